This design comes from an exercise in tuning for a short achievable clock period and few clock cycles on the open sky130 flow, not from production work.
RTL that was checked went through simulation tests only; none was proved equivalent to the original.
Order is by start time. A run may have started before the one above it ended, and the first run may already hold edits.
Some runs may be left out. An edit can pass the tests and still lose a function that they never use.
No functional check of the RTL was part of runs 2 to 6.
Power figures rest on the tool's default switching activity, not on a simulated workload.

File: flow/config.mk
export PLATFORM = sky130hd
export DESIGN_NAME = y86cpu
export DESIGN_NICKNAME = y86cpu
export VERILOG_FILES = /design/flow/design.v
export SDC_FILE = /design/flow/constraint.sdc
export NUM_CORES = 4
export LEC_CHECK = 0
export CAP_MARGIN = 20
export CORE_MARGIN = 2
export CORE_UTILIZATION = 40
export SETUP_SLACK_MARGIN = 3.5
export SLEW_MARGIN = 20
export TNS_END_PERCENT = 100
File: flow/constraint.sdc
create_clock -name core_clock -period 7.0 [get_ports {clk}]
set_input_delay 1.4000 -clock core_clock [delete_from_list [all_inputs] [get_ports {clk}]]
set_output_delay 1.4000 -clock core_clock [all_outputs]
set_load 0.01 [all_outputs]
File: flow/design.v
module y86cpu(
    input   wire                clk,
    input   wire                rst,
    input   wire[47:0]      rom_data_i,
    input   wire[31:0]         mem_data_i,
    output  wire                mem_read_o,
    output  wire                mem_write_o,
    output  wire[31:0]         mem_addr_o,
    output  wire[31:0]         mem_data_o,
    output  wire[31:0]         rom_addr_o,
    output  wire                halted_o
);
    reg [31:0]  N_valC, N_p1, N_p2, N_p5, N_p6, N_ret;
    reg [5:0]   N_sel;               
    reg         BR;                  
    reg [2:0]   ras_ptr;
    reg [31:0]  ras [0:7];
    reg [7:0]   ras_v;
    reg         zf, sf, of;
    reg         halted;
    reg         redir;
    reg [31:0]  redir_pc;
    reg [2:0]   redir_ptr;
    reg         D_valid;
    reg [3:0]   D_icode, D_ifun;
    reg [3:0]   D_srcA, D_srcB, D_dstE, D_dstM;
    reg [31:0]  D_valC, D_pred;
    reg         D_unres, D_ptaken;
    reg [2:0]   D_ptr;
    reg         E_valid;
    reg [3:0]   E_icode, E_ifun, E_dstE, E_dstM;
    reg [31:0]  E_aluA, E_aluB, E_valA, E_pred;
    reg         E_lateA;             
    reg         E_setcc, E_rr, E_load, E_halt;
    reg         E_fsum, E_fdiff, E_fand, E_fxor;
    reg         E_addrA;
    reg [2:0]   E_ptr;
    reg         M_valid;
    reg [3:0]   M_icode, M_dstE, M_dstM;
    reg [31:0]  M_valA, M_valE, M_addr, M_pred;
    reg [2:0]   M_ptr;
    reg [31:0]  regs [0:7];
    wire kill = redir | halted;
    wire Dv = D_valid & ~kill;
    wire Ev = E_valid & ~kill;
    wire Mv = M_valid & ~kill;
    function [31:0] ks_add(input [31:0] a, input [31:0] b, input cin);
        reg [31:0] g, p, gg, pp, gn, pn;
        integer i, d;
        begin
            g  = a & b;
            p  = a ^ b;
            gg = g;
            gg[0] = g[0] | (p[0] & cin);
            pp = p;
            for (d = 1; d < 32; d = d * 2) begin
                for (i = 0; i < 32; i = i + 1) begin
                    if (i >= d) begin
                        gn[i] = gg[i] | (pp[i] & gg[i-d]);
                        pn[i] = pp[i] & pp[i-d];
                    end else begin
                        gn[i] = gg[i];
                        pn[i] = pp[i];
                    end
                end
                gg = gn;
                pp = pn;
            end
            ks_add = p ^ {gg[30:0], cin};
        end
    endfunction
    function cond_eval(input [3:0] fn, input z, input s, input o);
        case (fn)
            4'H0:   cond_eval = 1'b1;
            4'H1:   cond_eval = (s ^ o) | z;
            4'H2:    cond_eval = (s ^ o);
            4'H3:    cond_eval = z;
            4'H4:   cond_eval = ~z;
            4'H5:   cond_eval = ~(s ^ o);
            4'H6:    cond_eval = ~(s ^ o) & ~z;
            default: cond_eval = 1'b0;
        endcase
    endfunction
    wire e_cnd = cond_eval(E_ifun, zf, sf, of);
    wire brmis = BR;
    wire [31:0] e_add = ks_add(E_aluB, E_aluA, 1'b0);
    wire [31:0] e_sub = ks_add(E_aluB, ~E_aluA, 1'b1);
    wire [31:0] e_and = E_aluB & E_aluA;
    wire [31:0] e_xor = E_aluB ^ E_aluA;
    wire [31:0] e_valE = ({32{E_fsum}}  & e_add) | ({32{E_fdiff}} & e_sub) |
                         ({32{E_fand}}  & e_and) | ({32{E_fxor}}  & e_xor);
    wire [3:0]  e_dstE = (E_rr & ~e_cnd) ? 4'HF : E_dstE;
    wire [31:0] e_or  = E_aluB | E_aluA;
    wire        z_add = &(~(e_xor ^ {e_or[30:0], 1'b0}));
    wire        z_eq  = ~|e_xor;
    wire        z_and = ~|e_and;
    wire        n_zf  = (E_fsum & z_add) | ((E_fdiff | E_fxor) & z_eq) | (E_fand & z_and);
    wire        n_sf  = e_valE[31];
    wire        n_of  = E_fsum  ? ((E_aluA[31] == E_aluB[31]) & (e_add[31] != E_aluA[31])) :
                        E_fdiff ? ((E_aluA[31] != E_aluB[31]) & (e_sub[31] != E_aluB[31])) : 1'b0;
    wire M_isRet   = M_icode == 4'H9;
    wire M_isStore = (M_icode == 4'H4) | (M_icode == 4'HA) | (M_icode == 4'H8);
    wire M_isRead  = (M_icode == 4'H5) | (M_icode == 4'HB) | M_isRet;
    assign mem_read_o  = Mv & M_isRead;
    assign mem_write_o = Mv & M_isStore;
    assign mem_addr_o  = M_addr;
    assign mem_data_o  = M_valA;
    wire mismatch = Mv & M_isRet & (mem_data_i != M_pred);
    wire cc_sel = Ev & E_setcc;
    wire c_zf = cc_sel ? n_zf : zf;
    wire c_sf = cc_sel ? n_sf : sf;
    wire c_of = cc_sel ? n_of : of;
    wire [31:0] rvalA = regs[D_srcA[2:0]];
    wire [31:0] rvalB = regs[D_srcB[2:0]];
    wire hitEA  = Ev & ~D_srcA[3] & (D_srcA == e_dstE);
    wire hitMMA = Mv & ~D_srcA[3] & (D_srcA == M_dstM);
    wire hitMEA = Mv & ~D_srcA[3] & (D_srcA == M_dstE);
    wire hitEB  = Ev & ~D_srcB[3] & (D_srcB == e_dstE);
    wire hitMMB = Mv & ~D_srcB[3] & (D_srcB == M_dstM);
    wire hitMEB = Mv & ~D_srcB[3] & (D_srcB == M_dstE);
    wire [31:0] oldA = hitMMA ? mem_data_i : hitMEA ? M_valE : rvalA;
    wire [31:0] oldB = hitMMB ? mem_data_i : hitMEB ? M_valE : rvalB;
    wire D_useA  = (D_icode == 4'H2) | (D_icode == 4'H6);
    wire D_noB   = (D_icode == 4'H2) | (D_icode == 4'H3);
    wire D_pc    = (D_icode == 4'H8) | (D_icode == 4'H7);
    reg [31:0] constA;
    always @(*) begin
        case (D_icode)
            4'H8, 4'HA:    constA = 32'hfffffffc;
            4'H9, 4'HB:      constA = 32'd4;
            default:            constA = D_valC;
        endcase
    end
    wire [31:0] d_valA  = D_pc ? N_p5 : ((hitEA & ~D_srcA[3]) ? e_valE : oldA);
    wire [31:0] d_aluA  = (D_useA & hitEA) ? e_valE : (D_useA ? oldA : constA);
    wire [31:0] d_aluB  = (~D_noB & hitEB) ? e_valE : (D_noB ? 32'd0 : oldB);
    wire D_store  = (D_icode == 4'H4) | (D_icode == 4'HA);
    wire luA      = E_load & (E_dstM == D_srcA) & ~D_srcA[3];
    wire luB      = E_load & (E_dstM == D_srcB) & ~D_srcB[3];
    wire stall    = Dv & Ev & ((luA & ~D_store) | luB);
    wire lateA    = Ev & luA & D_store;
    wire [31:0] F_seq = ({32{N_sel[0]}} & N_valC) | ({32{N_sel[1]}} & N_p1) |
                        ({32{N_sel[2]}} & N_p2)   | ({32{N_sel[3]}} & N_p5) |
                        ({32{N_sel[4]}} & N_p6)   | ({32{N_sel[5]}} & N_ret);
    wire selR = redir;
    wire selE = brmis;                   
    wire selF = ~redir & ~brmis;
    wire [31:0] f_pc = ({32{selR}} & redir_pc) | ({32{selE}} & E_valA) | ({32{selF}} & F_seq);
    assign rom_addr_o = f_pc;
    wire [3:0]  f_icode = rom_data_i[47:44];
    wire [3:0]  f_ifun  = rom_data_i[43:40];
    wire [3:0]  f_rA    = rom_data_i[39:36];
    wire [3:0]  f_rB    = rom_data_i[35:32];
    wire [31:0] f_valC_j = {rom_data_i[15:8], rom_data_i[23:16], rom_data_i[31:24], rom_data_i[39:32]};
    wire [31:0] f_valC_r = {rom_data_i[7:0], rom_data_i[15:8], rom_data_i[23:16], rom_data_i[31:24]};
    wire        f_isJC   = (f_icode == 4'H7) | (f_icode == 4'H8);
    wire [31:0] f_valC   = f_isJC ? f_valC_j : f_valC_r;
    wire [31:0] f_pc1 = ks_add(f_pc, 32'd1, 1'b0);
    wire [31:0] f_pc2 = ks_add(f_pc, 32'd2, 1'b0);
    wire [31:0] f_pc5 = ks_add(f_pc, 32'd5, 1'b0);
    wire [31:0] f_pc6 = ks_add(f_pc, 32'd6, 1'b0);
    wire f_len2 = (f_icode == 4'H2) | (f_icode == 4'H6) | (f_icode == 4'HA) | (f_icode == 4'HB);
    wire f_len6 = (f_icode == 4'H3) | (f_icode == 4'H4) | (f_icode == 4'H5);
    wire f_len5 = (f_icode == 4'H7) | (f_icode == 4'H8);
    wire f_len1 = ~f_len2 & ~f_len6 & ~f_len5;
    wire D_isOP     = D_icode == 4'H6;
    wire cc_settled = ~(Dv & D_isOP) & ~(Ev & E_setcc);
    wire f_known    = (f_ifun == 4'H0) | cc_settled;
    wire f_ptaken   = (f_ifun != 4'H3);
    wire f_jtaken   = f_known ? cond_eval(f_ifun, zf, sf, of) : f_ptaken;
    reg [3:0] f_srcA, f_srcB, f_dstE, f_dstM;
    always @(*) begin
        f_srcA = 4'HF; f_srcB = 4'HF; f_dstE = 4'HF; f_dstM = 4'HF;
        case (f_icode)
            4'H2: begin f_srcA = f_rA; f_dstE = f_rB; end
            4'H3: begin f_dstE = f_rB; end
            4'H4: begin f_srcA = f_rA; f_srcB = f_rB; end
            4'H5: begin f_srcB = f_rB; f_dstM = f_rA; end
            4'H6:    begin f_srcA = f_rA; f_srcB = f_rB; f_dstE = f_rB; end
            4'H8:   begin f_srcB = 4'H4; f_dstE = 4'H4; end
            4'H9:    begin f_srcA = 4'H4; f_srcB = 4'H4; f_dstE = 4'H4; end
            4'HA:  begin f_srcA = f_rA; f_srcB = 4'H4; f_dstE = 4'H4; end
            4'HB:   begin f_srcA = 4'H4; f_srcB = 4'H4; f_dstE = 4'H4; f_dstM = f_rA; end
            default: ;
        endcase
    end
    wire        E_mov    = E_rr | (E_icode == 4'H3);
    wire [31:0] pushval  = (hitEA & ~D_srcA[3]) ? E_aluA : oldA;
    wire        pushknow = Dv & (D_icode == 4'HA) & ~D_srcA[3] & ~(hitEA & ~E_mov) &
                           ~(Ev & luA);
    wire [2:0]  ras_base = redir ? redir_ptr : (brmis ? E_ptr : ras_ptr);
    wire [2:0]  ras_up   = ras_base + 3'd1;
    wire [2:0]  ras_dn   = ras_base - 3'd1;
    wire [31:0] ras_top  = ras_v[ras_base] ? ras[ras_base] : 32'd0;
    wire [31:0] ret_pred = pushknow ? pushval : ras_top;
    reg  [2:0]  f_ptr;
    always @(*) begin
        case (f_icode)
            4'H8:  f_ptr = ras_up;
            4'H9:   f_ptr = pushknow ? ras_base : ras_dn;
            default: f_ptr = ras_base;
        endcase
    end
    wire f_isJ   = f_icode == 4'H7;
    wire f_isRet = f_icode == 4'H9;
    wire [5:0] f_sel = {f_isRet, f_len6, f_isJ & ~f_jtaken, f_len2, f_len1 & ~f_isRet,
                        (f_isJ & f_jtaken) | (f_icode == 4'H8)};
    always @(posedge clk) begin
        if (rst) begin
            N_sel   <= 6'b000001;
            N_valC  <= 32'd0;
            ras_ptr <= 3'd0;
            ras_v   <= 8'd0;
        end else if (~stall) begin
            N_sel   <= f_sel;
            N_valC  <= f_valC_j;
            N_p1    <= f_pc1;
            N_p2    <= f_pc2;
            N_p5    <= f_pc5;
            N_p6    <= f_pc6;
            N_ret   <= ret_pred;
            ras_ptr <= f_ptr;
            if (f_icode == 4'H8) begin
                ras_v[ras_up] <= 1'b1;
                ras[ras_up]   <= f_pc5;
            end
        end
    end
    always @(posedge clk) begin
        if (rst) begin
            zf <= 1'b1; sf <= 1'b0; of <= 1'b0;
        end else if (cc_sel & ~mismatch) begin
            zf <= n_zf; sf <= n_sf; of <= n_of;
        end
    end
    wire halt_now = Ev & E_halt & ~mismatch;
    always @(posedge clk) begin
        if (rst) begin
            redir  <= 1'b0;
            halted <= 1'b0;
        end else begin
            redir  <= mismatch;
            halted <= halted | halt_now;
        end
        redir_pc  <= mem_data_i;
        redir_ptr <= M_ptr;
    end
    always @(posedge clk) begin
        if (rst | halted) begin
            D_valid <= 1'b0;
        end else if (~stall) begin
            D_valid <= 1'b1;
            D_icode <= f_icode;
            D_ifun  <= f_ifun;
            D_srcA  <= f_srcA;
            D_srcB  <= f_srcB;
            D_dstE  <= f_dstE;
            D_dstM  <= f_dstM;
            D_valC  <= f_valC;
            D_pred  <= ret_pred;
            D_unres <= (f_icode == 4'H7) & ~f_known;
            D_ptaken <= f_ptaken;
            D_ptr   <= f_ptr;
        end
    end
    wire d_cnd = cond_eval(D_ifun, c_zf, c_sf, c_of);
    always @(posedge clk)
        BR <= ~rst & Dv & ~stall & ~brmis & ~mismatch & ~halt_now &
              (D_icode == 4'H7) & D_unres & (d_cnd != D_ptaken);
    always @(posedge clk) begin
        E_valid <= ~rst & Dv & ~stall & ~brmis;
        E_icode <= D_icode;
        E_ifun  <= D_ifun;
        E_aluA  <= d_aluA;
        E_aluB  <= d_aluB;
        E_valA  <= ((D_icode == 4'H7) & ~D_ptaken) ? D_valC : d_valA;
        E_dstE  <= D_dstE;
        E_dstM  <= D_dstM;
        E_pred  <= D_pred;
        E_ptr   <= D_ptr;
        E_lateA <= lateA;
        E_setcc <= D_isOP;
        E_rr    <= D_icode == 4'H2;
        E_load  <= (D_icode == 4'H5) | (D_icode == 4'HB);
        E_halt  <= D_icode == 4'H0;
        E_fand  <= D_isOP & (D_ifun == 4'H2);
        E_fxor  <= D_isOP & (D_ifun == 4'H3);
        E_fdiff <= D_isOP & (D_ifun == 4'H1);
        E_fsum  <= ~(D_isOP & ((D_ifun == 4'H2) | (D_ifun == 4'H3) | (D_ifun == 4'H1)));
        E_addrA <= (D_icode == 4'HB) | (D_icode == 4'H9);
    end
    always @(posedge clk) begin
        M_valid <= ~rst & Ev;
        M_icode <= E_icode;
        M_valA  <= E_lateA ? mem_data_i : E_valA;
        M_valE  <= e_valE;
        M_addr  <= E_addrA ? E_valA : e_valE;
        M_dstE  <= e_dstE;
        M_dstM  <= E_dstM;
        M_pred  <= E_pred;
        M_ptr   <= E_ptr;
    end
    integer i;
    always @(posedge clk) begin
        for (i = 0; i < 8; i = i + 1) begin
            if (Mv && M_dstM == i)
                regs[i] <= mem_data_i;
            else if (Mv && M_dstE == i)
                regs[i] <= M_valE;
        end
    end
    assign halted_o = halted;
endmodule
File: flow/run.sh
#!/bin/bash
# synth_recipe.tcl (not shown) runs the flow's synth.tcl, then flattens the netlist and writes it again
# the make line also repeats each setting of config.mk as NAME=value (left out here)
make -C /OpenROAD-flow-scripts/flow DESIGN_CONFIG=/design/flow/config.mk WORK_HOME=/design/flow/orfs CLKGATE_MAP_FILE= SYNTH_SCRIPT=/design/flow/synth_recipe.tcl finish
==> reports/qor.yml, run 1 <==
power_and_ir_drop:
  vdd.ir_drop.worst_mv: 0.208
  power_per_cell_area_nw_per_um2: 278
  power.static_leakage_nw: 25.6
synthesis:
  netlist_instances: 4884
  synth_top_cells_by_count: "sky130_fd_sc_hd__edfxtp_1 (761), sky130_fd_sc_hd__nand2_1 (430), sky130_fd_sc_hd__dfxtp_1 (393), sky130_fd_sc_hd__mux2_2 (368), sky130_fd_sc_hd__nor2_1 (353)"
  synth.lib_cells_used.distinct: 103
  yosys_register_bits: 1154
  leading_cell_types_by_total_area_after_synthesis: "sky130_fd_sc_hd__edfxtp_1 (41%), sky130_fd_sc_hd__dfxtp_1 (14%), sky130_fd_sc_hd__mux2_2 (7.4%), sky130_fd_sc_hd__mux4_2 (3.6%), sky130_fd_sc_hd__nand2_1 (2.9%)"
  asyncSetResetFlopFracSynth_pct: 0
  ys.flop_type: "sky130_fd_sc_hd__edfxtp_1"
  avgSynthCellArea_um2: 11.5
  yosys_top_cell_by_area: "sky130_fd_sc_hd__edfxtp_1"
  synth-warning-count: 2
  post-synth-top-count-cell: "sky130_fd_sc_hd__edfxtp_1"
  synth.cell_area_um2: 56300
  synth.top_cell.area_share_pct: 40.6
  number_of_flops_mapped_to_enable_cells_by_yosys: 761
  ys_seq_area_share_pct: 54.5
timing:
  fmax_mhz: 265
  maxSlewHeadroom_pct: 26.6
  timing_worst_slew_pin_value_ps: 1100
  final.setup.worst_slack_ps: 3220
  timing.hold.ws_ps: 326
  final-hold-violation-count: 0
  post-route-period-util_pct: 54.0
  finalClockSkew_ps: 58.2
  finalMaxSlewViolations: 0
  rsz0062_at_grt: "true"
  post-route-min-period_ps: 3780
  final-setup-viol-count: 0
  tns_ps: 0
critical_path:
  worst_setup_path_end_kind: "output pin"
  startpoint_type: "register"
  startpoint: "N_sel[1]"
  timing_worst_setup_path_type: "reg2out"
  critical_path_arrival_ps: 2380
  worst_path_max_delay_cell: "sky130_fd_sc_hd__dfxtp_4"
  timing.critical_path.slowest_cell_delay_ps: 400
  critical_path_required_ps: 5600
  worst-path-max-fanout: 8
  reg2reg_from: "E_aluB[24]"
  timing.critical_path.cells: "buf_12 -> a22oi_2 -> a31oi_1 -> a221oi_2 -> buf_4 -> inv_8 -> buf_6"
  worst-r2r-cell-count: 15
floorplanning:
  initial_standard_cell_utilization_of_the_core_pct: 40.3
  floorplan.die.height_um: 379
  boundaryPins: 181
  placementRows: 137
  coreArea_um2: 140000
  floorplan.die_area_um2: 144000
  die_w_um: 379
detailed_routing:
  routed_via_density: 6.16
  drt.antenna.violating_nets: 0
  m1WireLength_um: 87000
  met2_wirelength_um: 98000
  routed_wire_length_per_instance_um: 30.6
  dr_wl_met3_um: 24000
  post-route-drc-count: 0
  highest_layer: "met5"
  routed_wirelength_um: 221000
  first_iter_violations: 6676
  drt_first_pass_iters: 7
  via_count: 44600
finish:
  largest_registers: "ras (256), regs (256)"
  share_of_final_layout_standard_cells_stronger_than_drive_strength_1_pct: 30.9
  area_delta_synth_final_pct: 24.9
  layout.nets: 5440
  final_core_area_utilization_pct: 50.4
  num-fill-cells: 12000
global_route:
  wire_length_of_the_first_global_routing_pass_um: 308000
  grt_antenna_before_repair: 9
  grt_max_degree: 80
  global_route.usage.total_pct: 29.7
  grt_overflow: 0
  grt_pass1_vias: 42000
placement:
  place.gp.congestion: 0.999
  place_worst_setup_slack_ps: 1880
  detailed_place_hpwl_um: 147000
  placement.io_buffers: 180
clock_tree:
  cts_tree: "built"
  cts.root.buffer_cell: "sky130_fd_sc_hd__clkbuf_16"
  clock_tree.htree_level_count: 3
  clk_buf_depth: 3
  cts_hold_buffers: 0
  clock_sink_count: 1154
  cts_buffers: 121
  worstSkewPairLatency_ps: 790
  clk_pin_slew_worst_setup_hold_paths_ps: 60
worst_hold_path:
  min-delay-start: "M_ptr[1]"
  hold_path_depth: 0
  timing.hold.worst.class: "reg2reg"
outcome:
  outcome: "no timing/DRC/antenna violations"
run:
  maxCapViolations: 0
## placed cells by master (no fill, tap or decap), types with 127 or more instances in the layout
cell,n
sky130_fd_sc_hd__buf_4,337
sky130_fd_sc_hd__mux2_2,362
sky130_fd_sc_hd__o21ai_0,216
sky130_fd_sc_hd__a21oi_1,238
sky130_fd_sc_hd__edfxtp_1,761
sky130_fd_sc_hd__clkbuf_16,127
sky130_fd_sc_hd__nand2_1,411
sky130_fd_sc_hd__inv_1,137
sky130_fd_sc_hd__clkdlybuf4s50_1,135
sky130_fd_sc_hd__dfxtp_1,356
sky130_fd_sc_hd__nor2_1,326
## stage by stage
stage	total power (W)	std cells	area [um^2]
final	0.0196	7238	70400
after global routing	0.0201	7237	70400
after CTS	0.0192	7167	68700
after detailed placement	0.0120	6701	60300
after global placement	0.0120	6697	60200
after floorplan	0.0106	4884	56500
## path summary, 6_finish.rpt
kind	endpoint	slack [ps]
setup / recovery	rom_addr_o[21]	3220
hold / removal	redir_ptr[1]	330
setup reg to reg	BR	3260
hold reg to reg	redir_ptr[1]	330
## power breakdown
part           switching (W)  internal, W
Clock                0.00290      0.00380
Sequential          0.000511      0.00794
Combinational        0.00239      0.00202
## critical path: cells and delay by family, from the launching register on
kind | cells | cell delay, ps
buffers and inverters | 4 | 530
AOI/OAI and AO/OA | 3 | 660
DFF | 1 | 400
## area by class of cell
| class | instances | area [um^2] | share of cell area [%] |
|---|---|---|---|
| multi-input cells | 3168 | 26400 | 37.6 |
| clock inverters | 69 | 752 | 1.07 |
| inverters | 191 | 786 | 1.12 |
| repair buffers | 617 | 5850 | 8.31 |
| clock buffers | 162 | 3400 | 4.83 |
| diodes | 1 | 2.50 | 0.00356 |
| well taps | 1876 | 2350 | 3.33 |
| flip-flops and latches | 1154 | 30800 | 43.8 |
## timing repair
item / in CTS / in global routing
setup endpoints to repair: 975 / 544
pin swaps: 103 / 111
resized for setup: 641 / 245
gates cloned: 8 / 6
buffers inserted: 227 / 64
## metal layers
layer  up-vias  global-route usage (%)
li1      18900                       -
met1     22200                    40.1
met2      2919                    45.5
met3       557                    6.83
met4        10                    13.5
met5         -                       0
## kinds of logic (layout without fill, tap and decap cells)
family          after synthesis  after routing  synth area share [%]
compound gates             1152           1153                  13.7
xor+xnor                    227            231                  3.54
fa+ha+maj                   105            105                  2.36
buf+inv                     568           1039                  4.14
flops                      1154           1154                  54.5
mux                         564            564                  12.8
other cells                   0              1                     0
simple gates               1114           1115                  8.90
Testbench counts, summed over its fixed seeds: cycles 56,719.
==> run 2, diff against run 1 <==
--- a/flow/design.v
+++ b/flow/design.v
@@ -12,4 +12,4 @@
 );
-    reg [31:0]  N_valC, N_p1, N_p2, N_p5, N_p6, N_ret;
-    reg [5:0]   N_sel;               
+    reg [31:0]  F_pc;                
+    reg [31:0]  N_p5;                
     reg         BR;                  
@@ -18,6 +18,6 @@
     reg [7:0]   ras_v;
-    reg         zf, sf, of;
+    reg         zf, lt;              
+    reg         zfp, ltp;            
     reg         halted;
     reg         redir;
-    reg [31:0]  redir_pc;
     reg [2:0]   redir_ptr;
@@ -37,3 +37,3 @@
     reg [2:0]   E_ptr;
-    reg         M_valid;
+    reg         M_valid, M_rd, M_wr;
     reg [3:0]   M_icode, M_dstE, M_dstM;
@@ -46,3 +46,3 @@
     wire Mv = M_valid & ~kill;
-    function [31:0] ks_add(input [31:0] a, input [31:0] b, input cin);
+    function [32:0] ks_add(input [31:0] a, input [31:0] b, input cin);
         reg [31:0] g, p, gg, pp, gn, pn;
@@ -68,14 +68,14 @@
             end
-            ks_add = p ^ {gg[30:0], cin};
+            ks_add = {gg[30], p ^ {gg[30:0], cin}};
         end
     endfunction
-    function cond_eval(input [3:0] fn, input z, input s, input o);
+    function cond_eval(input [3:0] fn, input z, input l);
         case (fn)
             4'H0:   cond_eval = 1'b1;
-            4'H1:   cond_eval = (s ^ o) | z;
-            4'H2:    cond_eval = (s ^ o);
+            4'H1:   cond_eval = l | z;
+            4'H2:    cond_eval = l;
             4'H3:    cond_eval = z;
             4'H4:   cond_eval = ~z;
-            4'H5:   cond_eval = ~(s ^ o);
-            4'H6:    cond_eval = ~(s ^ o) & ~z;
+            4'H5:   cond_eval = ~l;
+            4'H6:    cond_eval = ~l & ~z;
             default: cond_eval = 1'b0;
@@ -83,6 +83,8 @@
     endfunction
-    wire e_cnd = cond_eval(E_ifun, zf, sf, of);
+    wire e_cnd = cond_eval(E_ifun, zf, lt);
     wire brmis = BR;
-    wire [31:0] e_add = ks_add(E_aluB, E_aluA, 1'b0);
-    wire [31:0] e_sub = ks_add(E_aluB, ~E_aluA, 1'b1);
+    wire [32:0] e_add33 = ks_add(E_aluB, E_aluA, 1'b0);
+    wire [31:0] e_add = e_add33[31:0];
+    wire [32:0] e_sub33 = ks_add(E_aluB, ~E_aluA, 1'b1);
+    wire [31:0] e_sub = e_sub33[31:0];
     wire [31:0] e_and = E_aluB & E_aluA;
@@ -97,5 +99,5 @@
     wire        n_zf  = (E_fsum & z_add) | ((E_fdiff | E_fxor) & z_eq) | (E_fand & z_and);
-    wire        n_sf  = e_valE[31];
-    wire        n_of  = E_fsum  ? ((E_aluA[31] == E_aluB[31]) & (e_add[31] != E_aluA[31])) :
-                        E_fdiff ? ((E_aluA[31] != E_aluB[31]) & (e_sub[31] != E_aluB[31])) : 1'b0;
+    wire        lt_add = (E_aluA[31] == E_aluB[31]) ? E_aluB[31] : ~e_add33[32];
+    wire        lt_sub = (E_aluA[31] != E_aluB[31]) ? E_aluB[31] : ~e_sub33[32];
+    wire        n_lt  = (E_fsum & lt_add) | (E_fdiff & lt_sub) | ((E_fand | E_fxor) & e_valE[31]);
     wire M_isRet   = M_icode == 4'H9;
@@ -103,4 +105,4 @@
     wire M_isRead  = (M_icode == 4'H5) | (M_icode == 4'HB) | M_isRet;
-    assign mem_read_o  = Mv & M_isRead;
-    assign mem_write_o = Mv & M_isStore;
+    assign mem_read_o  = M_rd;
+    assign mem_write_o = M_wr;
     assign mem_addr_o  = M_addr;
@@ -110,4 +112,5 @@
     wire c_zf = cc_sel ? n_zf : zf;
-    wire c_sf = cc_sel ? n_sf : sf;
-    wire c_of = cc_sel ? n_of : of;
+    wire c_lt = cc_sel ? n_lt : lt;
+    wire r_zf = redir ? zfp : zf;
+    wire r_lt = redir ? ltp : lt;
     wire [31:0] rvalA = regs[D_srcA[2:0]];
@@ -141,9 +144,3 @@
     wire lateA    = Ev & luA & D_store;
-    wire [31:0] F_seq = ({32{N_sel[0]}} & N_valC) | ({32{N_sel[1]}} & N_p1) |
-                        ({32{N_sel[2]}} & N_p2)   | ({32{N_sel[3]}} & N_p5) |
-                        ({32{N_sel[4]}} & N_p6)   | ({32{N_sel[5]}} & N_ret);
-    wire selR = redir;
-    wire selE = brmis;                   
-    wire selF = ~redir & ~brmis;
-    wire [31:0] f_pc = ({32{selR}} & redir_pc) | ({32{selE}} & E_valA) | ({32{selF}} & F_seq);
+    wire [31:0] f_pc = ({32{brmis}} & E_valA) | ({32{~brmis}} & F_pc);
     assign rom_addr_o = f_pc;
@@ -157,6 +154,10 @@
     wire [31:0] f_valC   = f_isJC ? f_valC_j : f_valC_r;
-    wire [31:0] f_pc1 = ks_add(f_pc, 32'd1, 1'b0);
-    wire [31:0] f_pc2 = ks_add(f_pc, 32'd2, 1'b0);
-    wire [31:0] f_pc5 = ks_add(f_pc, 32'd5, 1'b0);
-    wire [31:0] f_pc6 = ks_add(f_pc, 32'd6, 1'b0);
+    wire [32:0] f_pc1x = ks_add(f_pc, 32'd1, 1'b0);
+    wire [31:0] f_pc1 = f_pc1x[31:0];
+    wire [32:0] f_pc2x = ks_add(f_pc, 32'd2, 1'b0);
+    wire [31:0] f_pc2 = f_pc2x[31:0];
+    wire [32:0] f_pc5x = ks_add(f_pc, 32'd5, 1'b0);
+    wire [31:0] f_pc5 = f_pc5x[31:0];
+    wire [32:0] f_pc6x = ks_add(f_pc, 32'd6, 1'b0);
+    wire [31:0] f_pc6 = f_pc6x[31:0];
     wire f_len2 = (f_icode == 4'H2) | (f_icode == 4'H6) | (f_icode == 4'HA) | (f_icode == 4'HB);
@@ -169,3 +170,3 @@
     wire f_ptaken   = (f_ifun != 4'H3);
-    wire f_jtaken   = f_known ? cond_eval(f_ifun, zf, sf, of) : f_ptaken;
+    wire f_jtaken   = f_known ? cond_eval(f_ifun, r_zf, r_lt) : f_ptaken;
     reg [3:0] f_srcA, f_srcB, f_dstE, f_dstM;
@@ -205,18 +206,21 @@
     wire f_isRet = f_icode == 4'H9;
-    wire [5:0] f_sel = {f_isRet, f_len6, f_isJ & ~f_jtaken, f_len2, f_len1 & ~f_isRet,
-                        (f_isJ & f_jtaken) | (f_icode == 4'H8)};
+    wire s_valC  = (f_isJ & f_jtaken) | (f_icode == 4'H8);
+    wire s_p5    = f_isJ & ~f_jtaken;
+    wire s_p1    = f_len1 & ~f_isRet;
+    wire [31:0] f_seq = ({32{s_valC}}  & f_valC_j) | ({32{s_p1}}   & f_pc1) |
+                        ({32{f_len2}}  & f_pc2)    | ({32{s_p5}}   & f_pc5) |
+                        ({32{f_len6}}  & f_pc6)    | ({32{f_isRet}} & ret_pred);
     always @(posedge clk) begin
         if (rst) begin
-            N_sel   <= 6'b000001;
-            N_valC  <= 32'd0;
+            F_pc    <= 32'd0;
             ras_ptr <= 3'd0;
             ras_v   <= 8'd0;
-        end else if (~stall) begin
-            N_sel   <= f_sel;
-            N_valC  <= f_valC_j;
-            N_p1    <= f_pc1;
-            N_p2    <= f_pc2;
+        end else begin
+            if (mismatch)
+                F_pc <= mem_data_i;
+            else if (~stall)
+                F_pc <= f_seq;
+        end
+        if (~rst & ~stall) begin
             N_p5    <= f_pc5;
-            N_p6    <= f_pc6;
-            N_ret   <= ret_pred;
             ras_ptr <= f_ptr;
@@ -230,6 +234,10 @@
         if (rst) begin
-            zf <= 1'b1; sf <= 1'b0; of <= 1'b0;
-        end else if (cc_sel & ~mismatch) begin
-            zf <= n_zf; sf <= n_sf; of <= n_of;
+            zf <= 1'b1; lt <= 1'b0;
+        end else if (redir) begin
+            zf <= zfp; lt <= ltp;
+        end else if (cc_sel) begin
+            zf <= n_zf; lt <= n_lt;
         end
+        zfp <= zf;
+        ltp <= lt;
     end
@@ -244,3 +252,2 @@
         end
-        redir_pc  <= mem_data_i;
         redir_ptr <= M_ptr;
@@ -265,5 +272,5 @@
     end
-    wire d_cnd = cond_eval(D_ifun, c_zf, c_sf, c_of);
+    wire d_cnd = cond_eval(D_ifun, c_zf, c_lt);
     always @(posedge clk)
-        BR <= ~rst & Dv & ~stall & ~brmis & ~mismatch & ~halt_now &
+        BR <= ~rst & Dv & ~stall & ~brmis & ~mismatch & ~(Ev & E_halt) &
               (D_icode == 4'H7) & D_unres & (d_cnd != D_ptaken);
@@ -293,2 +300,6 @@
         M_valid <= ~rst & Ev;
+        M_rd    <= ~rst & Ev & ~mismatch & ~halt_now &
+                   ((E_icode == 4'H5) | (E_icode == 4'HB) | (E_icode == 4'H9));
+        M_wr    <= ~rst & Ev & ~mismatch & ~halt_now &
+                   ((E_icode == 4'H4) | (E_icode == 4'HA) | (E_icode == 4'H8));
         M_icode <= E_icode;
==> run 2 against run 1 <==
Against the previous run:
- clock power shrank about 10%
- largest cell class unchanged
- count of clock-buffer cells in the layout down 18
- synthesized area is 7.3% lower
- critical endpoint is now F_pc[24]
==> reports/qor.yml, run 2 <==
outcome:
  outcome: "no timing/DRC/antenna violations"
global_route:
  grt_pass1_vias: 41300  # -1.6%
  grt_max_degree: 70  # -13%
  wire_length_of_the_first_global_routing_pass_um: 329000  # +6.9%
  grt_antenna_before_repair: 27  # +18
  grt_overflow: 0  # unchanged
  global_route.usage.total_pct: 35.1  # +5.4 points
timing:
  rsz0062_at_grt: "true"
  timing.hold.ws_ps: 311  # -15.3 ps
  maxSlewHeadroom_pct: 18.6  # -8.0 points
  tns_ps: 0  # unchanged
  fmax_mhz: 272  # +2.8%
  timing_worst_slew_pin_value_ps: 1220  # +119 ps
  post-route-period-util_pct: 52.5  # -1.5 points
  final-hold-violation-count: 0  # unchanged
  final-setup-viol-count: 0  # unchanged
  finalMaxSlewViolations: 0  # unchanged
  post-route-min-period_ps: 3680  # -102 ps
  finalClockSkew_ps: 70.3  # +12.1 ps
clock_tree:
  cts_hold_buffers: 0  # unchanged
  cts.root.buffer_cell: "sky130_fd_sc_hd__clkbuf_16"
  clock_tree.htree_level_count: 3  # unchanged
  clk_pin_slew_worst_setup_hold_paths_ps: 70  # about the same
  cts_buffers: 105  # -13%
  worstSkewPairLatency_ps: 780  # about the same
  clk_buf_depth: 3  # unchanged
  cts_tree: "built"
  clock_sink_count: 995  # -14%
synthesis:
  synth.lib_cells_used.distinct: 97  # -5.8%
  synth.top_cell.area_share_pct: 36.8  # -3.8 points
  netlist_instances: 4723  # -3.3%
  yosys_top_cell_by_area: "sky130_fd_sc_hd__edfxtp_1"
  synth.cell_area_um2: 52200  # -7.3%
  synth_top_cells_by_count: "sky130_fd_sc_hd__edfxtp_1 (640), sky130_fd_sc_hd__nand2_1 (457), sky130_fd_sc_hd__mux2_2 (385), sky130_fd_sc_hd__dfxtp_1 (355), sky130_fd_sc_hd__a21oi_1 (291)"
  ys.flop_type: "sky130_fd_sc_hd__edfxtp_1"
  yosys_register_bits: 995  # -14%
  post-synth-top-count-cell: "sky130_fd_sc_hd__edfxtp_1"
  avgSynthCellArea_um2: 11.1  # -4.1%
  ys_seq_area_share_pct: 50.4  # -4.1 points
  leading_cell_types_by_total_area_after_synthesis: "sky130_fd_sc_hd__edfxtp_1 (37%), sky130_fd_sc_hd__dfxtp_1 (14%), sky130_fd_sc_hd__mux2_2 (8.3%), sky130_fd_sc_hd__mux4_2 (4.3%), sky130_fd_sc_hd__nand2_1 (3.3%)"
  asyncSetResetFlopFracSynth_pct: 0  # unchanged
  number_of_flops_mapped_to_enable_cells_by_yosys: 640  # -16%
  synth-warning-count: 2  # unchanged
power_and_ir_drop:
  p_int_w: 0.0120  # -13%
  seq_power_share_pct: 41.7  # -1.5 points
  power_per_cell_area_nw_per_um2: 271  # -2.4%
  p_sw_w: 0.00554  # -4.4%
  power.static_leakage_nw: 23.2  # -9.1%
  clockPowerShare_pct: 34.3  # about the same
  vdd.ir_drop.worst_mv: 0.235  # +13%
  power.combinational.fraction_pct: 24.0  # +1.5 points
  power.switching_fraction_pct: 31.6  # +1.9 points
floorplanning:
  coreArea_um2: 129000  # -7.3%
  die_w_um: 365  # -3.7%
  boundaryPins: 181  # unchanged
  floorplan.die.height_um: 365  # -3.7%
  initial_standard_cell_utilization_of_the_core_pct: 40.3  # about the same
  placementRows: 132  # -3.6%
  floorplan.die_area_um2: 133000  # -7.2%
finish:
  stdcell_count: 6874  # -5.0%
  final_instance_area_um2: 64800  # -8.0%
  share_of_final_layout_standard_cells_stronger_than_drive_strength_1_pct: 30.2  # -0.79 points
  final_core_area_utilization_pct: 50.0  # -0.36 points
  most_common_cell_after_layout_fill_and_taps_aside: "sky130_fd_sc_hd__edfxtp_1"
  area_delta_synth_final_pct: 24.0
  layout.nets: 5220  # -4.0%
  layout_common_cells: "sky130_fd_sc_hd__edfxtp_1 (640), sky130_fd_sc_hd__nand2_1 (442), sky130_fd_sc_hd__mux2_2 (373)"
  largest_registers: "ras (256), regs (256)"
detailed_routing:
  post-route-drc-count: 0  # unchanged
  routed_wirelength_um: 241000  # +8.9%
  routed_wire_length_per_instance_um: 35.1  # +15%
  via_count: 45200  # +1.3%
  routed_via_density: 6.57  # +6.6%
  drt.antenna.violating_nets: 0  # unchanged
  first_iter_violations: 7272  # +8.9%
  drt_first_pass_iters: 7  # unchanged
critical_path:
  worst-r2r-cell-count: 12  # -3
  critical_path_arrival_ps: 4380  # +2000 ps
  ff2ff_setup_slack_ps: 3320  # +60 ps
  worst_setup_path_end_kind: "register"
  timing_worst_setup_path_type: "reg2reg"
  critical_path_required_ps: 7700  # +2100 ps
  reg2reg_from: "D_srcA[2]"
  startpoint_type: "register"
  worst_r2r_endpoint: "F_pc[24]"
  worst-path-max-fanout: 69  # +61
placement:
  detailed_place_hpwl_um: 164000  # +12%
  postPlaceCellArea_um2: 56400  # -6.5%
  place_inst: 6451  # -3.7%
  place.gp.congestion: 1.01  # +0.94%
  placement.io_buffers: 180  # unchanged
worst_hold_path:
  min-delay-start: "E_pred[31]"
  timing.hold.worst.class: "reg2reg"
  hold_path_depth: 0  # unchanged
  min_delay_worst_endpoint: "M_pred[31]"
run:
  maxCapViolations: 0  # unchanged
[run 2: cell types whose count changed after synthesis, moves of 33 or more]
cell	change
sky130_fd_sc_hd__dfxtp_1	-38
sky130_fd_sc_hd__a22oi_1	-93
sky130_fd_sc_hd__edfxtp_1	-121
sky130_fd_sc_hd__xnor2_1	-34
sky130_fd_sc_hd__xor2_1	-47
sky130_fd_sc_hd__o211ai_1	+33
sky130_fd_sc_hd__a31oi_1	-34
sky130_fd_sc_hd__nor2_1	-78
[run 2: worst max-delay path by stage]
stage / endpoint / depth (start not counted) / from
finish: F_pc[24] / 12 / D_srcA[2]
global route: rom_addr_o[0] / 8 / BR
CTS: rom_addr_o[24] / 6 / BR
detailed placement: F_pc[17] / 9 / mem_data_i[8]
global placement: F_pc[17] / 9 / mem_data_i[8]
floorplan: regs[7][0] / 4 / redir
[run 2: cell families after synthesis]
group                      Yosys count  share of synthesized area [%]
muxes                              584                           14.5
AOI/OAI and AO/OA                 1225                           15.9
buffers and inverters              547                           4.45
xor gates and xnor gates           145                           2.43
DFF                                995                           50.4
and+or+nand+nor                   1122                           9.78
adders and majority gates          105                           2.54
[run 2: power groups by stage]
| stage | Sequential [W] | Clock, W | Combinational, W |
|---|---|---|---|
| final | 0.00733 | 0.00602 | 0.00421 |
| after global placement | 0.00740 | 0 | 0.00348 |
| after floorplan | 0.00709 | 0 | 0.00220 |
| after detailed placement | 0.00740 | 0 | 0.00351 |
| after global routing | 0.00736 | 0.00626 | 0.00433 |
| after CTS | 0.00729 | 0.00604 | 0.00380 |
[run 2: per-layer routing]
| layer | routed length, um | share of wire (%) | track usage (%) | up-vias |
|---|---|---|---|---|
| met5 | 170 | 0.071 | 0 | - |
| met4 | 17000 | 7.1 | 19.2 | 26 |
| met3 | 34600 | 14 | 12.1 | 782 |
| met2 | 97900 | 41 | 49.5 | 3595 |
| met1 | 91200 | 38 | 47.1 | 22300 |
| li1 | - | - | - | 18500 |
[run 2: timing repair]
| item | 4_1_cts | 5_1_grt |
|---|---|---|
| setup buffers | 125 | 79 |
| pin swaps | 44 | 80 |
| resized for setup | 429 | 328 |
| gates cloned | 10 | 3 |
| setup endpoints to repair | 936 | 528 |
| endpoints found under the hold margin | 0 | 0 |
[run 2: layout make-up]
class | instances | area, um^2
antenna | 8 | 20.0
clock buffer | 144 | 3160
clock inverter | 54 | 597
fill | 11600 | 64700
inverter | 172 | 706
multi-input combinational | 3188 | 26300
sequential | 995 | 26400
tap | 1742 | 2180
timing repair buffer | 570 | 5410
timing repair inverter | 1 | 8.76
[run 2: critical path, stage by stage (launching register included)]
cell	delay (ps)
sky130_fd_sc_hd__edfxtp_1	410
sky130_fd_sc_hd__clkbuf_16	250
sky130_fd_sc_hd__inv_1	250
sky130_fd_sc_hd__buf_6	350
sky130_fd_sc_hd__a22o_1	200
sky130_fd_sc_hd__a222oi_1	80
sky130_fd_sc_hd__o21bai_1	170
sky130_fd_sc_hd__a221oi_1	350
sky130_fd_sc_hd__o22ai_2	230
sky130_fd_sc_hd__mux2i_1	590
sky130_fd_sc_hd__mux2_2	310
sky130_fd_sc_hd__nand2_1	90
sky130_fd_sc_hd__a21oi_1	150
[run 2: per-stage QoR]
step | total power [W] | setup slack [ps]
2_1_floorplan | 0.00929 | 3030
3_3_place_gp | 0.0109 | 1830
3_5_place_dp | 0.0109 | 1820
4_1_cts | 0.0171 | 3360
5_1_grt | 0.0179 | 3360
6_report | 0.0176 | 3320
==> run 3, diff against run 2 <==
--- a/flow/design.v
+++ b/flow/design.v
@@ -23,2 +23,3 @@
     reg [2:0]   redir_ptr;
+    reg [31:0]  redir_pc;
     reg         D_valid;
@@ -32,2 +33,3 @@
     reg [31:0]  E_aluA, E_aluB, E_valA, E_pred;
+    reg [31:0]  E_adrC;              
     reg         E_lateA;             
@@ -35,3 +37,2 @@
     reg         E_fsum, E_fdiff, E_fand, E_fxor;
-    reg         E_addrA;
     reg [2:0]   E_ptr;
@@ -89,2 +90,4 @@
     wire [31:0] e_sub = e_sub33[31:0];
+    wire [32:0] e_adr33 = ks_add(E_aluB, E_adrC, 1'b0);
+    wire [31:0] e_addr  = e_adr33[31:0];
     wire [31:0] e_and = E_aluB & E_aluA;
@@ -113,4 +116,2 @@
     wire c_lt = cc_sel ? n_lt : lt;
-    wire r_zf = redir ? zfp : zf;
-    wire r_lt = redir ? ltp : lt;
     wire [31:0] rvalA = regs[D_srcA[2:0]];
@@ -136,3 +137,5 @@
     end
-    wire [31:0] d_valA  = D_pc ? N_p5 : ((hitEA & ~D_srcA[3]) ? e_valE : oldA);
+    wire        D_alt   = (D_icode == 4'H7) & ~D_ptaken;
+    wire        eA_sel  = hitEA & ~D_pc;
+    wire [31:0] d_valA2 = eA_sel ? e_valE : (D_alt ? D_valC : (D_pc ? N_p5 : oldA));
     wire [31:0] d_aluA  = (D_useA & hitEA) ? e_valE : (D_useA ? oldA : constA);
@@ -154,10 +157,10 @@
     wire [31:0] f_valC   = f_isJC ? f_valC_j : f_valC_r;
-    wire [32:0] f_pc1x = ks_add(f_pc, 32'd1, 1'b0);
-    wire [31:0] f_pc1 = f_pc1x[31:0];
-    wire [32:0] f_pc2x = ks_add(f_pc, 32'd2, 1'b0);
-    wire [31:0] f_pc2 = f_pc2x[31:0];
-    wire [32:0] f_pc5x = ks_add(f_pc, 32'd5, 1'b0);
-    wire [31:0] f_pc5 = f_pc5x[31:0];
-    wire [32:0] f_pc6x = ks_add(f_pc, 32'd6, 1'b0);
-    wire [31:0] f_pc6 = f_pc6x[31:0];
+    wire [32:0] pF1 = ks_add(F_pc, 32'd1, 1'b0),   pE1 = ks_add(E_valA, 32'd1, 1'b0);
+    wire [32:0] pF2 = ks_add(F_pc, 32'd2, 1'b0),   pE2 = ks_add(E_valA, 32'd2, 1'b0);
+    wire [32:0] pF5 = ks_add(F_pc, 32'd5, 1'b0),   pE5 = ks_add(E_valA, 32'd5, 1'b0);
+    wire [32:0] pF6 = ks_add(F_pc, 32'd6, 1'b0),   pE6 = ks_add(E_valA, 32'd6, 1'b0);
+    wire [31:0] f_pc1 = ({32{brmis}} & pE1[31:0]) | ({32{~brmis}} & pF1[31:0]);
+    wire [31:0] f_pc2 = ({32{brmis}} & pE2[31:0]) | ({32{~brmis}} & pF2[31:0]);
+    wire [31:0] f_pc5 = ({32{brmis}} & pE5[31:0]) | ({32{~brmis}} & pF5[31:0]);
+    wire [31:0] f_pc6 = ({32{brmis}} & pE6[31:0]) | ({32{~brmis}} & pF6[31:0]);
     wire f_len2 = (f_icode == 4'H2) | (f_icode == 4'H6) | (f_icode == 4'HA) | (f_icode == 4'HB);
@@ -170,3 +173,3 @@
     wire f_ptaken   = (f_ifun != 4'H3);
-    wire f_jtaken   = f_known ? cond_eval(f_ifun, r_zf, r_lt) : f_ptaken;
+    wire f_jtaken   = f_known ? cond_eval(f_ifun, zf, lt) : f_ptaken;
     reg [3:0] f_srcA, f_srcB, f_dstE, f_dstM;
@@ -191,3 +194,3 @@
                            ~(Ev & luA);
-    wire [2:0]  ras_base = redir ? redir_ptr : (brmis ? E_ptr : ras_ptr);
+    wire [2:0]  ras_base = brmis ? E_ptr : ras_ptr;
     wire [2:0]  ras_up   = ras_base + 3'd1;
@@ -218,4 +221,4 @@
         end else begin
-            if (mismatch)
-                F_pc <= mem_data_i;
+            if (redir)
+                F_pc <= redir_pc;
             else if (~stall)
@@ -223,3 +226,5 @@
         end
-        if (~rst & ~stall) begin
+        if (~rst & redir) begin
+            ras_ptr <= redir_ptr;
+        end else if (~rst & ~stall) begin
             N_p5    <= f_pc5;
@@ -253,5 +258,6 @@
         redir_ptr <= M_ptr;
+        redir_pc  <= mem_data_i;
     end
     always @(posedge clk) begin
-        if (rst | halted) begin
+        if (rst | halted | redir) begin
             D_valid <= 1'b0;
@@ -272,6 +278,12 @@
     end
-    wire d_cnd = cond_eval(D_ifun, c_zf, c_lt);
+    wire d_brq = ~rst & Dv & ~stall & ~brmis & ~(Ev & E_halt) &
+                 (D_icode == 4'H7) & D_unres;
+    wire b00 = d_brq & (cond_eval(D_ifun, 1'b0, 1'b0) != D_ptaken);
+    wire b01 = d_brq & (cond_eval(D_ifun, 1'b0, 1'b1) != D_ptaken);
+    wire b10 = d_brq & (cond_eval(D_ifun, 1'b1, 1'b0) != D_ptaken);
+    wire b11 = d_brq & (cond_eval(D_ifun, 1'b1, 1'b1) != D_ptaken);
+    wire b_z0 = c_lt ? b01 : b00;
+    wire b_z1 = c_lt ? b11 : b10;
     always @(posedge clk)
-        BR <= ~rst & Dv & ~stall & ~brmis & ~mismatch & ~(Ev & E_halt) &
-              (D_icode == 4'H7) & D_unres & (d_cnd != D_ptaken);
+        BR <= c_zf ? b_z1 : b_z0;
     always @(posedge clk) begin
@@ -282,3 +294,3 @@
         E_aluB  <= d_aluB;
-        E_valA  <= ((D_icode == 4'H7) & ~D_ptaken) ? D_valC : d_valA;
+        E_valA  <= d_valA2;
         E_dstE  <= D_dstE;
@@ -296,3 +308,3 @@
         E_fsum  <= ~(D_isOP & ((D_ifun == 4'H2) | (D_ifun == 4'H3) | (D_ifun == 4'H1)));
-        E_addrA <= (D_icode == 4'HB) | (D_icode == 4'H9);
+        E_adrC  <= ((D_icode == 4'HB) | (D_icode == 4'H9)) ? 32'd0 : constA;
     end
@@ -307,3 +319,3 @@
         M_valE  <= e_valE;
-        M_addr  <= E_addrA ? E_valA : e_valE;
+        M_addr  <= e_addr;
         M_dstE  <= e_dstE;
==> run 3 against run 2 <==
Against the previous run:
- critical path type unchanged
- via count rose by 13%
- non-clock buffer count fell by 72
- sequential power rose by 5.3%
- clock skew rose by 34 ps
==> reports/qor.yml, run 3 <==
finish:
  most_common_cell_after_layout_fill_and_taps_aside: "sky130_fd_sc_hd__nand2_1"
  layout_common_cells: "sky130_fd_sc_hd__nand2_1 (752), sky130_fd_sc_hd__edfxtp_1 (640), sky130_fd_sc_hd__nor2_1 (373)"
  largest_registers: "ras (256), regs (256)"
  num-fill-cells: 13400  # +16%
  multi_input_area_um2: 30100  # +15%
  regArea_um2: 27700  # +4.8%
  share_of_final_layout_standard_cells_stronger_than_drive_strength_1_pct: 22.4  # -7.8 points
  area_delta_synth_final_pct: 18.9
  layout.nets: 6209  # +19%
global_route:
  global_route.usage.met3_pct: 8.21  # -3.8 points
  global_route_met1_utilization_pct: 43.9  # -3.2 points
  gr-usage-met2_pct: 51.9  # +2.4 points
  global_route.usage.total_pct: 34.4  # -0.67 points
  grt_max_degree: 75  # +7.1%
  grt_overflow: 0  # unchanged
  grt_antenna_before_repair: 18  # -33%
  most_used_layer_global_route: "met2"
  grt_pass1_vias: 47100  # +14%
  wire_length_of_the_first_global_routing_pass_um: 365000  # +11%
placement:
  placement.io_buffers: 180  # unchanged
  detailed_place_hpwl_um: 181000  # +10%
  place.gp.congestion: 1.03  # +2.0%
synthesis:
  yosys_top_cell_by_area: "sky130_fd_sc_hd__edfxtp_1"
  synth_top_cells_by_count: "sky130_fd_sc_hd__nand2_1 (759), sky130_fd_sc_hd__edfxtp_1 (640), sky130_fd_sc_hd__dfxtp_1 (418), sky130_fd_sc_hd__nor2_1 (402), sky130_fd_sc_hd__mux2_2 (379)"
  asyncSetResetFlopFracSynth_pct: 0  # unchanged
  post-synth-top-count-cell: "sky130_fd_sc_hd__nand2_1"
  number_of_flops_mapped_to_enable_cells_by_yosys: 640  # unchanged
  avgSynthCellArea_um2: 9.96  # -10%
  ys.flop_type: "sky130_fd_sc_hd__edfxtp_1"
  synth-warning-count: 2  # unchanged
  synth.lib_cells_used.distinct: 108  # +11%
  synth.top_cell.area_share_pct: 32.9  # -3.9 points
  leading_cell_types_by_total_area_after_synthesis: "sky130_fd_sc_hd__edfxtp_1 (33%), sky130_fd_sc_hd__dfxtp_1 (14%), sky130_fd_sc_hd__mux2_2 (7.3%), sky130_fd_sc_hd__nand2_1 (4.9%), sky130_fd_sc_hd__a21oi_1 (3.0%)"
  ys_seq_area_share_pct: 47.2  # -3.2 points
  yosys_register_bits: 1058  # +6.3%
  synth.cell_area_um2: 58400  # +12%
  netlist_instances: 5864  # +24%
critical_path:
  timing.critical_path.cells: "buf_4 -> inv_2 -> buf_4 -> mux2i_1 -> a21oi_1 -> a21oi_1 -> o21ai_0 -> nand2b_1 -> a21boi_0 -> a21oi_1 -> o211ai_1 -> a22oi_1 -> nor2_1"
  critPathMostFrequentCell: "sky130_fd_sc_hd__a21oi_1"
  timing_worst_setup_path_type: "reg2reg"
  worst_setup_path_end_kind: "register"
  critical_path_arrival_ps: 4430  # +50 ps
  timing.critical_path.slowest_cell_delay_ps: 570  # -20 ps
  path_buf_inv: 3  # unchanged
  critical_path_required_ps: 7690  # about the same
  critical-path-top-delay-family: "compound AO/OA/AOI/OAI gates"
  worst_path_max_delay_cell: "sky130_fd_sc_hd__a21oi_1"
  worst-path-max-fanout: 28  # -59%
  reg2reg_from: "D_srcA[0]"
  startpoint: "D_srcA[0]"
  startpoint_type: "register"
clock_tree:
  clock_tree.htree_level_count: 3  # unchanged
  clock_sink_count: 1058  # +6.3%
  worstSkewPairLatency_ps: 800  # +20 ps
  clk_buf_depth: 3  # unchanged
  clk_pin_slew_worst_setup_hold_paths_ps: 60  # about the same
  cts_buffers: 112  # +6.7%
  cts.root.buffer_cell: "sky130_fd_sc_hd__clkbuf_16"
  cts_tree: "built"
timing:
  finalMaxSlewViolations: 0  # unchanged
  timing_worst_slew_pin_value_ps: 1220  # +7.43 ps
  fmax_mhz: 268  # -1.6%
  post-route-period-util_pct: 53.4  # +0.87 points
  rsz0062_at_grt: "true"
  final-setup-viol-count: 0  # unchanged
  post-route-min-period_ps: 3740  # +60.9 ps
  tns_ps: 0  # unchanged
  maxSlewHeadroom_pct: 18.3  # -0.33 points
  final-hold-violation-count: 0  # unchanged
  finalClockSkew_ps: 104  # +33.7 ps
detailed_routing:
  routed_wirelength_um: 264000  # +9.6%
  first_iter_violations: 7627  # +4.9%
  via_count: 50800  # +13%
  drt_first_pass_iters: 6  # -1
  routed_via_density: 6.34  # -3.4%
  routed_wire_length_per_instance_um: 33.0  # -5.9%
  post-route-drc-count: 0  # unchanged
  drt.antenna.violating_nets: 0  # unchanged
floorplanning:
  floorplan.die.height_um: 386  # +5.7%
  boundaryPins: 181  # unchanged
  die_w_um: 386  # +5.7%
  floorplan.die_area_um2: 149000  # +12%
  placementRows: 140  # +6.1%
  initial_standard_cell_utilization_of_the_core_pct: 40.2  # -0.13 points
  coreArea_um2: 145000  # +12%
power_and_ir_drop:
  power.total_w: 0.0184  # +5.0%
  power.static_leakage_nw: 25.5  # +9.8%
  vdd.ir_drop.worst_mv: 0.231  # -1.6%
  power_per_cell_area_nw_per_um2: 265  # -2.1%
worst_hold_path:
  min-delay-start: "E_pred[29]"
  timing.hold.worst.class: "reg2reg"
outcome:
  outcome: "no timing/DRC/antenna violations"
run:
  maxCapViolations: 0  # unchanged
[run 3: cell types whose count changed after synthesis, moves of 36 or more]
cell                       before  now
sky130_fd_sc_hd__a21oi_1      291  352
sky130_fd_sc_hd__a31oi_1       28   71
sky130_fd_sc_hd__and3_1        24   62
sky130_fd_sc_hd__buf_1         17   62
sky130_fd_sc_hd__buf_2         69  119
sky130_fd_sc_hd__dfxtp_1      355  418
sky130_fd_sc_hd__mux4_2       100   36
sky130_fd_sc_hd__nand2_1      457  759
sky130_fd_sc_hd__nand3_1       70  165
sky130_fd_sc_hd__nor2_1       275  402
sky130_fd_sc_hd__nor3_1        79  115
sky130_fd_sc_hd__o221ai_1      68   20
sky130_fd_sc_hd__xnor2_1      120  163
sky130_fd_sc_hd__xor2_1        25  188
[run 3: cell families after synthesis]
| family | count (synthesis) | synth area share (%) |
|---|---|---|
| compound gates | 1352 | 15.3 |
| fa+ha+maj | 141 | 3.06 |
| xor+xnor | 351 | 5.26 |
| buf+inv | 661 | 4.78 |
| mux | 520 | 10.5 |
| simple gates | 1781 | 13.8 |
| flops | 1058 | 47.2 |
[run 3: power by group]
part           internal [W]  total, W  switching [W]  leakage [nW]
clock               0.00348   0.00625        0.00277          1.86
sequential          0.00718   0.00772       0.000537          9.44
combinational       0.00180   0.00447        0.00266          14.2
[run 3: worst paths after layout]
check	endpoint	slack (ps)	depth (start not counted)
max	F_pc[20]	3260	13
min	M_pred[29]	310	0
max reg2reg	F_pc[20]	3260	13
min reg2reg	M_pred[29]	310	0
[run 3: layer usage]
layer  vias up  share of wire, %
met2      3428                43
met4         8               8.2
li1      21600                 -
met3       856                11
met1     24900                37
met5         -             0.022
[run 3: area by class of cell]
| type | instances | share of cell area, % |
|---|---|---|
| antenna | 8 | 0.0288 |
| clock buffer | 158 | 4.61 |
| clock inverter | 55 | 0.944 |
| inverter | 165 | 0.950 |
| multi-input combinational | 4151 | 43.4 |
| sequential | 1058 | 39.9 |
| tap | 1917 | 3.45 |
| timing repair buffer | 498 | 6.75 |
[run 3: per-stage QoR]
| step | hold WS [ps] | instance area [um^2] | cells | utilization, % | setup WS, ps |
|---|---|---|---|---|---|
| finish | 306 | 69400 | 8010 | 47.8 | 3260 |
| global route | 315 | 69400 | 8002 | 47.8 | 3260 |
| global placement | 310 | 62300 | 7654 | 42.9 | 2060 |
| detailed placement | 312 | 62300 | 7656 | 42.9 | 2040 |
| floorplan | 310 | 58500 | 5864 | - | 2950 |
| CTS | 312 | 68100 | 7956 | 46.9 | 3250 |
[run 3: repair_timing]
action / in CTS / in global routing
pin swaps: 37 / 49
gates resized for setup: 333 / 304
gates cloned: 11 / 1
hold buffers: 0 / 0
buffers inserted: 76 / 45
setup endpoints to repair: 732 / 284
==> run 4, diff against run 3 <==
--- a/flow/config.mk
+++ b/flow/config.mk
@@ -10,3 +10,3 @@
 export CORE_UTILIZATION = 40
-export SETUP_SLACK_MARGIN = 3.5
+export SETUP_SLACK_MARGIN = 3.2
 export SLEW_MARGIN = 20
==> run 4 against run 3 <==
Against the previous run:
- wire length decreased by 1.3%
- power shrank 1.1%
- non-clock buffer count is 66 lower
- worst hold slack better by 4.4 ps
- synthesized cell count stayed put
- sequential share of layout area up 0.93 points
- critical path depth fell by 1
- critical endpoint is now F_pc[24]
- largest cell class unchanged
==> reports/qor.yml, run 4 <==
outcome:
  outcome: "no timing/DRC/antenna violations"
timing:
  fmax_mhz: 258  # -3.6%
  maxSlewHeadroom_pct: 16.8  # -1.4 points
  timing_worst_slew_pin_value_ps: 1250  # +23.7 ps
  final-setup-viol-count: 0  # unchanged
  post-route-min-period_ps: 3880  # +139 ps
  rsz0062_at_grt: "true"
  final.setup.worst_slack_ps: 3120  # -139 ps
  timing.hold.ws_ps: 311  # +4.35 ps
  final-hold-violation-count: 0  # unchanged
  post-route-period-util_pct: 55.4  # +2.0 points
  tns_ps: 0  # unchanged
  finalMaxSlewViolations: 0  # unchanged
  finalClockSkew_ps: 85.0  # -19.1 ps
placement:
  place.gp.congestion: 1.01  # -1.5%
  detailed_place_hpwl_um: 182000  # +0.40%
  placement.io_buffers: 180  # unchanged
  postPlaceCellArea_um2: 62300  # about the same
  place_worst_setup_slack_ps: 1950  # -85.6 ps
global_route:
  global_route.usage.total_pct: 33.9  # -0.58 points
  grt_max_degree: 90  # +20%
  wire_length_of_the_first_global_routing_pass_um: 359000  # -1.6%
  grt_overflow: 0  # unchanged
  grt_antenna_before_repair: 25  # +7
  grt_pass1_vias: 46700  # -0.82%
synthesis:
  ys.flop_type: "sky130_fd_sc_hd__edfxtp_1"
  ys_seq_area_share_pct: 47.2  # unchanged
  asyncSetResetFlopFracSynth_pct: 0  # unchanged
  number_of_flops_mapped_to_enable_cells_by_yosys: 640  # unchanged
  yosys_top_cell_by_area: "sky130_fd_sc_hd__edfxtp_1"
  yosys-mux-area-fraction_pct: 10.5  # unchanged
  synth.cell_area_um2: 58400  # unchanged
  synth-warning-count: 2  # unchanged
  synth_simple_gate_area_share_pct: 13.8  # unchanged
  yosys.area_share.adder_pct: 3.06  # unchanged
  combinational_family_with_the_most_area_after_synthesis: "compound AO/OA/AOI/OAI gates"
  synth_compound_area_share_pct: 15.3  # unchanged
  yosys_register_bits: 1058  # unchanged
  netlist_instances: 5864  # unchanged
  synth.lib_cells_used.distinct: 108  # unchanged
  leading_cell_types_by_total_area_after_synthesis: "sky130_fd_sc_hd__edfxtp_1 (33%), sky130_fd_sc_hd__dfxtp_1 (14%), sky130_fd_sc_hd__mux2_2 (7.3%), sky130_fd_sc_hd__nand2_1 (4.9%), sky130_fd_sc_hd__a21oi_1 (3.0%)"
  avgSynthCellArea_um2: 9.96  # unchanged
  synth.top_cell.area_share_pct: 32.9  # unchanged
  post-synth-top-count-cell: "sky130_fd_sc_hd__nand2_1"
  synth_top_cells_by_count: "sky130_fd_sc_hd__nand2_1 (759), sky130_fd_sc_hd__edfxtp_1 (640), sky130_fd_sc_hd__dfxtp_1 (418), sky130_fd_sc_hd__nor2_1 (402), sky130_fd_sc_hd__mux2_2 (379)"
  synth_xor_xnor_area_share_pct: 5.26  # unchanged
detailed_routing:
  routed_wire_length_per_instance_um: 32.8  # -0.43%
  drt.antenna.violating_nets: 0  # unchanged
  via_count: 50300  # -0.99%
  post-route-drc-count: 0  # unchanged
  routed_via_density: 6.34  # -0.15%
  drt_first_pass_iters: 10  # +4
  first_iter_violations: 7550  # -1.0%
  routed_wirelength_um: 261000  # -1.3%
critical_path:
  worst-path-max-fanout: 48  # +71%
  path_buf_inv: 1  # -2
  timing.critical_path.slowest_cell_delay_ps: 630  # +60 ps
  critical_path_arrival_ps: 4550  # +120 ps
  timing.critical_path.cells: "buf_12 -> nor2b_2 -> o2bb2ai_1 -> a21o_1 -> a21oi_1 -> o31ai_2 -> mux2i_1 -> nand2_1 -> o211ai_1 -> o31ai_4 -> a211oi_1 -> nor3_1"
  startpoint_type: "register"
  timing_worst_setup_path_type: "reg2reg"
  critical_path_required_ps: 7680  # about the same
  worst_setup_path_end_kind: "register"
  worst_path_max_delay_cell: "sky130_fd_sc_hd__o31ai_2"
  critical-path-top-delay-family: "compound AO/OA/AOI/OAI gates"
clock_tree:
  cts_tree: "built"
  clk_buf_depth: 3  # unchanged
  clock_sink_count: 1058  # unchanged
  clock_tree.htree_level_count: 3  # unchanged
  cts.root.buffer_cell: "sky130_fd_sc_hd__clkbuf_16"
  cts_buffers: 114  # +1.8%
  worstSkewPairLatency_ps: 790  # about the same
  cts_hold_buffers: 0  # unchanged
  clk_pin_slew_worst_setup_hold_paths_ps: 70  # about the same
power_and_ir_drop:
  power.static_leakage_nw: 24.9  # -2.4%
  power_per_cell_area_nw_per_um2: 269  # +1.5%
  vdd.ir_drop.worst_mv: 0.226  # -2.2%
finish:
  final_instance_area_um2: 67700  # -2.5%
  layout.nets: 6144  # -1.0%
  layout_common_cells: "sky130_fd_sc_hd__nand2_1 (755), sky130_fd_sc_hd__edfxtp_1 (640), sky130_fd_sc_hd__dfxtp_1 (393)"
  area_delta_synth_final_pct: 15.9
  most_common_cell_after_layout_fill_and_taps_aside: "sky130_fd_sc_hd__nand2_1"
  share_of_final_layout_standard_cells_stronger_than_drive_strength_1_pct: 18.5  # -3.9 points
  largest_registers: "ras (256), regs (256)"
floorplanning:
  coreArea_um2: 145000  # unchanged
  die_w_um: 386  # unchanged
  boundaryPins: 181  # unchanged
  floorplan.die.height_um: 386  # unchanged
  initial_standard_cell_utilization_of_the_core_pct: 40.2  # unchanged
  floorplan.die_area_um2: 149000  # unchanged
  placementRows: 140  # unchanged
run:
  maxCapViolations: 0  # unchanged
worst_hold_path:
  timing.hold.worst.class: "reg2reg"
-- run 4: cell counts after synthesis --
No cell type changed its count.
-- run 4: worst paths after layout --
| path | startpoint | endpoint | slack [ps] | depth (start not counted) |
|---|---|---|---|---|
| setup / recovery | D_srcA[0] | F_pc[24] | 3120 | 12 |
| hold / removal | D_ptr[1] | E_ptr[1] | 310 | 0 |
| setup reg to reg | D_srcA[0] | F_pc[24] | 3120 | 12 |
| hold reg to reg | D_ptr[1] | E_ptr[1] | 310 | 0 |
-- run 4: final cells by class --
type,count,area [um^2]
multi-input cells,4150,29100
flip-flops and latches,1058,27600
clock buffers,162,3220
inverters,165,643
well taps,1917,2400
fillers,13500,77500
clock inverters,53,656
diodes,6,15.0
repair buffers,432,4100
-- run 4: layer usage --
metal / track usage, % / up-vias / share of wire [%]
li1: - / 21400 / -
met1: 43.1 / 24600 / 37
met2: 51.3 / 3456 / 43
met3: 8.15 / 852 / 11
met4: 22.3 / 6 / 8.0
met5: 0 / - / 0.017
-- run 4: cell families (layout without fill, tap and decap cells) --
group / after synthesis / count (layout)
mux: 520 / 520
buf+inv: 661 / 812
compound gates: 1352 / 1352
xor+xnor: 351 / 351
fa+ha+maj: 141 / 141
flops: 1058 / 1058
simple gates: 1781 / 1786
other cells: 0 / 6
-- run 4: power by group --
part | internal [W] | switching [W] | leakage (nW)
clock network | 0.00356 | 0.00272 | 1.88
logic | 0.00168 | 0.00257 | 13.6
registers | 0.00717 | 0.000524 | 9.43
total | 0.0124 | 0.00581 | 24.9
-- run 4: repair_timing --
item                                    in CTS  in global routing
resized for setup                          109                 92
endpoints found under the setup margin     496                339
setup buffers                               27                 31
gates cloned                                 6                  5
pin swaps                                   11                 15
-- run 4: per-stage QoR --
| stage | total power (W) | utilization, % | std cells |
|---|---|---|---|
| floorplan | 0.0100 | - | 5864 |
| global placement | 0.0117 | 42.9 | 7648 |
| detailed placement | 0.0117 | 42.9 | 7652 |
| CTS | 0.0180 | 46.1 | 7900 |
| global route | 0.0187 | 46.6 | 7937 |
| finish | 0.0182 | 46.6 | 7943 |
==> run 5, diff against run 4 <==
--- a/flow/design.v
+++ b/flow/design.v
@@ -15,2 +15,3 @@
     reg         BR;                  
+    reg         BRn_o;
     reg [2:0]   ras_ptr;
@@ -18,2 +19,4 @@
     reg [7:0]   ras_v;
+    reg         P_call;
+    reg [2:0]   P_idx;
     reg         zf, lt;              
@@ -39,2 +42,3 @@
     reg         M_valid, M_rd, M_wr;
+    reg [7:0]   M_weE, M_weM;
     reg [3:0]   M_icode, M_dstE, M_dstM;
@@ -109,3 +113,3 @@
     assign mem_read_o  = M_rd;
-    assign mem_write_o = M_wr;
+    assign mem_write_o = M_wr & ~redir;
     assign mem_addr_o  = M_addr;
@@ -148,3 +152,3 @@
     wire [31:0] f_pc = ({32{brmis}} & E_valA) | ({32{~brmis}} & F_pc);
-    assign rom_addr_o = f_pc;
+    assign rom_addr_o = ({32{~BRn_o}} & E_valA) | ({32{BRn_o}} & F_pc);
     wire [3:0]  f_icode = rom_data_i[47:44];
@@ -191,5 +195,4 @@
     wire        E_mov    = E_rr | (E_icode == 4'H3);
-    wire [31:0] pushval  = (hitEA & ~D_srcA[3]) ? E_aluA : oldA;
-    wire        pushknow = Dv & (D_icode == 4'HA) & ~D_srcA[3] & ~(hitEA & ~E_mov) &
-                           ~(Ev & luA);
+    wire [31:0] pushval  = E_aluA;
+    wire        pushknow = Dv & (D_icode == 4'HA) & hitEA & E_mov;
     wire [2:0]  ras_base = brmis ? E_ptr : ras_ptr;
@@ -197,3 +200,4 @@
     wire [2:0]  ras_dn   = ras_base - 3'd1;
-    wire [31:0] ras_top  = ras_v[ras_base] ? ras[ras_base] : 32'd0;
+    wire [31:0] ras_top  = (P_call & (P_idx == ras_base)) ? N_p5 :
+                           (ras_v[ras_base] ? ras[ras_base] : 32'd0);
     wire [31:0] ret_pred = pushknow ? pushval : ras_top;
@@ -217,5 +221,13 @@
         if (rst) begin
+            ras_v   <= 8'd0;
+        end else if (P_call) begin
+            ras_v[P_idx] <= 1'b1;
+        end
+        if (P_call)
+            ras[P_idx] <= N_p5;
+        P_call <= ~rst & ~redir & ~stall & (f_icode == 4'H8);
+        P_idx  <= ras_up;
+        if (rst) begin
             F_pc    <= 32'd0;
             ras_ptr <= 3'd0;
-            ras_v   <= 8'd0;
         end else begin
@@ -231,6 +243,2 @@
             ras_ptr <= f_ptr;
-            if (f_icode == 4'H8) begin
-                ras_v[ras_up] <= 1'b1;
-                ras[ras_up]   <= f_pc5;
-            end
         end
@@ -286,4 +294,6 @@
     wire b_z1 = c_lt ? b11 : b10;
-    always @(posedge clk)
-        BR <= c_zf ? b_z1 : b_z0;
+    always @(posedge clk) begin
+        BR    <= c_zf ? b_z1 : b_z0;
+        BRn_o <= c_zf ? ~b_z1 : ~b_z0;
+    end
     always @(posedge clk) begin
@@ -310,8 +320,13 @@
     end
+    integer i;
     always @(posedge clk) begin
         M_valid <= ~rst & Ev;
-        M_rd    <= ~rst & Ev & ~mismatch & ~halt_now &
+        M_rd    <= ~rst & Ev &
                    ((E_icode == 4'H5) | (E_icode == 4'HB) | (E_icode == 4'H9));
-        M_wr    <= ~rst & Ev & ~mismatch & ~halt_now &
+        M_wr    <= ~rst & Ev &
                    ((E_icode == 4'H4) | (E_icode == 4'HA) | (E_icode == 4'H8));
+        for (i = 0; i < 8; i = i + 1) begin
+            M_weE[i] <= ~rst & Ev & (e_dstE == i);
+            M_weM[i] <= ~rst & Ev & (E_dstM == i);
+        end
         M_icode <= E_icode;
@@ -325,9 +340,6 @@
     end
-    integer i;
     always @(posedge clk) begin
         for (i = 0; i < 8; i = i + 1) begin
-            if (Mv && M_dstM == i)
-                regs[i] <= mem_data_i;
-            else if (Mv && M_dstE == i)
-                regs[i] <= M_valE;
+            if ((M_weM[i] | M_weE[i]) & ~redir)
+                regs[i] <= M_weM[i] ? mem_data_i : M_valE;
         end
--- a/flow/config.mk
+++ b/flow/config.mk
@@ -10,3 +10,3 @@
 export CORE_UTILIZATION = 40
-export SETUP_SLACK_MARGIN = 3.2
+export SETUP_SLACK_MARGIN = 3.5
 export SLEW_MARGIN = 20
==> run 5 against run 4 <==
Against the previous run:
- core utilization is 1.6 points higher
- power is 3.6% higher
- critical endpoint is now E_aluB[24]
- largest power group unchanged
- setup slack better by 250 ps
- synthesized area is 0.79% lower
- clock skew is 27 ps lower
==> reports/qor.yml, run 5 <==
detailed_routing:
  post-route-drc-count: 0  # unchanged
  first_iter_violations: 7610  # +0.79%
  routed_wirelength_um: 260000  # -0.50%
  drt.antenna.violating_nets: 0  # unchanged
  routed_wire_length_per_instance_um: 32.5  # -1.1%
  via_count: 51100  # +1.5%
  drt_first_pass_iters: 20  # +10
  routed_via_density: 6.39  # +0.88%
synthesis:
  synth_top_cells_by_count: "sky130_fd_sc_hd__nand2_1 (681), sky130_fd_sc_hd__edfxtp_1 (640), sky130_fd_sc_hd__nor2_1 (463), sky130_fd_sc_hd__dfxtp_1 (439), sky130_fd_sc_hd__a21oi_1 (408)"
  synth_xor_xnor_area_share_pct: 4.61  # -0.65 points
  synth.top_cell.area_share_pct: 33.2  # +0.26 points
  yosys.area_share.adder_pct: 3.11  # +0.046 points
  yosys-mux-area-fraction_pct: 9.90  # -0.60 points
  synth.lib_cells_used.distinct: 93  # -14%
  synth_simple_gate_area_share_pct: 13.2  # -0.64 points
  synth_compound_area_share_pct: 16.3  # +1.0 points
  ys.flop_type: "sky130_fd_sc_hd__edfxtp_1"
  yosys_top_cell_by_area: "sky130_fd_sc_hd__edfxtp_1"
  leading_cell_types_by_total_area_after_synthesis: "sky130_fd_sc_hd__edfxtp_1 (33%), sky130_fd_sc_hd__dfxtp_1 (15%), sky130_fd_sc_hd__mux2_2 (6.9%), sky130_fd_sc_hd__nand2_1 (4.4%), sky130_fd_sc_hd__a21oi_1 (3.5%)"
  avgSynthCellArea_um2: 9.89  # -0.67%
  number_of_flops_mapped_to_enable_cells_by_yosys: 640  # unchanged
  asyncSetResetFlopFracSynth_pct: 0  # unchanged
  post-synth-top-count-cell: "sky130_fd_sc_hd__nand2_1"
  synth-warning-count: 2  # unchanged
  ys_seq_area_share_pct: 48.3  # +1.1 points
  combinational_family_with_the_most_area_after_synthesis: "compound AO/OA/AOI/OAI gates"
  yosys_register_bits: 1079  # +2.0%
  netlist_instances: 5857  # -0.12%
  synth.cell_area_um2: 57900  # -0.79%
finish:
  largest_registers: "ras (256), regs (256)"
  stdcell_count: 7989  # +0.58%
  final_core_area_utilization_pct: 48.3  # +1.6 points
  area_delta_synth_final_pct: 19.7
  layout_common_cells: "sky130_fd_sc_hd__nand2_1 (674), sky130_fd_sc_hd__edfxtp_1 (640), sky130_fd_sc_hd__nor2_1 (412)"
  share_of_final_layout_standard_cells_stronger_than_drive_strength_1_pct: 22.0  # +3.5 points
  most_common_cell_after_layout_fill_and_taps_aside: "sky130_fd_sc_hd__nand2_1"
  layout.nets: 6191  # +0.76%
floorplanning:
  initial_standard_cell_utilization_of_the_core_pct: 40.3  # +0.12 points
  floorplan.die.height_um: 385  # -0.39%
  floorplan.die_area_um2: 148000  # -0.78%
  coreArea_um2: 144000  # -1.1%
  die_w_um: 385  # -0.39%
  boundaryPins: 181  # unchanged
  placementRows: 139  # -0.71%
timing:
  maxSlewHeadroom_pct: 13.1  # -3.7 points
  tns_ps: 0  # unchanged
  finalClockSkew_ps: 57.5  # -27.4 ps
  finalMaxSlewViolations: 0  # unchanged
  timing_worst_slew_pin_value_ps: 1300  # +56.2 ps
  fmax_mhz: 276  # +6.9%
  rsz0062_at_grt: "true"
  post-route-period-util_pct: 51.8  # -3.6 points
  final-setup-viol-count: 0  # unchanged
  post-route-min-period_ps: 3630  # -250 ps
  final-hold-violation-count: 0  # unchanged
  timing.hold.ws_ps: 327  # +16.6 ps
global_route:
  grt_overflow: 0  # unchanged
  grt_pass1_vias: 46900  # +0.44%
  global_route.usage.total_pct: 33.8  # about the same
  grt_max_degree: 79  # -12%
  grt_antenna_before_repair: 31  # +24%
  wire_length_of_the_first_global_routing_pass_um: 357000  # -0.46%
clock_tree:
  worstSkewPairLatency_ps: 780  # about the same
  clock_tree.htree_level_count: 3  # unchanged
  clk_pin_slew_worst_setup_hold_paths_ps: 70  # about the same
  clock_sink_count: 1079  # +2.0%
  cts_tree: "built"
  cts_buffers: 116  # +1.8%
  cts.root.buffer_cell: "sky130_fd_sc_hd__clkbuf_16"
  clk_buf_depth: 3  # unchanged
critical_path:
  startpoint_type: "register"
  worst-path-max-fanout: 5  # -90%
  timing_worst_setup_path_type: "reg2reg"
  worst_path_max_delay_cell: "sky130_fd_sc_hd__or4_4"
  critical_path_required_ps: 7640  # -40 ps
  timing.critical_path.cells: "inv_1 -> ha_4 -> or4_4 -> or3_4 -> a2111oi_4 -> nor4_4 -> o21bai_1 -> mux2_4 -> a211oi_4 -> buf_4 -> buf_6 -> o21ai_2"
  critical_path_arrival_ps: 4260  # -290 ps
  worst_setup_path_end_kind: "register"
  path_buf_inv: 3  # +2
  timing.critical_path.slowest_cell_delay_ps: 560  # -70 ps
  critical-path-top-delay-family: "simple AND/OR/NAND/NOR gates"
power_and_ir_drop:
  power_per_cell_area_nw_per_um2: 272  # +1.2%
  vdd.ir_drop.worst_mv: 0.189  # -16%
  power.switching_fraction_pct: 31.9  # +0.077 points
  p_int_w: 0.0129  # +3.5%
  seq_power_share_pct: 41.7  # -0.5 points
  p_sw_w: 0.00604  # +3.9%
  power.combinational.fraction_pct: 24.3  # +1.0 points
  power.static_leakage_nw: 25.5  # +2.4%
  clockPowerShare_pct: 34.0  # -0.4 points
placement:
  placement.io_buffers: 180  # unchanged
  detailed_place_hpwl_um: 175000  # -3.7%
  place_inst: 7603  # -0.64%
  place.gp.congestion: 1.01  # +0.19%
worst_hold_path:
  timing.hold.worst.class: "reg2reg"
run:
  maxCapViolations: 0  # unchanged
outcome:
  outcome: "no timing/DRC/antenna violations"
## run 5: changes by cell type after synthesis, moves of 56 or more
cell and change:
sky130_fd_sc_hd__a21oi_1 +56, sky130_fd_sc_hd__buf_2 -83, sky130_fd_sc_hd__clkbuf_1 +113, sky130_fd_sc_hd__nand2_1 -78
sky130_fd_sc_hd__nor2_1 +61, sky130_fd_sc_hd__o21ai_0 +87
## run 5: layout make-up
class                           count  area, um^2
Sequential cell                  1079       28100
Clock inverter                     55         564
Tap cell                         1903        2380
Fill cell                       13300       74300
Inverter                          182         721
Multi-Input combinational cell   4103       29500
Antenna cell                       15        37.5
Clock buffer                      167        3390
Timing Repair Buffer              485        4640
## run 5: what timing repair did
| item | 4_1_cts | 5_1_grt |
|---|---|---|
| cloned | 10 | 1 |
| buffers inserted | 49 | 89 |
| pin swaps | 50 | 82 |
| hold buffers | 0 | 0 |
| endpoints found under the setup margin | 322 | 176 |
| gates resized for setup | 364 | 246 |
## run 5: logic make-up (layout without fill, tap and decap cells)
logic type,after synthesis,count (layout)
AOI/OAI and AO/OA,1456,1459
xor gates and xnor gates,305,305
adders and majority gates,142,142
buffers and inverters,679,889
DFF,1079,1079
muxes,474,474
other,0,15
and+or+nand+nor,1722,1723
## run 5: worst paths after layout
| check | end | from | slack (ps) | cells past startpoint |
|---|---|---|---|---|
| setup reg to reg | E_aluB[24] | E_aluB[16] | 3370 | 12 |
| setup / recovery | E_aluB[24] | E_aluB[16] | 3370 | 12 |
| hold reg to reg | M_pred[26] | E_pred[26] | 330 | 0 |
| hold / removal | M_pred[26] | E_pred[26] | 330 | 0 |
## run 5: worst register-to-register path: stages (launching register included)
cell and delay, ps:
sky130_fd_sc_hd__dfxtp_4 350, sky130_fd_sc_hd__inv_1 90, sky130_fd_sc_hd__ha_4 220, sky130_fd_sc_hd__or4_4 570, sky130_fd_sc_hd__or3_4 450, sky130_fd_sc_hd__a2111oi_4 430, sky130_fd_sc_hd__nor4_4 120, sky130_fd_sc_hd__o21bai_1 200
sky130_fd_sc_hd__mux2_4 340, sky130_fd_sc_hd__a211oi_4 390, sky130_fd_sc_hd__buf_4 180, sky130_fd_sc_hd__buf_6 110, sky130_fd_sc_hd__o21ai_2 50
## run 5: metrics by stage
stage | power (W) | instance area [um^2] | setup slack (ps)
after floorplan | 0.0101 | 58000 | 2670
after global placement | 0.0118 | 61800 | 2300
after detailed placement | 0.0118 | 61800 | 2220
after CTS | 0.0184 | 67700 | 3260
after global routing | 0.0193 | 69300 | 3280
final | 0.0189 | 69300 | 3370
## run 5: layer usage
| layer | routed length [um] | vias to the layer above | global-route usage, % |
|---|---|---|---|
| met2 | 106000 | 3665 | 47.5 |
| li1 | - | 21600 | - |
| met1 | 102000 | 25000 | 45.8 |
| met5 | 105 | - | 0 |
| met4 | 17800 | 16 | 20.4 |
| met3 | 34000 | 741 | 9.84 |
## run 5: power groups by stage
stage / combinational [W] / clock, W / sequential, W
final: 0.00459 / 0.00643 / 0.00787
after global routing: 0.00477 / 0.00667 / 0.00790
after CTS: 0.00415 / 0.00644 / 0.00785
after detailed placement: 0.00382 / 0 / 0.00797
after global placement: 0.00380 / 0 / 0.00796
after floorplan: 0.00244 / 0 / 0.00762
==> run 6, diff against run 5 <==
--- a/flow/config.mk
+++ b/flow/config.mk
@@ -9,3 +9,4 @@
 export CORE_MARGIN = 2
-export CORE_UTILIZATION = 40
+export CORE_UTILIZATION = 55
+export PLACE_DENSITY = 0.72
 export SETUP_SLACK_MARGIN = 3.5
==> run 6 against run 5 <==
Against the previous run:
- still clean
- combinational power decreased by 2%
- count of clock-buffer cells in the layout decreased by 6
- wire length increased by 0.68%
- final cell count decreased by 7.1%
- sequential cell count unchanged
- power decreased by 2.0%
- synthesized cell count unchanged
- critical path depth unchanged
- clock skew increased by 32 ps
- critical endpoint unchanged
==> reports/qor.yml, run 6 <==
outcome:
  outcome: "no timing/DRC/antenna violations"
timing:
  final-hold-violation-count: 0  # unchanged
  fmax_mhz: 269  # -2.3%
  timing_worst_slew_pin_value_ps: 1200  # -100 ps
  final-setup-viol-count: 0  # unchanged
  post-route-min-period_ps: 3710  # +86.4 ps
  timing.hold.ws_ps: 323  # -4.15 ps
  finalMaxSlewViolations: 0  # unchanged
  maxSlewHeadroom_pct: 19.8  # +6.7 points
  tns_ps: 0  # unchanged
  finalClockSkew_ps: 89.2  # +31.7 ps
  rsz0062_at_grt: "true"
  post-route-period-util_pct: 53.0  # +1.2 points
detailed_routing:
  routed_wirelength_um: 261000  # +0.68%
  met2_wirelength_um: 102000  # -3.7%
  first_iter_violations: 9647  # +27%
  routed_wire_length_per_instance_um: 35.2  # +8.4%
  drt_first_pass_iters: 9  # -55%
  m1WireLength_um: 91400  # -10%
  highest_layer: "met5"
  dr_wl_met3_um: 45500  # +34%
  drt.antenna.violating_nets: 0  # unchanged
  routed_via_density: 7.10  # +11%
  post-route-drc-count: 0  # unchanged
  via_count: 52700  # +3.2%
floorplanning:
  placementRows: 119  # -14%
  die_w_um: 329  # -15%
  coreArea_um2: 105000  # -27%
  floorplan.die_area_um2: 108000  # -27%
  floorplan.die.height_um: 329  # -15%
  initial_standard_cell_utilization_of_the_core_pct: 55.3  # +15 points
  boundaryPins: 181  # unchanged
synthesis:
  leading_cell_types_by_total_area_after_synthesis: "sky130_fd_sc_hd__edfxtp_1 (33%), sky130_fd_sc_hd__dfxtp_1 (15%), sky130_fd_sc_hd__mux2_2 (6.9%), sky130_fd_sc_hd__nand2_1 (4.4%), sky130_fd_sc_hd__a21oi_1 (3.5%)"
  ys_seq_area_share_pct: 48.3  # unchanged
  synth-warning-count: 2  # unchanged
  asyncSetResetFlopFracSynth_pct: 0  # unchanged
  post-synth-top-count-cell: "sky130_fd_sc_hd__nand2_1"
  avgSynthCellArea_um2: 9.89  # unchanged
  synth.cell_area_um2: 57900  # unchanged
  synth.lib_cells_used.distinct: 93  # unchanged
  netlist_instances: 5857  # unchanged
  synth_top_cells_by_count: "sky130_fd_sc_hd__nand2_1 (681), sky130_fd_sc_hd__edfxtp_1 (640), sky130_fd_sc_hd__nor2_1 (463), sky130_fd_sc_hd__dfxtp_1 (439), sky130_fd_sc_hd__a21oi_1 (408)"
  yosys_register_bits: 1079  # unchanged
  ys.flop_type: "sky130_fd_sc_hd__edfxtp_1"
  yosys_top_cell_by_area: "sky130_fd_sc_hd__edfxtp_1"
  number_of_flops_mapped_to_enable_cells_by_yosys: 640  # unchanged
  synth.top_cell.area_share_pct: 33.2  # unchanged
power_and_ir_drop:
  power.static_leakage_nw: 25.0  # -1.9%
  vdd.ir_drop.worst_mv: 0.235  # +24%
  power_per_cell_area_nw_per_um2: 274  # +0.47%
critical_path:
  timing.critical_path.slowest_cell_delay_ps: 510  # -50 ps
  worst_path_max_delay_cell: "sky130_fd_sc_hd__or4_4"
  worst_r2r_endpoint: "E_aluB[24]"
  startpoint_type: "register"
  critical_path_arrival_ps: 4320  # +60 ps
  path_buf_inv: 3  # unchanged
  worst_setup_path_end_kind: "register"
  worst-path-max-fanout: 11  # +6
  startpoint: "E_aluA[17]"
  timing_worst_setup_path_type: "reg2reg"
  ff2ff_setup_slack_ps: 3290  # -90 ps
  reg2reg_from: "E_aluA[17]"
  critical_path_required_ps: 7600  # -40 ps
  timing.critical_path.cells: "inv_1 -> ha_4 -> or4_4 -> or3_4 -> a2111oi_4 -> nor4_4 -> o21bai_1 -> mux2_4 -> a211oi_4 -> buf_4 -> buf_4 -> o21ai_2"
  critPathMostFrequentCell: "sky130_fd_sc_hd__buf_4"
  worst-r2r-cell-count: 12  # unchanged
  critical-path-top-delay-family: "compound AO/OA/AOI/OAI gates"
clock_tree:
  cts_buffers: 109  # -6.0%
  cts.root.buffer_cell: "sky130_fd_sc_hd__clkbuf_16"
  clock_sink_count: 1079  # unchanged
  clk_buf_depth: 3  # unchanged
  cts_tree: "built"
  clk_pin_slew_worst_setup_hold_paths_ps: 60  # about the same
  clock_tree.htree_level_count: 3  # unchanged
  worstSkewPairLatency_ps: 760  # -20 ps
finish:
  area_delta_synth_final_pct: 16.8
  layout.nets: 6130  # -0.99%
  largest_registers: "ras (256), regs (256)"
  stdcell_count: 7420  # -7.1%
  layout_common_cells: "sky130_fd_sc_hd__nand2_1 (675), sky130_fd_sc_hd__edfxtp_1 (640), sky130_fd_sc_hd__nor2_1 (414)"
  share_of_final_layout_standard_cells_stronger_than_drive_strength_1_pct: 20.5  # -1.5 points
  num-fill-cells: 8236  # -38%
  most_common_cell_after_layout_fill_and_taps_aside: "sky130_fd_sc_hd__nand2_1"
global_route:
  grt_max_degree: 81  # +2.5%
  grt_pass1_vias: 47400  # +0.98%
  wire_length_of_the_first_global_routing_pass_um: 357000  # -0.14%
  grt_overflow: 0  # unchanged
  global_route.usage.total_pct: 46.6  # +13 points
  grt_antenna_before_repair: 52  # +68%
placement:
  place_inst: 7088  # -6.8%
  placement.io_buffers: 180  # unchanged
  place.gp.congestion: 1.10  # +8.1%
  detailed_place_hpwl_um: 174000  # -0.61%
worst_hold_path:
  hold_path_depth: 0  # unchanged
  timing.hold.worst.class: "reg2reg"
  min_delay_worst_endpoint: "M_pred[14]"
  min-delay-start: "E_pred[14]"
run:
  maxCapViolations: 0  # unchanged
==> run 6: final cells by class <==
type | instances | area [um^2] | area share (%)
sequential | 1079 | 28100 | 41.6
antenna | 28 | 70.1 | 0.104
multi-input combinational | 4100 | 29100 | 43.0
timing repair buffer | 434 | 4170 | 6.16
clock buffer | 161 | 3290 | 4.86
clock inverter | 45 | 454 | 0.671
tap | 1391 | 1740 | 2.57
inverter | 182 | 697 | 1.03
==> run 6: where the power goes <==
group	internal, W	leakage, nW	total [W]	switching [W]
registers	0.00730	9.58	0.00790	0.000597
clock network	0.00341	1.85	0.00611	0.00270
logic	0.00179	13.6	0.00451	0.00273
total	0.0125	25.0	0.0185	0.00602
==> run 6: cells by family (layout without fill, tap and decap cells) <==
| family | after synthesis | in the layout | share of synthesized area [%] |
|---|---|---|---|
| and+or+nand+nor | 1722 | 1722 | 13.2 |
| muxes | 474 | 474 | 9.90 |
| DFF | 1079 | 1079 | 48.3 |
| AOI/OAI and AO/OA | 1456 | 1457 | 16.3 |
| buffers and inverters | 679 | 822 | 4.52 |
| adders and majority gates | 142 | 142 | 3.11 |
| xor gates and xnor gates | 305 | 305 | 4.61 |
| other | 0 | 28 | 0 |
==> run 6: timing repair <==
action,CTS,global route
gates cloned,6,4
hold endpoints to repair,0,0
setup buffers,52,36
gates resized for setup,303,244
setup endpoints to repair,348,234
pin swaps,30,41
hold buffers,0,0
==> run 6: metal layers <==
layer	vias up	global-route usage, %
met1	25100	60.4
met3	1054	20.4
met4	30	31.7
met2	4953	62.4
li1	21500	-
met5	-	0.355
==> run 6: worst max-delay path by stage <==
stage / to / slack, ps / depth (start not counted)
detailed placement: F_pc[14] / 2120 / 11
CTS: rom_addr_o[2] / 3270 / 3
global route: E_aluB[24] / 3290 / 15
floorplan: D_dstE[0] / 2670 / 4
finish: E_aluB[24] / 3290 / 12
global placement: F_pc[30] / 2200 / 12
==> run 6: through the flow <==
| step | worst slack [ps] | power, W | util, % | area [um^2] |
|---|---|---|---|---|
| 4_1_cts | 3270 | 0.0180 | 63.3 | 66300 |
| 6_report | 3290 | 0.0185 | 64.5 | 67700 |
| 3_3_place_gp | 2200 | 0.0118 | 58.3 | 61100 |
| 2_1_floorplan | 2670 | 0.0101 | - | 58000 |
| 3_5_place_dp | 2120 | 0.0118 | 58.3 | 61100 |
| 5_1_grt | 3290 | 0.0188 | 64.5 | 67600 |
==> run 7, diff against run 6 <==
--- a/flow/design.v
+++ b/flow/design.v
@@ -37,2 +37,4 @@
     reg [31:0]  E_adrC;              
+    reg [31:0]  E_aluAn;             
+    reg [31:0]  E_adrB;              
     reg         E_lateA;             
@@ -90,7 +92,10 @@
     wire brmis = BR;
-    wire [32:0] e_add33 = ks_add(E_aluB, E_aluA, 1'b0);
+    wire [32:0] e_add33;
+    ks32 u_add(.a(E_aluB), .b(E_aluA), .cin(1'b0), .s(e_add33));
     wire [31:0] e_add = e_add33[31:0];
-    wire [32:0] e_sub33 = ks_add(E_aluB, ~E_aluA, 1'b1);
+    wire [32:0] e_sub33;
+    ks32 u_sub(.a(E_aluB), .b(E_aluAn), .cin(1'b1), .s(e_sub33));
     wire [31:0] e_sub = e_sub33[31:0];
-    wire [32:0] e_adr33 = ks_add(E_aluB, E_adrC, 1'b0);
+    wire [32:0] e_adr33;
+    ks32 u_adr(.a(E_adrB), .b(E_adrC), .cin(1'b0), .s(e_adr33));
     wire [31:0] e_addr  = e_adr33[31:0];
@@ -98,4 +103,9 @@
     wire [31:0] e_xor = E_aluB ^ E_aluA;
-    wire [31:0] e_valE = ({32{E_fsum}}  & e_add) | ({32{E_fdiff}} & e_sub) |
-                         ({32{E_fand}}  & e_and) | ({32{E_fxor}}  & e_xor);
+    wire [31:0] e_log  = ({32{E_fand}}  & e_and) | ({32{E_fxor}}  & e_xor);
+    wire [31:0] e_valE = ({32{E_fsum}}  & e_add) | ({32{E_fdiff}} & e_sub) | e_log;
+    function [31:0] efwd(input sel, input fsum, input fdiff, input [31:0] add,
+                         input [31:0] sub, input [31:0] log, input [31:0] other);
+        efwd = ({32{sel & fsum}} & add) | ({32{sel & fdiff}} & sub) |
+               ({32{sel}} & log) | ({32{~sel}} & other);
+    endfunction
     wire [3:0]  e_dstE = (E_rr & ~e_cnd) ? 4'HF : E_dstE;
@@ -143,5 +153,9 @@
     wire        eA_sel  = hitEA & ~D_pc;
-    wire [31:0] d_valA2 = eA_sel ? e_valE : (D_alt ? D_valC : (D_pc ? N_p5 : oldA));
-    wire [31:0] d_aluA  = (D_useA & hitEA) ? e_valE : (D_useA ? oldA : constA);
-    wire [31:0] d_aluB  = (~D_noB & hitEB) ? e_valE : (D_noB ? 32'd0 : oldB);
+    wire [31:0] d_valA2 = efwd(eA_sel, E_fsum, E_fdiff, e_add, e_sub, e_log,
+                               D_alt ? D_valC : (D_pc ? N_p5 : oldA));
+    wire [31:0] d_aluA  = efwd(D_useA & hitEA, E_fsum, E_fdiff, e_add, e_sub, e_log,
+                               D_useA ? oldA : constA);
+    wire [31:0] d_aluB  = efwd(~D_noB & hitEB, E_fsum, E_fdiff, e_add, e_sub, e_log,
+                               D_noB ? 32'd0 : oldB);
+    wire [31:0] d_adrB  = efwd(hitEB, E_fsum, E_fdiff, e_add, e_sub, e_log, oldB);
     wire D_store  = (D_icode == 4'H4) | (D_icode == 4'HA);
@@ -303,3 +317,5 @@
         E_aluA  <= d_aluA;
+        E_aluAn <= ~d_aluA;
         E_aluB  <= d_aluB;
+        E_adrB  <= d_adrB;
         E_valA  <= d_valA2;
@@ -348 +364,49 @@
 endmodule
+module ks32(
+    input   wire [31:0]     a,
+    input   wire [31:0]     b,
+    input   wire            cin,
+    output  wire [32:0]     s
+);
+    wire [31:0] g, p, c;
+    ks32_pg   u_pg(.a(a), .b(b), .g(g), .p(p));
+    ks32_tree u_tree(.g(g), .p(p), .cin(cin), .c(c));
+    assign s = {c[30], p ^ {c[30:0], cin}};
+endmodule
+module ks32_pg(
+    input   wire [31:0]     a,
+    input   wire [31:0]     b,
+    output  wire [31:0]     g,
+    output  wire [31:0]     p
+);
+    assign g = a & b;
+    assign p = a ^ b;
+endmodule
+module ks32_tree(
+    input   wire [31:0]     g,
+    input   wire [31:0]     p,
+    input   wire            cin,
+    output  reg  [31:0]     c
+);
+    reg [31:0] gg, pp, gn, pn;
+    integer i, d;
+    always @(*) begin
+        gg = g;
+        gg[0] = g[0] | (p[0] & cin);
+        pp = p;
+        for (d = 1; d < 32; d = d * 2) begin
+            for (i = 0; i < 32; i = i + 1) begin
+                if (i >= d) begin
+                    gn[i] = gg[i] | (pp[i] & gg[i-d]);
+                    pn[i] = pp[i] & pp[i-d];
+                end else begin
+                    gn[i] = gg[i];
+                    pn[i] = pp[i];
+                end
+            end
+            gg = gn;
+            pp = pn;
+        end
+        c = gg;
+    end
+endmodule
--- a/flow/config.mk
+++ b/flow/config.mk
@@ -9,6 +9,7 @@
 export CORE_MARGIN = 2
-export CORE_UTILIZATION = 55
-export PLACE_DENSITY = 0.72
+export CORE_UTILIZATION = 40
 export SETUP_SLACK_MARGIN = 3.5
 export SLEW_MARGIN = 20
+export SYNTH_HIERARCHICAL = 1
+export SYNTH_MINIMUM_KEEP_SIZE = 0
 export TNS_END_PERCENT = 100
==> run 7 against run 6 <==
Against the previous run:
- still clean
- count of clock-buffer cells in the layout decreased by 5
- core utilization decreased by 17 points
- setup slack improved by 72 ps
- wire length increased by 7.9%
- global-route usage decreased by 11 points
- critical path type is now reg2out
- critical endpoint is now rom_addr_o[18]
==> reports/qor.yml, run 7 <==
global_route:
  grt_antenna_before_repair: 35  # -33%
  grt_overflow: 0  # unchanged
  grt_pass1_vias: 47700  # +0.75%
  grt_max_degree: 70  # -14%
  wire_length_of_the_first_global_routing_pass_um: 384000  # +7.7%
  global_route.usage.total_pct: 35.7  # -11 points
placement:
  detailed_place_hpwl_um: 193000  # +11%
  place.gp.congestion: 1.04  # -5.6%
  place_worst_setup_slack_ps: 1680  # -443 ps
  placement.io_buffers: 180  # unchanged
  place_inst: 7765  # +9.6%
clock_tree:
  cts_buffers: 121  # +11%
  clock_sink_count: 1143  # +5.9%
  worstSkewPairLatency_ps: 800  # +40 ps
  cts.root.buffer_cell: "sky130_fd_sc_hd__clkbuf_16"
  cts_tree: "built"
  clk_pin_slew_worst_setup_hold_paths_ps: 60  # about the same
  clk_buf_depth: 3  # unchanged
  clock_tree.htree_level_count: 3  # unchanged
timing:
  final.setup.worst_slack_ps: 3360  # +72.4 ps
  finalMaxSlewViolations: 0  # unchanged
  final-setup-viol-count: 0  # unchanged
  tns_ps: 0  # unchanged
  finalClockSkew_ps: 67.1  # -22.0 ps
  fmax_mhz: 275  # +2.0%
  post-route-min-period_ps: 3640  # -72.4 ps
  final-hold-violation-count: 0  # unchanged
  timing_worst_slew_pin_value_ps: 1330  # +130 ps
  post-route-period-util_pct: 52.0  # -1.0 points
  maxSlewHeadroom_pct: 10.8  # -9.0 points
  rsz0062_at_grt: "true"
power_and_ir_drop:
  vdd.ir_drop.worst_mv: 0.234  # -0.29%
  power_per_cell_area_nw_per_um2: 282  # +2.9%
  power.static_leakage_nw: 26.9  # +7.5%
detailed_routing:
  drt_first_pass_iters: 8  # -1
  routed_via_density: 6.46  # -9.0%
  post-route-drc-count: 0  # unchanged
  via_count: 52500  # -0.41%
  routed_wirelength_um: 282000  # +7.9%
  first_iter_violations: 8489  # -12%
  routed_wire_length_per_instance_um: 34.8  # -1.3%
  drt.antenna.violating_nets: 0  # unchanged
critical_path:
  critical_path_required_ps: 5600  # -2000 ps
  timing.critical_path.slowest_cell_delay_ps: 480  # -30 ps
  timing.critical_path.cells: "buf_12 -> mux2_2 -> clkdlybuf4s50_1"
  timing_worst_setup_path_type: "reg2out"
  startpoint_type: "register"
  worst-path-max-fanout: 14  # +3
  worst_path_max_delay_cell: "sky130_fd_sc_hd__clkdlybuf4s50_1"
  worst_setup_path_end_kind: "output pin"
  critical_path_arrival_ps: 2240  # -2080 ps
floorplanning:
  floorplan.die.height_um: 392  # +19%
  coreArea_um2: 150000  # +43%
  die_w_um: 392  # +19%
  boundaryPins: 181  # unchanged
  initial_standard_cell_utilization_of_the_core_pct: 40.2  # -15 points
  placementRows: 142  # +19%
  floorplan.die_area_um2: 154000  # +42%
finish:
  layout.nets: 6218  # +1.4%
  area_delta_synth_final_pct: 18.8
  stdcell_count: 8117  # +9.4%
  largest_registers: "ras (256), regs (256)"
  layout_common_cells: "sky130_fd_sc_hd__edfxtp_1 (640), sky130_fd_sc_hd__nand2_1 (628), sky130_fd_sc_hd__dfxtp_1 (435)"
  most_common_cell_after_layout_fill_and_taps_aside: "sky130_fd_sc_hd__edfxtp_1"
  share_of_final_layout_standard_cells_stronger_than_drive_strength_1_pct: 21.5  # +1.0 points
outcome:
  outcome: "no timing/DRC/antenna violations"
synthesis:
  avgSynthCellArea_um2: 10.3  # +4.0%
  synth-warning-count: 9  # +7
  netlist_instances: 5850  # -0.12%
  synth.cell_area_um2: 60200  # +3.9%
worst_hold_path:
  timing.hold.worst.class: "reg2reg"
run:
  maxCapViolations: 0  # unchanged
==> run 7: worst paths after layout <==
check,start,to,slack (ps),depth (start not counted)
worst max register to register,E_aluB[26],BR,3380,15
worst min register to register,E_pred[12],M_pred[12],280,0
worst max-delay path,BRn_o,rom_addr_o[18],3360,3
worst min-delay path,E_pred[12],M_pred[12],280,0
==> run 7: area by class of cell <==
cell class	count	area (um^2)
Antenna cell	29	72.6
Clock buffer	156	3430
Clock inverter	76	928
Fill cell	13800	78100
Inverter	157	604
Multi-Input combinational cell	4091	30400
Sequential cell	1143	29400
Tap cell	2016	2520
Timing Repair Buffer	449	4160
==> run 7: critical path: cells and delay by family (launching register included) <==
family	cells	cell delay, ps
flops	1	380
buf+inv	2	660
mux	1	370
==> run 7: metrics by stage <==
| stage | instance area, um^2 | total power, W | hold slack (ps) | utilization (%) |
|---|---|---|---|---|
| after floorplan | 60300 | 0.0107 | 310 | - |
| after global routing | 71400 | 0.0206 | 294 | 47.8 |
| final | 71500 | 0.0202 | 283 | 47.8 |
| after detailed placement | 64400 | 0.0126 | 312 | 43.0 |
| after global placement | 64400 | 0.0126 | 311 | 43.0 |
| after CTS | 70800 | 0.0198 | 275 | 47.3 |
==> run 7: timing repair <==
item	4_1_cts	5_1_grt
pin swaps	74	21
hold buffers	0	0
gates resized for setup	340	114
buffers inserted	56	23
cloned	9	2
endpoints found under the setup margin	298	124
==> run 7: power breakdown <==
part	internal, W	total, W	switching, W
registers	0.00777	0.00843	0.000667
logic	0.00191	0.00467	0.00276
clock network	0.00405	0.00705	0.00300
==> run 7: per-layer routing <==
| metal | GRT usage (%) | up-vias | part of all wire, % |
|---|---|---|---|
| met1 | 48.4 | 25800 | 39 |
| met4 | 22.7 | 32 | 7.2 |
| met2 | 48.9 | 4113 | 40 |
| li1 | - | 21800 | - |
| met5 | 0.351 | - | 0.089 |
| met3 | 11.0 | 795 | 14 |
Testbench counts for the RTL of run 7, summed over its fixed seeds: cycles 56,719.
==> run 8, diff against run 7 <==
--- a/flow/design.v
+++ b/flow/design.v
@@ -15,3 +15,2 @@
     reg         BR;                  
-    reg         BRn_o;
     reg [2:0]   ras_ptr;
@@ -118,3 +117,3 @@
     wire        lt_sub = (E_aluA[31] != E_aluB[31]) ? E_aluB[31] : ~e_sub33[32];
-    wire        n_lt  = (E_fsum & lt_add) | (E_fdiff & lt_sub) | ((E_fand | E_fxor) & e_valE[31]);
+    wire        n_lt  = (E_fsum & lt_add) | (E_fdiff & lt_sub) | e_log[31];
     wire M_isRet   = M_icode == 4'H9;
@@ -165,4 +164,4 @@
     wire lateA    = Ev & luA & D_store;
-    wire [31:0] f_pc = ({32{brmis}} & E_valA) | ({32{~brmis}} & F_pc);
-    assign rom_addr_o = ({32{~BRn_o}} & E_valA) | ({32{BRn_o}} & F_pc);
+    wire [31:0] f_pc = F_pc;
+    assign rom_addr_o = F_pc;
     wire [3:0]  f_icode = rom_data_i[47:44];
@@ -175,10 +174,10 @@
     wire [31:0] f_valC   = f_isJC ? f_valC_j : f_valC_r;
-    wire [32:0] pF1 = ks_add(F_pc, 32'd1, 1'b0),   pE1 = ks_add(E_valA, 32'd1, 1'b0);
-    wire [32:0] pF2 = ks_add(F_pc, 32'd2, 1'b0),   pE2 = ks_add(E_valA, 32'd2, 1'b0);
-    wire [32:0] pF5 = ks_add(F_pc, 32'd5, 1'b0),   pE5 = ks_add(E_valA, 32'd5, 1'b0);
-    wire [32:0] pF6 = ks_add(F_pc, 32'd6, 1'b0),   pE6 = ks_add(E_valA, 32'd6, 1'b0);
-    wire [31:0] f_pc1 = ({32{brmis}} & pE1[31:0]) | ({32{~brmis}} & pF1[31:0]);
-    wire [31:0] f_pc2 = ({32{brmis}} & pE2[31:0]) | ({32{~brmis}} & pF2[31:0]);
-    wire [31:0] f_pc5 = ({32{brmis}} & pE5[31:0]) | ({32{~brmis}} & pF5[31:0]);
-    wire [31:0] f_pc6 = ({32{brmis}} & pE6[31:0]) | ({32{~brmis}} & pF6[31:0]);
+    wire [32:0] pF1 = ks_add(F_pc, 32'd1, 1'b0);
+    wire [32:0] pF2 = ks_add(F_pc, 32'd2, 1'b0);
+    wire [32:0] pF5 = ks_add(F_pc, 32'd5, 1'b0);
+    wire [32:0] pF6 = ks_add(F_pc, 32'd6, 1'b0);
+    wire [31:0] f_pc1 = pF1[31:0];
+    wire [31:0] f_pc2 = pF2[31:0];
+    wire [31:0] f_pc5 = pF5[31:0];
+    wire [31:0] f_pc6 = pF6[31:0];
     wire f_len2 = (f_icode == 4'H2) | (f_icode == 4'H6) | (f_icode == 4'HA) | (f_icode == 4'HB);
@@ -211,3 +210,3 @@
     wire        pushknow = Dv & (D_icode == 4'HA) & hitEA & E_mov;
-    wire [2:0]  ras_base = brmis ? E_ptr : ras_ptr;
+    wire [2:0]  ras_base = ras_ptr;
     wire [2:0]  ras_up   = ras_base + 3'd1;
@@ -241,3 +240,3 @@
             ras[P_idx] <= N_p5;
-        P_call <= ~rst & ~redir & ~stall & (f_icode == 4'H8);
+        P_call <= ~rst & ~redir & ~brmis & ~stall & (f_icode == 4'H8);
         P_idx  <= ras_up;
@@ -249,2 +248,4 @@
                 F_pc <= redir_pc;
+            else if (brmis)
+                F_pc <= E_valA;
             else if (~stall)
@@ -254,2 +255,4 @@
             ras_ptr <= redir_ptr;
+        end else if (~rst & brmis) begin
+            ras_ptr <= E_ptr;
         end else if (~rst & ~stall) begin
@@ -283,3 +286,3 @@
     always @(posedge clk) begin
-        if (rst | halted | redir) begin
+        if (rst | halted | redir | brmis) begin
             D_valid <= 1'b0;
@@ -306,7 +309,12 @@
     wire b11 = d_brq & (cond_eval(D_ifun, 1'b1, 1'b1) != D_ptaken);
-    wire b_z0 = c_lt ? b01 : b00;
-    wire b_z1 = c_lt ? b11 : b10;
+    wire       sgn_eq = E_aluA[31] == E_aluB[31];
+    wire       l_ca   = cc_sel & E_fsum  & ~sgn_eq;
+    wire       l_cs   = cc_sel & E_fdiff &  sgn_eq;
+    wire       l_k    = cc_sel ? ((E_fsum | E_fdiff) ? E_aluB[31] : e_log[31]) : lt;
+    wire       br_nx, brn_nx;
+    br_dec u_br(.ca(e_add33[32]), .cs(e_sub33[32]), .zn(n_zf), .l_ca(l_ca), .l_cs(l_cs),
+                .l_k(l_k), .z_new(cc_sel), .z_old(zf),
+                .b00(b00), .b01(b01), .b10(b10), .b11(b11), .br(br_nx), .brn(brn_nx));
     always @(posedge clk) begin
-        BR    <= c_zf ? b_z1 : b_z0;
-        BRn_o <= c_zf ? ~b_z1 : ~b_z0;
+        BR    <= br_nx;
     end
@@ -412 +420,23 @@
 endmodule
+module br_dec(
+    input   wire            ca,
+    input   wire            cs,
+    input   wire            zn,
+    input   wire            l_ca,
+    input   wire            l_cs,
+    input   wire            l_k,
+    input   wire            z_new,
+    input   wire            z_old,
+    input   wire            b00,
+    input   wire            b01,
+    input   wire            b10,
+    input   wire            b11,
+    output  wire            br,
+    output  wire            brn
+);
+    wire l = l_ca ? ~ca : (l_cs ? ~cs : l_k);
+    wire z = z_new ? zn : z_old;
+    wire r = z ? (l ? b11 : b10) : (l ? b01 : b00);
+    assign br  = r;
+    assign brn = ~r;
+endmodule
==> run 8 against run 7 <==
Against the previous run:
- via count shrank 16%
- setup slack gained 96 ps
- largest power group unchanged
- largest cell class is now registers
- final cell count shrank 13%
- sequential power shrank 0.7%
- highest routed layer unchanged
- first-iteration DRC count shrank 27%
- critical path type is now reg2reg
==> reports/qor.yml, run 8 <==
outcome:
  outcome: "no timing/DRC/antenna violations"
finish:
  layout_common_cells: "sky130_fd_sc_hd__edfxtp_1 (640), sky130_fd_sc_hd__dfxtp_1 (464), sky130_fd_sc_hd__nand2_1 (365)"
  most_common_cell_after_layout_fill_and_taps_aside: "sky130_fd_sc_hd__edfxtp_1"
  largest_registers: "ras (256), regs (256)"
  final_core_area_utilization_pct: 47.1  # -0.73 points
  share_of_final_layout_standard_cells_stronger_than_drive_strength_1_pct: 20.2  # -1.4 points
  layout.nets: 5319  # -14%
  area_delta_synth_final_pct: 16.4
critical_path:
  worst-r2r-cell-count: 9  # -6
  worst-path-max-fanout: 12  # -2
  reg2reg_from: "zf"
  critical_path_arrival_ps: 4260  # +2020 ps
  timing_worst_setup_path_type: "reg2reg"
  critical_path_required_ps: 7710  # +2110 ps
  worst_setup_path_end_kind: "register"
  ff2ff_setup_slack_ps: 3460  # +80 ps
  worst_r2r_endpoint: "F_pc[21]"
  setup.worst_path.end: "F_pc[21]"
  startpoint_type: "register"
  startpoint: "zf"
run:
  maxCapViolations: 0  # unchanged
floorplanning:
  floorplan.die.height_um: 380  # -3.1%
  placementRows: 137  # -3.5%
  die_w_um: 380  # -3.1%
  floorplan.die_area_um2: 144000  # -6.0%
  initial_standard_cell_utilization_of_the_core_pct: 40.4  # +0.18 points
  coreArea_um2: 140000  # -6.5%
  boundaryPins: 181  # unchanged
global_route:
  grt_pass1_vias: 41800  # -12%
  wire_length_of_the_first_global_routing_pass_um: 325000  # -15%
  grt_max_degree: 67  # -4.3%
  grt_antenna_before_repair: 28  # -20%
  grt_overflow: 0  # unchanged
  global_route.usage.total_pct: 31.6  # -4.1 points
detailed_routing:
  drt_first_pass_iters: 6  # -2
  via_count: 44000  # -16%
  first_iter_violations: 6239  # -27%
  post-route-drc-count: 0  # unchanged
  routed_via_density: 6.23  # -3.7%
  drt.antenna.violating_nets: 0  # unchanged
  routed_wirelength_um: 235000  # -17%
  routed_wire_length_per_instance_um: 33.3  # -4.1%
clock_tree:
  clk_buf_depth: 3  # unchanged
  cts_tree: "built"
  clock_tree.htree_level_count: 3  # unchanged
  worstSkewPairLatency_ps: 810  # about the same
  cts.root.buffer_cell: "sky130_fd_sc_hd__clkbuf_16"
  clock_sink_count: 1145  # +0.17%
  clk_pin_slew_worst_setup_hold_paths_ps: 70  # about the same
  cts_buffers: 121  # unchanged
placement:
  place.gp.congestion: 1.04  # +0.25%
  detailed_place_hpwl_um: 169000  # -12%
  place_worst_setup_slack_ps: 1890  # +207 ps
  placement.io_buffers: 180  # unchanged
synthesis:
  netlist_instances: 4952  # -15%
  avgSynthCellArea_um2: 11.4  # +11%
  synth.cell_area_um2: 56600  # -6.1%
  synth-warning-count: 9  # unchanged
power_and_ir_drop:
  power.static_leakage_nw: 24.3  # -9.6%
  power_per_cell_area_nw_per_um2: 292  # +3.8%
  vdd.ir_drop.worst_mv: 0.228  # -2.9%
timing:
  finalMaxSlewViolations: 0  # unchanged
  post-route-period-util_pct: 50.6  # -1.4 points
  fmax_mhz: 282  # +2.7%
  final-hold-violation-count: 0  # unchanged
  finalClockSkew_ps: 72.0  # +4.83 ps
  post-route-min-period_ps: 3540  # -96.4 ps
  final.setup.worst_slack_ps: 3460  # +96.4 ps
  maxSlewHeadroom_pct: 9.52  # -1.3 points
  timing_worst_slew_pin_value_ps: 1340  # +10.6 ps
  rsz0062_at_grt: "true"
  tns_ps: 0  # unchanged
  final-setup-viol-count: 0  # unchanged
worst_hold_path:
  timing.hold.worst.class: "reg2reg"
  hold_path_depth: 0  # unchanged
-- run 8: how the worst min path moves through the flow --
stage	start	end
2_1_floorplan	E_pred[0]	M_pred[0]
3_3_place_gp	E_pred[31]	M_pred[31]
3_5_place_dp	E_pred[19]	M_pred[19]
4_1_cts	D_pred[13]	E_pred[13]
5_1_grt	E_pred[1]	M_pred[1]
6_report	D_pred[13]	E_pred[13]
-- run 8: metal layers --
metal,global-route usage [%],part of all wire (%),vias up
li1,-,-,18700
met1,43.5,41,21900
met2,46.7,43,2710
met3,7.69,11,552
met4,14.6,5.3,22
met5,0,0.057,-
-- run 8: stage by stage --
stage          total power [W]  std cells  instance area, um^2  hold slack (ps)
3_5_place_dp            0.0122       6795                60500              312
3_3_place_gp            0.0122       6795                60500              310
6_report                0.0193       7059                65800              311
2_1_floorplan           0.0106       4956                56600              310
5_1_grt                 0.0198       7052                65800              329
4_1_cts                 0.0191       7034                65300              312
-- run 8: final cells by class --
class	instances	area (um^2)
Antenna cell	7	17.5
Clock buffer	171	3470
Clock inverter	59	758
Fill cell	12800	74000
Inverter	164	616
Multi-Input combinational cell	3293	26100
Sequential cell	1145	29400
Tap cell	1876	2350
Timing Repair Buffer	344	3150
-- run 8: where the power goes --
| group | internal, W | switching [W] | leakage (nW) |
|---|---|---|---|
| sequential | 0.00777 | 0.000598 | 10.1 |
| combinational | 0.00173 | 0.00233 | 12.1 |
| clock | 0.00395 | 0.00288 | 2.05 |
| total | 0.0134 | 0.00581 | 24.3 |
-- run 8: worst max-delay path, cell delays in order (launching register included) --
cell	delay [ps]
sky130_fd_sc_hd__dfxtp_1	620
sky130_fd_sc_hd__nor4b_2	400
sky130_fd_sc_hd__a21oi_4	80
sky130_fd_sc_hd__a41oi_2	310
sky130_fd_sc_hd__nand2_2	240
sky130_fd_sc_hd__a211o_4	440
sky130_fd_sc_hd__buf_12	180
sky130_fd_sc_hd__mux2i_1	820
sky130_fd_sc_hd__a32o_1	290
sky130_fd_sc_hd__a21o_1	80
-- run 8: timing repair --
item | 4_1_cts | 5_1_grt
endpoints found under the setup margin | 294 | 113
resized for setup | 112 | 97
hold buffers | 0 | 0
setup buffers | 8 | 17
pin swaps | 9 | 23
gates cloned | 1 | 0
Testbench counts for the RTL of run 8, summed over its fixed seeds: cycles 57,815.
==> run 9, diff against run 8 <==
--- a/flow/design.v
+++ b/flow/design.v
@@ -104,7 +104,2 @@
     wire [31:0] e_valE = ({32{E_fsum}}  & e_add) | ({32{E_fdiff}} & e_sub) | e_log;
-    function [31:0] efwd(input sel, input fsum, input fdiff, input [31:0] add,
-                         input [31:0] sub, input [31:0] log, input [31:0] other);
-        efwd = ({32{sel & fsum}} & add) | ({32{sel & fdiff}} & sub) |
-               ({32{sel}} & log) | ({32{~sel}} & other);
-    endfunction
     wire [3:0]  e_dstE = (E_rr & ~e_cnd) ? 4'HF : E_dstE;
@@ -152,9 +147,11 @@
     wire        eA_sel  = hitEA & ~D_pc;
-    wire [31:0] d_valA2 = efwd(eA_sel, E_fsum, E_fdiff, e_add, e_sub, e_log,
-                               D_alt ? D_valC : (D_pc ? N_p5 : oldA));
-    wire [31:0] d_aluA  = efwd(D_useA & hitEA, E_fsum, E_fdiff, e_add, e_sub, e_log,
-                               D_useA ? oldA : constA);
-    wire [31:0] d_aluB  = efwd(~D_noB & hitEB, E_fsum, E_fdiff, e_add, e_sub, e_log,
-                               D_noB ? 32'd0 : oldB);
-    wire [31:0] d_adrB  = efwd(hitEB, E_fsum, E_fdiff, e_add, e_sub, e_log, oldB);
+    wire [31:0] d_valA2, d_aluA, d_aluB, d_adrB;
+    efwd_mux u_fvA(.sel(eA_sel), .fsum(E_fsum), .fdiff(E_fdiff), .add(e_add), .sub(e_sub),
+                   .log(e_log), .other(D_alt ? D_valC : (D_pc ? N_p5 : oldA)), .y(d_valA2));
+    efwd_mux u_faA(.sel(D_useA & hitEA), .fsum(E_fsum), .fdiff(E_fdiff), .add(e_add), .sub(e_sub),
+                   .log(e_log), .other(D_useA ? oldA : constA), .y(d_aluA));
+    efwd_mux u_faB(.sel(~D_noB & hitEB), .fsum(E_fsum), .fdiff(E_fdiff), .add(e_add), .sub(e_sub),
+                   .log(e_log), .other(D_noB ? 32'd0 : oldB), .y(d_aluB));
+    efwd_mux u_fdB(.sel(hitEB), .fsum(E_fsum), .fdiff(E_fdiff), .add(e_add), .sub(e_sub),
+                   .log(e_log), .other(oldB), .y(d_adrB));
     wire D_store  = (D_icode == 4'H4) | (D_icode == 4'HA);
@@ -442 +439,14 @@
 endmodule
+module efwd_mux(
+    input   wire            sel,
+    input   wire            fsum,
+    input   wire            fdiff,
+    input   wire [31:0]     add,
+    input   wire [31:0]     sub,
+    input   wire [31:0]     log,
+    input   wire [31:0]     other,
+    output  wire [31:0]     y
+);
+    assign y = ({32{sel & fsum}} & add) | ({32{sel & fdiff}} & sub) |
+               ({32{sel}} & log) | ({32{~sel}} & other);
+endmodule
--- a/flow/config.mk
+++ b/flow/config.mk
@@ -10,3 +10,3 @@
 export CORE_UTILIZATION = 40
-export SETUP_SLACK_MARGIN = 3.5
+export SETUP_SLACK_MARGIN = 4.2
 export SLEW_MARGIN = 20
==> run 9 against run 8 <==
Against the previous run:
- clock power rose by 3%
- sequential power rose by 0.5%
- core utilization rose by 5.0 points
- critical endpoint is now E_adrB[24]
- largest power group unchanged
- maximum frequency rose by 14%
- via count rose by 13%
==> reports/qor.yml, run 9 <==
placement:
  place_inst: 7069  # +4.0%
  place_worst_setup_slack_ps: 1690  # -200 ps
  placement.io_buffers: 180  # unchanged
  place.gp.congestion: 1.00  # -3.3%
  detailed_place_hpwl_um: 167000  # -1.3%
timing:
  post-route-min-period_ps: 3100  # -446 ps
  final-setup-viol-count: 0  # unchanged
  finalMaxSlewViolations: 0  # unchanged
  post-route-period-util_pct: 44.3  # -6.4 points
  fmax_mhz: 323  # +14%
  final.setup.worst_slack_ps: 3900  # +446 ps
  rsz0062_at_grt: "true"
  timing_worst_slew_pin_value_ps: 1150  # -197 ps
  finalClockSkew_ps: 56.3  # -15.7 ps
  final-hold-violation-count: 0  # unchanged
  tns_ps: 0  # unchanged
  maxSlewHeadroom_pct: 23.3  # +14 points
floorplanning:
  coreArea_um2: 144000  # +3.0%
  placementRows: 139  # +1.5%
  floorplan.die_area_um2: 148000  # +2.8%
  boundaryPins: 181  # unchanged
  floorplan.die.height_um: 385  # +1.4%
  initial_standard_cell_utilization_of_the_core_pct: 40.4  # -0.061 points
  die_w_um: 385  # +1.4%
outcome:
  outcome: "no timing/DRC/antenna violations"
critical_path:
  path_buf_inv: 1  # unchanged
  critical-path-top-delay-family: "compound AO/OA/AOI/OAI gates"
  worst_setup_path_end_kind: "register"
  startpoint: "E_aluB[4]"
  timing.critical_path.cells: "ha_4 -> and4_1 -> a21o_1 -> o21a_4 -> o21ai_4 -> buf_4 -> a31oi_4 -> o21ai_4 -> nand2b_4 -> xor2_4 -> a221oi_1 -> a21oi_2"
  worst_path_max_delay_cell: "sky130_fd_sc_hd__a21oi_2"
  critical_path_required_ps: 7630  # -80 ps
  timing_worst_setup_path_type: "reg2reg"
  critical_path_arrival_ps: 3730  # -530 ps
  timing.critical_path.slowest_cell_delay_ps: 450  # -370 ps
  reg2reg_from: "E_aluB[4]"
  critPathMostFrequentCell: "sky130_fd_sc_hd__o21ai_4"
  startpoint_type: "register"
  worst-path-max-fanout: 4  # -8
synthesis:
  synth.cell_area_um2: 58100  # +2.8%
  synth-warning-count: 9  # unchanged
  avgSynthCellArea_um2: 11.0  # -3.4%
  netlist_instances: 5272  # +6.5%
detailed_routing:
  routed_wirelength_um: 259000  # +10%
  m1WireLength_um: 102000  # +6.3%
  met2_wirelength_um: 107000  # +6.3%
  post-route-drc-count: 0  # unchanged
  highest_layer: "met5"
  drt_first_pass_iters: 6  # unchanged
  via_count: 49800  # +13%
  routed_via_density: 6.46  # +3.6%
  first_iter_violations: 7496  # +20%
  dr_wl_met3_um: 35100  # +34%
  routed_wire_length_per_instance_um: 33.6  # +0.78%
  drt.antenna.violating_nets: 0  # unchanged
finish:
  regArea_um2: 29600  # +0.68%
  layout.nets: 5937  # +12%
  num-fill-cells: 12500  # -2.7%
  largest_registers: "ras (256), regs (256)"
  stdcell_count: 7708  # +9.2%
  layout_common_cells: "sky130_fd_sc_hd__edfxtp_1 (640), sky130_fd_sc_hd__nor2_1 (415), sky130_fd_sc_hd__dfxtp_1 (411)"
  most_common_cell_after_layout_fill_and_taps_aside: "sky130_fd_sc_hd__edfxtp_1"
  final_core_area_utilization_pct: 52.1  # +5.0 points
  multi_input_area_um2: 30700  # +18%
  share_of_final_layout_standard_cells_stronger_than_drive_strength_1_pct: 33.4  # +13 points
  area_delta_synth_final_pct: 29.0
global_route:
  global_route.usage.total_pct: 33.3  # +1.8 points
  grt_overflow: 0  # unchanged
  grt_pass1_vias: 45700  # +9.4%
  wire_length_of_the_first_global_routing_pass_um: 350000  # +7.8%
  grt_max_degree: 78  # +16%
  grt_antenna_before_repair: 22  # -21%
clock_tree:
  clock_sink_count: 1145  # unchanged
  cts.root.buffer_cell: "sky130_fd_sc_hd__clkbuf_16"
  clk_pin_slew_worst_setup_hold_paths_ps: 60  # about the same
  cts_buffers: 131  # +8.3%
  cts_hold_buffers: 0  # unchanged
  worstSkewPairLatency_ps: 800  # about the same
  cts_tree: "built"
  clk_buf_depth: 3  # unchanged
  clock_tree.htree_level_count: 4  # +1
power_and_ir_drop:
  power.total_w: 0.0206  # +7.1%
  power.static_leakage_nw: 28.2  # +16%
  power_per_cell_area_nw_per_um2: 275  # -6.0%
  vdd.ir_drop.worst_mv: 0.201  # -12%
worst_hold_path:
  min-delay-start: "E_pred[3]"
  timing.hold.worst.class: "reg2reg"
run:
  maxCapViolations: 0  # unchanged
==> run 9: final timing paths <==
check	endpoint	slack [ps]	depth (start not counted)
worst max-delay path	E_adrB[24]	3900	12
worst min register to register	M_pred[3]	320	0
worst min-delay path	M_pred[3]	320	0
worst max register to register	E_adrB[24]	3900	12
==> run 9: worst reg2reg max path, delay by kind of cell (launching register included) <==
kind	cells	cell delay (ps)
xor+xnor	1	250
fa+ha+maj	1	210
compound gates	7	1640
flops	1	390
buf+inv	1	160
simple gates	2	300
==> run 9: area by class of cell <==
type,count,share of cell area (%)
Tap cell,1903,3.18
Multi-Input combinational cell,3543,41.0
Antenna cell,8,0.0267
Timing Repair Buffer,685,9.60
Clock buffer,197,5.00
Inverter,180,0.938
Sequential cell,1145,39.5
Clock inverter,46,0.798
Timing Repair inverter,1,0.0100
==> run 9: what timing repair did <==
action	4_1_cts	5_1_grt
buffers inserted	218	133
setup endpoints to repair	477	335
resized for setup	1092	392
hold endpoints to repair	0	0
cloned	24	13
pin swaps	233	166
==> run 9: routing by layer <==
layer  GRT usage, %  vias up
li1               -    20700
met1           45.9    24700
met2           47.4     3584
met3           9.93      664
met4           16.7       14
met5              0        -
==> run 9: through the flow <==
stage	hold slack (ps)	cell area, um^2
final	317	75000
after global routing	327	75000
after CTS	322	72000
after detailed placement	312	62100
after global placement	311	62100
after floorplan	310	58600
==> run 9: power by group <==
group / switching (W) / internal [W] / total [W] / leakage [nW]
Sequential: 0.000646 / 0.00776 / 0.00841 / 10.2
Combinational: 0.00275 / 0.00243 / 0.00517 / 16.0
Clock: 0.00302 / 0.00402 / 0.00703 / 2.12
Total: 0.00641 / 0.0142 / 0.0206 / 28.2
Testbench counts for the RTL of run 9, summed over its fixed seeds: cycles 57,815.
==> run 10, diff against run 9 <==
--- a/flow/config.mk
+++ b/flow/config.mk
@@ -10,3 +10,3 @@
 export CORE_UTILIZATION = 40
-export SETUP_SLACK_MARGIN = 4.2
+export SETUP_SLACK_MARGIN = 4.5
 export SLEW_MARGIN = 20
==> run 10 against run 9 <==
Against the previous run:
- synthesized cell count is the same
- setup slack gained 16 ps
- synthesized area is the same
- die area is the same
- power grew 5.0%
- first-iteration DRC count grew 4.3%
- register-to-register slack gained 20 ps
- sequential power grew 0.5%
- worst hold slack lost 12 ps
- combinational power grew 14%
- cell area grew 6.6%
- highest routed layer unchanged
==> reports/qor.yml, run 10 <==
critical_path:
  worst-r2r-cell-count: 10  # -2
  startpoint: "D_icode[2]"
  worst_path_max_delay_cell: "sky130_fd_sc_hd__edfxtp_1"
  worst-path-max-fanout: 32  # +28
  reg2reg_from: "D_icode[2]"
  worst_setup_path_end_kind: "register"
  worst_r2r_endpoint: "E_valA[12]"
  critical_path_arrival_ps: 3740  # about the same
  timing.critical_path.slowest_cell_delay_ps: 430  # -20 ps
  startpoint_type: "register"
  timing.critical_path.cells: "buf_6 -> nor2b_2 -> nand3_1 -> a21boi_1 -> nor2_2 -> buf_4 -> a22oi_1 -> o21ai_1 -> nor2_1 -> a21oi_2"
  critical_path_required_ps: 7660  # +30 ps
  timing_worst_setup_path_type: "reg2reg"
  critical-path-top-delay-family: "compound AO/OA/AOI/OAI gates"
  path_buf_inv: 2  # +1
  ff2ff_setup_slack_ps: 3920  # +20 ps
worst_hold_path:
  timing.hold.worst.class: "reg2reg"
  min_delay_worst_endpoint: "M_pred[8]"
  hold_path_depth: 0  # unchanged
  min-delay-start: "E_pred[8]"
finish:
  layout.nets: 6107  # +2.9%
  final_instance_area_um2: 79900  # +6.6%
  final_core_area_utilization_pct: 55.5  # +3.4 points
  largest_registers: "ras (256), regs (256)"
  most_common_cell_after_layout_fill_and_taps_aside: "sky130_fd_sc_hd__edfxtp_1"
  layout_common_cells: "sky130_fd_sc_hd__edfxtp_1 (640), sky130_fd_sc_hd__buf_4 (378), sky130_fd_sc_hd__dfxtp_1 (371)"
  area_delta_synth_final_pct: 37.4
  share_of_final_layout_standard_cells_stronger_than_drive_strength_1_pct: 41.9  # +8.5 points
power_and_ir_drop:
  power_per_cell_area_nw_per_um2: 271  # -1.4%
  vdd.ir_drop.worst_mv: 0.194  # -3.2%
  power.total_w: 0.0217  # +5.0%
  power.static_leakage_nw: 30.0  # +6.2%
clock_tree:
  clk_buf_depth: 3  # unchanged
  clk_pin_slew_worst_setup_hold_paths_ps: 60  # about the same
  worstSkewPairLatency_ps: 820  # +20 ps
  clock_tree.htree_level_count: 4  # unchanged
  cts_hold_buffers: 0  # unchanged
  cts_tree: "built"
  clock_sink_count: 1145  # unchanged
  cts.root.buffer_cell: "sky130_fd_sc_hd__clkbuf_16"
  cts_buffers: 133  # +1.5%
timing:
  final-setup-viol-count: 0  # unchanged
  finalClockSkew_ps: 36.1  # -20.1 ps
  final-hold-violation-count: 0  # unchanged
  rsz0062_at_grt: "true"
  timing_worst_slew_pin_value_ps: 1010  # -133 ps
  maxSlewHeadroom_pct: 32.1  # +8.8 points
  post-route-period-util_pct: 44.0  # -0.22 points
  tns_ps: 0  # unchanged
  post-route-min-period_ps: 3080  # -15.5 ps
  fmax_mhz: 324  # +0.50%
  timing.hold.ws_ps: 305  # -11.6 ps
  finalMaxSlewViolations: 0  # unchanged
floorplanning:
  placementRows: 139  # unchanged
  coreArea_um2: 144000  # unchanged
  initial_standard_cell_utilization_of_the_core_pct: 40.4  # unchanged
  floorplan.die_area_um2: 148000  # unchanged
  boundaryPins: 181  # unchanged
  floorplan.die.height_um: 385  # unchanged
  die_w_um: 385  # unchanged
detailed_routing:
  routed_wirelength_um: 282000  # +8.7%
  via_count: 51800  # +4.2%
  first_iter_violations: 7817  # +4.3%
  post-route-drc-count: 0  # unchanged
  drt_first_pass_iters: 8  # +2
  drt.antenna.violating_nets: 0  # unchanged
  routed_wire_length_per_instance_um: 35.7  # +6.3%
  routed_via_density: 6.58  # +1.9%
global_route:
  grt_overflow: 0  # unchanged
  grt_max_degree: 88  # +13%
  grt_pass1_vias: 47900  # +4.7%
  grt_antenna_before_repair: 19  # -14%
  global_route.usage.total_pct: 36.3  # +3.0 points
  wire_length_of_the_first_global_routing_pass_um: 377000  # +7.8%
synthesis:
  synth.cell_area_um2: 58100  # unchanged
  avgSynthCellArea_um2: 11.0  # unchanged
  netlist_instances: 5272  # unchanged
  synth-warning-count: 9  # unchanged
run:
  maxCapViolations: 0  # unchanged
placement:
  place.gp.congestion: 1.02  # +1.9%
  postPlaceCellArea_um2: 62400  # +0.51%
  placement.io_buffers: 180  # unchanged
  detailed_place_hpwl_um: 176000  # +5.4%
outcome:
  outcome: "no timing/DRC/antenna violations"
## run 10: worst max path at each step
stage,end,slack [ps],depth (start not counted)
after floorplan,F_pc[21],3850,10
after global placement,F_pc[2],2040,8
after detailed placement,F_pc[22],2020,9
after CTS,E_aluAn[18],4000,14
after global routing,lt,3900,14
final,E_valA[12],3920,10
## run 10: repair_timing
action | 4_1_cts | 5_1_grt
hold endpoints to repair | 0 | 0
resized for setup | 1753 | 579
gates cloned | 45 | 13
pin swaps | 292 | 266
setup buffers | 350 | 138
setup endpoints to repair | 568 | 513
## run 10: cell type report
cell class / instances / area, um^2
antenna: 12 / 30.0
clock buffer: 176 / 3720
clock inverter: 69 / 828
fill: 12100 / 64100
inverter: 180 / 699
multi-input combinational: 3545 / 32900
sequential: 1145 / 29600
tap: 1903 / 2380
timing repair buffer: 852 / 9680
## run 10: through the flow
stage	instances	setup slack [ps]
floorplan	5276	3850
global placement	7079	2040
detailed placement	7079	2020
CTS	7719	4000
global route	7870	3900
finish	7882	3920
## run 10: per-layer routing
metal  part of all wire (%)  GRT usage, %  up-vias
li1                       -             -    21100
met5                  0.064             0        -
met4                    6.7          19.2        6
met3                     13          10.8      878
met1                     38          49.1    25900
met2                     42          52.3     3958
## run 10: report_power, final
group          total, W  switching (W)  internal (W)  leakage (nW)
registers       0.00845       0.000675       0.00778          10.2
logic           0.00587        0.00314       0.00273          17.6
clock network   0.00733        0.00309       0.00424          2.23
## run 10: worst register-to-register path: stages, from the launching register on
cell and delay (ps):
sky130_fd_sc_hd__edfxtp_1 430, sky130_fd_sc_hd__buf_6 140, sky130_fd_sc_hd__nor2b_2 260, sky130_fd_sc_hd__nand3_1 310, sky130_fd_sc_hd__a21boi_1 280, sky130_fd_sc_hd__nor2_2 140
sky130_fd_sc_hd__buf_4 410, sky130_fd_sc_hd__a22oi_1 350, sky130_fd_sc_hd__o21ai_1 180, sky130_fd_sc_hd__nor2_1 80, sky130_fd_sc_hd__a21oi_2 380
==> run 11, diff against run 10 <==
--- a/flow/design.v
+++ b/flow/design.v
@@ -123,2 +123,4 @@
     wire c_zf = cc_sel ? n_zf : zf;
+    wire ebr;
+    wire [31:0] d_alt = D_ptaken ? N_p5 : D_valC;
     wire c_lt = cc_sel ? n_lt : lt;
@@ -237,3 +239,3 @@
             ras[P_idx] <= N_p5;
-        P_call <= ~rst & ~redir & ~brmis & ~stall & (f_icode == 4'H8);
+        P_call <= ~rst & ~redir & ~brmis & ~ebr & ~stall & (f_icode == 4'H8);
         P_idx  <= ras_up;
@@ -247,2 +249,4 @@
                 F_pc <= E_valA;
+            else if (ebr)
+                F_pc <= d_alt;
             else if (~stall)
@@ -254,2 +258,4 @@
             ras_ptr <= E_ptr;
+        end else if (~rst & ebr) begin
+            ras_ptr <= D_ptr;
         end else if (~rst & ~stall) begin
@@ -283,3 +289,3 @@
     always @(posedge clk) begin
-        if (rst | halted | redir | brmis) begin
+        if (rst | halted | redir | brmis | ebr) begin
             D_valid <= 1'b0;
@@ -302,6 +308,8 @@
                  (D_icode == 4'H7) & D_unres;
-    wire b00 = d_brq & (cond_eval(D_ifun, 1'b0, 1'b0) != D_ptaken);
-    wire b01 = d_brq & (cond_eval(D_ifun, 1'b0, 1'b1) != D_ptaken);
-    wire b10 = d_brq & (cond_eval(D_ifun, 1'b1, 1'b0) != D_ptaken);
-    wire b11 = d_brq & (cond_eval(D_ifun, 1'b1, 1'b1) != D_ptaken);
+    wire d_zj  = (D_ifun == 4'H3) | (D_ifun == 4'H4);
+    wire d_brl = d_brq & ~d_zj;
+    wire b00 = d_brl & (cond_eval(D_ifun, 1'b0, 1'b0) != D_ptaken);
+    wire b01 = d_brl & (cond_eval(D_ifun, 1'b0, 1'b1) != D_ptaken);
+    wire b10 = d_brl & (cond_eval(D_ifun, 1'b1, 1'b0) != D_ptaken);
+    wire b11 = d_brl & (cond_eval(D_ifun, 1'b1, 1'b1) != D_ptaken);
     wire       sgn_eq = E_aluA[31] == E_aluB[31];
@@ -314,2 +322,3 @@
                 .b00(b00), .b01(b01), .b10(b10), .b11(b11), .br(br_nx), .brn(brn_nx));
+    assign ebr = d_brq & d_zj & (((D_ifun == 4'H3) ? c_zf : ~c_zf) != D_ptaken);
     always @(posedge clk) begin
==> run 11 against run 10 <==
Against the previous run:
- still clean
- combinational power grew 11%
- global-route usage rose by 2.0 points
- sequential cell count unchanged
- highest routed layer unchanged
==> reports/qor.yml, run 11 <==
outcome:
  outcome: "no timing/DRC/antenna violations"
power_and_ir_drop:
  power.total_w: 0.0219  # +0.90%
  vdd.ir_drop.worst_mv: 0.292  # +50%
  power_per_cell_area_nw_per_um2: 267  # -1.4%
  power.static_leakage_nw: 30.6  # +1.9%
timing:
  timing_worst_slew_pin_value_ps: 1130  # +112 ps
  rsz0062_at_grt: "true"
  post-route-period-util_pct: 48.5  # +4.5 points
  final-setup-viol-count: 0  # unchanged
  finalMaxSlewViolations: 0  # unchanged
  fmax_mhz: 294  # -9.3%
  finalClockSkew_ps: 92.9  # +56.8 ps
  maxSlewHeadroom_pct: 24.8  # -7.4 points
  post-route-min-period_ps: 3400  # +314 ps
  final-hold-violation-count: 0  # unchanged
  tns_ps: 0  # unchanged
synthesis:
  avgSynthCellArea_um2: 11.0  # about the same
  synth-warning-count: 9  # unchanged
  synth.cell_area_um2: 59000  # +1.5%
  netlist_instances: 5355  # +1.6%
global_route:
  wire_length_of_the_first_global_routing_pass_um: 404000  # +7.1%
  grt_antenna_before_repair: 30  # +11
  grt_overflow: 0  # unchanged
  grt_pass1_vias: 50100  # +4.6%
  grt_max_degree: 89  # +1.1%
  global_route.usage.total_pct: 38.3  # +2.0 points
clock_tree:
  clock_tree.htree_level_count: 3  # -1
  cts_hold_buffers: 0  # unchanged
  clock_sink_count: 1145  # unchanged
  clk_buf_depth: 3  # unchanged
  cts_tree: "built"
  cts_buffers: 121  # -9.0%
  cts.root.buffer_cell: "sky130_fd_sc_hd__clkbuf_16"
  clk_pin_slew_worst_setup_hold_paths_ps: 70  # about the same
  worstSkewPairLatency_ps: 830  # about the same
detailed_routing:
  drt_first_pass_iters: 9  # +1
  via_count: 53600  # +3.3%
  routed_wire_length_per_instance_um: 37.6  # +5.2%
  post-route-drc-count: 0  # unchanged
  routed_wirelength_um: 302000  # +7.2%
  first_iter_violations: 8540  # +9.2%
  routed_via_density: 6.67  # +1.4%
  drt.antenna.violating_nets: 0  # unchanged
critical_path:
  critical_path_required_ps: 7630  # -30 ps
  worst-path-max-fanout: 5  # -84%
  critical-path-top-delay-family: "compound AO/OA/AOI/OAI gates"
  timing.critical_path.cells: "buf_4 -> ha_4 -> a21oi_1 -> o21ai_1 -> o21ai_4 -> buf_6 -> a31oi_4 -> o21ai_4 -> buf_12 -> a21oi_4 -> xor2_4 -> a221oi_2 -> a21oi_2 -> buf_4 -> inv_1"
  worst_path_max_delay_cell: "sky130_fd_sc_hd__o21ai_1"
  startpoint_type: "register"
  path_buf_inv: 5  # +3
  critical_path_arrival_ps: 4030  # +290 ps
  reg2reg_from: "E_aluB[6]"
  worst_setup_path_end_kind: "register"
  worst-r2r-cell-count: 15  # +5
  worst_r2r_endpoint: "E_aluAn[26]"
  timing.critical_path.slowest_cell_delay_ps: 500  # +70 ps
  ff2ff_setup_slack_ps: 3600  # -310 ps
  timing_worst_setup_path_type: "reg2reg"
placement:
  placement.io_buffers: 180  # unchanged
  detailed_place_hpwl_um: 183000  # +3.9%
  place.gp.congestion: 1.02  # +0.15%
  postPlaceCellArea_um2: 63500  # +1.8%
worst_hold_path:
  timing.hold.worst.class: "reg2reg"
  hold_path_depth: 0  # unchanged
  min_delay_worst_endpoint: "E_pred[2]"
  min-delay-start: "D_pred[2]"
finish:
  share_of_final_layout_standard_cells_stronger_than_drive_strength_1_pct: 43.0  # +1.1 points
  final_core_area_utilization_pct: 56.0  # +0.48 points
  area_delta_synth_final_pct: 38.5
  most_common_cell_after_layout_fill_and_taps_aside: "sky130_fd_sc_hd__edfxtp_1"
  layout.nets: 6239  # +2.2%
  final_instance_area_um2: 81800  # +2.3%
  largest_registers: "ras (256), regs (256)"
  layout_common_cells: "sky130_fd_sc_hd__edfxtp_1 (640), sky130_fd_sc_hd__buf_4 (423), sky130_fd_sc_hd__nor2_1 (418)"
run:
  maxCapViolations: 0  # unchanged
floorplanning:
  floorplan.die_area_um2: 151000  # +1.5%
  initial_standard_cell_utilization_of_the_core_pct: 40.4  # about the same
  coreArea_um2: 146000  # +1.4%
  die_w_um: 388  # +0.74%
  boundaryPins: 181  # unchanged
  floorplan.die.height_um: 388  # +0.74%
  placementRows: 140  # +0.72%
[run 11: worst max-delay path by stage]
stage,start,to,slack (ps),cells past startpoint
global route,E_aluB[6],E_aluAn[26],3570,15
finish,E_aluB[6],E_aluAn[26],3600,15
floorplan,rst,D_dstE[0],1200,8
global placement,rom_data_i[47],F_pc[19],2060,9
detailed placement,rom_data_i[47],F_pc[19],2020,9
CTS,E_aluA[15],D_pred[29],3740,14
[run 11: power breakdown]
part	switching (W)	leakage (nW)	internal (W)
sequential	0.000695	10.2	0.00782
clock	0.00297	2.00	0.00383
combinational	0.00349	18.4	0.00305
total	0.00716	30.6	0.0147
[run 11: stage by stage]
stage,setup WS [ps],std cells,hold slack (ps)
finish,3600,8031,309
global route,3570,8018,313
CTS,3740,7863,303
detailed placement,2020,7194,312
global placement,2060,7193,311
floorplan,1200,5359,310
[run 11: what timing repair did]
action / CTS / global route
setup buffers: 384 / 137
pin swaps: 268 / 216
endpoints found under the setup margin: 579 / 527
gates resized for setup: 1848 / 474
cloned: 54 / 14
[run 11: metal layers]
layer / up-vias / wire length [um] / track usage [%]
met2: 4396 / 124000 / 54.9
met5: - / 519 / 1.08
met1: 26400 / 106000 / 46.7
met4: 14 / 29500 / 28.3
li1: 21500 / - / -
met3: 1269 / 42200 / 14.5
[run 11: worst register-to-register path, stage by stage (launching register included)]
cell and delay, ps:
sky130_fd_sc_hd__dfxtp_4 370, sky130_fd_sc_hd__buf_4 160, sky130_fd_sc_hd__ha_4 290, sky130_fd_sc_hd__a21oi_1 70, sky130_fd_sc_hd__o21ai_1 500, sky130_fd_sc_hd__o21ai_4 190
sky130_fd_sc_hd__buf_6 160, sky130_fd_sc_hd__a31oi_4 240, sky130_fd_sc_hd__o21ai_4 120, sky130_fd_sc_hd__buf_12 150, sky130_fd_sc_hd__a21oi_4 160, sky130_fd_sc_hd__xor2_4 320
sky130_fd_sc_hd__a221oi_2 110, sky130_fd_sc_hd__a21oi_2 150, sky130_fd_sc_hd__buf_4 160, sky130_fd_sc_hd__inv_1 60
[run 11: cell type report]
| type | instances | area, um^2 |
|---|---|---|
| multi-input cells | 3650 | 34500 |
| fillers | 12000 | 64300 |
| clock buffers | 180 | 3510 |
| diodes | 17 | 42.5 |
| repair buffers | 907 | 10300 |
| flip-flops and latches | 1145 | 29700 |
| inverters | 164 | 648 |
| well taps | 1917 | 2400 |
| clock inverters | 51 | 661 |
Testbench counts for the RTL of run 11, summed over its fixed seeds: cycles 56,966.
==> run 12, diff against run 11 <==
--- a/flow/design.v
+++ b/flow/design.v
@@ -241,25 +241,22 @@
         P_idx  <= ras_up;
-        if (rst) begin
-            F_pc    <= 32'd0;
+        if (rst)
+            F_pc <= 32'd0;
+        else if (redir)
+            F_pc <= redir_pc;
+        else if (brmis)
+            F_pc <= E_valA;
+        else if (~stall)
+            F_pc <= ebr ? d_alt : f_seq;
+        if (~stall)
+            N_p5 <= f_pc5;
+        if (rst)
             ras_ptr <= 3'd0;
-        end else begin
-            if (redir)
-                F_pc <= redir_pc;
-            else if (brmis)
-                F_pc <= E_valA;
-            else if (ebr)
-                F_pc <= d_alt;
-            else if (~stall)
-                F_pc <= f_seq;
-        end
-        if (~rst & redir) begin
+        else if (redir)
             ras_ptr <= redir_ptr;
-        end else if (~rst & brmis) begin
+        else if (brmis)
             ras_ptr <= E_ptr;
-        end else if (~rst & ebr) begin
+        else if (ebr)
             ras_ptr <= D_ptr;
-        end else if (~rst & ~stall) begin
-            N_p5    <= f_pc5;
+        else if (~stall)
             ras_ptr <= f_ptr;
-        end
     end
@@ -289,6 +286,7 @@
     always @(posedge clk) begin
-        if (rst | halted | redir | brmis | ebr) begin
+        if (rst | halted | redir | brmis | ebr)
             D_valid <= 1'b0;
-        end else if (~stall) begin
+        else if (~stall)
             D_valid <= 1'b1;
+        if (~stall) begin
             D_icode <= f_icode;
==> run 12 against run 11 <==
Against the previous run:
- still clean
- via count decreased by 1.4%
- synthesized area increased by 0.39%
- clock skew shrank 59 ps
==> reports/qor.yml, run 12 <==
finish:
  area_delta_synth_final_pct: 38.2
  share_of_final_layout_standard_cells_stronger_than_drive_strength_1_pct: 42.8  # -0.22 points
  layout_common_cells: "sky130_fd_sc_hd__edfxtp_1 (637), sky130_fd_sc_hd__buf_4 (406), sky130_fd_sc_hd__nor2_1 (379)"
  most_common_cell_after_layout_fill_and_taps_aside: "sky130_fd_sc_hd__edfxtp_1"
  layout.nets: 6226  # -0.21%
  stdcell_count: 8022  # -0.11%
  largest_registers: "ras (256), regs (256)"
critical_path:
  startpoint: "E_aluB[2]"
  timing.critical_path.slowest_cell_delay_ps: 430  # -70 ps
  reg2reg_from: "E_aluB[2]"
  worst_setup_path_end_kind: "register"
  critical_path_arrival_ps: 3880  # -150 ps
  timing.critical_path.cells: "ha_4 -> and4_1 -> a21o_4 -> o21a_4 -> o21ai_4 -> a31oi_4 -> nor2_4 -> o21ai_2 -> xor2_2 -> a221oi_2 -> a21oi_2"
  worst-path-max-fanout: 5  # unchanged
  startpoint_type: "register"
  critical_path_required_ps: 7660  # +30 ps
  timing_worst_setup_path_type: "reg2reg"
  worst_path_max_delay_cell: "sky130_fd_sc_hd__a21oi_2"
placement:
  placement.io_buffers: 180  # unchanged
  place.gp.congestion: 0.999  # -2.5%
  place_inst: 7221  # +0.38%
  detailed_place_hpwl_um: 181000  # -1.0%
floorplanning:
  initial_standard_cell_utilization_of_the_core_pct: 40.2  # -0.18 points
  die_w_um: 389  # +0.19%
  floorplan.die.height_um: 389  # +0.19%
  coreArea_um2: 147000  # +0.84%
  floorplan.die_area_um2: 151000  # +0.38%
  placementRows: 141  # +0.71%
  boundaryPins: 181  # unchanged
detailed_routing:
  post-route-drc-count: 0  # unchanged
  routed_wire_length_per_instance_um: 36.5  # -2.9%
  drt.antenna.violating_nets: 0  # unchanged
  routed_via_density: 6.58  # -1.3%
  drt_first_pass_iters: 7  # -2
  routed_wirelength_um: 293000  # -3.0%
  first_iter_violations: 7881  # -7.7%
  via_count: 52800  # -1.4%
timing:
  timing_worst_slew_pin_value_ps: 1110  # -15.0 ps
  tns_ps: 0  # unchanged
  fmax_mhz: 311  # +5.6%
  post-route-period-util_pct: 45.9  # -2.6 points
  final-hold-violation-count: 0  # unchanged
  post-route-min-period_ps: 3220  # -180 ps
  finalClockSkew_ps: 34.4  # -58.5 ps
  finalMaxSlewViolations: 0  # unchanged
  rsz0062_at_grt: "true"
  final-setup-viol-count: 0  # unchanged
  maxSlewHeadroom_pct: 25.9  # +1.1 points
  timing.hold.ws_ps: 324  # +15.1 ps
synthesis:
  netlist_instances: 5389  # +0.63%
  avgSynthCellArea_um2: 11.0  # -0.25%
  synth-warning-count: 9  # unchanged
  synth.cell_area_um2: 59200  # +0.39%
clock_tree:
  cts.root.buffer_cell: "sky130_fd_sc_hd__clkbuf_16"
  worstSkewPairLatency_ps: 810  # -20 ps
  clk_pin_slew_worst_setup_hold_paths_ps: 70  # about the same
  clock_sink_count: 1145  # unchanged
  cts_tree: "built"
  clk_buf_depth: 3  # unchanged
  clock_tree.htree_level_count: 4  # +1
  cts_buffers: 131  # +8.3%
power_and_ir_drop:
  power_per_cell_area_nw_per_um2: 274  # +2.6%
  vdd.ir_drop.worst_mv: 0.235  # -20%
  power.static_leakage_nw: 30.8  # +0.92%
  power.total_w: 0.0225  # +2.8%
global_route:
  grt_pass1_vias: 49500  # -1.2%
  global_route.usage.total_pct: 37.2  # -1.1 points
  grt_overflow: 0  # unchanged
  wire_length_of_the_first_global_routing_pass_um: 394000  # -2.5%
  grt_antenna_before_repair: 27  # -10%
  grt_max_degree: 81  # -9.0%
run:
  maxCapViolations: 0  # unchanged
worst_hold_path:
  min-delay-start: "E_pred[5]"
  timing.hold.worst.class: "reg2reg"
outcome:
  outcome: "no timing/DRC/antenna violations"
==> run 12: final cells by class <==
cell class | instances | area (um^2)
clock inverter | 59 | 696
clock buffer | 182 | 3720
antenna | 8 | 20.0
timing repair buffer | 861 | 9740
multi-input combinational | 3668 | 34900
fill | 12100 | 65400
sequential | 1145 | 29700
tap | 1930 | 2410
timing repair inverter | 3 | 37.5
inverter | 166 | 668
==> run 12: final timing paths <==
path	end	slack (ps)	cells after the start
hold / removal	M_pred[5]	320	0
setup reg to reg	E_adrB[22]	3780	11
hold reg to reg	M_pred[5]	320	0
setup / recovery	E_adrB[22]	3780	11
==> run 12: metal layers <==
| layer | GRT usage [%] | vias to the layer above | part of all wire (%) |
|---|---|---|---|
| li1 | - | 21500 | - |
| met1 | 49.0 | 26200 | 38 |
| met2 | 52.5 | 4017 | 41 |
| met3 | 12.9 | 1008 | 14 |
| met4 | 22.3 | 20 | 7.7 |
| met5 | 0 | - | 0.043 |
==> run 12: report_power, final <==
| part | total, W | internal [W] | switching (W) |
|---|---|---|---|
| clock | 0.00714 | 0.00410 | 0.00304 |
| sequential | 0.00861 | 0.00784 | 0.000764 |
| combinational | 0.00671 | 0.00321 | 0.00350 |
==> run 12: timing repair <==
| item | 4_1_cts | 5_1_grt |
|---|---|---|
| resized for setup | 1895 | 606 |
| hold buffers | 0 | 0 |
| buffers inserted | 380 | 116 |
| hold endpoints to repair | 0 | 0 |
| pin swaps | 272 | 312 |
| cloned | 47 | 9 |
| endpoints found under the setup margin | 596 | 503 |
==> run 12: through the flow <==
stage               area [um^2]  utilization, %  setup WS (ps)
floorplan                 60000               -           3770
global placement          63500            43.1           2060
detailed placement        63500            43.1           2100
CTS                       77900            52.9           3970
global route              81900            55.6           3820
finish                    81900            55.6           3780
==> run 12: critical path, delay by kind of cell (launching register included) <==
kind	cells	cell delay, ps
AO/OA/AOI/OAI	7	1580
XOR/XNOR	1	380
adder cells (fa/ha/maj)	1	270
flip-flops	1	380
AND/OR/NAND/NOR	2	470
Testbench counts for the RTL of run 12, summed over its fixed seeds: cycles 56,966.
==> run 13, diff against run 12 <==
--- a/flow/config.mk
+++ b/flow/config.mk
@@ -10,3 +10,3 @@
 export CORE_UTILIZATION = 40
-export SETUP_SLACK_MARGIN = 4.5
+export SETUP_SLACK_MARGIN = 4.8
 export SLEW_MARGIN = 20
==> run 13 against run 12 <==
Against the previous run:
- highest routed layer unchanged
- core utilization increased by 1.6 points
- sequential power increased by 0.7%
- combinational power increased by 11%
- still clean
- cell area increased by 3.0%
==> reports/qor.yml, run 13 <==
timing:
  final-setup-viol-count: 0  # unchanged
  timing_worst_slew_pin_value_ps: 1150  # +39.2 ps
  finalMaxSlewViolations: 0  # unchanged
  fmax_mhz: 307  # -1.1%
  tns_ps: 0  # unchanged
  finalClockSkew_ps: 45.8  # +11.4 ps
  post-route-period-util_pct: 46.5  # +0.53 points
  final-hold-violation-count: 0  # unchanged
  maxSlewHeadroom_pct: 23.3  # -2.6 points
  post-route-min-period_ps: 3250  # +36.8 ps
  rsz0062_at_grt: "true"
detailed_routing:
  routed_wire_length_per_instance_um: 37.6  # +3.0%
  routed_via_density: 6.67  # +1.3%
  routed_wirelength_um: 307000  # +4.9%
  first_iter_violations: 8479  # +7.6%
  post-route-drc-count: 0  # unchanged
  drt_first_pass_iters: 9  # +2
  via_count: 54400  # +3.1%
  drt.antenna.violating_nets: 0  # unchanged
placement:
  place.gp.congestion: 1.01  # +1.5%
  placement.io_buffers: 180  # unchanged
  detailed_place_hpwl_um: 190000  # +5.0%
critical_path:
  startpoint_type: "register"
  startpoint: "E_aluA[26]"
  critical-path-top-delay-family: "buffers and inverters"
  reg2reg_from: "E_aluA[26]"
  worst-path-max-fanout: 6  # +1
  critical_path_arrival_ps: 3940  # +60 ps
  path_buf_inv: 7  # +7
  worst_path_max_delay_cell: "sky130_fd_sc_hd__dfxtp_4"
  timing.critical_path.slowest_cell_delay_ps: 410  # -20 ps
  ff2ff_setup_slack_ps: 3750  # -40 ps
  timing_worst_setup_path_type: "reg2reg"
  timing.critical_path.cells: "inv_2 -> ha_4 -> nor4_4 -> nand4_1 -> nor3_4 -> buf_6 -> a311oi_4 -> buf_6 -> a211oi_4 -> buf_12 -> buf_12 -> o21ai_4 -> buf_12 -> buf_6 -> mux2i_2 -> a211oi_2"
  worst-r2r-cell-count: 16  # +5
  critical_path_depth: 16  # +5
  critical_path_required_ps: 7690  # +30 ps
  worst_setup_path_end_kind: "register"
clock_tree:
  worstSkewPairLatency_ps: 820  # about the same
  cts_tree: "built"
  cts_buffers: 130  # -0.76%
  cts.root.buffer_cell: "sky130_fd_sc_hd__clkbuf_16"
  clock_tree.htree_level_count: 4  # unchanged
  clk_pin_slew_worst_setup_hold_paths_ps: 60  # about the same
  clock_sink_count: 1145  # unchanged
  clk_buf_depth: 3  # unchanged
power_and_ir_drop:
  power.static_leakage_nw: 31.8  # +3.3%
  power.total_w: 0.0233  # +3.9%
  vdd.ir_drop.worst_mv: 0.303  # +29%
  power_per_cell_area_nw_per_um2: 277  # +0.93%
global_route:
  grt_max_degree: 96  # +19%
  global_route.usage.total_pct: 39.1  # +1.9 points
  grt_antenna_before_repair: 29  # +7.4%
  wire_length_of_the_first_global_routing_pass_um: 412000  # +4.5%
  grt_overflow: 0  # unchanged
  grt_pass1_vias: 50400  # +1.9%
  global_route.usage.met3_pct: 14.4  # +1.5 points
  global_route_met1_utilization_pct: 50.2  # +1.2 points
  most_used_layer_global_route: "met2"
  gr-usage-met2_pct: 54.1  # +1.7 points
synthesis:
  synth.cell_area_um2: 59200  # unchanged
  netlist_instances: 5389  # unchanged
  synth-warning-count: 9  # unchanged
  avgSynthCellArea_um2: 11.0  # unchanged
run:
  maxCapViolations: 0  # unchanged
outcome:
  outcome: "no timing/DRC/antenna violations"
finish:
  largest_registers: "ras (256), regs (256)"
  most_common_cell_after_layout_fill_and_taps_aside: "sky130_fd_sc_hd__edfxtp_1"
  layout.nets: 6356  # +2.1%
  layout_common_cells: "sky130_fd_sc_hd__edfxtp_1 (637), sky130_fd_sc_hd__buf_4 (451), sky130_fd_sc_hd__nor2_1 (388)"
  share_of_final_layout_standard_cells_stronger_than_drive_strength_1_pct: 45.0  # +2.3 points
  area_delta_synth_final_pct: 42.3
floorplanning:
  placementRows: 141  # unchanged
  floorplan.die_area_um2: 151000  # unchanged
  coreArea_um2: 147000  # unchanged
  initial_standard_cell_utilization_of_the_core_pct: 40.2  # unchanged
  boundaryPins: 181  # unchanged
  floorplan.die.height_um: 389  # unchanged
  die_w_um: 389  # unchanged
worst_hold_path:
  hold_path_depth: 0  # unchanged
  timing.hold.worst.class: "reg2reg"
[run 13: changes by cell type in the layout (fill, tap and decap cells not counted), moves of 18 or more]
cell and change:
sky130_fd_sc_hd__buf_6 +55, sky130_fd_sc_hd__buf_4 +45, sky130_fd_sc_hd__a221oi_1 -22, sky130_fd_sc_hd__a221oi_4 +20
sky130_fd_sc_hd__dfxtp_2 +19, sky130_fd_sc_hd__ha_4 +18
[run 13: repair_timing]
action                                   CTS  global route
pin swaps                                331           250
buffers inserted                         462           153
hold buffers                               0             0
gates resized for setup                 2051           462
gates cloned                              71             4
endpoints found under the setup margin   626           564
[run 13: per-stage QoR]
stage	instance area [um^2]	util (%)	hold WS, ps	std cells	worst slack [ps]
6_report	84300	57.2	323	8163	3750
4_1_cts	80600	54.7	322	7984	3950
3_3_place_gp	64100	43.5	310	7212	2000
2_1_floorplan	60900	-	310	5393	3800
3_5_place_dp	64100	43.5	312	7214	2130
5_1_grt	84300	57.2	328	8144	3710
[run 13: how the worst min path moves through the flow]
stage	startpoint	endpoint	slack [ps]
2_1_floorplan	E_pred[0]	M_pred[0]	310
3_3_place_gp	E_pred[14]	M_pred[14]	310
3_5_place_dp	E_pred[21]	M_pred[21]	310
4_1_cts	E_pred[21]	M_pred[21]	320
5_1_grt	E_pred[2]	M_pred[2]	330
6_report	E_pred[21]	M_pred[21]	320
[run 13: power by group]
group	internal (W)	total [W]	leakage (nW)	switching [W]
Clock	0.00419	0.00721	2.18	0.00302
Sequential	0.00784	0.00867	10.4	0.000838
Combinational	0.00356	0.00745	19.3	0.00389
[run 13: final cells by class]
type | count | area (um^2)
repair inverters | 4 | 63.8
inverters | 166 | 694
clock buffers | 183 | 3800
repair buffers | 985 | 11300
fillers | 11700 | 63000
well taps | 1930 | 2410
flip-flops and latches | 1145 | 29700
multi-input cells | 3674 | 35600
clock inverters | 54 | 627
diodes | 22 | 55.1
[run 13: per-layer routing]
layer | share of wire (%) | wire length, um | vias up
li1 | - | - | 21900
met1 | 37 | 114000 | 27000
met4 | 8.9 | 27200 | 24
met5 | 0.16 | 489 | -
met3 | 14 | 42500 | 1132
met2 | 40 | 123000 | 4479

-- static timing again, ports no longer ideal --
No port has a modelled driver above. Below, the same layouts with a new extraction and two added sets of constraints.
Step 1: set_driving_cell puts a clkbuf_16 on clk and a buf_2 on each other input, an assumption about the parent block.
Step 2 adds t to the input delays and takes it off the output delays; t is the mean of the earliest and latest rising clock arrival at the registers after step 1. Input paths then give back, and output paths get back, about the clock's delay inside the block.
a / b / c = ideal / step 1 / step 2; a / b = the first two.
run	t (ns)	setup slack, ns	worst hold slack (ns)	worst data-port slew with drivers (ns)
run 1	0.837	3.222 / 3.142 / 2.726	0.326 / 0.326 / 0.326	0.05
run 2	0.820	3.323 / 3.322 / 2.669	0.311 / 0.311 / 0.311	0.13
run 3	0.834	3.263 / 3.263 / 2.732	0.306 / 0.306 / 0.306	0.06
run 4	0.834	3.124 / 3.124 / 2.556	0.311 / 0.311 / 0.311	0.06
run 5	0.845	3.374 / 3.317 / 2.699	0.327 / 0.327 / 0.327	0.15
run 6	0.799	3.287 / 3.287 / 2.619	0.323 / 0.323 / 0.323	0.15
run 7	0.854	3.360 / 3.275 / 2.608	0.283 / 0.283 / 0.283	0.16
run 8	0.855	3.456 / 3.451 / 2.635	0.311 / 0.311 / 0.311	0.17
run 9	0.847	3.902 / 3.902 / 3.219	0.317 / 0.317 / 0.317	0.14
run 10	0.881	3.918 / 3.918 / 3.407	0.305 / 0.305 / 0.305	0.23
run 11	0.870	3.604 / 3.604 / 3.062	0.309 / 0.309 / 0.309	0.09
run 12	0.878	3.784 / 3.784 / 3.155	0.324 / 0.324 / 0.324	0.26
run 13	0.881	3.747 / 3.747 / 3.157	0.323 / 0.323 / 0.323	0.14
After both steps setup and hold are still met in every run listed. For run 8, which loses most, drivers alone change the setup slack by -0.005 ns; drivers and shift together by -0.821 ns.
